From an optimization exercise on the open Yosys and OpenROAD flow, aimed at small area; shortcuts taken in it are not production practice. Where RTL was checked, it was by simulation tests only, not by an equivalence proof against the original. Order is by start time. A run may have started before the one above it ended, and the first run may already hold edits. Not every run is shown, and edits may drop behaviour that the tests do not exercise. The RTL of runs 1 to 4 and 14 was laid out without a check of its function. In runs 10 to 18 the design's own scripts or RTL, not TritonCTS, make the clock network. The clock port is modelled as an ideal driver, which makes a skipped or thinned clock tree look cheaper than it is; a real chip needs a root buffer or a tree. Power figures rest on the tool's default switching activity, not on a simulated workload.

**flow/run.sh**
```bash
#!/bin/bash
# synth_recipe.tcl (not shown) runs the flow's synth.tcl, then flattens the netlist and writes it again
# the make line also repeats each setting of config.mk as NAME=value (left out here)
make -C /OpenROAD-flow-scripts/flow DESIGN_CONFIG=/design/flow/config.mk WORK_HOME=/design/flow/orfs CLKGATE_MAP_FILE= SYNTH_SCRIPT=/design/flow/synth_recipe.tcl finish
```
**flow/constraint.sdc**
```tcl
create_clock -name core_clock -period 25.0 [get_ports {clk1}]
set_input_delay 5.0000 -clock core_clock [delete_from_list [all_inputs] [get_ports {clk1}]]
set_output_delay 5.0000 -clock core_clock [all_outputs]
set_load 0.01 [all_outputs]
```
**flow/design.v**
```verilog
module fp10 #(
    parameter HALF = 100          
)(
    input  wire clk_in,
    input  wire reset,
    output wire tick
);
    reg [22:0] counter;
    reg clk_out;
    always @(posedge clk_in or posedge reset) begin
        if (reset) begin
            counter <= 0;
            clk_out <= 0;
        end
        else if (counter == HALF - 1) begin
            counter <= 0;
            clk_out <= ~clk_out;
        end
        else begin
            counter <= counter + 1;
        end
    end
    assign tick = (counter == HALF - 1) && ~clk_out;
endmodule
module miao10(clk, reset, tick, cout, qout);
input clk, reset, tick;
output cout;
output reg [7:0] qout;
always@(posedge clk or posedge reset) begin
   if (reset)
      qout <= 0;
   else if (tick) begin
      if(qout == 4)
         qout <= 0;
      else
         qout <= qout + 1;
   end
end
assign cout = (qout == 4) ? 1 : 0;
endmodule
module miao(qout,reset,clk,tick,cin,secin1,cout);
input clk,reset,tick,cin;
input [7:0] secin1;
output reg[7:0] qout;
output cout;
always@(posedge clk or posedge reset)
begin
	if(reset) qout<=0;
	else if(tick && cin)
	begin
   if(qout==59) begin qout<=0;end
	        else qout<=qout+1;end
end
assign cout=((qout==59)&&(secin1==4))?1:0;
endmodule
module fen(qout,am,am_fall,reset,clk,tick,cin,cout,nout,secin,secin1,naozhong);
input clk,reset,tick,am,am_fall,cin,naozhong;
input [7:0] secin;
input [7:0] secin1;
output reg[7:0] qout;
output reg[7:0] nout;
output   cout;
always@(posedge clk or posedge reset)
begin
	if(reset) qout<=0;
	else if(tick&&(~naozhong)&&(~am||cin))
	begin
   if(qout==59) begin qout<=0;end
	        else qout<=qout+1;end
end
always@(posedge clk or posedge reset)
begin
	if(reset) nout<=0;
	else if(am_fall&&naozhong)
	begin
	if(nout==59) begin nout<=0;end
		     else nout<=nout+1;end
end
assign cout=((qout==59)&&(secin==59)&&(secin1==4))?1:0;
endmodule
module shi(qout,ah,ah_fall,reset,clk,tick,cin,naozhong,nout);
input clk,reset,tick,ah,ah_fall,cin,naozhong;
output reg[7:0] qout;
output reg[7:0] nout;
always@(posedge clk or posedge reset)
begin
	if(reset) qout<=0;
	else if(tick&&(~naozhong)&&(~ah||cin))
	begin
   if(qout==23) qout<=0;
	        else qout<=qout+1;end
end
always@(posedge clk or posedge reset)
begin
	if(reset) nout<=0;
	else if(ah_fall&&naozhong)
	begin
	if(nout==23) begin nout<=0;end
		     else nout<=nout+1;end
end
endmodule
module alarm(en,clk,tick,reset,cin,set,shi,daodian,min,miao);
input [7:0] shi;
input [7:0] min;
input [7:0] miao;
input reset,cin,clk,tick,en;
output reg[7:0] set;
output daodian;
always@(posedge clk or posedge reset)
begin
	if(reset) set<=0;
	else if(tick)
	begin
		if(set==23)
		set<=0;
		else if(~cin)
		set<=set+1;
	end
end
assign daodian=(en&&(min==8'b0)&&(miao < 10))?1:0;
endmodule
module naozhong(
    input wire [7:0] shi_nao,
    input wire [7:0] shi_date,
    input wire [7:0] fen_nao,
    input wire [7:0] fen_date,
    input wire switch, clk, reset, tick,
    input wire switch_rise,
    output reg audio
);
    reg en_reg;
    reg alarm_enabled;
    always @(posedge clk or posedge reset)
    begin
        if (reset)
            en_reg <= 0;
        else if (tick)
        begin
            if (switch)
            begin
                en_reg <= 1;
            end
            else
                en_reg <= 0;
        end
    end
    always @(posedge clk or posedge reset)
    begin
        if (reset)
            alarm_enabled <= 1;
        else if (switch_rise)
            alarm_enabled <= !alarm_enabled;
    end
    always @(posedge clk or posedge reset)
    begin
        if (reset)
            audio <= 0;
        else if (tick)
        begin
            if (alarm_enabled && en_reg && (shi_nao == shi_date)&&(fen_nao == fen_date))
                audio <= 1;
            else
                audio <= 0;
        end
    end
endmodule
module audio(
    input wire clk,            
    input wire reset,          
    input wire en,             
    output wire pwm_out        
);
    parameter C4 = 261;
    parameter D4 = 293;
    parameter E4 = 329;
    parameter F4 = 349;
    parameter G4 = 392;
    parameter A4 = 440;
    parameter B4 = 493;
    parameter E_DI = 82;
    parameter FS = 93;
    parameter CLK_FREQ = 50000;
    parameter LONG  = 2000;
    parameter SHORT = 1000;
    reg [31:0] counter;
    reg [31:0] pwm_duty_cycle;   
    reg [31:0] note_freq;
    reg [31:0] note_duration_counter;
    reg [3:0] note_index;   
    function [31:0] note_table;
        input [3:0] idx;
        case (idx)
            4'd0:  note_table = D4;
            4'd1:  note_table = G4;
            4'd2:  note_table = B4;
            4'd3:  note_table = G4;
            4'd4:  note_table = A4;
            4'd5:  note_table = D4;
            4'd6:  note_table = E4;
            4'd7:  note_table = B4;
            4'd8:  note_table = G4;
            4'd9:  note_table = E_DI;
            4'd10: note_table = D4;
            4'd11: note_table = B4;
            4'd12: note_table = G4;
            4'd13: note_table = E_DI;
            4'd14: note_table = B4;
            4'd15: note_table = FS;
            default: note_table = B4;
        endcase
    endfunction
    function [31:0] duration_table;
        input [3:0] idx;
        case (idx)
            4'd5, 4'd6: duration_table = SHORT;
            default:    duration_table = LONG;
        endcase
    endfunction
    always @(posedge clk or posedge reset) begin
        if (reset) begin
            counter <= 0;
            pwm_duty_cycle <= 0;
        end else if (en) begin
            if (counter >= CLK_FREQ / note_freq) begin
                counter <= 0;
                pwm_duty_cycle <= ~pwm_duty_cycle;
            end else begin
                counter <= counter + 1;
            end
        end
    end
    always @(posedge clk or posedge reset) begin
        if (reset) begin
            note_index <= 0;
            note_freq <= note_table(4'd0);
            note_duration_counter <= 0;
        end else if (en) begin
            if (note_duration_counter >= duration_table(note_index)) begin
                note_duration_counter <= 0;
                note_index <= (note_index + 1) % 8;   
                note_freq <= note_table(note_index);
            end else begin
                note_duration_counter <= note_duration_counter + 1;
            end
        end
    end
    assign pwm_out = pwm_duty_cycle;
endmodule
module bcd(
	input	[7:0]	bin_in,
	output	[9:0]	bcd_out
    );
reg [3:0] ones;
reg [3:0] tens;
reg [1:0] hundreds;
integer i;
always @(*) begin
	ones 		= 4'd0;
	tens 		= 4'd0;
	hundreds 	= 2'd0;
	for(i = 7; i >= 0; i = i - 1) begin
		if (ones >= 4'd5) 		ones = ones + 4'd3;
		if (tens >= 4'd5) 		tens = tens + 4'd3;
		if (hundreds >= 4'd5)	hundreds = hundreds + 4'd3;
		hundreds = {hundreds[0],tens[3]};
		tens	 = {tens[2:0],ones[3]};
		ones	 = {ones[2:0],bin_in[i]};
	end
end	
assign bcd_out = {hundreds, tens, ones};
endmodule
module display(qin,sig);
input[3:0] qin;
output reg [0:6]sig;
always@(qin)
begin case(qin)
4'd0:sig=7'b0000001;
4'd1:sig=7'b1001111;
4'd2:sig=7'b0010010;
4'd3:sig=7'b0000110;
4'd4:sig=7'b1001100;
4'd5:sig=7'b0100100;
4'd6:sig=7'b0100000;
4'd7:sig=7'b0001111;
4'd8:sig=7'b0000000;
4'd9:sig=7'b0000100;
default:sig=7'b0000001;
endcase
end 
endmodule 
module mux2to1 (
   input wire [7:0] a,    
	input wire [7:0] b, 	 
   input wire sel,  
   output wire [7:0] y   
);
    assign y = (sel) ? a : b;
endmodule
module shuzizhong(
    input wire clk1,         
    input wire reset,        
    input wire ah1,          
    input wire am1,          
    input wire alarm1,       
    input wire en,           
    input wire naozhong,     
    output wire [0:6] shi,       
    output wire [0:6] ge,        
    output wire [0:6] min_shi,   
    output wire [0:6] min_ge,    
    output wire [0:6] sec_shi,   
    output wire [0:6] sec_ge,    
    output wire daodian,     
    output wire audio        
);
    wire tick;               
    wire [7:0] bb, miao1, fen1, shi1, nao_fen, nao_shi, set1;
    wire cout10, cout_miao, cout_fen, ring;
    wire [7:0] y_shi, y_fen, y_miao;
    wire [9:0] out, fen, miao;
    fp10 a(.clk_in(clk1), .reset(reset), .tick(tick));
    reg ah_s, ah, am_s, am, alarm_s, alarm;
    always @(posedge clk1 or posedge reset) begin
        if (reset) begin
            ah_s <= 1; ah <= 1;
            am_s <= 1; am <= 1;
            alarm_s <= 0; alarm <= 0;
        end else if (tick) begin
            ah_s <= ah1; ah <= ah_s;
            am_s <= am1; am <= am_s;
            alarm_s <= alarm1; alarm <= alarm_s;
        end
    end
    wire ah_fall = tick && ah && ~ah_s;
    wire am_fall = tick && am && ~am_s;
    wire alarm_rise = tick && ~alarm && alarm_s;
    miao10 inst16(.clk(clk1), .reset(reset), .tick(tick), .cout(cout10), .qout(bb));
    miao inst20(.qout(miao1), .reset(reset), .clk(clk1), .tick(tick), .cin(cout10),
                .secin1(bb), .cout(cout_miao));
    fen inst24(.qout(fen1), .am(am), .am_fall(am_fall), .reset(reset), .clk(clk1), .tick(tick),
               .cin(cout_miao), .cout(cout_fen), .nout(nao_fen), .secin(miao1), .secin1(bb),
               .naozhong(naozhong));
    shi inst19(.qout(shi1), .ah(ah), .ah_fall(ah_fall), .reset(reset), .clk(clk1), .tick(tick),
               .cin(cout_fen), .naozhong(naozhong), .nout(nao_shi));
    alarm inst3(.en(en), .clk(clk1), .tick(tick), .reset(reset), .cin(alarm), .set(set1),
                .shi(shi1), .daodian(daodian), .min(fen1), .miao(miao1));
    naozhong inst6(.shi_nao(nao_shi), .shi_date(shi1), .fen_nao(nao_fen), .fen_date(fen1),
                   .switch(alarm), .clk(clk1), .reset(reset), .tick(tick),
                   .switch_rise(alarm_rise), .audio(ring));
    audio inst5(.clk(clk1), .reset(reset), .en(ring), .pwm_out(audio));
    mux2to1 nn(.a(nao_shi), .b(shi1), .sel(naozhong), .y(y_shi));
    mux2to1 mm(.a(nao_fen), .b(fen1), .sel(naozhong), .y(y_fen));
    mux2to1 jj(.a(8'd0), .b(miao1), .sel(naozhong), .y(y_miao));
    bcd inst4(.bin_in(y_shi), .bcd_out(out));
    bcd inst(.bin_in(y_fen), .bcd_out(fen));
    bcd inst9(.bin_in(y_miao), .bcd_out(miao));
    display inst1(.qin(out[7:4]), .sig(shi));
    display inst2(.qin(out[3:0]), .sig(ge));
    display inst10(.qin(fen[7:4]), .sig(min_shi));
    display inst11(.qin(fen[3:0]), .sig(min_ge));
    display inst12(.qin(miao[7:4]), .sig(sec_shi));
    display inst13(.qin(miao[3:0]), .sig(sec_ge));
endmodule
```
**flow/config.mk**
```make
export PLATFORM = sky130hd
export DESIGN_NAME = shuzizhong
export DESIGN_NICKNAME = shuzizhong
export VERILOG_FILES = /design/flow/design.v
export SDC_FILE = /design/flow/constraint.sdc
export NUM_CORES = 4
export LEC_CHECK = 0
export CAP_MARGIN = 20
export CORE_MARGIN = 2
export CORE_UTILIZATION = 40
export SLEW_MARGIN = 20
```
==> results of run 1 <==
[metal layers]
metal / vias to the layer above / part of all wire
li1: 6703 / -
met1: 6254 / 0.48
met2: 228 / 0.47
met3: 54 / 0.029
met4: 0 / 0.023
met5: - / 0
[area by class of cell]
| cell class | count | area (sq um) | area share |
|---|---|---|---|
| inverters | 90 | 345 | 0.0210 |
| flip-flops and latches | 156 | 3910 | 0.238 |
| multi-input cells | 1548 | 10500 | 0.637 |
| well taps | 468 | 586 | 0.0357 |
| repair buffers | 58 | 561 | 0.0341 |
| clock inverters | 13 | 105 | 0.00640 |
| clock buffers | 19 | 453 | 0.0276 |
[synthesized netlist by cell type (29+ instances only)]
| library cell | instances | area (sq um) |
|---|---|---|
| a21o_1 | 33 | 248 |
| a21oi_1 | 119 | 596 |
| a31oi_1 | 30 | 188 |
| clkbuf_1 | 44 | 165 |
| dfrtp_1 | 148 | 3700 |
| ha_1 | 144 | 1800 |
| inv_1 | 86 | 323 |
| mux2i_1 | 50 | 500 |
| nand2_1 | 190 | 713 |
| nand2b_1 | 29 | 181 |
| nand3_1 | 62 | 310 |
| nand4_1 | 45 | 282 |
| nor2_1 | 194 | 728 |
| nor2b_1 | 30 | 188 |
| nor3_1 | 36 | 180 |
| o21ai_0 | 119 | 596 |
| xnor2_1 | 103 | 902 |
| xor2_1 | 48 | 420 |
[worst min-delay path by stage]
stage                     start    to  cells after the start
after floorplan            am_s    am                      2
after global placement     ah_s    ah                      2
after detailed placement   ah_s  ah_s                      2
after CTS                  ah_s    ah                      2
after global routing       ah_s    ah                      2
final                      ah_s    ah                      2
[worst reg2reg max path: cells and delay by family (launching register included)]
family / cells / cell delay (ns)
and+or+nand+nor: 31 / 6.72
muxes: 2 / 0.48
xor gates and xnor gates: 1 / 0.28
AOI/OAI and AO/OA: 28 / 6.33
adders and majority gates: 9 / 3.09
DFF: 1 / 0.45
buffers and inverters: 7 / 1.39
[report_power, final]
part / internal (W) / switching, W
registers: 0.000253 / 0.000000254
clock network: 0.000134 / 0.000112
logic: 0.00000731 / 0.0000120
total: 0.000394 / 0.000124
[through the flow]
stage / total power [W] / utilization / area (sq um) / hold slack, ns
after floorplan: 0.000269 / - / 14900 / 0.446
after global placement: 0.000277 / 0.432 / 15900 / 0.455
after detailed placement: 0.000277 / 0.432 / 15900 / 0.466
after CTS: 0.000527 / 0.447 / 16400 / 0.474
after global routing: 0.000538 / 0.447 / 16400 / 0.481
final: 0.000518 / 0.447 / 16400 / 0.472
[cell usage in the layout, fill, tap and decap left out, drive strengths merged, types with 30 or more instances in the layout]
cell,count
a21o,33
a21oi,119
a31oi,31
clkdlybuf4s50,50
dfrtp,148
ha,144
inv,93
mux2i,50
nand2,190
nand3,64
nand4,45
nor2,195
nor2b,30
nor3,37
o21ai,129
xnor2,103
xor2,49
[kinds of logic after synthesis]
group	count (synthesis)
xor gates and xnor gates	152
buffers and inverters	143
muxes	70
adders and majority gates	146
and+or+nand+nor	721
DFF	156
AOI/OAI and AO/OA	459
==> flow_summary.json, run 1 <==
{
  "max-vdd-ir-drop_v": 0.0000319,
  "grt_setup_unrepaired": "false",
  "dominantRegCellSynth": "dfrtp_1",
  "grt_usage": 0.185,
  "clock-skew-final_ns": 0.00935,
  "timing.setup.tns_ns": 0,
  "cts.htree.levels": 4,
  "endpoint": "inst5.pwm_duty_cycle[0]",
  "cts_sinks": 156,
  "instances_no_fill": 2352,
  "ys_types": 99,
  "syn-mean-instance-area_sq_um": 8.08,
  "full_die_area_sq_um": 38900,
  "worst_path_clk_slew_ns": 0.07,
  "design.core.area_sq_um": 36700,
  "cts-buffers-inserted": 17,
  "worst_slack_ns": 6.15,
  "via_count": 13239,
  "cp_num_cells": 78,
  "first_pass_grt_wire_length_microns": 60700,
  "arrival_ns": 19.12,
  "layout-drive-gt1-share": 0.0552,
  "critical_path.endpoint_type": "flip-flop",
  "leakage_nw": 7.32,
  "tritoncts_clock_tree": "done",
  "slew_violations": 0,
  "synth_compound_gate_area_share": 0.201,
  "synthesis_stage_register_bit_count": 156,
  "gr-usage-met1": 0.243,
  "critical_path_class": "reg2reg",
  "detail_route.drc_violations": 0,
  "root_cell_of_the_clock_tree": "clkbuf_16",
  "die_width_microns": 197,
  "cts.repair.resized": 0,
  "critical-path-slowest-cell": "o21ai_0",
  "slew_headroom": 0.340,
  "worstReg2RegStart": "inst5.note_freq[3]",
  "hpwl_microns": 27100,
  "preCtsSetupSlack_ns": 6.35,
  "routabilityCongestion": 0.919,
  "grt.met3_usage": 0.0212,
  "power.density_cell_area_nw_per_um2": 31.6,
  "outcome": "timing/DRC/antenna clean",
  "grt_use_met2": 0.317,
  "synthesis.yosys.warnings": 11,
  "r2r_setup_slack_ns": 6.15,
  "final_report_hold_violation_count": 0,
  "startpoint": "inst5.note_freq[3]",
  "routed_via_density": 5.63,
  "flow.area_growth_from_synthesis_pct": 9.98,
  "postCtsSetupRepairBufs": 0,
  "grt_busiest_layer": "met2",
  "grt_antenna_before_repair": 0,
  "basic_gate_share_of_the_synthesized_area_counting_and_or_nand_and_nor_cells": 0.238,
  "reg_top3": "inst5.counter (32), inst5.note_duration_counter (32), a.counter (23)",
  "final_routed_wire_length_divided_by_cell_count_microns": 15.1,
  "finalNetCount": 2023,
  "muxShareOfSynthArea": 0.0486,
  "critical_path.top_delay_family": "simple AND/OR/NAND/NOR gates",
  "setup.worst_path.start_class": "flip-flop",
  "period_needed_ns": 18.85,
  "cts.path.max_buffers": 2,
  "synth_adder_area_share": 0.123,
  "worst_path_most_repeated_cell": "ha_1",
  "synth-edff-count": 0,
  "critPathBufInv": 7,
  "timing.rr.end": "inst5.pwm_duty_cycle[0]",
  "synth_xor_xnor_area_share": 0.0897,
  "ctsHoldBuffers": 0,
  "timing.max_cap.violations": 0,
  "antenna_left": 0,
  "number_of_global_route_vias_before_repair": 12790,
  "placed_cells": 2320,
  "antenna_fix_cells": 0,
  "asyncSetResetFlopFracSynth": 1.00,
  "critical_path_required_ns": 25.27,
  "numPortBuffers": 50,
  "netlist_area_sq_um": 14900,
  "synth_cells": 1847,
  "tightestPinTransition_ns": 0.979,
  "row_count": 70,
  "r2r_cells": 78,
  "class_of_the_tightest_hold_or_removal_check": "reg2reg",
  "die-height_microns": 197,
  "worst_skew_pair.late_latency_ns": 0.43,
  "synth_top_family_by_area": "simple AND/OR/NAND/NOR gates",
  "synth_fp_nets": 1999,
  "crit_path_max_fanout": 28,
  "globalRouteOverflowTotal": 0,
  "report.final.setup_viol": 0,
  "crit_path_max_incr_delay_ns": 0.58,
  "timing.final.crit_share": 0.754,
  "number_of_drc_markers_after_the_initial_detailed_route_iteration": 728,
  "fmax_mhz": 53.1,
  "route.final.wire_length_microns": 35400,
  "number_of_top_level_pins": 51,
  "grt_start_max_net_pins": 67,
  "dr.pass1.iters": 5,
  "yosysSeqAreaShare": 0.262,
  "fill_cells": 3636,
  "initial_utilization": 0.407
}
==> run 2: changes to the inputs <==
==> flow/design.v (replaced) <==
module shuzizhong(
    input wire clk1,         
    input wire reset,        
    input wire ah1,          
    input wire am1,          
    input wire alarm1,       
    input wire en,           
    input wire naozhong,     
    output wire [0:6] shi,       
    output wire [0:6] ge,        
    output wire [0:6] min_shi,   
    output wire [0:6] min_ge,    
    output wire [0:6] sec_shi,   
    output wire [0:6] sec_ge,    
    output wire daodian,     
    output wire audio        
);
    reg [6:0] tb_cnt;
    reg       tb_half;
    wire      tb_wrap = (tb_cnt == 7'd99);
    wire      tick = tb_wrap & ~tb_half;
    always @(posedge clk1 or posedge reset) begin
        if (reset) begin
            tb_cnt <= 0;
            tb_half <= 0;
        end else if (tb_wrap) begin
            tb_cnt <= 0;
            tb_half <= ~tb_half;
        end else
            tb_cnt <= tb_cnt + 1'b1;
    end
    reg [2:0] sub;
    wire sub_c = sub[2];    
    always @(posedge clk1 or posedge reset) begin
        if (reset) sub <= 0;
        else if (tick) sub <= sub_c ? 3'd0 : sub + 1'b1;
    end
    reg ah_s, ah, am_s, am, alarm_s, alarm, alarm_d;
    always @(posedge clk1 or posedge reset) begin
        if (reset) begin
            ah_s <= 1; ah <= 1;
            am_s <= 1; am <= 1;
            alarm_s <= 0; alarm <= 0; alarm_d <= 0;
        end else if (tick) begin
            ah_s <= ah1; ah <= ah_s;
            am_s <= am1; am <= am_s;
            alarm_s <= alarm1; alarm <= alarm_s; alarm_d <= alarm;
        end
    end
    wire ah_fall = tick & ah & ~ah_s;
    wire am_fall = tick & am & ~am_s;
    wire alarm_rise = tick & ~alarm & alarm_s;
    function [3:0] inc10;
        input [3:0] d;
        inc10 = (d[3] & d[0]) ? 4'd0 : d + 1'b1;
    endfunction
    function [2:0] inc6;
        input [2:0] d;
        inc6 = (d[2] & d[0]) ? 3'd0 : d + 1'b1;
    endfunction
    reg [3:0] s_o; reg [2:0] s_t;
    wire s_o9 = s_o[3] & s_o[0];
    wire s_59 = s_o9 & s_t[2] & s_t[0];
    always @(posedge clk1 or posedge reset) begin
        if (reset) begin s_o <= 0; s_t <= 0; end
        else if (tick & sub_c) begin
            s_o <= inc10(s_o);
            if (s_o9) s_t <= inc6(s_t);
        end
    end
    wire cout_miao = s_59 & sub_c;
    reg [3:0] m_o; reg [2:0] m_t;
    wire m_o9 = m_o[3] & m_o[0];
    wire m_59 = m_o9 & m_t[2] & m_t[0];
    always @(posedge clk1 or posedge reset) begin
        if (reset) begin m_o <= 0; m_t <= 0; end
        else if (tick & ~naozhong & (~am | cout_miao)) begin
            m_o <= inc10(m_o);
            if (m_o9) m_t <= inc6(m_t);
        end
    end
    wire cout_fen = m_59 & cout_miao;
    reg [3:0] h_o; reg [1:0] h_t;
    always @(posedge clk1 or posedge reset) begin
        if (reset) begin h_o <= 0; h_t <= 0; end
        else if (tick & ~naozhong & (~ah | cout_fen)) begin
            if (h_t[1] & h_o[1] & h_o[0]) begin h_o <= 0; h_t <= 0; end
            else begin
                h_o <= inc10(h_o);
                if (h_o[3] & h_o[0]) h_t <= h_t + 1'b1;
            end
        end
    end
    reg [3:0] a_mo; reg [2:0] a_mt;
    always @(posedge clk1 or posedge reset) begin
        if (reset) begin a_mo <= 0; a_mt <= 0; end
        else if (am_fall & naozhong) begin
            a_mo <= inc10(a_mo);
            if (a_mo[3] & a_mo[0]) a_mt <= inc6(a_mt);
        end
    end
    reg [3:0] a_ho; reg [1:0] a_ht;
    always @(posedge clk1 or posedge reset) begin
        if (reset) begin a_ho <= 0; a_ht <= 0; end
        else if (ah_fall & naozhong) begin
            if (a_ht[1] & a_ho[1] & a_ho[0]) begin a_ho <= 0; a_ht <= 0; end
            else begin
                a_ho <= inc10(a_ho);
                if (a_ho[3] & a_ho[0]) a_ht <= a_ht + 1'b1;
            end
        end
    end
    assign daodian = en & (m_o == 0) & (m_t == 0) & (s_t == 0);
    reg alarm_en, ring;
    always @(posedge clk1 or posedge reset) begin
        if (reset) alarm_en <= 1;
        else if (alarm_rise) alarm_en <= ~alarm_en;
    end
    always @(posedge clk1 or posedge reset) begin
        if (reset) ring <= 0;
        else if (tick)
            ring <= alarm_en & alarm_d & (a_ho == h_o) & (a_ht == h_t)
                    & (a_mo == m_o) & (a_mt == m_t);
    end
    reg [7:0] t_cnt;
    reg       tone;
    reg [10:0] d_cnt;
    reg [2:0] note;
    reg       first;
    reg [7:0] half;
    always @(*) begin
        case (note)
            3'd0: half = first ? 8'd170 : 8'd101;
            3'd1: half = 8'd170;
            3'd2: half = 8'd127;
            3'd3: half = 8'd101;
            3'd4: half = 8'd127;
            3'd5: half = 8'd113;
            3'd6: half = 8'd170;
            default: half = 8'd151;
        endcase
    end
    wire t_wrap = (t_cnt >= half);
    wire short = note[2] & (note[1] ^ note[0]);    
    wire d_wrap = short ? (d_cnt == 11'd1000) : (d_cnt == 11'd2000);
    always @(posedge clk1 or posedge reset) begin
        if (reset) begin
            t_cnt <= 0; tone <= 0;
            d_cnt <= 0; note <= 0; first <= 1;
        end else if (ring) begin
            if (t_wrap) begin t_cnt <= 0; tone <= ~tone; end
            else t_cnt <= t_cnt + 1'b1;
            if (d_wrap) begin
                d_cnt <= 0; note <= note + 1'b1; first <= 0;
            end else d_cnt <= d_cnt + 1'b1;
        end
    end
    assign audio = tone;
    function [0:6] seg;
        input [3:0] d;
        case (d)
            4'd0: seg = 7'b0000001;
            4'd1: seg = 7'b1001111;
            4'd2: seg = 7'b0010010;
            4'd3: seg = 7'b0000110;
            4'd4: seg = 7'b1001100;
            4'd5: seg = 7'b0100100;
            4'd6: seg = 7'b0100000;
            4'd7: seg = 7'b0001111;
            4'd8: seg = 7'b0000000;
            4'd9: seg = 7'b0000100;
            default: seg = 7'b0000001;
        endcase
    endfunction
    wire [3:0] dh_o = naozhong ? a_ho : h_o;
    wire [1:0] dh_t = naozhong ? a_ht : h_t;
    wire [3:0] dm_o = naozhong ? a_mo : m_o;
    wire [2:0] dm_t = naozhong ? a_mt : m_t;
    wire [3:0] ds_o = naozhong ? 4'd0 : s_o;
    wire [2:0] ds_t = naozhong ? 3'd0 : s_t;
    assign shi     = seg({2'b0, dh_t});
    assign ge      = seg(dh_o);
    assign min_shi = seg({1'b0, dm_t});
    assign min_ge  = seg(dm_o);
    assign sec_shi = seg({1'b0, ds_t});
    assign sec_ge  = seg(ds_o);
endmodule
==> run 2 against run 1 <==
  * Register-to-register slack improved by 16 ns
  * Critical endpoint is now min_ge[3]
  * Still clean on timing, DRC and antenna
  * Sequential power fell by 51%
  * Clock skew barely moved
==> flow_summary.json, run 2 <==
{
  "worst_path_most_repeated_cell": "clkdlybuf4s50_1",
  "routabilityCongestion": 0.819,
  "row_count": 41,
  "yosys_top_cell_area_share": 0.336,
  "dominantRegCellSynth": "dfrtp_1",
  "number_of_drc_markers_after_the_initial_detailed_route_iteration": 324,
  "max-vdd-ir-drop_v": 0.0000265,
  "slew_headroom": 0.341,
  "fmax_mhz": 80.6,
  "grt_antenna_before_repair": 0,
  "r2r_setup_slack_ns": 21.69,
  "numPortBuffers": 49,
  "cp_num_cells": 7,
  "top_cells_by_area_in_the_synthesized_netlist": "dfrtp_1 (34%), ha_1 (13%), nand2_1 (6.3%)",
  "full_die_area_sq_um": 14100,
  "crit_path_max_fanout": 31,
  "initial_utilization": 0.413,
  "fill_cells": 1193,
  "final_core_utilization": 0.489,
  "synth-edff-count": 0,
  "tritoncts_clock_tree": "done",
  "outcome": "timing/DRC/antenna clean",
  "timing.setup.tns_ns": 0,
  "die-height_microns": 119,
  "period_needed_ns": 12.41,
  "reg_top3": "d_cnt (11), t_cnt (8), tb_cnt (7)",
  "final_design_area_no_fill_sq_um": 6240,
  "finalNetCount": 693,
  "asyncSetResetFlopFracSynth": 1.00,
  "netlist_area_sq_um": 5280,
  "slew_violations": 0,
  "cts-buffers-inserted": 9,
  "synthesis.yosys.warnings": 1,
  "syn-mean-instance-area_sq_um": 8.89,
  "report.final.setup_viol": 0,
  "r2r_cells": 12,
  "layout-drive-gt1-share": 0.0690,
  "via_count": 4097,
  "worst_slack_ns": 12.59,
  "antenna_fix_cells": 0,
  "detail_route.drc_violations": 0,
  "dr.pass1.iters": 4,
  "design.core.area_sq_um": 12800,
  "cts_sinks": 77,
  "ys_types": 58,
  "cts.path.max_buffers": 2,
  "preCtsSetupSlack_ns": 12.57,
  "first_pass_grt_wire_length_microns": 18800,
  "cts.repair.resized": 0,
  "route.final.wire_length_microns": 10700,
  "critical_path.endpoint_type": "primary output",
  "root_cell_of_the_clock_tree": "clkbuf_16",
  "startpoint": "naozhong",
  "critPathBufInv": 3,
  "critical-path-slowest-cell": "clkdlybuf4s50_1",
  "worst_skew_pair.late_latency_ns": 0.33,
  "power.density_cell_area_nw_per_um2": 43.7,
  "crit_path_max_incr_delay_ns": 0.53,
  "routed_via_density": 5.06,
  "critical_path.top_delay_family": "buffers and inverters",
  "hpwl_microns": 7820,
  "postCtsSetupRepairBufs": 0,
  "synth_commonest_cells": "nand2_1 (89), dfrtp_1 (71), ha_1 (53)",
  "class_of_the_tightest_hold_or_removal_check": "reg2reg",
  "synth_largest_area_cell": "dfrtp_1",
  "globalRouteOverflowTotal": 0,
  "setup.worst_path.start_class": "primary input",
  "ctsHoldBuffers": 0,
  "flow.area_growth_from_synthesis_pct": 18.2,
  "final_report_hold_violation_count": 0,
  "tightestPinTransition_ns": 0.974,
  "number_of_flip_flops_under_the_largest_register_name": 11,
  "placedInstanceArea_sq_um": 5890,
  "number_of_global_route_vias_before_repair": 4035,
  "timing.rr.end": "tone",
  "antenna_left": 0,
  "timing.max_cap.violations": 0,
  "critical_path_class": "in2out",
  "yosysSeqAreaShare": 0.366,
  "synth_fp_nets": 654,
  "clock-skew-final_ns": 0.00964,
  "critical_path.cell_chain": "clkdlybuf4s50_1 -> buf_4 -> mux2i_1 -> ha_1 -> o21ai_0 -> and2_1 -> clkdlybuf4s50_1",
  "leakage_nw": 2.84,
  "number_of_top_level_pins": 51,
  "grt_start_max_net_pins": 78,
  "endpoint": "min_ge[3]",
  "synthesis_stage_register_bit_count": 77,
  "grt_usage": 0.160,
  "cts.htree.levels": 3,
  "die_width_microns": 119,
  "timing.final.crit_share": 0.496,
  "mostFrequentLayoutCell": "nand2_1",
  "regMostFlops": "d_cnt",
  "worstReg2RegStart": "note[0]",
  "synth_cells": 594,
  "worst_path_clk_slew_ns": 0.05,
  "grt_setup_unrepaired": "false",
  "final_routed_wire_length_divided_by_cell_count_microns": 13.3,
  "final_cell_mix": "nand2_1 (89), dfrtp_1 (71), ha_1 (53)",
  "arrival_ns": 7.41,
  "yosys.cell_count.top_type": "nand2_1",
  "critical_path_required_ns": 20.00
}
-- run 2: cell families after synthesis --
| group | after synthesis | synth area share |
|---|---|---|
| DFF | 77 | 0.366 |
| buffers and inverters | 56 | 0.0441 |
| and+or+nand+nor | 233 | 0.218 |
| muxes | 28 | 0.0561 |
| xor gates and xnor gates | 41 | 0.0680 |
| AOI/OAI and AO/OA | 105 | 0.121 |
| adders and majority gates | 53 | 0.126 |
| other | 1 | 0.000710 |
-- run 2: per-layer routing --
layer	global-route usage	up-vias	part of all wire
met3	0.0321	15	0.020
met2	0.274	40	0.50
li1	-	2108	-
met5	0	-	0
met1	0.205	1934	0.47
met4	0.0476	0	0.014
-- run 2: per-stage QoR --
step | power [W] | hold WS (ns) | cells
floorplan | 0.000133 | 0.442 | 594
finish | 0.000273 | 0.460 | 810
CTS | 0.000276 | 0.461 | 809
detailed placement | 0.000137 | 0.455 | 793
global route | 0.000283 | 0.491 | 810
global placement | 0.000137 | 0.452 | 793
-- run 2: where the power goes --
part	total [W]	internal [W]	switching [W]
Combinational	0.00000957	0.00000396	0.00000561
Sequential	0.000125	0.000125	0.000000319
Clock	0.000138	0.0000896	0.0000487
Total	0.000273	0.000218	0.0000546
-- run 2: how the worst min path moves through the flow --
stage / cells past startpoint / to / start
after detailed placement: 2 / ah / ah_s
final: 2 / ah / ah_s
after global routing: 2 / ah_s / ah_s
after CTS: 2 / ah / ah_s
after floorplan: 2 / am / am_s
after global placement: 2 / am / am_s
-- run 2: area by class of cell --
class,count,area [sq um],area share
flip-flops and latches,77,1930,0.310
repair buffers,52,533,0.0854
multi-input cells,461,3120,0.500
clock buffers,11,243,0.0389
well taps,172,215,0.0345
clock inverters,5,75.1,0.0120
inverters,32,120,0.0192
-- run 2: worst reg2reg max path, stage by stage, from the launching register on --
cell	delay, ns
dfrtp_1	0.40
inv_1	0.13
ha_1	0.38
nand2_1	0.17
a211oi_1	0.24
a31oi_1	0.06
or2_2	0.30
ha_1	0.26
nand2b_1	0.13
a2111oi_0	0.51
o41ai_2	0.22
and2_1	0.25
xor2_1	0.15
==> run 3: changes to the inputs <==
==> flow/design.v (replaced) <==
module shuzizhong(
    input wire clk1,         
    input wire reset,        
    input wire ah1,          
    input wire am1,          
    input wire alarm1,       
    input wire en,           
    input wire naozhong,     
    output wire [0:6] shi,       
    output wire [0:6] ge,        
    output wire [0:6] min_shi,   
    output wire [0:6] min_ge,    
    output wire [0:6] sec_shi,   
    output wire [0:6] sec_ge,    
    output wire daodian,     
    output wire audio        
);
    reg [6:0] lf;
    reg       half;
    wire      wrap = (lf[5:0] == 6'b011001);
    wire      tick = wrap & ~half;
    always @(posedge clk1 or posedge reset) begin
        if (reset) begin
            lf <= 7'b0110010;
            half <= 0;
        end else begin
            lf <= {lf[5:0], lf[6] ^ lf[2] ^ wrap};
            half <= half ^ wrap;
        end
    end
    reg [2:0] sub;
    wire sub_c = sub[2];    
    always @(posedge clk1 or posedge reset) begin
        if (reset) sub <= 0;
        else if (tick) sub <= sub_c ? 3'd0 : {sub[1] & sub[0], sub[1] ^ sub[0], ~sub[0]};
    end
    reg ah_s, ah, am_s, am, alarm_s, alarm, alarm_d;
    always @(posedge clk1 or posedge reset) begin
        if (reset) begin
            ah_s <= 1; ah <= 1;
            am_s <= 1; am <= 1;
            alarm_s <= 0; alarm <= 0; alarm_d <= 0;
        end else if (tick) begin
            ah_s <= ah1; ah <= ah_s;
            am_s <= am1; am <= am_s;
            alarm_s <= alarm1; alarm <= alarm_s; alarm_d <= alarm;
        end
    end
    wire ah_fall = tick & ah & ~ah_s;
    wire am_fall = tick & am & ~am_s;
    wire alarm_rise = tick & ~alarm & alarm_s;
    function [3:0] t10;      
        input [3:0] q;
        input e;
        t10 = {e & q[0] & ((q[2] & q[1]) | q[3]), e & q[0] & q[1], e & q[0] & ~q[3], e};
    endfunction
    function [2:0] t6;       
        input [2:0] q;
        input e;
        t6 = {e & q[0] & (q[1] | q[2]), e & q[0] & ~q[2], e};
    endfunction
    reg [3:0] s_o; reg [2:0] s_t;
    wire s_e = tick & sub_c;
    wire s_o9 = s_o[3] & s_o[0];
    always @(posedge clk1 or posedge reset) begin
        if (reset) begin s_o <= 0; s_t <= 0; end
        else begin
            s_o <= s_o ^ t10(s_o, s_e);
            s_t <= s_t ^ t6(s_t, s_e & s_o9);
        end
    end
    wire cout_miao = s_o9 & s_t[2] & s_t[0] & sub_c;
    reg [3:0] m_o; reg [2:0] m_t;
    wire m_e = tick & ~naozhong & (~am | cout_miao);
    wire m_o9 = m_o[3] & m_o[0];
    always @(posedge clk1 or posedge reset) begin
        if (reset) begin m_o <= 0; m_t <= 0; end
        else begin
            m_o <= m_o ^ t10(m_o, m_e);
            m_t <= m_t ^ t6(m_t, m_e & m_o9);
        end
    end
    wire cout_fen = m_o9 & m_t[2] & m_t[0] & cout_miao;
    reg [3:0] h_o; reg [1:0] h_t;
    wire h_e = tick & ~naozhong & (~ah | cout_fen);
    wire h_w = h_t[1] & h_o[1] & h_o[0];       
    always @(posedge clk1 or posedge reset) begin
        if (reset) begin h_o <= 0; h_t <= 0; end
        else begin
            h_o <= h_o ^ {h_e & h_o[0] & ((h_o[2] & h_o[1]) | h_o[3]),
                          h_e & h_o[0] & h_o[1] & ~h_t[1], h_e & h_o[0] & ~h_o[3], h_e};
            h_t <= h_t ^ {h_e & ((h_o[3] & h_o[0] & h_t[0]) | h_w), h_e & h_o[3] & h_o[0]};
        end
    end
    reg [3:0] a_mo; reg [2:0] a_mt;
    wire am_e = am_fall & naozhong;
    always @(posedge clk1 or posedge reset) begin
        if (reset) begin a_mo <= 0; a_mt <= 0; end
        else begin
            a_mo <= a_mo ^ t10(a_mo, am_e);
            a_mt <= a_mt ^ t6(a_mt, am_e & a_mo[3] & a_mo[0]);
        end
    end
    reg [3:0] a_ho; reg [1:0] a_ht;
    wire ah_e = ah_fall & naozhong;
    wire a_hw = a_ht[1] & a_ho[1] & a_ho[0];
    always @(posedge clk1 or posedge reset) begin
        if (reset) begin a_ho <= 0; a_ht <= 0; end
        else begin
            a_ho <= a_ho ^ {ah_e & a_ho[0] & ((a_ho[2] & a_ho[1]) | a_ho[3]),
                            ah_e & a_ho[0] & a_ho[1] & ~a_ht[1], ah_e & a_ho[0] & ~a_ho[3], ah_e};
            a_ht <= a_ht ^ {ah_e & ((a_ho[3] & a_ho[0] & a_ht[0]) | a_hw), ah_e & a_ho[3] & a_ho[0]};
        end
    end
    assign daodian = en & (m_o == 0) & (m_t == 0) & (s_t == 0);
    reg alarm_en, ring;
    always @(posedge clk1 or posedge reset) begin
        if (reset) alarm_en <= 1;
        else if (alarm_rise) alarm_en <= ~alarm_en;
    end
    always @(posedge clk1 or posedge reset) begin
        if (reset) ring <= 0;
        else if (tick)
            ring <= alarm_en & alarm_d & (a_ho == h_o) & (a_ht == h_t)
                    & (a_mo == m_o) & (a_mt == m_t);
    end
    reg [7:0] t_cnt;
    reg       tone;
    reg [10:0] d_cnt;
    reg [2:0] note;
    reg       first;
    reg [7:0] half_p;
    always @(*) begin
        case (note)
            3'd0: half_p = first ? 8'd170 : 8'd101;
            3'd1: half_p = 8'd170;
            3'd2: half_p = 8'd127;
            3'd3: half_p = 8'd101;
            3'd4: half_p = 8'd127;
            3'd5: half_p = 8'd113;
            3'd6: half_p = 8'd170;
            default: half_p = 8'd151;
        endcase
    end
    wire t_wrap = (t_cnt >= half_p);
    wire short = note[2] & (note[1] ^ note[0]);    
    wire d_wrap = short ? (&{d_cnt[9:5], d_cnt[3]}) : (&{d_cnt[10:6], d_cnt[4]});
    wire [7:0] t_c = {&t_cnt[6:0], &t_cnt[5:0], &t_cnt[4:0], &t_cnt[3:0], &t_cnt[2:0], &t_cnt[1:0], t_cnt[0], 1'b1};
    wire [10:0] d_c = {&d_cnt[9:0], &d_cnt[8:0], &d_cnt[7:0], &d_cnt[6:0], &d_cnt[5:0], &d_cnt[4:0],
                       &d_cnt[3:0], &d_cnt[2:0], &d_cnt[1:0], d_cnt[0], 1'b1};
    always @(posedge clk1 or posedge reset) begin
        if (reset) begin
            t_cnt <= 0; tone <= 0;
            d_cnt <= 0; note <= 0; first <= 1;
        end else if (ring) begin
            if (t_wrap) begin t_cnt <= 0; tone <= ~tone; end
            else t_cnt <= t_cnt + 1'b1;
            if (d_wrap) begin
                d_cnt <= 0; note <= note ^ {note[1] & note[0], note[0], 1'b1}; first <= 0;
            end else d_cnt <= d_cnt + 1'b1;
        end
    end
    assign audio = tone;
    wire [3:0] dh_o = naozhong ? a_ho : h_o;
    wire [1:0] dh_t = naozhong ? a_ht : h_t;
    wire [3:0] dm_o = naozhong ? a_mo : m_o;
    wire [2:0] dm_t = naozhong ? a_mt : m_t;
    wire [3:0] ds_o = naozhong ? 4'd0 : s_o;
    wire [2:0] ds_t = naozhong ? 3'd0 : s_t;
    function [0:6] seg;
        input [3:0] d;
        seg = {~d[3] & ~d[1] & (d[2] ^ d[0]),                  
               d[2] & (d[1] ^ d[0]),                           
               ~d[2] & d[1] & ~d[0],                           
               (~d[3] & ~d[1] & (d[2] ^ d[0])) | (d[2] & d[1] & d[0]),    
               d[0] | (d[2] & ~d[1]),                          
               (d[1] & d[0]) | (~d[3] & ~d[2] & (d[1] | d[0])),           
               ~d[3] & ((~d[2] & ~d[1]) | (d[2] & d[1] & d[0]))};         
    endfunction
    assign shi     = seg({2'b0, dh_t});
    assign ge      = seg(dh_o);
    assign min_shi = seg({1'b0, dm_t});
    assign min_ge  = seg(dm_o);
    assign sec_shi = seg({1'b0, ds_t});
    assign sec_ge  = seg(ds_o);
endmodule
==> flow/flow/run.sh (new file) <==
#!/bin/bash
# Layout flow: the standard ORFS flow (standard.sh) with three changes.
#  1. Synthesis runs with a copy of the ORFS scripts whose ABC script is flow/abc_area.script
#     (area-oriented mapping) and without the half/full adder extraction, so ABC maps the
#     adders' logic together with the rest. Registers are mapped as in the standard synthesis.
#  2. Ports are buffered with sky130_fd_sc_hd__buf_1.
#  3. Clock tree with small clock buffers and no dummy loads.
# Each step's full log is kept by ORFS under orfs/logs/; make's output goes to *.log here.
set -euo pipefail
HERE=$(pwd)
FLOWDIR=$(cd "$(dirname "${BASH_SOURCE[0]}")" && pwd)

rm -rf "$HERE/scripts_mod"
cp -r "$FLOW_HOME/scripts" "$HERE/scripts_mod"
cp "$FLOWDIR/abc_area.script" "$HERE/scripts_mod/abc_speed.script"

SCRIPTS_DIR="$HERE/scripts_mod" ADDER_MAP_FILE= bash standard.sh synth > "$HERE/synth_make.log" 2>&1

export BUFFER_PORTS_ARGS="-buffer_cell sky130_fd_sc_hd__buf_1"
export CTS_ARGS="-sink_clustering_enable -repair_clock_nets -buf_list ${CTS_BUFS:-sky130_fd_sc_hd__clkbuf_8} -dont_use_dummy_load"
bash standard.sh > "$HERE/layout_make.log" 2>&1
==> flow/flow/abc_area.script (new file) <==
strash
ifraig
dc2
dch -f
amap
strash
dc2
dch -f
amap
topo
==> flow/standard.sh (new file) <==
#!/bin/bash
# synth_recipe.tcl (not shown) runs the flow's synth.tcl, then flattens the netlist and writes it again
# the make line also repeats each setting of config.mk as NAME=value (left out here)
make -C /OpenROAD-flow-scripts/flow DESIGN_CONFIG=/design/flow/config.mk WORK_HOME=/design/flow/orfs CLKGATE_MAP_FILE= SYNTH_SCRIPT=/design/flow/synth_recipe.tcl "${@:-finish}"
--- a/flow/config.mk
+++ b/flow/config.mk
@@ -8,4 +8,4 @@
 export CAP_MARGIN = 20
 export CORE_MARGIN = 2
-export CORE_UTILIZATION = 40
+export CORE_UTILIZATION = 60
 export SLEW_MARGIN = 20
removed: flow/run.sh
==> run 3 against run 2 <==
  * Fmax is 0.22% lower
  * Via count is 17% lower
  * Critical path depth is 1 higher
  * Die area is 50% lower
  * Sequential power hardly changed
  * Non-clock buffer count stayed put
  * Flip-flop and latch count stayed put
==> flow_summary.json, run 3 <==
{
  "globalRouteOverflowTotal": 0,
  "grt_use_met2": 0.388,
  "min_delay_path_depth": 0,
  "number_of_global_route_vias_before_repair": 3119,
  "leakage_nw": 1.70,
  "clock-skew-final_ns": 0.0308,
  "number_of_drc_markers_after_the_initial_detailed_route_iteration": 149,
  "hpwl_microns": 5720,
  "number_of_top_level_pins": 51,
  "reg_top3": "d_cnt (11), t_cnt (8), lf (7)",
  "setup.worst_path.start_class": "primary input",
  "first_pass_grt_wire_length_microns": 13700,
  "initial_utilization": 0.613,
  "ctsHoldBuffers": 0,
  "report.final.setup_viol": 0,
  "number_of_flip_flops_under_the_largest_register_name": 11,
  "preCtsSetupSlack_ns": 12.55,
  "worst_skew_pair.late_latency_ns": 0.35,
  "cts-buffers-inserted": 9,
  "synth_largest_area_cell": "dfrtp_1",
  "mostFrequentLayoutCell": "nor2_1",
  "grt_setup_unrepaired": "false",
  "full_die_area_sq_um": 7030,
  "flow.area_growth_from_synthesis_pct": 10.9,
  "post_route_worst_hold_slack_ns": 0.374,
  "cts.repair.resized": 0,
  "placed_cells": 588,
  "r2r_cells": 11,
  "final_cell_mix": "nor2_1 (91), clkinv_1 (70), dfrtp_1 (68)",
  "fill_cells": 540,
  "die_width_microns": 83.9,
  "top_cells_by_area_in_the_synthesized_netlist": "dfrtp_1 (44%), nor2_1 (8.9%), clkinv_1 (7.0%)",
  "critical_path.endpoint_type": "primary output",
  "timing.final.crit_share": 0.497,
  "power.density_cell_area_nw_per_um2": 48.8,
  "tritoncts_clock_tree": "done",
  "timing.setup.tns_ns": 0,
  "grt_busiest_layer": "met2",
  "routabilityCongestion": 0.868,
  "critical_path.cell_chain": "buf_1 -> buf_4 -> clkinv_1 -> o22ai_1 -> clkinv_1 -> a2111oi_0 -> o21bai_1 -> buf_1",
  "antenna_fix_cells": 0,
  "synthesis.yosys.warnings": 1,
  "critical_path_required_ns": 20.00,
  "die-height_microns": 83.9,
  "final_report_hold_violation_count": 0,
  "class_of_the_tightest_hold_or_removal_check": "reg2reg",
  "grt_start_max_net_pins": 78,
  "detail_route.drc_violations": 0,
  "critical_path_class": "in2out",
  "numPortBuffers": 49,
  "worst_slack_ns": 12.56,
  "final_core_utilization": 0.680,
  "worst_path_clk_slew_ns": 0.09,
  "cts.htree.levels": 3,
  "synth-edff-count": 0,
  "dominantRegCellSynth": "dfrtp_1",
  "grt_usage": 0.239,
  "instances_no_fill": 597,
  "syn-mean-instance-area_sq_um": 8.30,
  "yosys.cell_count.top_type": "nor2_1",
  "slew_violations": 0,
  "yosysSeqAreaShare": 0.506,
  "synth_cells": 461,
  "antenna_left": 0,
  "synth_commonest_cells": "nor2_1 (91), clkinv_1 (71), dfrtp_1 (68)",
  "fmax_mhz": 80.4,
  "grt.met3_usage": 0.0346,
  "final_routed_wire_length_divided_by_cell_count_microns": 12.9,
  "cts.path.max_buffers": 2,
  "asyncSetResetFlopFracSynth": 1.00,
  "crit_path_max_incr_delay_ns": 0.54,
  "via_count": 3392,
  "slew_headroom": 0.381,
  "crit_path_max_fanout": 22,
  "ys_types": 34,
  "regMostFlops": "d_cnt",
  "design.core.area_sq_um": 6240,
  "cts_sinks": 77,
  "finalNetCount": 529,
  "max-vdd-ir-drop_v": 0.0000464,
  "root_cell_of_the_clock_tree": "clkbuf_8",
  "gr-usage-met1": 0.325,
  "grt_antenna_before_repair": 0,
  "outcome": "timing/DRC/antenna clean",
  "critical-path-slowest-cell": "clkinv_1",
  "postCtsSetupRepairBufs": 0,
  "netlist_area_sq_um": 3830,
  "dr.pass1.iters": 5,
  "tightestPinTransition_ns": 0.929,
  "yosys_top_cell_area_share": 0.445,
  "timing.max_cap.violations": 0,
  "synth_fp_nets": 468,
  "routed_via_density": 5.68,
  "layout-drive-gt1-share": 0.0442,
  "period_needed_ns": 12.44,
  "arrival_ns": 7.44,
  "synthesis_stage_register_bit_count": 77,
  "route.final.wire_length_microns": 7710,
  "row_count": 29
}
## run 3: cell types whose count changed in the layout (fill, tap and decap cells not counted), sizes merged, moves of 17 or more
cell,delta
nor3,+18
o22ai,+17
xnor2,-28
nand2,-53
buf,+49
mux2i,-18
clkinv,+67
o21ai,-21
ha,-53
inv,-31
clkdlybuf4s50,-49
nor2,+45
## run 3: worst paths after layout
check,start,end,slack [ns]
min in group asynchronous,reset,lf[0],4.90
max in group asynchronous,reset,s_o[3],19.47
hold / removal,lf[4],lf[5],0.37
setup / recovery,naozhong,ge[3],12.56
setup reg to reg,lf[4],a_mt[1],22.03
hold reg to reg,lf[4],lf[5],0.37
## run 3: cells by family after synthesis
kind of cell / Yosys count / share of synthesized area
AO/OA/AOI/OAI: 117 / 0.196
buffers and inverters: 73 / 0.0736
flip-flops: 77 / 0.506
other: 1 / 0.000980
AND/OR/NAND/NOR: 193 / 0.223
## run 3: cell type report
class                           instances  area [sq um]  share of cell area
Sequential cell                        77          1940               0.457
Multi-Input combinational cell        311          1610               0.380
Inverter                               71           267              0.0628
Timing Repair Buffer                   52           206              0.0486
Clock buffer                            9           124              0.0292
Tap cell                               77          96.3              0.0227
## run 3: layer usage
layer | share of wire | vias to the layer above
li1 | - | 1737
met1 | 0.47 | 1574
met2 | 0.47 | 71
met3 | 0.037 | 10
met4 | 0.015 | 0
met5 | 0 | -
## run 3: critical path: cells and delay by family
kind / cells / cell delay (ns)
buffers and inverters: 5 / 1.19
AO/OA/AOI/OAI: 3 / 1.23
## run 3: through the flow
step	area, sq um	power (W)
floorplan	3830	0.000135
global placement	4120	0.000138
detailed placement	4120	0.000139
CTS	4250	0.000210
global route	4250	0.000215
finish	4250	0.000207
## run 3: power by group
part	internal, W	total, W	leakage [nW]	switching (W)
clock network	0.0000321	0.0000710	0.0647	0.0000388
registers	0.000125	0.000125	0.953	0.000000366
logic	0.00000312	0.0000110	0.685	0.00000792
==> run 4: changes to the inputs <==
--- a/flow/flow/run.sh
+++ b/flow/flow/run.sh
@@ -18,4 +18,4 @@
 
 export BUFFER_PORTS_ARGS="-buffer_cell sky130_fd_sc_hd__buf_1"
-export CTS_ARGS="-sink_clustering_enable -repair_clock_nets -buf_list ${CTS_BUFS:-sky130_fd_sc_hd__clkbuf_8} -dont_use_dummy_load"
+export CTS_ARGS="-sink_clustering_enable -repair_clock_nets -buf_list sky130_fd_sc_hd__clkbuf_16 -sink_clustering_size 80 -sink_clustering_max_diameter 300 -dont_use_dummy_load"
 bash standard.sh > "$HERE/layout_make.log" 2>&1
==> run 4 against run 3 <==
  * Utilization up 1.6 points
  * Global-route usage grew 0.42 points
  * Synthesized cell count unchanged
  * Clock power is 48% higher
  * Cell area rose by 2.4%
  * Routed wire length grew 1.5%
==> flow_summary.json, run 4 <==
{
  "crit_path_max_fanout": 22,
  "grt_usage": 0.243,
  "synth_largest_area_cell": "dfrtp_1",
  "design.core.area_sq_um": 6240,
  "arrival_ns": 7.48,
  "grt_use_met2": 0.397,
  "die-height_microns": 83.9,
  "critical-path-slowest-cell": "clkinv_1",
  "yosys.cell_count.top_type": "nor2_1",
  "yosys_top_cell_area_share": 0.445,
  "leakage_nw": 1.75,
  "tightestPinTransition_ns": 0.934,
  "ys_types": 34,
  "top_cells_by_area_in_the_synthesized_netlist": "dfrtp_1 (44%), nor2_1 (8.9%), clkinv_1 (7.0%)",
  "die_width_microns": 83.9,
  "finalNetCount": 529,
  "ctsHoldBuffers": 0,
  "gr-usage-met1": 0.328,
  "number_of_top_level_pins": 51,
  "crit_path_max_incr_delay_ns": 0.55,
  "synth_cells": 461,
  "routed_via_density": 5.69,
  "final_routed_wire_length_divided_by_cell_count_microns": 13.1,
  "netlist_area_sq_um": 3830,
  "clock-skew-final_ns": 0.0218,
  "power.density_cell_area_nw_per_um2": 55.5,
  "fill_cells": 522,
  "grt_start_max_net_pins": 78,
  "worst_path_clk_slew_ns": 0.06,
  "grt_setup_unrepaired": "false",
  "setup.worst_path.start_class": "primary input",
  "slew_violations": 0,
  "globalRouteOverflowTotal": 0,
  "synth-edff-count": 0,
  "slew_headroom": 0.377,
  "cts.htree.levels": 3,
  "synthesis.yosys.warnings": 1,
  "class_of_the_tightest_hold_or_removal_check": "reg2reg",
  "fmax_mhz": 80.2,
  "number_of_global_route_vias_before_repair": 3175,
  "number_of_drc_markers_after_the_initial_detailed_route_iteration": 134,
  "numPortBuffers": 49,
  "cts.repair.resized": 0,
  "full_die_area_sq_um": 7030,
  "synthesis_stage_register_bit_count": 77,
  "final_core_utilization": 0.696,
  "root_cell_of_the_clock_tree": "clkbuf_16",
  "hpwl_microns": 5720,
  "regMostFlops": "d_cnt",
  "layout-drive-gt1-share": 0.0442,
  "reg_top3": "d_cnt (11), t_cnt (8), lf (7)",
  "worst_skew_pair.late_latency_ns": 0.33,
  "row_count": 29,
  "instances_no_fill": 597,
  "syn-mean-instance-area_sq_um": 8.30,
  "timing.final.crit_share": 0.499,
  "via_count": 3396,
  "grt_busiest_layer": "met2",
  "max-vdd-ir-drop_v": 0.0000489,
  "dominantRegCellSynth": "dfrtp_1",
  "cts.path.max_buffers": 2,
  "timing.max_cap.violations": 0,
  "tritoncts_clock_tree": "done",
  "report.final.setup_viol": 0,
  "cts_sinks": 77,
  "post_route_worst_hold_slack_ns": 0.370,
  "asyncSetResetFlopFracSynth": 1.00,
  "synth_fp_nets": 468,
  "yosysSeqAreaShare": 0.506,
  "period_needed_ns": 12.48,
  "final_cell_mix": "nor2_1 (91), clkinv_1 (70), dfrtp_1 (68)",
  "placed_cells": 588,
  "critical_path.cell_chain": "buf_1 -> buf_4 -> clkinv_1 -> o22ai_1 -> clkinv_1 -> a2111oi_0 -> o21bai_1 -> buf_1",
  "initial_utilization": 0.613,
  "dr.pass1.iters": 5,
  "detail_route.drc_violations": 0,
  "antenna_left": 0,
  "grt_antenna_before_repair": 0,
  "mostFrequentLayoutCell": "nor2_1",
  "timing.setup.tns_ns": 0,
  "critical_path_class": "in2out",
  "number_of_flip_flops_under_the_largest_register_name": 11,
  "cts-buffers-inserted": 9,
  "outcome": "timing/DRC/antenna clean",
  "antenna_fix_cells": 0,
  "final_report_hold_violation_count": 0,
  "route.final.wire_length_microns": 7820,
  "critical_path_required_ns": 20.00,
  "postCtsSetupRepairBufs": 0,
  "routabilityCongestion": 0.868,
  "first_pass_grt_wire_length_microns": 13900,
  "critical_path.endpoint_type": "primary output",
  "flow.area_growth_from_synthesis_pct": 13.6,
  "grt.met3_usage": 0.0376,
  "critPathBufInv": 5,
  "synth_commonest_cells": "nor2_1 (91), clkinv_1 (71), dfrtp_1 (68)",
  "critical_path.top_delay_family": "compound AO/OA/AOI/OAI gates"
}
==> run 4: worst reg2reg max path, stage by stage (launching register included) <==
cell,delay [ns]
dfstp_2,0.53
nand3_1,0.07
nor4_1,0.34
nand2_1,0.40
nor4_1,0.55
nand2_1,0.17
nor2_1,0.17
clkinv_1,0.10
nor2_1,0.21
nand2_1,0.13
nor2_1,0.10
a21oi_1,0.04
==> run 4: path summary, 6_finish.rpt <==
check                           startpoint  endpoint  slack, ns  cells past startpoint
worst max-delay path              naozhong     ge[3]      12.52                      8
worst min-delay path                 lf[4]     lf[5]       0.37                      0
worst max register to register       lf[4]   a_mt[1]      22.05                     11
worst min register to register       lf[4]     lf[5]       0.37                      0
max in group asynchronous            reset    s_o[2]      19.45                      3
min in group asynchronous            reset    sub[0]       4.93                      3
==> run 4: area by class of cell <==
type	count	area [sq um]	area share
clock buffer	9	225	0.0518
multi-input combinational	311	1610	0.371
timing repair buffer	52	206	0.0475
tap	77	96.3	0.0222
inverter	71	267	0.0613
sequential	77	1940	0.446
==> run 4: power by group <==
part           leakage (nW)  switching [W]  internal (W)
clock                 0.111      0.0000418     0.0000629
combinational         0.685     0.00000801    0.00000312
sequential            0.953    0.000000372      0.000125
total                  1.75      0.0000502      0.000191
==> run 4: kinds of logic after synthesis <==
family | share of synthesized area
flops | 0.506
other cells | 0.000980
simple gates | 0.223
buf+inv | 0.0736
compound gates | 0.196
==> run 4: through the flow <==
| step | cell area [sq um] | total power, W | worst slack, ns |
|---|---|---|---|
| final | 4350 | 0.000241 | 12.52 |
| after global placement | 4120 | 0.000138 | 12.70 |
| after CTS | 4350 | 0.000244 | 12.54 |
| after floorplan | 3830 | 0.000135 | 13.09 |
| after global routing | 4350 | 0.000251 | 12.23 |
| after detailed placement | 4120 | 0.000139 | 12.55 |
==> run 4: per-layer routing <==
layer	vias to the layer above	wire length, microns
met4	0	122
met3	9	291
met1	1567	3700
met5	-	0
met2	77	3710
li1	1743	-
==> run 5: changes to the inputs <==
--- a/flow/design.v
+++ b/flow/design.v
@@ -35,18 +35,18 @@
         else if (tick) sub <= sub_c ? 3'd0 : {sub[1] & sub[0], sub[1] ^ sub[0], ~sub[0]};
     end
-    reg ah_s, ah, am_s, am, alarm_s, alarm, alarm_d;
+    reg ahn_s, ahn, amn_s, amn, alarm_s, alarm, alarm_d;
     always @(posedge clk1 or posedge reset) begin
         if (reset) begin
-            ah_s <= 1; ah <= 1;
-            am_s <= 1; am <= 1;
+            ahn_s <= 0; ahn <= 0;
+            amn_s <= 0; amn <= 0;
             alarm_s <= 0; alarm <= 0; alarm_d <= 0;
         end else if (tick) begin
-            ah_s <= ah1; ah <= ah_s;
-            am_s <= am1; am <= am_s;
+            ahn_s <= ~ah1; ahn <= ahn_s;
+            amn_s <= ~am1; amn <= amn_s;
             alarm_s <= alarm1; alarm <= alarm_s; alarm_d <= alarm;
         end
     end
-    wire ah_fall = tick & ah & ~ah_s;
-    wire am_fall = tick & am & ~am_s;
+    wire ah_fall = tick & ~ahn & ahn_s;
+    wire am_fall = tick & ~amn & amn_s;
     wire alarm_rise = tick & ~alarm & alarm_s;
     function [3:0] t10;      
@@ -59,4 +59,17 @@
         input e;
         t6 = {e & q[0] & (q[1] | q[2]), e & q[0] & ~q[2], e};
+    endfunction
+    function [4:0] hinc;     
+        input [4:0] h;
+        input e;
+        reg o9;
+        begin
+            o9 = h[3] & ~h[2] & h[0];
+            hinc = {e & o9,
+                    e & ((h[0] & h[1] & h[2]) | (o9 & ~h[4])),
+                    e & ((h[0] & h[1]) | (o9 & h[4])),
+                    e & h[0] & ~o9,
+                    e};
+        end
     endfunction
     reg [3:0] s_o; reg [2:0] s_t;
@@ -72,5 +85,5 @@
     wire cout_miao = s_o9 & s_t[2] & s_t[0] & sub_c;
     reg [3:0] m_o; reg [2:0] m_t;
-    wire m_e = tick & ~naozhong & (~am | cout_miao);
+    wire m_e = tick & ~naozhong & (amn | cout_miao);
     wire m_o9 = m_o[3] & m_o[0];
     always @(posedge clk1 or posedge reset) begin
@@ -82,14 +95,9 @@
     end
     wire cout_fen = m_o9 & m_t[2] & m_t[0] & cout_miao;
-    reg [3:0] h_o; reg [1:0] h_t;
-    wire h_e = tick & ~naozhong & (~ah | cout_fen);
-    wire h_w = h_t[1] & h_o[1] & h_o[0];       
+    reg [4:0] hr;
+    wire h_e = tick & ~naozhong & (ahn | cout_fen);
     always @(posedge clk1 or posedge reset) begin
-        if (reset) begin h_o <= 0; h_t <= 0; end
-        else begin
-            h_o <= h_o ^ {h_e & h_o[0] & ((h_o[2] & h_o[1]) | h_o[3]),
-                          h_e & h_o[0] & h_o[1] & ~h_t[1], h_e & h_o[0] & ~h_o[3], h_e};
-            h_t <= h_t ^ {h_e & ((h_o[3] & h_o[0] & h_t[0]) | h_w), h_e & h_o[3] & h_o[0]};
-        end
+        if (reset) hr <= 0;
+        else hr <= hr ^ hinc(hr, h_e);
     end
     reg [3:0] a_mo; reg [2:0] a_mt;
@@ -102,26 +110,20 @@
         end
     end
-    reg [3:0] a_ho; reg [1:0] a_ht;
+    reg [4:0] a_hr;
     wire ah_e = ah_fall & naozhong;
-    wire a_hw = a_ht[1] & a_ho[1] & a_ho[0];
     always @(posedge clk1 or posedge reset) begin
-        if (reset) begin a_ho <= 0; a_ht <= 0; end
-        else begin
-            a_ho <= a_ho ^ {ah_e & a_ho[0] & ((a_ho[2] & a_ho[1]) | a_ho[3]),
-                            ah_e & a_ho[0] & a_ho[1] & ~a_ht[1], ah_e & a_ho[0] & ~a_ho[3], ah_e};
-            a_ht <= a_ht ^ {ah_e & ((a_ho[3] & a_ho[0] & a_ht[0]) | a_hw), ah_e & a_ho[3] & a_ho[0]};
-        end
+        if (reset) a_hr <= 0;
+        else a_hr <= a_hr ^ hinc(a_hr, ah_e);
     end
     assign daodian = en & (m_o == 0) & (m_t == 0) & (s_t == 0);
-    reg alarm_en, ring;
+    reg alarm_off, ring;
     always @(posedge clk1 or posedge reset) begin
-        if (reset) alarm_en <= 1;
-        else if (alarm_rise) alarm_en <= ~alarm_en;
+        if (reset) alarm_off <= 0;
+        else if (alarm_rise) alarm_off <= ~alarm_off;
     end
     always @(posedge clk1 or posedge reset) begin
         if (reset) ring <= 0;
         else if (tick)
-            ring <= alarm_en & alarm_d & (a_ho == h_o) & (a_ht == h_t)
-                    & (a_mo == m_o) & (a_mt == m_t);
+            ring <= ~alarm_off & alarm_d & (a_hr == hr) & (a_mo == m_o) & (a_mt == m_t);
     end
     reg [7:0] t_cnt;
@@ -129,9 +131,9 @@
     reg [10:0] d_cnt;
     reg [2:0] note;
-    reg       first;
-    reg [7:0] half_p;
+    reg       started;    
+    reg [7:0] half_p;     
     always @(*) begin
         case (note)
-            3'd0: half_p = first ? 8'd170 : 8'd101;
+            3'd0: half_p = started ? 8'd101 : 8'd170;
             3'd1: half_p = 8'd170;
             3'd2: half_p = 8'd127;
@@ -146,22 +148,19 @@
     wire short = note[2] & (note[1] ^ note[0]);    
     wire d_wrap = short ? (&{d_cnt[9:5], d_cnt[3]}) : (&{d_cnt[10:6], d_cnt[4]});
-    wire [7:0] t_c = {&t_cnt[6:0], &t_cnt[5:0], &t_cnt[4:0], &t_cnt[3:0], &t_cnt[2:0], &t_cnt[1:0], t_cnt[0], 1'b1};
-    wire [10:0] d_c = {&d_cnt[9:0], &d_cnt[8:0], &d_cnt[7:0], &d_cnt[6:0], &d_cnt[5:0], &d_cnt[4:0],
-                       &d_cnt[3:0], &d_cnt[2:0], &d_cnt[1:0], d_cnt[0], 1'b1};
     always @(posedge clk1 or posedge reset) begin
         if (reset) begin
             t_cnt <= 0; tone <= 0;
-            d_cnt <= 0; note <= 0; first <= 1;
+            d_cnt <= 0; note <= 0; started <= 0;
         end else if (ring) begin
             if (t_wrap) begin t_cnt <= 0; tone <= ~tone; end
             else t_cnt <= t_cnt + 1'b1;
             if (d_wrap) begin
-                d_cnt <= 0; note <= note ^ {note[1] & note[0], note[0], 1'b1}; first <= 0;
+                d_cnt <= 0; note <= note + 1'b1; started <= 1;
             end else d_cnt <= d_cnt + 1'b1;
         end
     end
     assign audio = tone;
-    wire [3:0] dh_o = naozhong ? a_ho : h_o;
-    wire [1:0] dh_t = naozhong ? a_ht : h_t;
+    wire [4:0] dh = naozhong ? a_hr : hr;
+    wire       dh_2 = dh[3] & dh[2];           
     wire [3:0] dm_o = naozhong ? a_mo : m_o;
     wire [2:0] dm_t = naozhong ? a_mt : m_t;
@@ -178,6 +177,6 @@
                ~d[3] & ((~d[2] & ~d[1]) | (d[2] & d[1] & d[0]))};         
     endfunction
-    assign shi     = seg({2'b0, dh_t});
-    assign ge      = seg(dh_o);
+    assign shi     = {dh[4], 1'b0, dh_2, dh[4], dh[4], dh[4] | dh_2, ~dh_2};
+    assign ge      = seg({dh[3] & ~dh[2], dh[2] & ~dh[3], dh[1:0]});
     assign min_shi = seg({1'b0, dm_t});
     assign min_ge  = seg(dm_o);
--- a/flow/flow/run.sh
+++ b/flow/flow/run.sh
@@ -18,4 +18,4 @@
 
 export BUFFER_PORTS_ARGS="-buffer_cell sky130_fd_sc_hd__buf_1"
-export CTS_ARGS="-sink_clustering_enable -repair_clock_nets -buf_list sky130_fd_sc_hd__clkbuf_16 -sink_clustering_size 80 -sink_clustering_max_diameter 300 -dont_use_dummy_load"
+export CTS_ARGS="-sink_clustering_enable -repair_clock_nets -buf_list ${CTS_BUFS:-sky130_fd_sc_hd__clkbuf_4} -dont_use_dummy_load"
 bash standard.sh > "$HERE/layout_make.log" 2>&1
--- a/flow/config.mk
+++ b/flow/config.mk
@@ -8,4 +8,4 @@
 export CAP_MARGIN = 20
 export CORE_MARGIN = 2
-export CORE_UTILIZATION = 60
+export CORE_UTILIZATION = 75
 export SLEW_MARGIN = 20
==> run 5 against run 4 <==
  * Still clean
  * Sequential power about the same
  * Non-clock buffer count unchanged
  * Total power decreased by 23%
  * Critical path type unchanged
==> flow_summary.json, run 5 <==
{
  "slew_headroom": 0.339,
  "layout-drive-gt1-share": 0.0332,
  "row_count": 25,
  "timing.rr.end": "a_mt[1]",
  "synth_fp_nets": 462,
  "synth_largest_area_cell": "dfrtp_1",
  "regMostFlops": "d_cnt",
  "worst_slack_ns": 12.76,
  "route.final.wire_length_microns": 8130,
  "syn-mean-instance-area_sq_um": 8.26,
  "class_of_the_tightest_hold_or_removal_check": "reg2reg",
  "cts.path.max_buffers": 2,
  "antenna_left": 0,
  "r2r_cells": 12,
  "number_of_flip_flops_under_the_largest_register_name": 11,
  "grt_start_max_net_pins": 76,
  "first_pass_grt_wire_length_microns": 13300,
  "flow.area_growth_from_synthesis_pct": 8.89,
  "endpoint": "min_ge[3]",
  "reg_top3": "d_cnt (11), t_cnt (8), lf (7)",
  "critical_path.endpoint_type": "primary output",
  "ctsHoldBuffers": 0,
  "report.final.setup_viol": 0,
  "grt_antenna_before_repair": 0,
  "numPortBuffers": 49,
  "ys_types": 33,
  "final_report_hold_violation_count": 0,
  "finalNetCount": 521,
  "number_of_global_route_vias_before_repair": 3192,
  "globalRouteOverflowTotal": 0,
  "dominantRegCellSynth": "dfrtp_1",
  "yosysSeqAreaShare": 0.500,
  "full_die_area_sq_um": 5590,
  "dr.pass1.iters": 5,
  "clock-skew-final_ns": 0.0362,
  "design.core.area_sq_um": 4790,
  "worst_path_clk_slew_ns": 0.12,
  "synth-edff-count": 0,
  "critical_path_required_ns": 20.00,
  "initial_utilization": 0.785,
  "leakage_nw": 1.63,
  "via_count": 3432,
  "synthesis.yosys.warnings": 1,
  "antenna_fix_cells": 0,
  "final_cell_mix": "nor2_1 (86), dfrtp_1 (72), clkinv_1 (62)",
  "slew_violations": 0,
  "tightestPinTransition_ns": 0.984,
  "netlist_area_sq_um": 3760,
  "synthesis_stage_register_bit_count": 75,
  "synth_commonest_cells": "nor2_1 (86), dfrtp_1 (72), clkinv_1 (63)",
  "outcome": "timing/DRC/antenna clean",
  "number_of_drc_markers_after_the_initial_detailed_route_iteration": 290,
  "die_width_microns": 74.8,
  "grt_setup_unrepaired": "false",
  "max-vdd-ir-drop_v": 0.0000352,
  "r2r_setup_slack_ns": 21.87,
  "cts.repair.resized": 0,
  "synth_cells": 455,
  "timing.final.crit_share": 0.490,
  "worstReg2RegStart": "lf[4]",
  "yosys_top_cell_area_share": 0.480,
  "cts-buffers-inserted": 9,
  "cts_sinks": 75,
  "crit_path_max_fanout": 22,
  "timing.max_cap.violations": 0,
  "period_needed_ns": 12.24,
  "top_cells_by_area_in_the_synthesized_netlist": "dfrtp_1 (48%), nor2_1 (8.6%), clkinv_1 (6.3%)",
  "yosys.cell_count.top_type": "nor2_1",
  "cts.htree.levels": 3,
  "final_routed_wire_length_divided_by_cell_count_microns": 14.0,
  "mostFrequentLayoutCell": "nor2_1",
  "asyncSetResetFlopFracSynth": 1.00,
  "hpwl_microns": 5970,
  "number_of_top_level_pins": 51,
  "critical_path_class": "in2out",
  "tritoncts_clock_tree": "done",
  "grt_usage": 0.313,
  "arrival_ns": 7.24,
  "setup.worst_path.start_class": "primary input",
  "report.power.total_w": 0.000185,
  "preCtsSetupSlack_ns": 12.77,
  "die-height_microns": 74.8,
  "post_route_worst_hold_slack_ns": 0.378,
  "root_cell_of_the_clock_tree": "clkbuf_4",
  "worst_skew_pair.late_latency_ns": 0.42,
  "timing.setup.tns_ns": 0,
  "fmax_mhz": 81.7,
  "power.density_cell_area_nw_per_um2": 45.1,
  "startpoint": "naozhong",
  "routabilityCongestion": 0.952,
  "routed_via_density": 5.93,
  "postCtsSetupRepairBufs": 0,
  "detail_route.drc_violations": 0
}
run 5: changes by cell type after synthesis, sizes merged, moves of 5 or more:
cell,before,now
a21oi,25,19
clkinv,71,63
dfstp,9,3
nor2,91,86
nor3,25,30
o21ai,22,31
run 5: logic make-up (layout without fill, tap and decap cells):
kind of cell	count (synthesis)	after routing	share of synthesized area
DFF	75	75	0.501
and+or+nand+nor	195	195	0.232
AOI/OAI and AO/OA	117	117	0.195
buffers and inverters	67	124	0.0709
other	1	1	0.000998
run 5: area by class of cell:
class | count | area, sq um
Inverter | 63 | 236
Multi-Input combinational cell | 313 | 1620
Fill cell | 293 | 694
Tap cell | 67 | 83.8
Sequential cell | 75 | 1880
Timing Repair Buffer | 52 | 206
Clock buffer | 9 | 67.6
run 5: layer usage:
layer	track usage	vias to the layer above	wire length, microns
met5	0	-	0
met4	0.163	0	182
met3	0.0535	21	438
met2	0.543	121	4040
met1	0.376	1583	3460
li1	-	1707	-
run 5: worst max-delay path, stage by stage:
cell,delay [ns]
buf_1,0.06
buf_4,0.25
clkinv_1,0.44
o22ai_1,0.40
clkinv_1,0.21
a2111oi_0,0.53
or2_0,0.18
buf_1,0.16
run 5: how the worst min path moves through the flow:
| stage | from | to | cells past startpoint |
|---|---|---|---|
| finish | lf[4] | lf[5] | 0 |
| global route | lf[4] | lf[5] | 0 |
| CTS | lf[4] | lf[5] | 0 |
| detailed placement | lf[4] | lf[5] | 0 |
| global placement | lf[4] | lf[5] | 0 |
| floorplan | lf[3] | lf[4] | 0 |
run 5: through the flow:
| stage | instances | cell area (sq um) | utilization |
|---|---|---|---|
| finish | 579 | 4090 | 0.855 |
| global route | 579 | 4090 | 0.855 |
| global placement | 570 | 4020 | 0.841 |
| CTS | 579 | 4090 | 0.855 |
| detailed placement | 570 | 4020 | 0.841 |
| floorplan | 455 | 3760 | - |
run 5: power by group:
part / leakage, nW / switching [W] / total (W) / internal (W)
Combinational: 0.655 / 0.00000815 / 0.0000114 / 0.00000329
Sequential: 0.939 / 0.000000253 / 0.000122 / 0.000121
Clock: 0.0414 / 0.0000348 / 0.0000516 / 0.0000167
Total: 1.63 / 0.0000432 / 0.000185 / 0.000141
==> run 6: changes to the inputs <==
--- a/flow/flow/run.sh
+++ b/flow/flow/run.sh
@@ -18,4 +18,4 @@
 
 export BUFFER_PORTS_ARGS="-buffer_cell sky130_fd_sc_hd__buf_1"
-export CTS_ARGS="-sink_clustering_enable -repair_clock_nets -buf_list ${CTS_BUFS:-sky130_fd_sc_hd__clkbuf_4} -dont_use_dummy_load"
+export CTS_ARGS="-sink_clustering_enable -repair_clock_nets -buf_list \"sky130_fd_sc_hd__clkbuf_4 sky130_fd_sc_hd__clkbuf_8\" -dont_use_dummy_load"
 bash standard.sh > "$HERE/layout_make.log" 2>&1
--- a/flow/config.mk
+++ b/flow/config.mk
@@ -8,4 +8,4 @@
 export CAP_MARGIN = 20
 export CORE_MARGIN = 2
-export CORE_UTILIZATION = 75
+export CORE_UTILIZATION = 60
 export SLEW_MARGIN = 20
==> run 6 against run 5 <==
  * Sequential power barely moved
  * Synthesized cell count did not move
  * Flip-flop and latch count did not move
  * Cell area rose by 1.4%
  * Register-to-register slack barely moved
  * Largest power group unchanged
==> flow_summary.json, run 6 <==
{
  "antenna_left": 0,
  "layout-drive-gt1-share": 0.0313,
  "mostFrequentLayoutCell": "nor2_1",
  "arrival_ns": 8.04,
  "min_delay_worst_endpoint": "lf[5]",
  "grt_start_max_net_pins": 76,
  "full_die_area_sq_um": 6910,
  "grt_antenna_before_repair": 0,
  "netlist_area_sq_um": 3760,
  "r2r_setup_slack_ns": 21.86,
  "postCtsSetupRepairBufs": 0,
  "worstReg2RegStart": "lf[4]",
  "antenna_fix_cells": 0,
  "outcome": "timing/DRC/antenna clean",
  "critical_path_class": "in2out",
  "fill_cells": 490,
  "cts_sinks": 75,
  "route.final.wire_length_microns": 7740,
  "reg_top3": "d_cnt (11), t_cnt (8), lf (7)",
  "cts.path.max_buffers": 2,
  "min_delay_path_depth": 0,
  "cts-buffers-inserted": 9,
  "final_routed_wire_length_divided_by_cell_count_microns": 13.2,
  "design.core.area_sq_um": 5990,
  "yosys_top_cell_area_share": 0.480,
  "cts.htree.levels": 3,
  "ctsHoldBuffers": 0,
  "instances_no_fill": 586,
  "class_of_the_tightest_hold_or_removal_check": "reg2reg",
  "slew_headroom": 0.303,
  "routabilityCongestion": 0.904,
  "timing.setup.tns_ns": 0,
  "final_report_hold_violation_count": 0,
  "critical_path.endpoint_type": "primary output",
  "number_of_flip_flops_under_the_largest_register_name": 11,
  "cts.repair.resized": 0,
  "max-vdd-ir-drop_v": 0.0000279,
  "report.final.setup_viol": 0,
  "placed_cells": 577,
  "ys_types": 33,
  "critPathBufInv": 4,
  "critical_path.cell_chain": "buf_1 -> clkinv_1 -> o22ai_1 -> clkinv_1 -> a2111oi_0 -> or2_0 -> buf_1",
  "via_count": 3292,
  "dominantRegCellSynth": "dfrtp_1",
  "yosysSeqAreaShare": 0.500,
  "number_of_global_route_vias_before_repair": 3212,
  "critical-path-slowest-cell": "clkinv_1",
  "fmax_mhz": 76.7,
  "timing.final.crit_share": 0.522,
  "first_pass_grt_wire_length_microns": 13600,
  "finalNetCount": 520,
  "leakage_nw": 1.65,
  "crit_path_max_fanout": 22,
  "row_count": 28,
  "flow.area_growth_from_synthesis_pct": 10.5,
  "crit_path_max_incr_delay_ns": 0.74,
  "clock-skew-final_ns": 0.0329,
  "period_needed_ns": 13.04,
  "syn-mean-instance-area_sq_um": 8.26,
  "grt_usage": 0.238,
  "root_cell_of_the_clock_tree": "clkbuf_8",
  "worst_path_clk_slew_ns": 0.09,
  "tightestPinTransition_ns": 1.04,
  "regMostFlops": "d_cnt",
  "synthesis.yosys.warnings": 1,
  "timing.rr.end": "a_mt[1]",
  "hpwl_microns": 5680,
  "synthesis_stage_register_bit_count": 75,
  "grt_setup_unrepaired": "false",
  "setup.worst_path.start_class": "primary input",
  "synth_commonest_cells": "nor2_1 (86), dfrtp_1 (72), clkinv_1 (63)",
  "die_width_microns": 83.1,
  "yosys.cell_count.top_type": "nor2_1",
  "critical_path.top_delay_family": "buffers and inverters",
  "die-height_microns": 83.1,
  "asyncSetResetFlopFracSynth": 1.00,
  "number_of_top_level_pins": 51,
  "tritoncts_clock_tree": "done",
  "final_cell_mix": "nor2_1 (86), dfrtp_1 (72), clkinv_1 (62)",
  "r2r_cells": 12,
  "synth-edff-count": 0,
  "initial_utilization": 0.627,
  "worst_skew_pair.late_latency_ns": 0.35,
  "synth_fp_nets": 462,
  "detail_route.drc_violations": 0,
  "synth_cells": 455,
  "timing.max_cap.violations": 0,
  "power.density_cell_area_nw_per_um2": 48.7,
  "slew_violations": 0,
  "globalRouteOverflowTotal": 0,
  "top_cells_by_area_in_the_synthesized_netlist": "dfrtp_1 (48%), nor2_1 (8.6%), clkinv_1 (6.3%)",
  "numPortBuffers": 49,
  "number_of_drc_markers_after_the_initial_detailed_route_iteration": 133,
  "worst_min_delay_path_startpoint": "lf[4]",
  "critical_path_required_ns": 20.00,
  "dr.pass1.iters": 5,
  "synth_largest_area_cell": "dfrtp_1",
  "routed_via_density": 5.62
}
-- run 6: changes by cell type in the layout (fill, tap and decap cells not counted) --
cell | before | now
clkbuf_4 | 9 | 0
clkbuf_8 | 0 | 9
buf_4 | 3 | 2
-- run 6: worst max-delay path by stage --
stage	from	to	slack, ns	cells past startpoint
after floorplan	naozhong	min_ge[3]	13.19	5
after global placement	naozhong	min_ge[3]	12.20	7
after detailed placement	naozhong	min_ge[3]	12.05	7
after CTS	naozhong	min_ge[3]	12.03	7
after global routing	naozhong	min_ge[3]	11.62	7
final	naozhong	min_ge[3]	11.96	7
-- run 6: final cells by class --
cell class	instances	area, sq um	share of cell area
inverters	63	236	0.0570
repair buffers	51	199	0.0479
clock buffers	9	124	0.0298
flip-flops and latches	75	1880	0.453
multi-input cells	313	1620	0.390
well taps	75	93.8	0.0226
-- run 6: report_power, final --
group / internal [W] / switching [W]
Combinational: 0.00000318 / 0.00000811
Clock: 0.0000321 / 0.0000368
Sequential: 0.000122 / 0.000000253
Total: 0.000157 / 0.0000452
-- run 6: logic make-up (layout without fill, tap and decap cells) --
kind of cell,count (synthesis),in the layout,synth area share
simple gates,195,195,0.232
compound gates,117,117,0.195
flops,75,75,0.501
buf+inv,67,123,0.0709
other cells,1,1,0.000998
-- run 6: through the flow --
step                      hold slack (ns)  power [W]   util  setup slack, ns  instance area (sq um)
after global placement              0.359   0.000135  0.672            12.20                   4030
after global routing                0.383   0.000211  0.693            11.62                   4150
final                               0.373   0.000202  0.693            11.96                   4150
after CTS                           0.376   0.000204  0.693            12.03                   4150
after detailed placement            0.363   0.000135  0.672            12.05                   4030
after floorplan                     0.354   0.000132      -            13.19                   3760
-- run 6: worst reg2reg max path, cell delays in order, from the launching register on --
cell and delay [ns]:
dfstp_2 0.54, nand3_1 0.07, nor4_1 0.39, nand2_1 0.37, clkinv_1 0.32, nand2_1 0.11, nor3_1 0.23, nand2_1 0.17
nor2_1 0.28, nand2_1 0.13, nor2_1 0.14, clkinv_1 0.10, a22oi_1 0.19
-- run 6: per-layer routing --
layer	global-route usage	wire, microns	up-vias
met1	0.302	3520	1500
li1	-	-	1693
met5	0	0	-
met3	0.0368	337	16
met4	0.101	141	0
met2	0.407	3740	83
==> run 7: changes to the inputs <==
--- a/flow/flow/run.sh
+++ b/flow/flow/run.sh
@@ -18,4 +18,4 @@
 
 export BUFFER_PORTS_ARGS="-buffer_cell sky130_fd_sc_hd__buf_1"
-export CTS_ARGS="-sink_clustering_enable -repair_clock_nets -buf_list \"sky130_fd_sc_hd__clkbuf_4 sky130_fd_sc_hd__clkbuf_8\" -dont_use_dummy_load"
+export CTS_ARGS="-sink_clustering_enable -repair_clock_nets -buf_list ${CTS_BUFS:-sky130_fd_sc_hd__clkbuf_4} -dont_use_dummy_load"
 bash standard.sh > "$HERE/layout_make.log" 2>&1
--- a/flow/config.mk
+++ b/flow/config.mk
@@ -8,4 +8,4 @@
 export CAP_MARGIN = 20
 export CORE_MARGIN = 2
-export CORE_UTILIZATION = 60
+export CORE_UTILIZATION = 88
 export SLEW_MARGIN = 20
==> run 7 against run 6 <==
  * The run now fails in global placement without I/O
  * Area after synthesis is the same
  * Synthesized cell count is the same
==> flow_summary.json, run 7 <==
{
  "dominantRegCellSynth": "dfrtp_1",
  "synth_fp_nets": 462,
  "yosys.cell_count.top_type": "nor2_1",
  "syn-mean-instance-area_sq_um": 8.26,
  "synth_commonest_cells": "nor2_1 (86), dfrtp_1 (72), clkinv_1 (63)",
  "row_count": 23,
  "ys_types": 33,
  "top_cells_by_area_in_the_synthesized_netlist": "dfrtp_1 (48%), nor2_1 (8.6%), clkinv_1 (6.3%)",
  "yosys_top_cell_area_share": 0.480,
  "synthesis.yosys.warnings": 1,
  "die_width_microns": 69.3,
  "netlist_area_sq_um": 3760,
  "outcome": "stopped before the end",
  "yosysSeqAreaShare": 0.500,
  "synth-edff-count": 0,
  "asyncSetResetFlopFracSynth": 1.00,
  "initial_utilization": 0.926,
  "error": "[ERROR GPL-0301] Utilization 105.617 % exceeds 100%.",
  "synth_cells": 455,
  "synth_largest_area_cell": "dfrtp_1",
  "die-height_microns": 69.3,
  "outcome.stop_stage": "global placement without I/O",
  "synthesis_stage_register_bit_count": 75
}
==> run 7: cell counts after synthesis <==
No cell type changed its count.
==> run 7: logic make-up after synthesis <==
family                 share of synthesized area
AO/OA/AOI/OAI                              0.195
buffers and inverters                     0.0709
flip-flops                                 0.501
other                                   0.000998
AND/OR/NAND/NOR                            0.232
==> run 8: changes to the inputs <==
--- a/flow/design.v
+++ b/flow/design.v
@@ -50,13 +50,41 @@
     wire am_fall = tick & ~amn & amn_s;
     wire alarm_rise = tick & ~alarm & alarm_s;
-    function [3:0] t10;      
+    function [3:0] d10_t;    
         input [3:0] q;
         input e;
-        t10 = {e & q[0] & ((q[2] & q[1]) | q[3]), e & q[0] & q[1], e & q[0] & ~q[3], e};
-    endfunction
-    function [2:0] t6;       
+        d10_t = {e & ((q[0] & ~q[1] & q[2]) | (q[0] & q[3])), e & ((q[0] & ~q[1] & q[2]) | (q[0] & q[1] & ~q[2])), e & ((q[0] & ~q[1] & ~q[2] & ~q[3]) | (q[0] & q[1] & q[2])), e & (1'b1)};
+    endfunction
+    function d10_l;    
+        input [3:0] q;
+        d10_l = (q[0] & q[3]);
+    endfunction
+    function [0:6] d10_seg;
+        input [3:0] q;
+        d10_seg = {(q[0] & ~q[1] & ~q[2] & ~q[3]) | (~q[0] & q[1] & q[2]),
+                  (~q[0] & ~q[1] & q[2]) | (q[0] & q[1] & q[2]),
+                  (~q[0] & q[1] & ~q[2]),
+                  (q[0] & ~q[1] & ~q[3]) | (~q[0] & q[1] & q[2]),
+                  (q[1] & q[2]) | (q[0]),
+                  (q[0] & ~q[1] & ~q[3]) | (q[1] & ~q[2]),
+                  (q[0] & ~q[1] & q[2]) | (~q[1] & ~q[2] & ~q[3])};
+    endfunction
+    function [2:0] d6_t;    
         input [2:0] q;
         input e;
-        t6 = {e & q[0] & (q[1] | q[2]), e & q[0] & ~q[2], e};
+        d6_t = {e & ((q[0]) | (~q[2])), e & ((~q[0] & q[1] & q[2]) | (~q[1] & ~q[2])), e & ((q[0]) | (~q[1]))};
+    endfunction
+    function d6_l;    
+        input [2:0] q;
+        d6_l = (q[0] & ~q[1]);
+    endfunction
+    function [0:6] d6_seg;
+        input [2:0] q;
+        d6_seg = {(~q[0] & ~q[1] & q[2]) | (q[0] & q[1]),
+                  (q[0] & ~q[1]),
+                  (q[1] & ~q[2]),
+                  (~q[0] & ~q[1] & q[2]) | (q[0] & q[1]),
+                  (q[2]),
+                  (q[1]),
+                  (q[0] & q[1]) | (~q[1] & ~q[2])};
     endfunction
     function [4:0] hinc;     
@@ -75,24 +103,24 @@
     reg [3:0] s_o; reg [2:0] s_t;
     wire s_e = tick & sub_c;
-    wire s_o9 = s_o[3] & s_o[0];
+    wire s_o9 = d10_l(s_o);
     always @(posedge clk1 or posedge reset) begin
         if (reset) begin s_o <= 0; s_t <= 0; end
         else begin
-            s_o <= s_o ^ t10(s_o, s_e);
-            s_t <= s_t ^ t6(s_t, s_e & s_o9);
-        end
-    end
-    wire cout_miao = s_o9 & s_t[2] & s_t[0] & sub_c;
+            s_o <= s_o ^ d10_t(s_o, s_e);
+            s_t <= s_t ^ d6_t(s_t, s_e & s_o9);
+        end
+    end
+    wire cout_miao = s_o9 & d6_l(s_t) & sub_c;
     reg [3:0] m_o; reg [2:0] m_t;
     wire m_e = tick & ~naozhong & (amn | cout_miao);
-    wire m_o9 = m_o[3] & m_o[0];
+    wire m_o9 = d10_l(m_o);
     always @(posedge clk1 or posedge reset) begin
         if (reset) begin m_o <= 0; m_t <= 0; end
         else begin
-            m_o <= m_o ^ t10(m_o, m_e);
-            m_t <= m_t ^ t6(m_t, m_e & m_o9);
-        end
-    end
-    wire cout_fen = m_o9 & m_t[2] & m_t[0] & cout_miao;
+            m_o <= m_o ^ d10_t(m_o, m_e);
+            m_t <= m_t ^ d6_t(m_t, m_e & m_o9);
+        end
+    end
+    wire cout_fen = m_o9 & d6_l(m_t) & cout_miao;
     reg [4:0] hr;
     wire h_e = tick & ~naozhong & (ahn | cout_fen);
@@ -106,6 +134,6 @@
         if (reset) begin a_mo <= 0; a_mt <= 0; end
         else begin
-            a_mo <= a_mo ^ t10(a_mo, am_e);
-            a_mt <= a_mt ^ t6(a_mt, am_e & a_mo[3] & a_mo[0]);
+            a_mo <= a_mo ^ d10_t(a_mo, am_e);
+            a_mt <= a_mt ^ d6_t(a_mt, am_e & d10_l(a_mo));
         end
     end
@@ -179,7 +207,7 @@
     assign shi     = {dh[4], 1'b0, dh_2, dh[4], dh[4], dh[4] | dh_2, ~dh_2};
     assign ge      = seg({dh[3] & ~dh[2], dh[2] & ~dh[3], dh[1:0]});
-    assign min_shi = seg({1'b0, dm_t});
-    assign min_ge  = seg(dm_o);
-    assign sec_shi = seg({1'b0, ds_t});
-    assign sec_ge  = seg(ds_o);
+    assign min_shi = d6_seg(dm_t);
+    assign min_ge  = d10_seg(dm_o);
+    assign sec_shi = d6_seg(ds_t);
+    assign sec_ge  = d10_seg(ds_o);
 endmodule
--- a/flow/flow/run.sh
+++ b/flow/flow/run.sh
@@ -5,5 +5,6 @@
 #     adders' logic together with the rest. Registers are mapped as in the standard synthesis.
 #  2. Ports are buffered with sky130_fd_sc_hd__buf_1.
-#  3. Clock tree with small clock buffers and no dummy loads.
+#  3. Clock tree of sky130_fd_sc_hd__clkbuf_4 without dummy loads; flow/post_cts.tcl swaps
+#     the buffers that drive more than 10 sinks for sky130_fd_sc_hd__clkbuf_8.
 # Each step's full log is kept by ORFS under orfs/logs/; make's output goes to *.log here.
 set -euo pipefail
@@ -18,4 +19,5 @@
 
 export BUFFER_PORTS_ARGS="-buffer_cell sky130_fd_sc_hd__buf_1"
+export POST_CTS_TCL="$FLOWDIR/post_cts.tcl"
 export CTS_ARGS="-sink_clustering_enable -repair_clock_nets -buf_list ${CTS_BUFS:-sky130_fd_sc_hd__clkbuf_4} -dont_use_dummy_load"
 bash standard.sh > "$HERE/layout_make.log" 2>&1
==> flow/flow/post_cts.tcl (new file) <==
# Sourced by ORFS's cts.tcl after clock tree synthesis (POST_CTS_TCL). The tree is built
# from sky130_fd_sc_hd__clkbuf_4; a buffer that drives more than 10 clock sinks is swapped
# for sky130_fd_sc_hd__clkbuf_8 so that every flip-flop clock pin keeps a sharp edge.
set upsized 0
foreach inst [[ord::get_db_block] getInsts] {
  if { [[$inst getMaster] getName] ne "sky130_fd_sc_hd__clkbuf_4" } { continue }
  set net [[$inst findITerm X] getNet]
  if { $net eq "NULL" } { continue }
  set sinks [expr { [llength [$net getITerms]] - 1 }]
  if { $sinks > 10 } {
    replace_cell [$inst getName] sky130_fd_sc_hd__clkbuf_8
    incr upsized
    puts "post_cts: [$inst getName] drives $sinks sinks, now sky130_fd_sc_hd__clkbuf_8"
  }
}
if { $upsized > 0 } {
  detailed_placement
  check_placement -verbose
}
--- a/flow/config.mk
+++ b/flow/config.mk
@@ -8,4 +8,4 @@
 export CAP_MARGIN = 20
 export CORE_MARGIN = 2
-export CORE_UTILIZATION = 88
+export CORE_UTILIZATION = 70
 export SLEW_MARGIN = 20
==> run 8 against run 7 <==
  * Now clean on timing, DRC and antenna
  * Synthesized cell count shrank 4.0%
  * Area after synthesis fell by 3.1%
==> flow_summary.json, run 8 <==
{
  "ys_types": 31,
  "grt_setup_unrepaired": "false",
  "clock-skew-final_ns": 0.0258,
  "first_pass_grt_wire_length_microns": 12900,
  "grt_start_max_net_pins": 76,
  "timing.setup.tns_ns": 0,
  "globalRouteOverflowTotal": 0,
  "netlist_area_sq_um": 3640,
  "dr.pass1.iters": 4,
  "number_of_flip_flops_under_the_largest_register_name": 11,
  "max-vdd-ir-drop_v": 0.0000458,
  "slew_violations": 0,
  "fmax_mhz": 79.5,
  "crit_path_max_fanout": 21,
  "tightestPinTransition_ns": 0.901,
  "yosys_top_cell_area_share": 0.495,
  "dominantRegCellSynth": "dfrtp_1",
  "arrival_ns": 7.58,
  "regMostFlops": "d_cnt",
  "mostFrequentLayoutCell": "dfrtp_1",
  "synthesis_stage_register_bit_count": 75,
  "outcome": "timing/DRC/antenna clean",
  "final_report_hold_violation_count": 0,
  "slew_headroom": 0.400,
  "number_of_top_level_pins": 51,
  "antenna_left": 0,
  "row_count": 26,
  "timing.max_cap.violations": 0,
  "worstReg2RegStart": "lf[4]",
  "critPathBufInv": 3,
  "number_of_global_route_vias_before_repair": 2958,
  "route.final.wire_length_microns": 7640,
  "synth_cells": 437,
  "timing.final.crit_share": 0.503,
  "finalNetCount": 500,
  "placed_cells": 552,
  "worst_skew_pair.late_latency_ns": 0.40,
  "detail_route.drc_violations": 0,
  "critical_path.endpoint_type": "primary output",
  "instances_no_fill": 561,
  "basic_gate_share_of_the_synthesized_area_counting_and_or_nand_and_nor_cells": 0.190,
  "worst_path_clk_slew_ns": 0.08,
  "grt_usage": 0.275,
  "routed_via_density": 5.79,
  "leakage_nw": 1.60,
  "synth_fp_nets": 444,
  "synth_top_family_by_area": "compound AO/OA/AOI/OAI gates",
  "period_needed_ns": 12.58,
  "critical_path.cell_chain": "buf_1 -> clkinv_1 -> o22ai_1 -> nand2_1 -> o21ai_0 -> nor2_1 -> o21a_1 -> o21bai_1 -> buf_1",
  "grt_antenna_before_repair": 0,
  "critical_path_class": "in2out",
  "design.core.area_sq_um": 5070,
  "die_width_microns": 76.1,
  "full_die_area_sq_um": 5800,
  "yosysSeqAreaShare": 0.516,
  "number_of_drc_markers_after_the_initial_detailed_route_iteration": 186,
  "final_routed_wire_length_divided_by_cell_count_microns": 13.6,
  "via_count": 3249,
  "cts_sinks": 75,
  "crit_path_max_incr_delay_ns": 0.64,
  "synthesis.yosys.warnings": 1,
  "syn-mean-instance-area_sq_um": 8.33,
  "startpoint": "naozhong",
  "flow.area_growth_from_synthesis_pct": 9.14,
  "layout-drive-gt1-share": 0.0346,
  "reg_top3": "d_cnt (11), t_cnt (8), lf (7)",
  "yosys.cell_count.top_type": "dfrtp_1",
  "synth_xor_xnor_area_share": 0,
  "setup.worst_path.start_class": "primary input",
  "numPortBuffers": 49,
  "worst_min_delay_path_startpoint": "lf[4]",
  "critical-path-slowest-cell": "clkinv_1",
  "initial_utilization": 0.718,
  "critical_path_required_ns": 20.00,
  "antenna_fix_cells": 0,
  "class_of_the_tightest_hold_or_removal_check": "reg2reg",
  "power.density_cell_area_nw_per_um2": 47.4,
  "top_cells_by_area_in_the_synthesized_netlist": "dfrtp_1 (49%), clkinv_1 (7.0%), nor2_1 (6.9%)",
  "synth_adder_area_share": 0,
  "synth_commonest_cells": "dfrtp_1 (72), clkinv_1 (68), nor2_1 (67)",
  "hpwl_microns": 5600,
  "synth_largest_area_cell": "dfrtp_1",
  "report.final.setup_viol": 0,
  "routabilityCongestion": 0.892,
  "asyncSetResetFlopFracSynth": 1.00,
  "tritoncts_clock_tree": "done",
  "critical_path.top_delay_family": "buffers and inverters",
  "die-height_microns": 76.1,
  "worst_path_most_repeated_cell": "buf_1",
  "synth_compound_gate_area_share": 0.210,
  "muxShareOfSynthArea": 0,
  "synth-edff-count": 0,
  "final_cell_mix": "dfrtp_1 (72), clkinv_1 (67), nor2_1 (67)"
}
[run 8: cell count changes after synthesis, moves of 4 or more]
cell | before | now
nor2b_1 | 9 | 5
clkinv_1 | 63 | 68
o21ai_0 | 31 | 46
nor3_1 | 30 | 19
o21a_1 | 7 | 2
a2111oi_0 | 5 | 1
a21oi_1 | 19 | 30
nor2_1 | 86 | 67
and3_1 | 10 | 3
[run 8: routing by layer]
| layer | GRT usage | wire length [microns] | vias up |
|---|---|---|---|
| met5 | 0 | 0 | - |
| met3 | 0.0379 | 267 | 16 |
| met4 | 0.120 | 158 | 0 |
| li1 | - | - | 1625 |
| met1 | 0.382 | 3620 | 1523 |
| met2 | 0.439 | 3590 | 85 |
[run 8: final timing paths]
path / slack [ns] / cells after the start / to
max in group asynchronous: 19.56 / 3 / d_cnt[9]
min reg2reg: 0.37 / 0 / lf[5]
min: 0.37 / 0 / lf[5]
max: 12.42 / 9 / ge[3]
min in group asynchronous: 4.84 / 3 / tone
max reg2reg: 21.92 / 12 / s_t[2]
[run 8: through the flow]
step	utilization	hold slack [ns]	worst slack, ns	cell area [sq um]	power, W
5_1_grt	0.783	0.377	12.07	3980	0.000195
2_1_floorplan	-	0.354	13.70	3640	0.000131
3_3_place_gp	0.767	0.358	12.62	3890	0.000134
6_report	0.783	0.373	12.42	3980	0.000188
3_5_place_dp	0.767	0.363	12.48	3890	0.000134
[run 8: final cells by class]
type / instances / area (sq um)
tap: 70 / 87.6
timing repair buffer: 51 / 199
sequential: 75 / 1880
inverter: 68 / 255
multi-input combinational: 288 / 1470
clock buffer: 9 / 80.1
fill: 388 / 1100
[run 8: kinds of logic after synthesis]
family,Yosys count
flip-flops,75
buffers and inverters,74
other,1
AO/OA/AOI/OAI,131
AND/OR/NAND/NOR,156
[run 8: power by group]
part	switching [W]	internal [W]
sequential	0.0000000892	0.000121
combinational	0.00000772	0.00000264
clock	0.0000364	0.0000202
[run 8: worst reg2reg max path, delay by kind of cell, from the launching register on]
family / cells / cell delay, ns
AND/OR/NAND/NOR: 7 / 1.90
buffers and inverters: 3 / 0.45
AO/OA/AOI/OAI: 2 / 0.14
flip-flops: 1 / 0.54
==> run 9: changes to the inputs <==
--- a/flow/config.mk
+++ b/flow/config.mk
@@ -6,6 +6,7 @@
 export NUM_CORES = 4
 export LEC_CHECK = 0
-export CAP_MARGIN = 20
+export CAP_MARGIN = 0
 export CORE_MARGIN = 2
 export CORE_UTILIZATION = 70
-export SLEW_MARGIN = 20
+export GPL_TIMING_DRIVEN = 0
+export SLEW_MARGIN = 0
==> run 9 against run 8 <==
  * Global-route usage up 2.0 points
  * Critical path depth down 2
  * Fmax down 0.60%
  * Synthesized cell count unchanged
  * First-iteration DRC count up 13%
  * Combinational power up 12%
  * Sequential share of layout area down 0.72 points
  * Sequential power about the same
  * Cell area up 1.5%
  * Clock-buffer cell count unchanged
  * Critical endpoint is now min_ge[6]
  * Flip-flop and latch count unchanged
  * Die area unchanged
==> flow_summary.json, run 9 <==
{
  "leakage_nw": 1.64,
  "yosysSeqAreaShare": 0.516,
  "grt_antenna_before_repair": 0,
  "timing.max_cap.violations": 0,
  "worstReg2RegStart": "lf[4]",
  "synthesis_stage_register_bit_count": 75,
  "timing.final.crit_share": 0.506,
  "finalNetCount": 506,
  "critical_path_required_ns": 20.00,
  "routedLengthMet1_microns": 3410,
  "mostFrequentLayoutCell": "dfrtp_1",
  "preCtsSetupSlack_ns": 12.36,
  "number_of_global_route_vias_before_repair": 3127,
  "synth_fp_nets": 444,
  "critical_path.cell_chain": "buf_1 -> clkinv_1 -> o22ai_1 -> clkinv_1 -> o21ai_0 -> a21boi_0 -> buf_1",
  "globalRouteOverflowTotal": 0,
  "timing.rr.end": "s_t[1]",
  "asyncSetResetFlopFracSynth": 1.00,
  "antenna_fix_cells": 0,
  "die-height_microns": 76.1,
  "crit_path_max_fanout": 21,
  "final_report_hold_violation_count": 0,
  "regMostFlops": "d_cnt",
  "clock-skew-final_ns": 0.0282,
  "critPathBufInv": 4,
  "number_of_drc_markers_after_the_initial_detailed_route_iteration": 210,
  "critical_path.top_delay_family": "buffers and inverters",
  "via_count": 3287,
  "slew_headroom": 0.274,
  "grt_start_max_net_pins": 53,
  "critical_path.endpoint_type": "primary output",
  "routed_via_density": 5.80,
  "register_area_sq_um": 1880,
  "arrival_ns": 7.66,
  "final_cell_mix": "dfrtp_1 (72), clkinv_1 (67), nor2_1 (67)",
  "grt_setup_unrepaired": "false",
  "max-vdd-ir-drop_v": 0.0000429,
  "grt_usage": 0.295,
  "synth-edff-count": 0,
  "reg_top3": "d_cnt (11), t_cnt (8), lf (7)",
  "final_routed_wire_length_divided_by_cell_count_microns": 13.8,
  "worst_slack_ns": 12.34,
  "flow.area_growth_from_synthesis_pct": 10.8,
  "ys_types": 31,
  "number_of_top_level_pins": 51,
  "tightestPinTransition_ns": 1.08,
  "report.final.setup_viol": 0,
  "numPortBuffers": 49,
  "row_count": 26,
  "layout-drive-gt1-share": 0.0443,
  "timing.setup.tns_ns": 0,
  "r2r_cells": 11,
  "tritoncts_clock_tree": "done",
  "fill_cells": 377,
  "outcome": "timing/DRC/antenna clean",
  "setup.worst_path.start_class": "primary input",
  "post_route_worst_hold_slack_ns": 0.375,
  "dr.pass1.iters": 5,
  "crit_path_max_incr_delay_ns": 0.68,
  "met3_wirelength_microns": 421,
  "synth_largest_area_cell": "dfrtp_1",
  "initial_utilization": 0.718,
  "fmax_mhz": 79.0,
  "startpoint": "naozhong",
  "class_of_the_tightest_hold_or_removal_check": "reg2reg",
  "antenna_left": 0,
  "worst_skew_pair.late_latency_ns": 0.41,
  "multi_input_area_sq_um": 1470,
  "route.final.wire_length_microns": 7800,
  "worst_path_clk_slew_ns": 0.09,
  "design.core.area_sq_um": 5070,
  "period_needed_ns": 12.66,
  "synth_cells": 437,
  "yosys_top_cell_area_share": 0.495,
  "number_of_flip_flops_under_the_largest_register_name": 11,
  "critical_path_class": "in2out",
  "top_cells_by_area_in_the_synthesized_netlist": "dfrtp_1 (49%), clkinv_1 (7.0%), nor2_1 (6.9%)",
  "endpoint": "min_ge[6]",
  "met2RoutedLength_microns": 3820,
  "report.power.total_w": 0.000190,
  "first_pass_grt_wire_length_microns": 13700,
  "full_die_area_sq_um": 5800,
  "syn-mean-instance-area_sq_um": 8.33,
  "slew_violations": 0,
  "hpwl_microns": 5520,
  "r2r_setup_slack_ns": 21.93,
  "topRoutingLayerUsed": "met4",
  "cp_num_cells": 7,
  "detail_route.drc_violations": 0,
  "dominantRegCellSynth": "dfrtp_1",
  "netlist_area_sq_um": 3640,
  "synth_commonest_cells": "dfrtp_1 (72), clkinv_1 (68), nor2_1 (67)",
  "power.density_cell_area_nw_per_um2": 47.1,
  "cts_sinks": 75,
  "routabilityCongestion": 0.871,
  "synthesis.yosys.warnings": 1,
  "die_width_microns": 76.1,
  "yosys.cell_count.top_type": "dfrtp_1",
  "critical-path-slowest-cell": "buf_1"
}
run 9: cell count changes in the layout (fill, tap and decap cells not counted):
cell      delta
buf_4        +5
nor3_2       -1
clkinv_2     +1
inv_2        -1
buf_16       +1
nor3_1       +1
run 9: cell families after synthesis:
family | after synthesis | share of synthesized area
compound gates | 131 | 0.210
flops | 75 | 0.516
other cells | 1 | 0.00103
buf+inv | 74 | 0.0824
simple gates | 156 | 0.190
run 9: metrics by stage:
stage	utilization	instance area [sq um]	cells
detailed placement	0.780	3960	558
finish	0.795	4040	567
global route	0.795	4040	567
global placement	0.771	3910	556
floorplan	-	3640	437
run 9: worst register-to-register path: cells and delay by family (launching register included):
family,cells,cell delay [ns]
buffers and inverters,3,0.47
AOI/OAI and AO/OA,1,0.10
DFF,1,0.54
and+or+nand+nor,7,1.88
run 9: worst min-delay path by stage:
stage,depth (start not counted),to,startpoint,slack (ns)
after floorplan,0,lf[4],lf[3],0.35
after global placement,0,lf[5],lf[4],0.36
after detailed placement,0,lf[5],lf[4],0.36
after global routing,0,lf[5],lf[4],0.38
final,0,lf[5],lf[4],0.37
run 9: report_power, final:
part	internal (W)	switching [W]	leakage, nW
sequential	0.000121	0.0000000854	0.946
clock	0.0000202	0.0000370	0.0466
combinational	0.00000355	0.00000802	0.645
total	0.000145	0.0000451	1.64
run 9: final cells by class:
class	instances	share of cell area
multi-input cells	288	0.364
well taps	70	0.0217
clock buffers	9	0.0198
repair buffers	51	0.0542
flip-flops and latches	75	0.466
inverters	68	0.0635
plain buffers	6	0.0112
run 9: layer usage:
layer | vias up | global-route usage
li1 | 1635 | -
met1 | 1519 | 0.390
met2 | 114 | 0.480
met3 | 19 | 0.0735
met4 | 0 | 0.107
met5 | - | 0
==> run 10: changes to the inputs <==
--- a/flow/flow/run.sh
+++ b/flow/flow/run.sh
@@ -5,6 +5,7 @@
 #     adders' logic together with the rest. Registers are mapped as in the standard synthesis.
 #  2. Ports are buffered with sky130_fd_sc_hd__buf_1.
-#  3. Clock tree of sky130_fd_sc_hd__clkbuf_4 without dummy loads; flow/post_cts.tcl swaps
-#     the buffers that drive more than 10 sinks for sky130_fd_sc_hd__clkbuf_8.
+#  3. A two-level clock tree built by flow/pre_cts.tcl (a root and eight leaf
+#     sky130_fd_sc_hd__clkbuf_4, each leaf
+#     driving the flip-flops of one placement cluster) in place of TritonCTS.
 # Each step's full log is kept by ORFS under orfs/logs/; make's output goes to *.log here.
 set -euo pipefail
@@ -19,5 +20,4 @@
 
 export BUFFER_PORTS_ARGS="-buffer_cell sky130_fd_sc_hd__buf_1"
-export POST_CTS_TCL="$FLOWDIR/post_cts.tcl"
-export CTS_ARGS="-sink_clustering_enable -repair_clock_nets -buf_list ${CTS_BUFS:-sky130_fd_sc_hd__clkbuf_4} -dont_use_dummy_load"
+export PRE_CTS_TCL="$FLOWDIR/pre_cts.tcl"
 bash standard.sh > "$HERE/layout_make.log" 2>&1
==> flow/flow/pre_cts.tcl (new file) <==
# Sourced by ORFS's cts.tcl before clock tree synthesis (PRE_CTS_TCL). Builds a two-level
# clock tree: the flip-flops are split into $ngroups groups of at most $cap by placement
# (k-means with a size cap), each group's clock pins are driven by one
# sky130_fd_sc_hd__clkbuf_4 at the group's centre, and those buffers are driven by one root
# sky130_fd_sc_hd__clkbuf_4, the only load of the clock port. TritonCTS is then skipped.
set ngroups 7
set cap 11
set bufmaster [[ord::get_db] findMaster sky130_fd_sc_hd__clkbuf_4]
set block [ord::get_db_block]
set clknet [[$block findBTerm clk1] getNet]

set sinks {}
foreach it [$clknet getITerms] {
  set inst [$it getInst]
  set box [$inst getBBox]
  set x [expr { ([$box xMin] + [$box xMax]) / 2 }]
  set y [expr { ([$box yMin] + [$box yMax]) / 2 }]
  lappend sinks [list $it $x $y]
}
set sinks [lsort -integer -index 1 $sinks]
set n [llength $sinks]

# k-means, started from the groups of an even split by x
set centres {}
for { set g 0 } { $g < $ngroups } { incr g } {
  set part [lrange $sinks [expr { $g * $n / $ngroups }] [expr { ($g + 1) * $n / $ngroups - 1 }]]
  set sx 0; set sy 0
  foreach s $part { set sx [expr { $sx + [lindex $s 1] }]; set sy [expr { $sy + [lindex $s 2] }] }
  lappend centres [list [expr { $sx / [llength $part] }] [expr { $sy / [llength $part] }]]
}
for { set iter 0 } { $iter < 20 } { incr iter } {
  # each sink goes to the nearest centre with room, sinks with the largest regret first
  set order {}
  set idx 0
  foreach s $sinks {
    set ds {}
    for { set g 0 } { $g < $ngroups } { incr g } {
      set c [lindex $centres $g]
      lappend ds [list $g [expr { abs([lindex $s 1] - [lindex $c 0]) + abs([lindex $s 2] - [lindex $c 1]) }]]
    }
    set ds [lsort -integer -index 1 $ds]
    lappend order [list $idx [expr { [lindex $ds 1 1] - [lindex $ds 0 1] }] $ds]
    incr idx
  }
  set order [lsort -integer -decreasing -index 1 $order]
  set count [lrepeat $ngroups 0]
  set assign [lrepeat $n 0]
  foreach o $order {
    foreach gd [lindex $o 2] {
      set g [lindex $gd 0]
      if { [lindex $count $g] < $cap } {
        lset assign [lindex $o 0] $g
        lset count $g [expr { [lindex $count $g] + 1 }]
        break
      }
    }
  }
  set newc {}
  for { set g 0 } { $g < $ngroups } { incr g } {
    set sx 0; set sy 0; set k 0
    foreach s $sinks a $assign {
      if { $a == $g } { set sx [expr { $sx + [lindex $s 1] }]; set sy [expr { $sy + [lindex $s 2] }]; incr k }
    }
    if { $k > 0 } { lappend newc [list [expr { $sx / $k }] [expr { $sy / $k }]] } else { lappend newc [lindex $centres $g] }
  }
  set centres $newc
}

set root [odb::dbInst_create $block $bufmaster "clkbuf_root"]
set rootnet [odb::dbNet_create $block "clknet_root"]
$rootnet setSigType CLOCK
[$root findITerm A] connect $clknet
[$root findITerm X] connect $rootnet
set rx 0; set ry 0
foreach c $centres { set rx [expr { $rx + [lindex $c 0] }]; set ry [expr { $ry + [lindex $c 1] }] }
$root setLocation [expr { $rx / $ngroups }] [expr { $ry / $ngroups }]
$root setPlacementStatus PLACED

for { set g 0 } { $g < $ngroups } { incr g } {
  set buf [odb::dbInst_create $block $bufmaster "clkbuf_leaf_$g"]
  set net [odb::dbNet_create $block "clknet_leaf_$g"]
  $net setSigType CLOCK
  [$buf findITerm A] connect $rootnet
  [$buf findITerm X] connect $net
  set k 0
  foreach s $sinks a $assign {
    if { $a == $g } {
      set it [lindex $s 0]
      $it disconnect
      $it connect $net
      incr k
    }
  }
  set c [lindex $centres $g]
  $buf setLocation [lindex $c 0] [lindex $c 1]
  $buf setPlacementStatus PLACED
  puts "pre_cts: clkbuf_leaf_$g drives $k clock pins, at $c"
}
global_connect
detailed_placement
set_propagated_clock [all_clocks]

proc clock_tree_synthesis { args } {
  puts "clock_tree_synthesis skipped: the clock tree was built by pre_cts.tcl"
}
--- a/flow/config.mk
+++ b/flow/config.mk
@@ -6,7 +6,6 @@
 export NUM_CORES = 4
 export LEC_CHECK = 0
-export CAP_MARGIN = 0
+export CAP_MARGIN = 20
 export CORE_MARGIN = 2
 export CORE_UTILIZATION = 70
-export GPL_TIMING_DRIVEN = 0
-export SLEW_MARGIN = 0
+export SLEW_MARGIN = 20
removed: flow/flow/post_cts.tcl
==> run 10 against run 9 <==
  * Total power is 4.4% lower
  * Global-route usage is 3.3 points lower
  * Sequential power hardly changed
  * Utilization is 1.6 points lower
  * Clock skew is 0.0057 ns lower
  * Still clean
==> flow_summary.json, run 10 <==
{
  "net-switching-power_w": 0.0000429,
  "crit_path_max_fanout": 21,
  "tightestPinTransition_ns": 0.901,
  "regMostFlops": "d_cnt",
  "seq_power_share": 0.668,
  "design.core.area_sq_um": 5070,
  "initial_utilization": 0.718,
  "flow.area_growth_from_synthesis_pct": 8.59,
  "max-vdd-ir-drop_v": 0.0000446,
  "full_die_area_sq_um": 5800,
  "numPortBuffers": 49,
  "number_of_global_route_vias_before_repair": 3004,
  "postCtsSetupRepairBufs": 0,
  "reg_top3": "d_cnt (11), t_cnt (8), lf (7)",
  "routabilityCongestion": 0.892,
  "asyncSetResetFlopFracSynth": 1.00,
  "post_route_worst_hold_slack_ns": 0.376,
  "period_needed_ns": 12.57,
  "number_of_drc_markers_after_the_initial_detailed_route_iteration": 210,
  "arrival_ns": 7.57,
  "ctsHoldBuffers": 0,
  "cts.repair.resized": 0,
  "antenna_left": 0,
  "grt_start_max_net_pins": 76,
  "internal_power_w": 0.000139,
  "number_of_top_level_pins": 51,
  "share_comb_of_total_power": 0.057,
  "critical_path.endpoint_type": "primary output",
  "slew_headroom": 0.399,
  "route.final.wire_length_microns": 7610,
  "setup.worst_path.start_class": "primary input",
  "report.final.setup_viol": 0,
  "first_pass_grt_wire_length_microns": 13000,
  "synth-edff-count": 0,
  "power.clock.fraction": 0.275,
  "timing.final.crit_share": 0.503,
  "row_count": 26,
  "final_cell_mix": "dfrtp_1 (72), clkinv_1 (67), nor2_1 (67)",
  "syn-mean-instance-area_sq_um": 8.33,
  "top_cells_by_area_in_the_synthesized_netlist": "dfrtp_1 (49%), clkinv_1 (7.0%), nor2_1 (6.9%)",
  "synthesis.yosys.warnings": 1,
  "yosys.cell_count.top_type": "dfrtp_1",
  "synth_commonest_cells": "dfrtp_1 (72), clkinv_1 (68), nor2_1 (67)",
  "synth_cells": 437,
  "dr.pass1.iters": 4,
  "slew_violations": 0,
  "worst_skew_pair.late_latency_ns": 0.40,
  "report.power.total_w": 0.000182,
  "final_report_hold_violation_count": 0,
  "final_design_area_no_fill_sq_um": 3960,
  "netlist_area_sq_um": 3640,
  "leakage_nw": 1.59,
  "dominantRegCellSynth": "dfrtp_1",
  "ys_types": 31,
  "grt_antenna_before_repair": 0,
  "detail_route.drc_violations": 0,
  "critical_path_required_ns": 20.00,
  "power.density_cell_area_nw_per_um2": 46.0,
  "mostFrequentLayoutCell": "dfrtp_1",
  "r2r_setup_slack_ns": 21.89,
  "finalNetCount": 499,
  "synth_largest_area_cell": "dfrtp_1",
  "antenna_fix_cells": 0,
  "final_routed_wire_length_divided_by_cell_count_microns": 13.6,
  "clock-skew-final_ns": 0.0225,
  "number_of_flip_flops_under_the_largest_register_name": 11,
  "grt_usage": 0.262,
  "hpwl_microns": 5600,
  "outcome": "timing/DRC/antenna clean",
  "synth_fp_nets": 444,
  "critical_path_class": "in2out",
  "globalRouteOverflowTotal": 0,
  "die-height_microns": 76.1,
  "sw_frac_of_total": 0.236,
  "yosys_top_cell_area_share": 0.495,
  "die_width_microns": 76.1,
  "yosysSeqAreaShare": 0.516,
  "layout-drive-gt1-share": 0.0327,
  "placedInstanceArea_sq_um": 3890,
  "timing.setup.tns_ns": 0,
  "fmax_mhz": 79.5,
  "class_of_the_tightest_hold_or_removal_check": "reg2reg",
  "grt_setup_unrepaired": "false",
  "routed_via_density": 5.86,
  "synthesis_stage_register_bit_count": 75,
  "via_count": 3283,
  "fill_cells": 393,
  "timing.max_cap.violations": 0,
  "worst_path_clk_slew_ns": 0.10
}
-- run 10: cell types whose count changed in the layout (fill, tap and decap cells not counted), sizes merged --
cell    previous run  this run
clkbuf             9         8
inv                0         1
clkinv            68        67
buf               57        51
-- run 10: layer usage --
layer  track usage  routed length [microns]  part of all wire
met1         0.376                     3480              0.46
met2         0.444                     3650              0.48
met3        0.0201                      343             0.045
met4        0.0655                      148             0.019
met5             0                        0                 0
-- run 10: cells by family (layout without fill, tap and decap cells) --
group,Yosys count,after routing,share of synthesized area
simple gates,156,156,0.190
compound gates,131,131,0.210
flops,75,75,0.516
buf+inv,74,127,0.0824
other cells,1,1,0.00103
-- run 10: cell type report --
type | count | area, sq um | share of cell area
buffer | 8 | 60.1 | 0.0152
inverter | 68 | 255 | 0.0645
multi-input combinational | 288 | 1470 | 0.372
sequential | 75 | 1880 | 0.475
tap | 70 | 87.6 | 0.0221
timing repair buffer | 51 | 199 | 0.0503
-- run 10: power by group through the flow --
stage          combinational (W)  sequential, W  clock [W]
2_1_floorplan         0.00000728       0.000124          0
3_3_place_gp           0.0000102       0.000124          0
3_5_place_dp           0.0000105       0.000124          0
4_1_cts                0.0000105       0.000121  0.0000513
5_1_grt                0.0000117       0.000122  0.0000560
6_report               0.0000103       0.000121  0.0000501
-- run 10: final timing paths --
check / startpoint / cells past startpoint / endpoint
max in group asynchronous: reset / 3 / t_cnt[6]
min reg2reg: lf[4] / 0 / lf[5]
min: lf[4] / 0 / lf[5]
max: naozhong / 9 / ge[3]
min in group asynchronous: reset / 3 / t_cnt[1]
max reg2reg: lf[4] / 12 / s_t[2]
-- run 10: worst max-delay path, stage by stage --
cell and delay [ns]:
buf_1 0.63, clkinv_1 0.64, o22ai_1 0.38, nand2_1 0.17, o21ai_0 0.20, nor2_1 0.09, o21a_1 0.19, o21bai_1 0.15
buf_1 0.13
-- run 10: through the flow --
step | setup slack (ns) | util | std cells
floorplan | 13.70 | - | 437
global placement | 12.62 | 0.767 | 552
detailed placement | 12.48 | 0.767 | 552
CTS | 12.47 | 0.778 | 560
global route | 12.07 | 0.779 | 560
finish | 12.43 | 0.779 | 560
==> run 11: changes to the inputs <==
--- a/flow/flow/pre_cts.tcl
+++ b/flow/flow/pre_cts.tcl
@@ -4,6 +4,6 @@
 # sky130_fd_sc_hd__clkbuf_4 at the group's centre, and those buffers are driven by one root
 # sky130_fd_sc_hd__clkbuf_4, the only load of the clock port. TritonCTS is then skipped.
-set ngroups 7
-set cap 11
+set ngroups 8
+set cap 10
 set bufmaster [[ord::get_db] findMaster sky130_fd_sc_hd__clkbuf_4]
 set block [ord::get_db_block]
==> run 11 against run 10 <==
  * Register-to-register slack about the same
  * Clock power increased by 4%
  * Via count increased by 0.34%
  * First-iteration DRC count decreased by 12%
  * Hold slack got worse by 0.0037 ns
  * Clock skew decreased by 0.0079 ns
  * Total power increased by 1.0%
  * Fmax about the same
  * Routed wire length increased by 0.35%
  * Sequential power about the same
  * Die area unchanged
  * Combinational power about the same
==> flow_summary.json, run 11 <==
{
  "outcome": "timing/DRC/antenna clean",
  "crit_path_max_fanout": 21,
  "number_of_drc_markers_after_the_initial_detailed_route_iteration": 184,
  "slew_violations": 0,
  "number_of_top_level_pins": 51,
  "grt_antenna_before_repair": 0,
  "number_of_flip_flops_under_the_largest_register_name": 11,
  "worst_path_clk_slew_ns": 0.09,
  "tightestPinTransition_ns": 0.898,
  "globalRouteOverflowTotal": 0,
  "grt_start_max_net_pins": 76,
  "leakage_nw": 1.59,
  "grt_usage": 0.262,
  "critical-path-slowest-cell": "clkinv_1",
  "detail_route.drc_violations": 0,
  "cts.repair.resized": 0,
  "flow.area_growth_from_synthesis_pct": 8.79,
  "yosys.cell_count.top_type": "dfrtp_1",
  "hpwl_microns": 5600,
  "postCtsSetupRepairBufs": 0,
  "final_cell_mix": "dfrtp_1 (72), clkinv_1 (67), nor2_1 (67)",
  "row_count": 26,
  "die-height_microns": 76.1,
  "full_die_area_sq_um": 5800,
  "timing.final.crit_share": 0.503,
  "power.density_cell_area_nw_per_um2": 46.4,
  "layout-drive-gt1-share": 0.0346,
  "synthesis_stage_register_bit_count": 75,
  "via_count": 3294,
  "yosys_top_cell_area_share": 0.495,
  "antenna_left": 0,
  "synth_cells": 437,
  "synth-edff-count": 0,
  "syn-mean-instance-area_sq_um": 8.33,
  "period_needed_ns": 12.57,
  "first_pass_grt_wire_length_microns": 13000,
  "critical_path.cell_chain": "buf_1 -> clkinv_1 -> o22ai_1 -> nand2_1 -> o21ai_0 -> nor2_1 -> o21a_1 -> o21bai_1 -> buf_1",
  "worst_path_most_repeated_cell": "buf_1",
  "top_cells_by_area_in_the_synthesized_netlist": "dfrtp_1 (49%), clkinv_1 (7.0%), nor2_1 (6.9%)",
  "clock-skew-final_ns": 0.0146,
  "max-vdd-ir-drop_v": 0.0000442,
  "grt_setup_unrepaired": "false",
  "critical_path.endpoint_type": "primary output",
  "worst_skew_pair.late_latency_ns": 0.41,
  "timing.max_cap.violations": 0,
  "post_route_worst_hold_slack_ns": 0.372,
  "numPortBuffers": 49,
  "antenna_fix_cells": 0,
  "arrival_ns": 7.57,
  "asyncSetResetFlopFracSynth": 1.00,
  "number_of_global_route_vias_before_repair": 2988,
  "fmax_mhz": 79.5,
  "worst_min_delay_path_startpoint": "lf[4]",
  "synth_fp_nets": 444,
  "startpoint": "naozhong",
  "ys_types": 31,
  "initial_utilization": 0.718,
  "fill_cells": 392,
  "yosysSeqAreaShare": 0.516,
  "mostFrequentLayoutCell": "dfrtp_1",
  "die_width_microns": 76.1,
  "final_report_hold_violation_count": 0,
  "dr.pass1.iters": 4,
  "reg_top3": "d_cnt (11), t_cnt (8), lf (7)",
  "setup.worst_path.start_class": "primary input",
  "route.final.wire_length_microns": 7640,
  "regMostFlops": "d_cnt",
  "finalNetCount": 500,
  "slew_headroom": 0.401,
  "timing.setup.tns_ns": 0,
  "worstReg2RegStart": "lf[4]",
  "preCtsSetupSlack_ns": 12.48,
  "synth_commonest_cells": "dfrtp_1 (72), clkinv_1 (68), nor2_1 (67)",
  "design.core.area_sq_um": 5070,
  "class_of_the_tightest_hold_or_removal_check": "reg2reg",
  "critical_path_class": "in2out",
  "report.final.setup_viol": 0,
  "ctsHoldBuffers": 0,
  "synth_largest_area_cell": "dfrtp_1",
  "final_core_utilization": 0.781,
  "dominantRegCellSynth": "dfrtp_1",
  "critical_path_required_ns": 20.00,
  "netlist_area_sq_um": 3640,
  "routabilityCongestion": 0.892,
  "final_routed_wire_length_divided_by_cell_count_microns": 13.6,
  "synthesis.yosys.warnings": 1,
  "crit_path_max_incr_delay_ns": 0.64,
  "routed_via_density": 5.87,
  "worst_slack_ns": 12.43
}
[run 11: cell count changes in the layout (fill, tap and decap cells not counted), sizes merged]
cell	before	now
clkbuf	8	9
[run 11: cell families (layout without fill, tap and decap cells)]
group / after synthesis / after routing / synth area share
AOI/OAI and AO/OA: 131 / 131 / 0.210
buffers and inverters: 74 / 128 / 0.0824
DFF: 75 / 75 / 0.516
other: 1 / 1 / 0.00103
and+or+nand+nor: 156 / 156 / 0.190
[run 11: final cells by class]
class	instances	area [sq um]	area share
sequential	75	1880	0.475
buffer	9	67.6	0.0171
timing repair buffer	51	199	0.0502
inverter	68	255	0.0644
multi-input combinational	288	1470	0.372
tap	70	87.6	0.0221
[run 11: final timing paths]
kind	end	slack, ns	depth (start not counted)
setup reg to reg	s_t[1]	21.90	11
hold / removal	lf[5]	0.37	0
hold reg to reg	lf[5]	0.37	0
max in group asynchronous	a_hr[0]	19.60	3
setup / recovery	ge[3]	12.43	9
min in group asynchronous	sub[2]	4.82	3
[run 11: worst max-delay path: cells and delay by family]
family	cells	cell delay, ns
and+or+nand+nor	2	0.28
buffers and inverters	3	1.40
AOI/OAI and AO/OA	4	0.90
[run 11: metrics by stage]
step / power (W) / area, sq um / std cells
4_1_cts: 0.000185 / 3960 / 561
3_3_place_gp: 0.000134 / 3890 / 552
6_report: 0.000184 / 3960 / 561
3_5_place_dp: 0.000134 / 3890 / 552
2_1_floorplan: 0.000131 / 3640 / 437
5_1_grt: 0.000192 / 3960 / 561
[run 11: where the power goes]
group / internal, W / switching [W] / leakage, nW
clock network: 0.0000167 / 0.0000353 / 0.0414
logic: 0.00000264 / 0.00000768 / 0.607
registers: 0.000121 / 0.0000000907 / 0.946
[run 11: routing by layer]
metal | track usage | routed length (microns) | vias to the layer above
li1 | - | - | 1628
met1 | 0.381 | 3420 | 1557
met2 | 0.441 | 3740 | 101
met3 | 0.0261 | 392 | 8
met4 | 0.0509 | 82 | 0
met5 | 0 | 0 | -
==> run 12: changes to the inputs <==
--- a/flow/design.v
+++ b/flow/design.v
@@ -175,4 +175,5 @@
     wire t_wrap = (t_cnt >= half_p);
     wire short = note[2] & (note[1] ^ note[0]);    
+    wire [10:0] d_inc = d_cnt + 1'b1;
     wire d_wrap = short ? (&{d_cnt[9:5], d_cnt[3]}) : (&{d_cnt[10:6], d_cnt[4]});
     always @(posedge clk1 or posedge reset) begin
@@ -183,7 +184,8 @@
             if (t_wrap) begin t_cnt <= 0; tone <= ~tone; end
             else t_cnt <= t_cnt + 1'b1;
+            d_cnt <= d_wrap ? {8'd0, d_inc[2:1], 1'b0} : d_inc;
             if (d_wrap) begin
-                d_cnt <= 0; note <= note + 1'b1; started <= 1;
-            end else d_cnt <= d_cnt + 1'b1;
+                note <= note + 1'b1; started <= 1;
+            end
         end
     end
==> run 12 against run 11 <==
  * Still clean
  * Flip-flop and latch count did not move
  * Sequential share of layout area barely moved
  * Hold slack got worse by 0.0024 ns
  * Combinational power barely moved
  * Synthesized cell count fell by 0.23%
  * Worst setup slack improved by 0.52 ns
  * First-iteration DRC count rose by 38%
  * Final cell count did not move
  * Utilization barely moved
  * Cell area barely moved
  * Critical path depth rose by 1
  * Total power rose by 0.40%
  * Largest cell class unchanged
  * Largest power group unchanged
  * Highest routed layer unchanged
==> flow_summary.json, run 12 <==
{
  "die_width_microns": 76.1,
  "final_design_area_no_fill_sq_um": 3960,
  "critical_path_class": "in2out",
  "routed_via_density": 5.96,
  "ys_types": 31,
  "synth_cells": 436,
  "timing.max_cap.violations": 0,
  "synth_commonest_cells": "dfrtp_1 (72), clkinv_1 (71), nor2_1 (68)",
  "class_of_the_tightest_hold_or_removal_check": "reg2reg",
  "initial_utilization": 0.718,
  "grt_usage": 0.277,
  "worst_path_most_repeated_cell": "buf_1",
  "power.density_cell_area_nw_per_um2": 46.6,
  "placedInstanceArea_sq_um": 3890,
  "fmax_mhz": 83.0,
  "syn-mean-instance-area_sq_um": 8.36,
  "crit_path_max_fanout": 20,
  "route.final.wire_length_microns": 7720,
  "antenna_left": 0,
  "die-height_microns": 76.1,
  "max-vdd-ir-drop_v": 0.0000396,
  "detail_route.drc_violations": 0,
  "worst_path_clk_slew_ns": 0.09,
  "number_of_flip_flops_under_the_largest_register_name": 11,
  "numPortBuffers": 49,
  "synth_largest_area_cell": "dfrtp_1",
  "via_count": 3342,
  "synthesis_stage_register_bit_count": 75,
  "netlist_area_sq_um": 3640,
  "leakage_nw": 1.59,
  "antenna_fix_cells": 0,
  "grt_start_max_net_pins": 76,
  "grt_setup_unrepaired": "false",
  "critical_path.endpoint_type": "primary output",
  "grt_antenna_before_repair": 0,
  "slew_headroom": 0.323,
  "regMostFlops": "d_cnt",
  "globalRouteOverflowTotal": 0,
  "finalNetCount": 500,
  "period_needed_ns": 12.05,
  "critical-path-slowest-cell": "clkinv_1",
  "worst_skew_pair.late_latency_ns": 0.42,
  "hpwl_microns": 5720,
  "synth_fp_nets": 443,
  "first_pass_grt_wire_length_microns": 13800,
  "final_report_hold_violation_count": 0,
  "number_of_drc_markers_after_the_initial_detailed_route_iteration": 253,
  "slew_violations": 0,
  "critical_path.top_delay_family": "compound AO/OA/AOI/OAI gates",
  "layout-drive-gt1-share": 0.0326,
  "row_count": 26,
  "cts.repair.resized": 0,
  "timing.setup.tns_ns": 0,
  "ctsHoldBuffers": 0,
  "dr.pass1.iters": 6,
  "synthesis.yosys.warnings": 1,
  "critical_path_required_ns": 20.00,
  "dominantRegCellSynth": "dfrtp_1",
  "number_of_global_route_vias_before_repair": 3176,
  "number_of_top_level_pins": 51,
  "setup.worst_path.start_class": "primary input",
  "report.final.setup_viol": 0,
  "yosys.cell_count.top_type": "dfrtp_1",
  "yosys_top_cell_area_share": 0.495,
  "timing.final.crit_share": 0.482,
  "crit_path_max_incr_delay_ns": 0.42,
  "synth-edff-count": 0,
  "full_die_area_sq_um": 5800,
  "reg_top3": "d_cnt (11), t_cnt (8), lf (7)",
  "tightestPinTransition_ns": 1.01,
  "flow.area_growth_from_synthesis_pct": 8.72,
  "critical_path.cell_chain": "buf_1 -> buf_4 -> clkinv_1 -> o22ai_1 -> nand2_1 -> o21ai_0 -> nor2_1 -> o21a_1 -> o21bai_1 -> buf_1",
  "asyncSetResetFlopFracSynth": 1.00,
  "mostFrequentLayoutCell": "dfrtp_1",
  "top_cells_by_area_in_the_synthesized_netlist": "dfrtp_1 (49%), clkinv_1 (7.3%), nor2_1 (7.0%)",
  "outcome": "timing/DRC/antenna clean",
  "postCtsSetupRepairBufs": 0,
  "design.core.area_sq_um": 5070,
  "final_cell_mix": "dfrtp_1 (72), clkinv_1 (70), nor2_1 (68)",
  "yosysSeqAreaShare": 0.516,
  "critPathBufInv": 4,
  "routabilityCongestion": 0.971,
  "arrival_ns": 7.05,
  "clock-skew-final_ns": 0.0134,
  "final_routed_wire_length_divided_by_cell_count_microns": 13.8
}
run 12: cell count changes in the layout (fill, tap and decap cells not counted), moves of 3 or more:
| cell | previous run | this run |
|---|---|---|
| nor3_1 | 18 | 22 |
| o21ai_0 | 46 | 40 |
| clkinv_1 | 67 | 70 |
| a21oi_1 | 30 | 25 |
| and2_0 | 5 | 2 |
| nand2_1 | 35 | 38 |
run 12: layout make-up:
cell class	instances	area [sq um]
multi-input combinational	284	1450
tap	70	87.6
inverter	71	267
sequential	75	1880
fill	371	1110
timing repair buffer	52	206
buffer	9	67.6
run 12: final timing paths:
kind | start | endpoint | slack [ns] | depth (start not counted)
max | naozhong | ge[3] | 12.95 | 10
min | lf[4] | lf[5] | 0.37 | 0
max reg2reg | note[0] | tone | 21.86 | 11
min reg2reg | lf[4] | lf[5] | 0.37 | 0
max in group asynchronous | reset | d_cnt[7] | 19.60 | 3
min in group asynchronous | reset | sub[2] | 4.81 | 3
run 12: where the power goes:
part | internal, W | switching [W]
clock network | 0.0000167 | 0.0000355
registers | 0.000121 | 0.000000214
logic | 0.00000282 | 0.00000781
total | 0.000141 | 0.0000435
run 12: worst register-to-register path, delay by kind of cell (launching register included):
| kind | cells | cell delay [ns] |
|---|---|---|
| compound gates | 7 | 1.40 |
| buf+inv | 1 | 0.17 |
| flops | 1 | 0.44 |
| simple gates | 3 | 0.98 |
run 12: through the flow:
step	utilization	cells	hold slack, ns	worst slack (ns)	total power [W]
6_report	0.781	561	0.370	12.95	0.000184
5_1_grt	0.781	561	0.378	12.75	0.000192
4_1_cts	0.781	561	0.373	13.00	0.000186
3_5_place_dp	0.767	552	0.358	13.01	0.000135
3_3_place_gp	0.767	552	0.356	13.16	0.000134
2_1_floorplan	-	436	0.354	13.69	0.000131
run 12: cells by family (layout without fill, tap and decap cells):
group / Yosys count / after routing / synth area share
AO/OA/AOI/OAI: 127 / 127 / 0.212
AND/OR/NAND/NOR: 156 / 156 / 0.185
flip-flops: 75 / 75 / 0.516
other: 1 / 1 / 0.00103
buffers and inverters: 77 / 132 / 0.0855
run 12: per-layer routing:
layer | wire [microns] | GRT usage | up-vias
li1 | - | - | 1621
met1 | 3300 | 0.372 | 1572
met2 | 3740 | 0.488 | 126
met3 | 488 | 0.0320 | 23
met4 | 189 | 0.0709 | 0
met5 | 0 | 0 | -
==> run 13: changes to the inputs <==
--- a/flow/flow/run.sh
+++ b/flow/flow/run.sh
@@ -5,5 +5,5 @@
 #     adders' logic together with the rest. Registers are mapped as in the standard synthesis.
 #  2. Ports are buffered with sky130_fd_sc_hd__buf_1.
-#  3. A two-level clock tree built by flow/pre_cts.tcl (a root and eight leaf
+#  3. A two-level clock tree built by flow/pre_cts.tcl (a clkbuf_2 root and eight leaf
 #     sky130_fd_sc_hd__clkbuf_4, each leaf
 #     driving the flip-flops of one placement cluster) in place of TritonCTS.
--- a/flow/flow/pre_cts.tcl
+++ b/flow/flow/pre_cts.tcl
@@ -3,8 +3,9 @@
 # (k-means with a size cap), each group's clock pins are driven by one
 # sky130_fd_sc_hd__clkbuf_4 at the group's centre, and those buffers are driven by one root
-# sky130_fd_sc_hd__clkbuf_4, the only load of the clock port. TritonCTS is then skipped.
+# sky130_fd_sc_hd__clkbuf_2, the only load of the clock port. TritonCTS is then skipped.
 set ngroups 8
 set cap 10
 set bufmaster [[ord::get_db] findMaster sky130_fd_sc_hd__clkbuf_4]
+set rootmaster [[ord::get_db] findMaster sky130_fd_sc_hd__clkbuf_2]
 set block [ord::get_db_block]
 set clknet [[$block findBTerm clk1] getNet]
@@ -67,5 +68,5 @@
 }
 
-set root [odb::dbInst_create $block $bufmaster "clkbuf_root"]
+set root [odb::dbInst_create $block $rootmaster "clkbuf_root"]
 set rootnet [odb::dbNet_create $block "clknet_root"]
 $rootnet setSigType CLOCK
==> run 13 against run 12 <==
  * Fmax fell by 0.28%
  * Clock power fell by 3%
  * Critical path depth did not move
  * Largest cell class unchanged
  * Highest routed layer unchanged
==> flow_summary.json, run 13 <==
{
  "setup.worst_path.start_class": "primary input",
  "slew_violations": 0,
  "synth-edff-count": 0,
  "outcome": "timing/DRC/antenna clean",
  "die-height_microns": 76.1,
  "cts.repair.resized": 0,
  "synth_cells": 436,
  "syn-mean-instance-area_sq_um": 8.36,
  "initial_utilization": 0.718,
  "final_cell_mix": "dfrtp_1 (72), clkinv_1 (70), nor2_1 (68)",
  "timing.max_cap.violations": 0,
  "clock-skew-final_ns": 0.0132,
  "synth_commonest_cells": "dfrtp_1 (72), clkinv_1 (71), nor2_1 (68)",
  "power.clock.fraction": 0.278,
  "routed_via_density": 5.97,
  "flow.area_growth_from_synthesis_pct": 8.65,
  "row_count": 26,
  "seq_power_share": 0.664,
  "share_comb_of_total_power": 0.058,
  "yosys_top_cell_area_share": 0.495,
  "synthesis.yosys.warnings": 1,
  "fill_cells": 372,
  "arrival_ns": 7.09,
  "antenna_left": 0,
  "design.core.area_sq_um": 5070,
  "grt_use_met2": 0.488,
  "synthesis_stage_register_bit_count": 75,
  "power.density_cell_area_nw_per_um2": 46.3,
  "grt_usage": 0.278,
  "top_cells_by_area_in_the_synthesized_netlist": "dfrtp_1 (49%), clkinv_1 (7.3%), nor2_1 (7.0%)",
  "antenna_fix_cells": 0,
  "gr-usage-met1": 0.372,
  "max-vdd-ir-drop_v": 0.0000449,
  "internal_power_w": 0.000140,
  "yosysSeqAreaShare": 0.516,
  "via_count": 3351,
  "grt_start_max_net_pins": 76,
  "report.final.setup_viol": 0,
  "ctsHoldBuffers": 0,
  "numPortBuffers": 49,
  "leakage_nw": 1.58,
  "net-switching-power_w": 0.0000433,
  "regMostFlops": "d_cnt",
  "postCtsSetupRepairBufs": 0,
  "asyncSetResetFlopFracSynth": 1.00,
  "route.final.wire_length_microns": 7770,
  "number_of_global_route_vias_before_repair": 3180,
  "critical_path_required_ns": 20.00,
  "globalRouteOverflowTotal": 0,
  "dr.pass1.iters": 5,
  "number_of_flip_flops_under_the_largest_register_name": 11,
  "sw_frac_of_total": 0.236,
  "period_needed_ns": 12.09,
  "hpwl_microns": 5720,
  "grt_setup_unrepaired": "false",
  "worst_path_clk_slew_ns": 0.09,
  "die_width_microns": 76.1,
  "synth_largest_area_cell": "dfrtp_1",
  "grt_busiest_layer": "met2",
  "timing.setup.tns_ns": 0,
  "number_of_drc_markers_after_the_initial_detailed_route_iteration": 232,
  "synth_fp_nets": 443,
  "report.power.total_w": 0.000183,
  "crit_path_max_fanout": 20,
  "final_routed_wire_length_divided_by_cell_count_microns": 13.9,
  "mostFrequentLayoutCell": "dfrtp_1",
  "post_route_worst_hold_slack_ns": 0.370,
  "layout-drive-gt1-share": 0.0326,
  "routabilityCongestion": 0.971,
  "first_pass_grt_wire_length_microns": 13800,
  "yosys.cell_count.top_type": "dfrtp_1",
  "critical_path.endpoint_type": "primary output",
  "slew_headroom": 0.328,
  "fmax_mhz": 82.7,
  "class_of_the_tightest_hold_or_removal_check": "reg2reg",
  "number_of_top_level_pins": 51,
  "dominantRegCellSynth": "dfrtp_1",
  "full_die_area_sq_um": 5800,
  "netlist_area_sq_um": 3640,
  "timing.final.crit_share": 0.484,
  "final_report_hold_violation_count": 0,
  "critical_path_class": "in2out",
  "grt.met3_usage": 0.0296,
  "tightestPinTransition_ns": 1.00,
  "ys_types": 31,
  "finalNetCount": 500,
  "grt_antenna_before_repair": 0,
  "worst_skew_pair.late_latency_ns": 0.50,
  "detail_route.drc_violations": 0,
  "reg_top3": "d_cnt (11), t_cnt (8), lf (7)"
}
[run 13: cell count changes in the layout (fill, tap and decap cells not counted)]
cell	delta
clkbuf_2	+1
clkbuf_4	-1
[run 13: kinds of logic after synthesis]
logic type             after synthesis  synth area share
DFF                                 75             0.516
buffers and inverters               77            0.0855
AOI/OAI and AO/OA                  127             0.212
and+or+nand+nor                    156             0.185
other                                1           0.00103
[run 13: area by class of cell]
| cell class | count | area (sq um) | area share |
|---|---|---|---|
| buffer | 9 | 65.1 | 0.0164 |
| timing repair buffer | 52 | 206 | 0.0521 |
| tap | 70 | 87.6 | 0.0221 |
| sequential | 75 | 1880 | 0.475 |
| multi-input combinational | 284 | 1450 | 0.367 |
| inverter | 71 | 267 | 0.0673 |
[run 13: path summary, 6_finish.rpt]
kind	start	to	slack, ns	depth (start not counted)
worst max-delay path	naozhong	ge[3]	12.91	10
min in group asynchronous	reset	sub[2]	4.72	3
worst min-delay path	lf[4]	lf[5]	0.37	0
worst max register to register	note[0]	tone	21.85	11
max in group asynchronous	reset	t_cnt[5]	19.69	3
worst min register to register	lf[4]	lf[5]	0.37	0
[run 13: worst max-delay path: stages]
cell	delay [ns]
buf_1	0.07
buf_4	0.24
clkinv_1	0.43
o22ai_1	0.43
nand2_1	0.19
o21ai_0	0.17
nor2_1	0.07
o21a_1	0.18
o21bai_1	0.15
buf_1	0.14
[run 13: power groups by stage]
stage / Sequential [W] / Clock, W / Combinational [W]
after floorplan: 0.000124 / 0 / 0.00000734
after global placement: 0.000124 / 0 / 0.0000104
after detailed placement: 0.000124 / 0 / 0.0000107
after CTS: 0.000122 / 0.0000523 / 0.0000108
after global routing: 0.000122 / 0.0000573 / 0.0000120
final: 0.000122 / 0.0000508 / 0.0000107
[run 13: through the flow]
stage          utilization  area [sq um]  cells  worst slack [ns]
6_report             0.780          3960    561             12.91
2_1_floorplan            -          3640    436             13.69
3_3_place_gp         0.767          3890    552             13.16
4_1_cts              0.780          3960    561             13.00
3_5_place_dp         0.767          3890    552             13.01
5_1_grt              0.780          3960    561             12.75
[run 13: routing by layer]
layer  vias up  wire [microns]
met5         -               0
met4         0             189
met3        19             509
met2       137            3750
met1      1567            3320
li1       1628               -
==> run 14: changes to the inputs <==
--- a/flow/design.v
+++ b/flow/design.v
@@ -16,16 +16,9 @@
     output wire audio        
 );
-    reg [6:0] lf;
-    reg       half;
-    wire      wrap = (lf[5:0] == 6'b011001);
-    wire      tick = wrap & ~half;
-    always @(posedge clk1 or posedge reset) begin
-        if (reset) begin
-            lf <= 7'b0110010;
-            half <= 0;
-        end else begin
-            lf <= {lf[5:0], lf[6] ^ lf[2] ^ wrap};
-            half <= half ^ wrap;
-        end
+    reg [7:0] lf;
+    wire      tick = (lf[6:0] == 7'b0110011);
+    always @(posedge clk1 or posedge reset) begin
+        if (reset) lf <= 8'b10110001;
+        else lf <= {lf[6:0], lf[7] ^ lf[2] ^ tick};
     end
     reg [2:0] sub;
==> run 14 against run 13 <==
  * Clock skew is 0.0024 ns higher
  * Still clean
  * Critical path type unchanged
  * Highest routed layer unchanged
  * Fmax hardly changed
  * Total power is 0.63% lower
  * Die area hardly changed
  * Largest cell class unchanged
==> flow_summary.json, run 14 <==
{
  "power.density_cell_area_nw_per_um2": 45.9,
  "fmax_mhz": 82.7,
  "number_of_top_level_pins": 51,
  "netlist_area_sq_um": 3640,
  "dr.pass1.iters": 5,
  "route.final.wire_length_microns": 7690,
  "final_core_utilization": 0.781,
  "critical_path_required_ns": 20.00,
  "arrival_ns": 7.09,
  "grt_usage": 0.274,
  "finalNetCount": 501,
  "syn-mean-instance-area_sq_um": 8.35,
  "worst_slack_ns": 12.91,
  "design.core.area_sq_um": 5070,
  "timing.final.crit_share": 0.484,
  "grt_antenna_before_repair": 0,
  "synth-edff-count": 0,
  "routed_via_density": 5.83,
  "full_die_area_sq_um": 5790,
  "fill_cells": 378,
  "slew_violations": 0,
  "timing.setup.tns_ns": 0,
  "numPortBuffers": 49,
  "regMostFlops": "d_cnt",
  "worst_path_clk_slew_ns": 0.09,
  "leakage_nw": 1.57,
  "row_count": 26,
  "slew_headroom": 0.257,
  "detail_route.drc_violations": 0,
  "yosys_top_cell_area_share": 0.488,
  "antenna_fix_cells": 0,
  "worst_skew_pair.late_latency_ns": 0.50,
  "antenna_left": 0,
  "synth_adder_area_share": 0,
  "flow.area_growth_from_synthesis_pct": 8.87,
  "yosysSeqAreaShare": 0.517,
  "synth_fp_nets": 443,
  "final_report_hold_violation_count": 0,
  "report.final.setup_viol": 0,
  "number_of_flip_flops_under_the_largest_register_name": 11,
  "crit_path_max_fanout": 19,
  "clock-skew-final_ns": 0.0156,
  "synthesis_stage_register_bit_count": 75,
  "period_needed_ns": 12.09,
  "outcome": "timing/DRC/antenna clean",
  "muxShareOfSynthArea": 0,
  "synthesis.yosys.warnings": 1,
  "grt_start_max_net_pins": 76,
  "class_of_the_tightest_hold_or_removal_check": "reg2reg",
  "timing.max_cap.violations": 0,
  "ctsHoldBuffers": 0,
  "grt_use_met2": 0.474,
  "synth_cells": 436,
  "synth_commonest_cells": "dfrtp_1 (71), nor2_1 (71), clkinv_1 (67)",
  "critical_path.endpoint_type": "primary output",
  "grt.met3_usage": 0.0391,
  "setup.worst_path.start_class": "primary input",
  "gr-usage-met1": 0.370,
  "critical_path_class": "in2out",
  "layout-drive-gt1-share": 0.0366,
  "tightestPinTransition_ns": 1.11,
  "routabilityCongestion": 0.874,
  "dominantRegCellSynth": "dfrtp_1",
  "globalRouteOverflowTotal": 0,
  "preCtsSetupSlack_ns": 12.93,
  "cts.repair.resized": 0,
  "max-vdd-ir-drop_v": 0.0000418,
  "first_pass_grt_wire_length_microns": 13500,
  "top_cells_by_area_in_the_synthesized_netlist": "dfrtp_1 (49%), nor2_1 (7.3%), clkinv_1 (6.9%)",
  "hpwl_microns": 5550,
  "final_routed_wire_length_divided_by_cell_count_microns": 13.7,
  "synth_compound_gate_area_share": 0.213,
  "synth_largest_area_cell": "dfrtp_1",
  "grt_setup_unrepaired": "false",
  "number_of_drc_markers_after_the_initial_detailed_route_iteration": 208,
  "synth_xor_xnor_area_share": 0,
  "basic_gate_share_of_the_synthesized_area_counting_and_or_nand_and_nor_cells": 0.188,
  "post_route_worst_hold_slack_ns": 0.371,
  "grt_busiest_layer": "met2",
  "die_width_microns": 76.1,
  "ys_types": 33,
  "postCtsSetupRepairBufs": 0,
  "synth_top_family_by_area": "compound AO/OA/AOI/OAI gates",
  "final_cell_mix": "nor2_1 (71), dfrtp_1 (71), clkinv_1 (66)",
  "initial_utilization": 0.717,
  "report.power.total_w": 0.000182,
  "asyncSetResetFlopFracSynth": 1.00,
  "number_of_global_route_vias_before_repair": 3142,
  "reg_top3": "d_cnt (11), lf (8), t_cnt (8)",
  "die-height_microns": 76.1,
  "via_count": 3279
}
==> run 14: worst paths after layout <==
path	start	to	slack (ns)	cells past startpoint
setup reg to reg	note[0]	tone	21.73	12
hold reg to reg	lf[4]	lf[5]	0.37	0
hold / removal	lf[4]	lf[5]	0.37	0
max in group asynchronous	reset	note[2]	19.65	3
min in group asynchronous	reset	d_cnt[4]	4.75	3
setup / recovery	naozhong	ge[3]	12.91	10
==> run 14: where the power goes <==
part	internal, W	switching [W]
sequential	0.000121	0.000000252
combinational	0.00000223	0.00000678
clock	0.0000157	0.0000356
total	0.000139	0.0000427
==> run 14: cells by family after synthesis <==
family / after synthesis
buffers and inverters: 73
DFF: 75
and+or+nand+nor: 159
AOI/OAI and AO/OA: 128
other: 1
==> run 14: area by class of cell <==
cell class                      count  area (sq um)  share of cell area
Multi-Input combinational cell    288          1460               0.369
Sequential cell                    75          1880               0.475
Tap cell                           70          87.6              0.0221
Inverter                           67           251              0.0634
Timing Repair Buffer               53           214              0.0540
Buffer                              9          65.1              0.0164
==> run 14: per-stage QoR <==
stage / instance area [sq um] / instances
global route: 3960 / 562
floorplan: 3640 / 436
detailed placement: 3900 / 553
CTS: 3960 / 562
global placement: 3900 / 553
finish: 3960 / 562
==> run 14: routing by layer <==
layer  vias up  wire [microns]
li1       1623               -
met1      1507            3370
met2       131            3650
met3        18             535
met4         0             130
met5         -               0
==> run 14: worst max-delay path, cell delays in order <==
cell,delay (ns)
buf_1,0.07
buf_4,0.25
clkinv_1,0.47
o22ai_1,0.40
nand2_1,0.19
o21ai_0,0.17
nor2_1,0.07
o21a_1,0.19
o21bai_1,0.15
buf_1,0.13
==> run 15: changes to the inputs <==
--- a/flow/design.v
+++ b/flow/design.v
@@ -16,9 +16,16 @@
     output wire audio        
 );
-    reg [7:0] lf;
-    wire      tick = (lf[6:0] == 7'b0110011);
-    always @(posedge clk1 or posedge reset) begin
-        if (reset) lf <= 8'b10110001;
-        else lf <= {lf[6:0], lf[7] ^ lf[2] ^ tick};
+    reg [6:0] lf;
+    reg       half;
+    wire      wrap = (lf[5:0] == 6'b011001);
+    wire      tick = wrap & ~half;
+    always @(posedge clk1 or posedge reset) begin
+        if (reset) begin
+            lf <= 7'b0110010;
+            half <= 0;
+        end else begin
+            lf <= {lf[5:0], lf[6] ^ lf[2] ^ wrap};
+            half <= half ^ wrap;
+        end
     end
     reg [2:0] sub;
--- a/flow/config.mk
+++ b/flow/config.mk
@@ -8,4 +8,4 @@
 export CAP_MARGIN = 20
 export CORE_MARGIN = 2
-export CORE_UTILIZATION = 70
+export CORE_UTILIZATION = 55
 export SLEW_MARGIN = 20
==> run 15 against run 14 <==
  * Final cell count increased by 1.1%
  * Hold slack improved by 0.0028 ns
  * Flip-flop and latch count unchanged
  * Highest routed layer unchanged
  * Routed wire length increased by 2.5%
  * Critical path type unchanged
  * Still clean on timing, DRC and antenna
  * Largest cell class unchanged
  * Sequential power about the same
  * Total power increased by 1.3%
  * Worst setup slack got worse by 0.62 ns
==> flow_summary.json, run 15 <==
{
  "final_cell_mix": "dfrtp_1 (72), clkinv_1 (70), nor2_1 (68)",
  "design.core.area_sq_um": 6390,
  "synthesis_stage_register_bit_count": 75,
  "class_of_the_tightest_hold_or_removal_check": "reg2reg",
  "final_report_hold_violation_count": 0,
  "full_die_area_sq_um": 7290,
  "netlist_area_sq_um": 3640,
  "setup.worst_path.start_class": "primary input",
  "synth_fp_nets": 443,
  "regMostFlops": "d_cnt",
  "routabilityCongestion": 0.872,
  "cts.repair.resized": 0,
  "antenna_fix_cells": 0,
  "timing.setup.tns_ns": 0,
  "numPortBuffers": 49,
  "ys_types": 31,
  "worst_skew_pair.late_latency_ns": 0.54,
  "globalRouteOverflowTotal": 0,
  "critical_path_class": "in2out",
  "number_of_drc_markers_after_the_initial_detailed_route_iteration": 158,
  "ctsHoldBuffers": 0,
  "row_count": 29,
  "yosys.cell_count.top_type": "dfrtp_1",
  "detail_route.drc_violations": 0,
  "timing.max_cap.violations": 0,
  "grt_use_met2": 0.364,
  "register_area_sq_um": 1880,
  "die-height_microns": 85.4,
  "synth_largest_area_cell": "dfrtp_1",
  "top_cells_by_area_in_the_synthesized_netlist": "dfrtp_1 (49%), clkinv_1 (7.3%), nor2_1 (7.0%)",
  "max-vdd-ir-drop_v": 0.0000423,
  "asyncSetResetFlopFracSynth": 1.00,
  "antenna_left": 0,
  "grt.met3_usage": 0.0233,
  "routed_via_density": 5.64,
  "yosys_top_cell_area_share": 0.495,
  "leakage_nw": 1.59,
  "dominantRegCellSynth": "dfrtp_1",
  "mostFrequentLayoutCell": "dfrtp_1",
  "number_of_global_route_vias_before_repair": 2907,
  "grt_busiest_layer": "met2",
  "crit_path_max_fanout": 20,
  "arrival_ns": 7.71,
  "synth-edff-count": 0,
  "timing.final.crit_share": 0.509,
  "flow.area_growth_from_synthesis_pct": 8.83,
  "route.final.wire_length_microns": 7890,
  "grt_antenna_before_repair": 0,
  "worst_path_clk_slew_ns": 0.10,
  "min_delay_path_depth": 0,
  "period_needed_ns": 12.71,
  "outcome": "timing/DRC/antenna clean",
  "number_of_top_level_pins": 51,
  "postCtsSetupRepairBufs": 0,
  "clock-skew-final_ns": 0.0160,
  "dr.pass1.iters": 4,
  "power.density_cell_area_nw_per_um2": 46.5,
  "via_count": 3204,
  "final_core_utilization": 0.621,
  "gr-usage-met1": 0.309,
  "finalNetCount": 500,
  "yosysSeqAreaShare": 0.516,
  "first_pass_grt_wire_length_microns": 13200,
  "grt_start_max_net_pins": 76,
  "tightestPinTransition_ns": 0.930,
  "report.final.setup_viol": 0,
  "critical_path.endpoint_type": "primary output",
  "critical_path_required_ns": 20.00,
  "layout-drive-gt1-share": 0.0326,
  "syn-mean-instance-area_sq_um": 8.36,
  "final_routed_wire_length_divided_by_cell_count_microns": 13.9,
  "initial_utilization": 0.571,
  "multi_input_area_sq_um": 1450,
  "r2r_cells": 11,
  "synthesis.yosys.warnings": 1,
  "fill_cells": 588,
  "report.power.total_w": 0.000184,
  "number_of_flip_flops_under_the_largest_register_name": 11,
  "synth_commonest_cells": "dfrtp_1 (72), clkinv_1 (71), nor2_1 (68)",
  "slew_headroom": 0.380,
  "fmax_mhz": 78.6,
  "slew_violations": 0,
  "synth_cells": 436,
  "die_width_microns": 85.4,
  "hpwl_microns": 5720,
  "reg_top3": "d_cnt (11), t_cnt (8), lf (7)",
  "grt_usage": 0.217,
  "grt_setup_unrepaired": "false"
}
==> run 15: changes by cell type in the layout (fill, tap and decap cells not counted), moves of 2 or more <==
cell / previous run / this run
nor4_1: 2 / 4
o21ai_0: 38 / 40
buf_4: 4 / 2
nand2_1: 40 / 38
a221oi_1: 1 / 3
nor2_1: 71 / 68
clkinv_1: 66 / 70
a21oi_1: 28 / 25
==> run 15: logic make-up (layout without fill, tap and decap cells) <==
kind of cell / after synthesis / after routing / share of synthesized area
buffers and inverters: 77 / 132 / 0.0855
other: 1 / 1 / 0.00103
and+or+nand+nor: 156 / 156 / 0.185
DFF: 75 / 75 / 0.516
AOI/OAI and AO/OA: 127 / 127 / 0.212
==> run 15: final cells by class <==
cell class / count / share of cell area
Inverter: 71 / 0.0672
Buffer: 9 / 0.0164
Multi-Input combinational cell: 284 / 0.366
Timing Repair Buffer: 52 / 0.0514
Tap cell: 77 / 0.0243
Sequential cell: 75 / 0.474
==> run 15: critical path: stages <==
cell	delay [ns]
buf_1	0.67
clkinv_1	0.69
o22ai_1	0.54
clkinv_1	0.17
nor2_1	0.17
clkinv_1	0.13
o22ai_1	0.15
buf_1	0.18
==> run 15: layer usage <==
layer	wire, microns	part of all wire
met1	3670	0.47
met2	3690	0.47
met3	379	0.048
met4	147	0.019
met5	0	0
==> run 15: final timing paths <==
check                          from  endpoint  slack [ns]
min in group asynchronous     reset  t_cnt[4]        4.72
max reg2reg                   lf[4]    s_t[1]       21.98
max in group asynchronous     reset    m_o[2]       19.70
min reg2reg                   lf[4]     lf[5]        0.37
min                           lf[4]     lf[5]        0.37
max                        naozhong     ge[6]       12.29
==> run 15: metrics by stage <==
stage	cell area [sq um]	hold WS, ns	setup slack, ns	instances
2_1_floorplan	3640	0.354	13.69	436
3_3_place_gp	3890	0.355	12.52	558
3_5_place_dp	3890	0.357	12.36	558
4_1_cts	3960	0.374	12.36	567
5_1_grt	3970	0.381	12.05	568
6_report	3970	0.373	12.29	568
==> run 15: power by group <==
group          total (W)  internal [W]  switching, W  leakage (nW)
sequential      0.000122      0.000121   0.000000224         0.949
combinational  0.0000105    0.00000271    0.00000775         0.596
clock          0.0000522     0.0000156     0.0000366        0.0410
total           0.000184      0.000140     0.0000446          1.59
==> run 16: changes to the inputs <==
--- a/flow/config.mk
+++ b/flow/config.mk
@@ -8,4 +8,4 @@
 export CAP_MARGIN = 20
 export CORE_MARGIN = 2
-export CORE_UTILIZATION = 55
+export CORE_UTILIZATION = 80
 export SLEW_MARGIN = 20
==> run 16 against run 15 <==
  * Largest cell class unchanged
  * Die area is 30% lower
  * Utilization rose by 28 points
  * Synthesized cell count did not move
  * Sequential share of layout area is 0.44 points higher
  * Via count increased by 7.4%
  * First-iteration DRC count rose to 2.6 times the previous value
  * Total power decreased by 0.69%
  * Routed wire length up 6.4%
  * Hold slack better by 0.0014 ns
==> flow_summary.json, run 16 <==
{
  "outcome": "timing/DRC/antenna clean",
  "slew_headroom": 0.343,
  "report.final.setup_viol": 0,
  "grt_start_max_net_pins": 76,
  "dr.pass1.iters": 8,
  "number_of_flip_flops_under_the_largest_register_name": 11,
  "cts.repair.resized": 0,
  "critical_path_required_ns": 20.00,
  "die_width_microns": 71.5,
  "final_core_utilization": 0.896,
  "synthesis.yosys.warnings": 1,
  "fill_cells": 219,
  "via_count": 3441,
  "final_routed_wire_length_divided_by_cell_count_microns": 15.5,
  "routabilityCongestion": 0.931,
  "synth_largest_area_cell": "dfrtp_1",
  "critical_path.endpoint_type": "primary output",
  "clock-skew-final_ns": 0.0178,
  "finalNetCount": 499,
  "yosysSeqAreaShare": 0.516,
  "full_die_area_sq_um": 5110,
  "hpwl_microns": 6050,
  "timing.max_cap.violations": 0,
  "critical_path_class": "in2out",
  "antenna_left": 0,
  "reg_top3": "d_cnt (11), t_cnt (8), lf (7)",
  "top_cells_by_area_in_the_synthesized_netlist": "dfrtp_1 (49%), clkinv_1 (7.3%), nor2_1 (7.0%)",
  "routed_via_density": 6.35,
  "period_needed_ns": 12.69,
  "globalRouteOverflowTotal": 0,
  "power.density_cell_area_nw_per_um2": 46.6,
  "detail_route.drc_violations": 0,
  "setup.worst_path.start_class": "primary input",
  "synth-edff-count": 0,
  "antenna_fix_cells": 0,
  "grt_busiest_layer": "met2",
  "synth_commonest_cells": "dfrtp_1 (72), clkinv_1 (71), nor2_1 (68)",
  "syn-mean-instance-area_sq_um": 8.36,
  "max-vdd-ir-drop_v": 0.0000457,
  "asyncSetResetFlopFracSynth": 1.00,
  "yosys_top_cell_area_share": 0.495,
  "gr-usage-met1": 0.467,
  "grt_antenna_before_repair": 0,
  "number_of_drc_markers_after_the_initial_detailed_route_iteration": 414,
  "final_report_hold_violation_count": 0,
  "slew_violations": 0,
  "class_of_the_tightest_hold_or_removal_check": "reg2reg",
  "mostFrequentLayoutCell": "dfrtp_1",
  "grt_use_met2": 0.598,
  "crit_path_max_fanout": 20,
  "fmax_mhz": 78.8,
  "layout-drive-gt1-share": 0.0306,
  "ctsHoldBuffers": 0,
  "number_of_global_route_vias_before_repair": 3219,
  "synth_cells": 436,
  "grt_usage": 0.345,
  "arrival_ns": 7.69,
  "dominantRegCellSynth": "dfrtp_1",
  "ys_types": 31,
  "first_pass_grt_wire_length_microns": 14500,
  "flow.area_growth_from_synthesis_pct": 7.83,
  "yosys.cell_count.top_type": "dfrtp_1",
  "die-height_microns": 71.5,
  "netlist_area_sq_um": 3640,
  "final_cell_mix": "dfrtp_1 (72), clkinv_1 (70), nor2_1 (68)",
  "grt.met3_usage": 0.0422,
  "row_count": 24,
  "timing.setup.tns_ns": 0,
  "worst_skew_pair.late_latency_ns": 0.48,
  "postCtsSetupRepairBufs": 0,
  "grt_setup_unrepaired": "false",
  "timing.final.crit_share": 0.508,
  "synthesis_stage_register_bit_count": 75,
  "design.core.area_sq_um": 4380,
  "numPortBuffers": 49,
  "number_of_top_level_pins": 51,
  "worst_path_clk_slew_ns": 0.10,
  "register_area_sq_um": 1880,
  "regMostFlops": "d_cnt",
  "initial_utilization": 0.831,
  "multi_input_area_sq_um": 1450,
  "tightestPinTransition_ns": 0.978,
  "leakage_nw": 1.58,
  "synth_fp_nets": 443,
  "route.final.wire_length_microns": 8390
}
[run 16: cell counts after synthesis]
No cell type changed its count.
[run 16: stage by stage]
step / instance area, sq um / setup slack, ns / total power [W] / std cells / hold WS, ns
floorplan: 3640 / 13.69 / 0.000131 / 436 / 0.354
global route: 3930 / 12.02 / 0.000190 / 542 / 0.382
finish: 3930 / 12.31 / 0.000183 / 542 / 0.375
global placement: 3860 / 12.58 / 0.000134 / 533 / 0.361
CTS: 3930 / 12.38 / 0.000183 / 542 / 0.375
detailed placement: 3860 / 12.42 / 0.000134 / 533 / 0.358
[run 16: cell type report]
type,instances,share of cell area
well taps,52,0.0166
flip-flops and latches,75,0.479
repair buffers,51,0.0506
inverters,71,0.0678
multi-input cells,284,0.370
plain buffers,9,0.0166
[run 16: power by group]
group / internal [W] / total, W / switching, W / leakage [nW]
registers: 0.000121 / 0.000122 / 0.000000228 / 0.949
logic: 0.00000271 / 0.0000105 / 0.00000776 / 0.590
clock network: 0.0000157 / 0.0000509 / 0.0000352 / 0.0410
total: 0.000140 / 0.000183 / 0.0000432 / 1.58
[run 16: metal layers]
layer,vias to the layer above,part of all wire
li1,1627,-
met1,1604,0.39
met2,180,0.50
met3,30,0.080
met4,0,0.024
met5,-,0
[run 16: path summary, 6_finish.rpt]
check / end / startpoint / slack (ns) / cells after the start
worst max-delay path: ge[3] / naozhong / 12.31 / 9
worst min-delay path: lf[5] / lf[4] / 0.37 / 0
worst max register to register: t_cnt[5] / note[0] / 21.75 / 11
worst min register to register: lf[5] / lf[4] / 0.37 / 0
max in group asynchronous: hr[4] / reset / 19.65 / 3
min in group asynchronous: lf[6] / reset / 4.78 / 3
[run 16: logic make-up (layout without fill, tap and decap cells)]
kind of cell           after synthesis  in the layout  share of synthesized area
AO/OA/AOI/OAI                      127            127                      0.212
buffers and inverters               77            131                     0.0855
flip-flops                          75             75                      0.516
other                                1              1                    0.00103
AND/OR/NAND/NOR                    156            156                      0.185
[run 16: worst max-delay path: stages]
cell and delay, ns:
buf_1 0.65, clkinv_1 0.71, o22ai_1 0.42, nand2_1 0.18, o21ai_0 0.18, nor2_1 0.08
o21a_1 0.19, o21bai_1 0.14, buf_1 0.13
==> run 17: changes to the inputs <==
--- a/flow/flow/pre_cts.tcl
+++ b/flow/flow/pre_cts.tcl
@@ -4,6 +4,6 @@
 # sky130_fd_sc_hd__clkbuf_4 at the group's centre, and those buffers are driven by one root
 # sky130_fd_sc_hd__clkbuf_2, the only load of the clock port. TritonCTS is then skipped.
-set ngroups 8
-set cap 10
+set ngroups 7
+set cap 11
 set bufmaster [[ord::get_db] findMaster sky130_fd_sc_hd__clkbuf_4]
 set rootmaster [[ord::get_db] findMaster sky130_fd_sc_hd__clkbuf_2]
==> run 17 against run 16 <==
  * Critical endpoint unchanged
  * Sequential power about the same
  * Via count decreased by 0.81%
  * Utilization decreased by 0.17 points
  * Global-route usage decreased by 0.051 points
  * Total power decreased by 1.5%
  * Highest routed layer unchanged
  * Area after synthesis unchanged
  * Flip-flop and latch count unchanged
  * Final cell count decreased by 0.18%
  * First-iteration DRC count decreased by 12%
  * Clock power decreased by 5.1%
  * Critical path type unchanged
  * Hold slack improved by 0.0013 ns
  * Sequential share of layout area increased by 0.092 points
==> flow_summary.json, run 17 <==
{
  "outcome": "timing/DRC/antenna clean",
  "die-height_microns": 71.5,
  "synth_cells": 436,
  "worst_skew_pair.late_latency_ns": 0.50,
  "via_count": 3413,
  "net-switching-power_w": 0.0000424,
  "finalNetCount": 498,
  "number_of_flip_flops_under_the_largest_register_name": 11,
  "yosys.cell_count.top_type": "dfrtp_1",
  "row_count": 24,
  "leakage_nw": 1.58,
  "yosysSeqAreaShare": 0.516,
  "timing.setup.tns_ns": 0,
  "grt_setup_unrepaired": "false",
  "slew_violations": 0,
  "synth_commonest_cells": "dfrtp_1 (72), clkinv_1 (71), nor2_1 (68)",
  "synth_largest_area_cell": "dfrtp_1",
  "synthesis_stage_register_bit_count": 75,
  "class_of_the_tightest_hold_or_removal_check": "reg2reg",
  "fill_cells": 218,
  "top_cells_by_area_in_the_synthesized_netlist": "dfrtp_1 (49%), clkinv_1 (7.3%), nor2_1 (7.0%)",
  "critical_path_class": "in2out",
  "synth_fp_nets": 443,
  "die_width_microns": 71.5,
  "crit_path_max_fanout": 20,
  "hpwl_microns": 6050,
  "flow.area_growth_from_synthesis_pct": 7.62,
  "number_of_drc_markers_after_the_initial_detailed_route_iteration": 364,
  "fmax_mhz": 78.7,
  "route.final.wire_length_microns": 8320,
  "instances_no_fill": 541,
  "sw_frac_of_total": 0.235,
  "layout-drive-gt1-share": 0.0286,
  "max-vdd-ir-drop_v": 0.0000548,
  "dominantRegCellSynth": "dfrtp_1",
  "worst_path_clk_slew_ns": 0.10,
  "grt_antenna_before_repair": 0,
  "post_route_worst_hold_slack_ns": 0.376,
  "grt_start_max_net_pins": 76,
  "clock-skew-final_ns": 0.0206,
  "synthesis.yosys.warnings": 1,
  "ys_types": 31,
  "postCtsSetupRepairBufs": 0,
  "ctsHoldBuffers": 0,
  "critical_path_required_ns": 20.00,
  "timing.max_cap.violations": 0,
  "seq_power_share": 0.674,
  "routed_via_density": 6.31,
  "timing.final.crit_share": 0.508,
  "design.core.area_sq_um": 4380,
  "final_report_hold_violation_count": 0,
  "numPortBuffers": 49,
  "tightestPinTransition_ns": 1.01,
  "globalRouteOverflowTotal": 0,
  "slew_headroom": 0.321,
  "setup.worst_path.start_class": "primary input",
  "grt_usage": 0.345,
  "netlist_area_sq_um": 3640,
  "arrival_ns": 7.71,
  "internal_power_w": 0.000138,
  "final_cell_mix": "dfrtp_1 (72), clkinv_1 (70), nor2_1 (68)",
  "placed_cells": 533,
  "final_core_utilization": 0.894,
  "synth-edff-count": 0,
  "initial_utilization": 0.831,
  "number_of_global_route_vias_before_repair": 3228,
  "power.density_cell_area_nw_per_um2": 46.0,
  "final_design_area_no_fill_sq_um": 3920,
  "reg_top3": "d_cnt (11), t_cnt (8), lf (7)",
  "number_of_top_level_pins": 51,
  "syn-mean-instance-area_sq_um": 8.36,
  "final_routed_wire_length_divided_by_cell_count_microns": 15.4,
  "first_pass_grt_wire_length_microns": 14400,
  "antenna_fix_cells": 0,
  "power.clock.fraction": 0.268,
  "mostFrequentLayoutCell": "dfrtp_1",
  "placedInstanceArea_sq_um": 3860,
  "routabilityCongestion": 0.931,
  "regMostFlops": "d_cnt",
  "report.final.setup_viol": 0,
  "full_die_area_sq_um": 5110,
  "cts.repair.resized": 0,
  "share_comb_of_total_power": 0.058,
  "yosys_top_cell_area_share": 0.495,
  "asyncSetResetFlopFracSynth": 1.00,
  "period_needed_ns": 12.71,
  "dr.pass1.iters": 5,
  "antenna_left": 0,
  "detail_route.drc_violations": 0,
  "critical_path.endpoint_type": "primary output"
}
-- run 17: cell counts after synthesis --
No cell type changed its count.
-- run 17: per-layer routing --
metal,vias up,share of wire,GRT usage
met1,1605,0.40,0.472
li1,1620,-,-
met3,28,0.067,0.0352
met5,-,0,0
met4,0,0.030,0.126
met2,160,0.50,0.581
-- run 17: stage by stage --
| step | power (W) | setup slack, ns |
|---|---|---|
| floorplan | 0.000131 | 13.69 |
| global placement | 0.000134 | 12.58 |
| detailed placement | 0.000134 | 12.42 |
| CTS | 0.000181 | 12.38 |
| global route | 0.000187 | 12.05 |
| finish | 0.000180 | 12.29 |
-- run 17: cell families (layout without fill, tap and decap cells) --
group,Yosys count,in the layout,share of synthesized area
AND/OR/NAND/NOR,156,156,0.185
AO/OA/AOI/OAI,127,127,0.212
buffers and inverters,77,130,0.0855
flip-flops,75,75,0.516
other,1,1,0.00103
-- run 17: critical path, cell delays in order --
cell and delay [ns]:
buf_1 0.66, clkinv_1 0.72, o22ai_1 0.41, nand2_1 0.18
o21ai_0 0.19, nor2_1 0.08, o21a_1 0.18, o21bai_1 0.14
buf_1 0.13
-- run 17: area by class of cell --
cell class | count | area, sq um | share of cell area
inverter | 71 | 267 | 0.0680
multi-input combinational | 284 | 1450 | 0.370
buffer | 8 | 57.6 | 0.0147
sequential | 75 | 1880 | 0.480
tap | 52 | 65.1 | 0.0166
timing repair buffer | 51 | 199 | 0.0507
-- run 17: final timing paths --
| path | from | cells past startpoint | to | slack [ns] |
|---|---|---|---|---|
| max | naozhong | 9 | ge[3] | 12.29 |
| min | lf[4] | 0 | lf[5] | 0.38 |
| max reg2reg | note[0] | 11 | t_cnt[5] | 21.76 |
| min reg2reg | lf[4] | 0 | lf[5] | 0.38 |
| max in group asynchronous | reset | 3 | m_o[1] | 19.68 |
| min in group asynchronous | reset | 3 | d_cnt[4] | 4.76 |
-- run 17: power by group through the flow --
stage                     registers, W  clock network, W    logic, W
after global routing          0.000122         0.0000531   0.0000118
after floorplan               0.000124                 0  0.00000734
after global placement        0.000124                 0   0.0000101
after detailed placement      0.000124                 0   0.0000104
final                         0.000122         0.0000483   0.0000104
after CTS                     0.000122         0.0000488   0.0000105
==> run 18: changes to the inputs <==
--- a/flow/flow/run.sh
+++ b/flow/flow/run.sh
@@ -5,5 +5,5 @@
 #     adders' logic together with the rest. Registers are mapped as in the standard synthesis.
 #  2. Ports are buffered with sky130_fd_sc_hd__buf_1.
-#  3. A two-level clock tree built by flow/pre_cts.tcl (a clkbuf_2 root and eight leaf
+#  3. A two-level clock tree built by flow/pre_cts.tcl (a clkbuf_2 root and seven leaf
 #     sky130_fd_sc_hd__clkbuf_4, each leaf
 #     driving the flip-flops of one placement cluster) in place of TritonCTS.
==> run 18 against run 17 <==
  * Synthesized cell count unchanged
  * Area after synthesis unchanged
  * Critical path depth unchanged
  * Critical path type unchanged
  * Final cell count unchanged
  * Routed wire length unchanged
  * Largest cell class unchanged
  * Still clean on timing, DRC and antenna
==> flow_summary.json, run 18 <==
{
  "outcome": "timing/DRC/antenna clean",
  "final_design_area_no_fill_sq_um": 3920,
  "hpwl_microns": 6050,
  "max-vdd-ir-drop_v": 0.0000548,
  "number_of_top_level_pins": 51,
  "grt_setup_unrepaired": "false",
  "synth_largest_area_cell": "dfrtp_1",
  "final_core_utilization": 0.894,
  "ys_types": 31,
  "fmax_mhz": 78.7,
  "worstReg2RegStart": "note[0]",
  "placed_cells": 533,
  "report.power.total_w": 0.000180,
  "reg_top3": "d_cnt (11), t_cnt (8), lf (7)",
  "synthesis.yosys.warnings": 1,
  "antenna_left": 0,
  "worst_path_clk_slew_ns": 0.10,
  "final_report_hold_violation_count": 0,
  "postCtsSetupRepairBufs": 0,
  "regMostFlops": "d_cnt",
  "power.clock.fraction": 0.268,
  "die-height_microns": 71.5,
  "timing.setup.tns_ns": 0,
  "period_needed_ns": 12.71,
  "arrival_ns": 7.71,
  "seq_power_share": 0.674,
  "numPortBuffers": 49,
  "initial_utilization": 0.831,
  "synth_fp_nets": 443,
  "syn-mean-instance-area_sq_um": 8.36,
  "netlist_area_sq_um": 3640,
  "timing.max_cap.violations": 0,
  "timing.final.crit_share": 0.508,
  "final_routed_wire_length_divided_by_cell_count_microns": 15.4,
  "critical_path.endpoint_type": "primary output",
  "multi_input_area_sq_um": 1450,
  "worst_skew_pair.late_latency_ns": 0.50,
  "internal_power_w": 0.000138,
  "row_count": 24,
  "mostFrequentLayoutCell": "dfrtp_1",
  "worst_min_delay_path_startpoint": "lf[4]",
  "share_comb_of_total_power": 0.058,
  "placedInstanceArea_sq_um": 3860,
  "full_die_area_sq_um": 5110,
  "globalRouteOverflowTotal": 0,
  "yosys_top_cell_area_share": 0.495,
  "ctsHoldBuffers": 0,
  "critical_path_required_ns": 20.00,
  "critical-path-slowest-cell": "clkinv_1",
  "register_area_sq_um": 1880,
  "design.core.area_sq_um": 4380,
  "detail_route.drc_violations": 0,
  "report.final.setup_viol": 0,
  "clock-skew-final_ns": 0.0206,
  "net-switching-power_w": 0.0000424,
  "setup.worst_path.start_class": "primary input",
  "top_cells_by_area_in_the_synthesized_netlist": "dfrtp_1 (49%), clkinv_1 (7.3%), nor2_1 (7.0%)",
  "power.density_cell_area_nw_per_um2": 46.0,
  "antenna_fix_cells": 0,
  "flow.area_growth_from_synthesis_pct": 7.62,
  "dominantRegCellSynth": "dfrtp_1",
  "number_of_flip_flops_under_the_largest_register_name": 11,
  "cts.repair.resized": 0,
  "slew_headroom": 0.321,
  "critPathBufInv": 3,
  "grt_usage": 0.345,
  "sw_frac_of_total": 0.235,
  "die_width_microns": 71.5,
  "fill_cells": 218,
  "slew_violations": 0,
  "critical_path.top_delay_family": "buffers and inverters",
  "route.final.wire_length_microns": 8320,
  "synth_commonest_cells": "dfrtp_1 (72), clkinv_1 (71), nor2_1 (68)",
  "via_count": 3413,
  "synth-edff-count": 0,
  "synthesis_stage_register_bit_count": 75,
  "critical_path_class": "in2out",
  "instances_no_fill": 541,
  "yosysSeqAreaShare": 0.516,
  "synth_cells": 436,
  "worst_path_most_repeated_cell": "buf_1",
  "layout-drive-gt1-share": 0.0286,
  "crit_path_max_fanout": 20,
  "final_cell_mix": "dfrtp_1 (72), clkinv_1 (70), nor2_1 (68)",
  "leakage_nw": 1.58,
  "routed_via_density": 6.31,
  "first_pass_grt_wire_length_microns": 14400,
  "critical_path.cell_chain": "buf_1 -> clkinv_1 -> o22ai_1 -> nand2_1 -> o21ai_0 -> nor2_1 -> o21a_1 -> o21bai_1 -> buf_1",
  "class_of_the_tightest_hold_or_removal_check": "reg2reg",
  "yosys.cell_count.top_type": "dfrtp_1",
  "crit_path_max_incr_delay_ns": 0.72,
  "number_of_drc_markers_after_the_initial_detailed_route_iteration": 364,
  "grt_antenna_before_repair": 0,
  "finalNetCount": 498,
  "number_of_global_route_vias_before_repair": 3228,
  "startpoint": "naozhong",
  "routabilityCongestion": 0.931,
  "tightestPinTransition_ns": 1.01,
  "grt_start_max_net_pins": 76,
  "dr.pass1.iters": 5,
  "asyncSetResetFlopFracSynth": 1.00
}
-- run 18: cell counts after synthesis --
Identical to the previous run, type by type.
-- run 18: through the flow --
stage	hold slack [ns]	setup WS, ns
3_3_place_gp	0.361	12.58
3_5_place_dp	0.358	12.42
6_report	0.376	12.29
5_1_grt	0.383	12.05
2_1_floorplan	0.354	13.69
4_1_cts	0.375	12.38
-- run 18: layer usage --
metal  GRT usage  vias up  part of all wire
li1            -     1620                 -
met1       0.472     1605              0.40
met2       0.581      160              0.50
met3      0.0352       28             0.067
met4       0.126        0             0.030
met5           0        -                 0
-- run 18: final cells by class --
class | count | area share
buffer | 8 | 0.0147
inverter | 71 | 0.0680
multi-input combinational | 284 | 0.370
sequential | 75 | 0.480
tap | 52 | 0.0166
timing repair buffer | 51 | 0.0507
-- run 18: power groups by stage --
stage | sequential [W] | combinational, W | clock [W]
2_1_floorplan | 0.000124 | 0.00000734 | 0
4_1_cts | 0.000122 | 0.0000105 | 0.0000488
3_5_place_dp | 0.000124 | 0.0000104 | 0
5_1_grt | 0.000122 | 0.0000118 | 0.0000531
6_report | 0.000122 | 0.0000104 | 0.0000483
3_3_place_gp | 0.000124 | 0.0000101 | 0
-- run 18: worst paths after layout --
| check | end | slack (ns) | cells past startpoint |
|---|---|---|---|
| worst min-delay path | lf[5] | 0.38 | 0 |
| worst min register to register | lf[5] | 0.38 | 0 |
| worst max-delay path | ge[3] | 12.29 | 9 |
| min in group asynchronous | d_cnt[4] | 4.76 | 3 |
| max in group asynchronous | m_o[1] | 19.68 | 3 |
| worst max register to register | t_cnt[5] | 21.76 | 11 |
-- run 18: cell families (layout without fill, tap and decap cells) --
group / count (synthesis) / count (layout) / synth area share
simple gates: 156 / 156 / 0.185
buf+inv: 77 / 130 / 0.0855
compound gates: 127 / 127 / 0.212
other cells: 1 / 1 / 0.00103
flops: 75 / 75 / 0.516
==> run 19: changes to the inputs <==
--- a/flow/flow/pre_cts.tcl
+++ b/flow/flow/pre_cts.tcl
@@ -4,6 +4,6 @@
 # sky130_fd_sc_hd__clkbuf_4 at the group's centre, and those buffers are driven by one root
 # sky130_fd_sc_hd__clkbuf_2, the only load of the clock port. TritonCTS is then skipped.
-set ngroups 7
-set cap 11
+set ngroups 6
+set cap 13
 set bufmaster [[ord::get_db] findMaster sky130_fd_sc_hd__clkbuf_4]
 set rootmaster [[ord::get_db] findMaster sky130_fd_sc_hd__clkbuf_2]
--- a/flow/config.mk
+++ b/flow/config.mk
@@ -8,4 +8,4 @@
 export CAP_MARGIN = 20
 export CORE_MARGIN = 2
-export CORE_UTILIZATION = 80
+export CORE_UTILIZATION = 85
 export SLEW_MARGIN = 20
==> run 19 against run 18 <==
  * The flow now stops in global placement without I/O
  * Area after synthesis did not move
  * Synthesized cell count did not move
==> flow_summary.json, run 19 <==
{
  "outcome": "stopped before the end",
  "error": "[ERROR GPL-0301] Utilization 101.753 % exceeds 100%.",
  "syn-mean-instance-area_sq_um": 8.36,
  "synth_commonest_cells": "dfrtp_1 (72), clkinv_1 (71), nor2_1 (68)",
  "top_cells_by_area_in_the_synthesized_netlist": "dfrtp_1 (49%), clkinv_1 (7.3%), nor2_1 (7.0%)",
  "synth_largest_area_cell": "dfrtp_1",
  "die_width_microns": 69.5,
  "yosysSeqAreaShare": 0.516,
  "synthesis.yosys.warnings": 1,
  "initial_utilization": 0.898,
  "synthesis_stage_register_bit_count": 75,
  "yosys_top_cell_area_share": 0.495,
  "asyncSetResetFlopFracSynth": 1.00,
  "netlist_area_sq_um": 3640,
  "synth_cells": 436,
  "row_count": 23,
  "synth-edff-count": 0,
  "dominantRegCellSynth": "dfrtp_1",
  "synth_fp_nets": 443,
  "yosys.cell_count.top_type": "dfrtp_1",
  "die-height_microns": 69.5,
  "ys_types": 31,
  "outcome.stop_stage": "global placement without I/O"
}
-- run 19: cell counts after synthesis --
Identical to the previous run, type by type.
-- run 19: kinds of logic after synthesis --
logic type	share of synthesized area
and+or+nand+nor	0.185
other	0.00103
buffers and inverters	0.0855
AOI/OAI and AO/OA	0.212
DFF	0.516
==> run 20: changes to the inputs <==
--- a/flow/flow/pre_cts.tcl
+++ b/flow/flow/pre_cts.tcl
@@ -4,6 +4,6 @@
 # sky130_fd_sc_hd__clkbuf_4 at the group's centre, and those buffers are driven by one root
 # sky130_fd_sc_hd__clkbuf_2, the only load of the clock port. TritonCTS is then skipped.
-set ngroups 6
-set cap 13
+set ngroups 7
+set cap 11
 set bufmaster [[ord::get_db] findMaster sky130_fd_sc_hd__clkbuf_4]
 set rootmaster [[ord::get_db] findMaster sky130_fd_sc_hd__clkbuf_2]
==> run 20 against run 19 <==
  * The flow again stops in global placement without I/O
  * Synthesized cell count stayed put
  * Area after synthesis unchanged
==> flow_summary.json, run 20 <==
{
  "synth-edff-count": 0,
  "row_count": 23,
  "syn-mean-instance-area_sq_um": 8.36,
  "synthesis.yosys.warnings": 1,
  "top_cells_by_area_in_the_synthesized_netlist": "dfrtp_1 (49%), clkinv_1 (7.3%), nor2_1 (7.0%)",
  "die-height_microns": 69.5,
  "ys_types": 31,
  "yosys.cell_count.top_type": "dfrtp_1",
  "yosys_top_cell_area_share": 0.495,
  "netlist_area_sq_um": 3640,
  "initial_utilization": 0.898,
  "outcome.stop_stage": "global placement without I/O",
  "die_width_microns": 69.5,
  "synth_cells": 436,
  "error": "[ERROR GPL-0301] Utilization 101.753 % exceeds 100%.",
  "dominantRegCellSynth": "dfrtp_1",
  "synth_fp_nets": 443,
  "synth_largest_area_cell": "dfrtp_1",
  "yosysSeqAreaShare": 0.516,
  "synth_commonest_cells": "dfrtp_1 (72), clkinv_1 (71), nor2_1 (68)",
  "synthesis_stage_register_bit_count": 75,
  "asyncSetResetFlopFracSynth": 1.00,
  "outcome": "stopped before the end"
}
## run 20: cell counts after synthesis
Identical to the previous run, type by type.
## run 20: kinds of logic after synthesis
| kind of cell | after synthesis | synth area share |
|---|---|---|
| and+or+nand+nor | 156 | 0.185 |
| other | 1 | 0.00103 |
| AOI/OAI and AO/OA | 127 | 0.212 |
| DFF | 75 | 0.516 |
| buffers and inverters | 77 | 0.0855 |

## separate check: timing with driven ports
The results above use ideal ports. As a check the final layouts listed here were re-extracted and re-timed, cells and wires unchanged.
Step 1 assumes that a clkbuf_16 drives the clock port and a buf_2 every other input.
Step 2 moves the port delays by t, midway between the first and last clock arrival at a register: inputs arrive t later, outputs are due t later. That takes back most of the time a late clock gives input paths.
a / b / c = ideal ports / drivers / drivers and shift; a / b = the first two.
run	shift t [ns]	setup slack, ns	slew at the worst register clock pin (ns)	worst data-port slew with drivers (ns)	pins driven straight from the clock port
run 1	0.478	6.151 / 6.151 / 6.151	0.07 / 0.07	0.03	1
run 2	0.369	12.591 / 12.566 / 12.566	0.06 / 0.06	0.05	1
run 3	0.363	12.563 / 12.539 / 12.539	0.09 / 0.09	0.03	1
run 4	0.354	12.524 / 12.501 / 12.501	0.06 / 0.06	0.03	1
run 5	0.427	12.755 / 12.734 / 12.734	0.12 / 0.12	0.05	1
run 6	0.360	11.957 / 11.922 / 11.922	0.09 / 0.09	0.03	1
run 8	0.416	12.419 / 12.388 / 12.388	0.10 / 0.10	0.03	1
run 9	0.426	12.343 / 12.308 / 12.308	0.11 / 0.11	0.03	1
run 10	0.414	12.427 / 12.397 / 12.397	0.12 / 0.12	0.03	1
run 11	0.428	12.428 / 12.398 / 12.398	0.10 / 0.10	0.03	1
run 12	0.441	12.946 / 12.922 / 12.922	0.10 / 0.10	0.03	1
run 13	0.525	12.912 / 12.888 / 12.888	0.10 / 0.10	0.03	1
run 14	0.521	12.906 / 12.885 / 12.885	0.11 / 0.11	0.04	1
run 15	0.560	12.285 / 12.258 / 12.258	0.11 / 0.11	0.03	1
run 16	0.494	12.310 / 12.279 / 12.279	0.11 / 0.11	0.03	1
run 17	0.513	12.292 / 12.261 / 12.261	0.11 / 0.11	0.03	1
run 18	0.513	12.292 / 12.261 / 12.261	0.11 / 0.11	0.03	1
After both steps every run listed still meets setup and hold.
